This design comes from an exercise in tuning for small area on the open sky130 flow, not from production work. RTL that was checked went through simulation tests only; none was proved equivalent to the original. The runs stand in the order in which they began. Some may have run side by side, so a run need not build on the results above it, and the first need not be the original design. Some runs may be left out. An edit can pass the tests and still lose a function that they never use. Function not checked in runs 3, 6 and 18: the RTL went through the layout flow alone.

==> design/flow/config.mk <==
export PLATFORM = sky130hd
export DESIGN_NAME = adpll_ctr
export DESIGN_NICKNAME = adpll_ctr
export VERILOG_FILES = /design/flow/design.v
export SDC_FILE = /design/flow/constraint.sdc
export NUM_CORES = 4
export LEC_CHECK = 0
export CAP_MARGIN = 20
export CORE_MARGIN = 2
export CORE_UTILIZATION = 40
export PLACE_DENSITY = 0.6
export SLEW_MARGIN = 20
==> design/flow/constraint.sdc <==
create_clock -name core_clock -period 40.0 [get_ports {clk}]
set_input_delay 8.0000 -clock core_clock [delete_from_list [all_inputs] [get_ports {clk}]]
set_output_delay 8.0000 -clock core_clock [all_outputs]
set_load 0.01 [all_outputs]
==> design/flow/design.v <==
`timescale 1fs / 1fs
module row_col_cod #(
		     parameter WORD_W = 8,
		     parameter ROW_W = 4,  
			 parameter SIZE = (1<<ROW_W)
		     )
   (
    input 		  rst,
    input 		  en,
    input 		  clk,
    input [WORD_W-1:0] 	  word,
    output reg [SIZE-1:0] r_all_nxt, 
    output reg [SIZE-1:0] row_nxt,
    output reg [SIZE-1:0] col_nxt);
   integer 		  i;
   reg [WORD_W-ROW_W-1:0] 	  r_all_bin, col_bin;
   always @* begin
      r_all_nxt[SIZE-1] = 1'b1;
      r_all_bin = word>>ROW_W;  
      for(i = 0; i < SIZE ; i=i+1)begin
	 if( i < r_all_bin)
	   r_all_nxt[i] = 1'b0;
	 else
	   r_all_nxt[i] = 1'b1;
	 if(i == r_all_bin)
	   row_nxt[i] = 1'b1;
	 else
	   row_nxt[i] = 1'b0;
      end
      col_bin = (word<<ROW_W)>>ROW_W;  
      if(r_all_bin[0] == 0)
	for(i=0; i < SIZE; i = i+1)
	  if(i < col_bin)
	    col_nxt[i] = 1'b1;
	  else
	    col_nxt[i] = 1'b0;
      else
	for(i=(SIZE-1); i >= 0 ; i = i-1)
	  if(i >= (SIZE-col_bin))
	    col_nxt[i] = 1'b1;
	  else
	    col_nxt[i] = 1'b0;
   end
endmodule 
`timescale 1fs / 1fs
module row_col_cod_reg #(
		     parameter WORD_W = 8,
		     parameter ROW_W = 4,  
			 parameter SIZE = (1<<ROW_W)
		     )
   (
    input 		  rst,
    input 		  en,
    input 		  clk,
	input [SIZE-1:0] r_all_nxt, 
    input [SIZE-1:0] row_nxt,
    input [SIZE-1:0] col_nxt,
    output reg [SIZE-1:0] r_all, 
    output reg [SIZE-1:0] row,
    output reg [SIZE-1:0] col);
   always @ (posedge clk, posedge rst) begin 
      if(rst)begin
	 r_all <= 16'd0;
	   col <= 16'd0;
	   row <= 16'd0;
      end
      else if(en)begin
	 r_all <= r_all_nxt;
	 row <= row_nxt;
	 col <= col_nxt;
      end
   end 
endmodule
`timescale 1fs / 1fs
module row_col_cod_5x5 #(
		     parameter MAX = 25  
		     )
   (
    input 		  rst,
    input 		  en,
    input 		  clk,
    input [4:0] 	  word,
    output reg [4:0] r_all, 
    output reg [4:0] row,
    output reg [4:0] col);
    parameter SIZE = 3'd5;  
   integer 		  i;
   reg [4:0] 	  r_all_nxt, row_nxt, col_nxt;
   reg [2:0] 	  r_all_bin; 
   reg [2:0] 	  col_bin;
   always @* begin
	  r_all_nxt[4] = 1'b1;
      r_all_nxt[3:0] = r_all[3:0];
      row_nxt = row;
      r_all_bin = 3'd0;
      col_bin = 3'd0;
      col_nxt = col;
      if(word > MAX)
	 r_all_nxt = {SIZE{1'b1}};
      else begin
	 if(word <= 5'd5)begin
	   r_all_bin = 3'd0;
	   col_bin = word;
	 end
	 else
	   if(word <= 5'd10)begin
	      r_all_bin = 3'd1;
	      col_bin = word - 5'd5;
	   end
	   else
	     if(word <= 5'd15)begin
		r_all_bin = 3'd2;
		col_bin = word - 5'd10;
	     end
	     else
	       if(word <= 5'd20)begin
		  r_all_bin = 3'd3;
		  col_bin = word - 5'd15;
	       end
	       else begin
		  r_all_bin = 3'd4;
		  col_bin = word - 5'd20;
	       end
	 for(i = 0; i < SIZE ; i=i+1)begin
	    if( i < r_all_bin)
	      r_all_nxt[i] = 1'b0;
	    else
	      r_all_nxt[i] = 1'b1;
	    if(i == r_all_bin)
	      row_nxt[i] = 1'b1;
	    else
	      row_nxt[i] = 1'b0;
	 end
	 if(r_all_bin[0] == 0)
	   for(i=0; i < SIZE; i = i+1)
	     if(i < col_bin)
	       col_nxt[i] = 1'b1;
	     else
	       col_nxt[i] = 1'b0;
	 else
	   for(i=(SIZE-1); i >= 0 ; i = i-1)
	     if(i >= (SIZE-col_bin))
	       col_nxt[i] = 1'b1;
	     else
	       col_nxt[i] = 1'b0;
      end
   end
   always @ (posedge clk, posedge rst) begin 
      if(rst)begin
	 r_all <= 5'd0;
	 row <= 5'd0;
	 col <= 5'd0;
      end
      else if(en)begin
	 r_all <= r_all_nxt;
	 row <= row_nxt;
	 col <= col_nxt;
      end
   end 
endmodule  
`timescale 1fs / 1fs
module tdc_digital (
		    input 	  rst,
		    input 	  en,
		    input 	  clk,
		    input [6:0]  counter_in,
		    input [15:0] phase_in,
		    output [11:0] tdc_word);
   reg [6:0]				      counter;
   reg [15:0] 				      phase; 				      
   integer 				      i,j;
   always @ (posedge clk, posedge rst) begin 
      if(rst == 1'b1) begin
	 for (i=0; i<7; i=i+1) 
	   counter[i] <= 1'b0;
	 for (i=0; i<16; i=i+1) 
	   phase[i] <= 1'b0;
      end
      else if(en == 1'b1) begin
	 for (i=0; i<7; i=i+1) 
	   counter[i] <= counter_in[i];
	 for (i=0; i<16; i=i+1) 
	   phase[i] <= phase_in[i];
      end
   end 
   wire [6:0]			      counter_aux,counter_mod;
   reg [6:0] 			      counter_last;
   assign counter_aux = (phase[0] == 1) ? counter-1 : counter;
   assign counter_mod = counter_last - counter_aux;
   reg 				      edge_flag;
   reg  [4:0] 			      edge_index,edge_index_last;
   wire [4:0] 			      phase_shift;
   always @* begin
      edge_flag = 1'b0;
      edge_index = 5'd0;
      for (j=1; j<16; j = j+1) begin
	 if(phase[j-1]==1'b1 && phase[j]==1'b0) begin
	    edge_index = j-1'd1;
	    edge_flag = 1'b1;
	 end
	 if(phase[j-1]==1'b0 && phase[j]==1'b1) begin
	    edge_index = j-1'b1 + 5'd16;
	    edge_flag = 1'b1;
	 end
      end
      if(edge_flag == 1'b0)
	if(phase[5] == 1'b1)
	  edge_index = 5'd15;
	else
	  edge_index = 5'd31;
   end 
   assign tdc_word = (counter_mod<<5) + edge_index - edge_index_last;
   always @ (posedge clk, posedge rst)
     if(rst) begin
	counter_last <= 1'b0;
	edge_index_last <= 1'b0;
	end
     else if(en) begin
       counter_last <= counter_aux;
	edge_index_last <= edge_index;
     end	
endmodule
`timescale 1fs / 1fs
module adpll_ctr0(
    input 	      rst,
    input 	      en,
    input 	      clk,
    input [26-1:0] FCW,
    input [1:0]       adpll_mode,
    output reg 	      channel_lock,
    output 	      channel_sat,
    input 	      data_mod,
    output 	      dco_pd,
    output [4:0]      dco_c_l_rall,
    output [4:0]      dco_c_l_row,
    output [4:0]      dco_c_l_col,
    output [15:0]     dco_c_m_rall,
    output [15:0]     dco_c_m_row,
    output [15:0]     dco_c_m_col,
    output [15:0]     dco_c_s_rall,
    output [15:0]     dco_c_s_row,
    output [15:0]     dco_c_s_col,
    output 	      tdc_pd,
    output 	      tdc_pd_inj,
    input [6:0]       tdc_ripple_count,
    input [15:0]      tdc_phase,
    input [3:0]       alpha_l,
    input [3:0]       alpha_m,
    input [3:0]       alpha_s_rx,
    input [3:0]       alpha_s_tx,
    input [3:0]       beta,
    input [2:0]       lambda_rx,
    input [2:0]       lambda_tx,
    input [1:0]       iir_n_rx,
    input [1:0]       iir_n_tx, 
    input [4:0]       FCW_mod,
    input [4:0]       dco_c_l_word_test,
    input [7:0]       dco_c_m_word_test,
    input [7:0]       dco_c_s_word_test,
    input 	      dco_pd_test,
    input 	      tdc_pd_test,
    input 	      tdc_pd_inj_test		 
		 );
   wire signed [4:0]  dco_c_l_word;
   wire signed [7:0]  dco_c_m_word;
   wire signed [7:0]  dco_c_s_word;
   wire [11:0] 	      tdc_word;
   wire [15:0]     dco_c_m_rall_nxt;
   wire [15:0]     dco_c_m_row_nxt;
   wire [15:0]     dco_c_m_col_nxt;
   wire [15:0]     dco_c_s_rall_nxt;
   wire [15:0]     dco_c_s_row_nxt;
   wire [15:0]     dco_c_s_col_nxt;
   parameter IDLE = 5'b00001, PU = 5'b00010, C_L = 5'b00100, C_M = 5'b01000, C_S = 5'b10000;
   parameter  PD = 2'd0, TEST = 2'd1, RX = 2'd2, TX = 2'd3;
   reg [26-1:0] FCW_last;
   reg [1:0] 	   adpll_mode_last;
   reg [3:0] 	   alpha;
   reg [8:0] 	   time_count, time_count_nxt;
   reg 		   dco_pd_state, dco_pd_state_nxt;
   reg 		   tdc_pd_state, tdc_pd_state_nxt;
   reg 		   tdc_pd_inj_state, tdc_pd_inj_state_nxt;
   reg [4:0] 	   state_rx, state_rx_nxt;
   reg 		   rst_accum, rst_accum_nxt;
   reg 		   rst_lock_detect_nxt, rst_lock_detect;
   reg 		   en_lock_detect_nxt, en_lock_detect;
   reg 		   channel_lock_nxt;
   reg 		   en_integral, en_integral_nxt;
   reg 		   en_mod,en_mod_nxt;
   wire 	   rst_accum_all;
   wire        rst_lock_detect_all;
   wire signed [7:0] 		otw_int_round_sat;
   reg signed [4:0] 		otw_l_fixed, otw_l_fixed_nxt;
   reg signed [7:0] 		otw_m_fixed, otw_m_fixed_nxt;
   reg signed [7:0] 		otw_s_fixed, otw_s_fixed_nxt;
   wire signed [27-1:0] 	      ph_diff;
   wire signed [27-1:0] 	      ph_diff_accum;
   reg signed [27-1:0] 	ph_diff_accum_last;
   wire signed [27-1:0] 	ph_diff_mod;
   wire signed [27-1:0] 	freq_dev;
   wire signed [27-1:0] 	integral;
   wire signed [27-1:0] 	integral_beta;
   reg signed [27-1:0] 	integral_last;
   reg [1:0] 			iir_n;
   reg [2:0] 			lambda;
   wire signed [27-1:0] 	iir_out;
   wire signed [27-1:0] 	iir1_in, iir2_in, iir3_in;
   wire signed [27-1:0] 	iir1_out, iir2_out, iir3_out;
   reg signed [27-1:0] 	iir1_out_last, iir2_out_last, iir3_out_last;
   reg signed [27-1-14:0]      aux1, aux1_nxt, aux2, aux2_nxt;
   reg [4:0] 			      aux1_count, aux1_count_nxt, aux2_count, aux2_count_nxt;
   reg 				      lock_detect, lock_detect_nxt;
   reg signed [27-1-14:0]       lock_detect_word, lock_detect_word_nxt;
   row_col_cod_5x5 row_col_cod_l(
			    .rst(rst),
			    .en(en),
			    .clk(clk),
			    .word((dco_c_l_word[4]==0)?dco_c_l_word+5'd13:
				  dco_c_l_word-5'd19),
			    .r_all(dco_c_l_rall),
			    .row(dco_c_l_row),
			    .col(dco_c_l_col)
			    );
   row_col_cod row_col_cod_m(
			    .rst(rst),
			    .en(en),
			    .clk(clk),
			    .word({~dco_c_m_word[7],dco_c_m_word[6:0]}), 
			    .r_all_nxt(dco_c_m_rall_nxt),
			    .row_nxt(dco_c_m_row_nxt),
			    .col_nxt(dco_c_m_col_nxt)
			    );
   row_col_cod_reg row_col_cod_reg_m(
			    .rst(rst),
			    .en(en),
			    .clk(clk),
				.r_all_nxt(dco_c_m_rall_nxt),
			    .row_nxt(dco_c_m_row_nxt),
			    .col_nxt(dco_c_m_col_nxt),
			    .r_all(dco_c_m_rall),
			    .row(dco_c_m_row),
			    .col(dco_c_m_col)
			    );
   row_col_cod row_col_cod_s(
			    .rst(rst),
			    .en(en),
			    .clk(clk),
			    .word({~dco_c_s_word[7],dco_c_s_word[6:0]}),
			    .r_all_nxt(dco_c_s_rall_nxt),
			    .row_nxt(dco_c_s_row_nxt),
			    .col_nxt(dco_c_s_col_nxt)
			    );
   row_col_cod_reg row_col_cod_reg_s(
			    .rst(rst),
			    .en(en),
			    .clk(clk),
				.r_all_nxt(dco_c_s_rall_nxt),
			    .row_nxt(dco_c_s_row_nxt),
			    .col_nxt(dco_c_s_col_nxt),
			    .r_all(dco_c_s_rall),
			    .row(dco_c_s_row),
			    .col(dco_c_s_col)
			    );
   tdc_digital tdc_digital0(
			  .clk(clk),
			  .rst(rst),
			  .en(en),
			  .counter_in(tdc_ripple_count),
			  .phase_in(tdc_phase),
			  .tdc_word(tdc_word));
   assign dco_pd = (adpll_mode == TEST)? dco_pd_test : dco_pd_state;
   assign tdc_pd = (adpll_mode == TEST)? tdc_pd_test : tdc_pd_state;
   assign tdc_pd_inj = (adpll_mode == TEST)? tdc_pd_inj_test : tdc_pd_inj_state;
   assign ph_diff = FCW - {tdc_word,{{(14){1'b0}}}};
   assign freq_dev = (data_mod == 1'b1)? 
		     {{{(12+1){1'b0}}},FCW_mod,{{(14-5){1'b0}}}}:
		     ~{{{(12+1){1'b0}}},FCW_mod,{{(14-5){1'b0}}}}+1;
   assign ph_diff_mod = (en_mod==1'b0)? ph_diff: ph_diff + freq_dev;
   assign ph_diff_accum = ph_diff_accum_last + ph_diff_mod;
   assign rst_accum_all = rst | rst_accum;
   always @ (posedge clk, posedge rst_accum_all)
     if(rst_accum_all)
       ph_diff_accum_last <= 27'd0;
     else if(en)
       ph_diff_accum_last <= ph_diff_accum;
   assign integral = iir_out + integral_last;
   assign integral_beta = integral >>> beta;
   always @ (posedge clk, posedge rst_accum_all)
      if(rst_accum_all)
         integral_last <= 27'd0;
      else if(en&en_integral) 
	          integral_last <= integral;
   assign iir1_in = ph_diff_accum;
   assign iir1_out = (iir1_in>>>lambda)-(iir1_out_last>>>lambda)+iir1_out_last;
   assign iir2_in = iir1_out;
   assign iir2_out = (iir2_in>>>lambda)-(iir2_out_last>>>lambda)+iir2_out_last;
   assign iir3_in = iir2_out;
   assign iir3_out = (iir3_in>>>lambda)-(iir3_out_last>>>lambda)+iir3_out_last;
   assign iir_out = iir_n[1] ? (iir_n[0] ? iir3_out : iir2_out) :
		    (iir_n[0] ? iir1_out : iir1_in);
   always @ (posedge clk, posedge rst_accum_all )
     if(rst_accum_all) begin
	iir1_out_last <= 27'd0;
	iir2_out_last <= 27'd0;
	iir3_out_last <= 27'd0;
     end
     else if(en) begin
	iir1_out_last <= iir1_out;
	iir2_out_last <= iir2_out;
	iir3_out_last <= iir3_out;
     end 
   wire signed [27-1:0] 	ntw;
   wire signed [27-1:0] 	otw;
   wire [14-1:0] 		otw_frac;
   wire signed [27-1-14:0] otw_int;
   wire signed [27-1-14:0] otw_int_round; 
   assign ntw = (en_integral == 1'b1)? integral_beta + (iir_out >>> alpha) :
		iir_out >>> alpha;
   assign otw = (ntw << 7);
   assign otw_int = otw[27-1:14];
   assign otw_int_round = (otw[13]) ? otw_int + 1 : otw_int;
   assign otw_int_round_sat = (state_rx == C_L)? ((otw_int_round > 16'sd12 ) ? 8'sd12 :
   			      ((otw_int_round < -16'sd13 ) ? -8'sd13:otw_int_round )) : 
			      (otw_int_round > 16'sd127 ) ? 8'sd127 :
			      ((otw_int_round < -16'sd128 ) ? -8'sd128: otw_int_round); 
   assign dco_c_l_word = (adpll_mode == TEST)? dco_c_l_word_test :
			 (((state_rx == C_L) && ~rst_accum )? otw_int_round_sat :
			  otw_l_fixed);
   assign dco_c_m_word = (adpll_mode == TEST)? dco_c_m_word_test :
			 (((state_rx == C_M) && ~rst_accum )? otw_int_round_sat :
			 otw_m_fixed);
   assign dco_c_s_word = (adpll_mode == TEST)? dco_c_s_word_test :
			 (((state_rx == C_S) && ~rst_accum )? otw_int_round_sat :
			 otw_s_fixed);
   assign channel_sat = (dco_c_s_word == -8'sd128) || (dco_c_s_word == 8'sd127);
   always @ * begin
      state_rx_nxt = state_rx;
      otw_l_fixed_nxt = otw_l_fixed;
      otw_m_fixed_nxt = otw_m_fixed;
      otw_s_fixed_nxt = otw_s_fixed;
      time_count_nxt = time_count;
      dco_pd_state_nxt = dco_pd_state;
      tdc_pd_state_nxt = tdc_pd_state;
      tdc_pd_inj_state_nxt = tdc_pd_inj_state;  
      rst_accum_nxt = rst_accum;
      rst_lock_detect_nxt = rst_lock_detect;
      en_lock_detect_nxt = en_lock_detect;
      alpha = alpha_s_rx;
      channel_lock_nxt = channel_lock;
      en_integral_nxt = en_integral;
      lambda = lambda_rx;
      iir_n = 2'd0;
      en_mod_nxt = en_mod;
      if( (FCW != FCW_last) || (adpll_mode != adpll_mode_last))
	state_rx_nxt = IDLE;
      else
	case(state_rx)
	  IDLE:
	    begin
	       time_count_nxt = 9'd0;
	       otw_l_fixed_nxt = 5'sd0;
	       otw_m_fixed_nxt = 8'sd0;
	       otw_s_fixed_nxt = 8'sd0;
	       en_lock_detect_nxt = 1'b0;
	       rst_lock_detect_nxt = 1'b1;
	       channel_lock_nxt = 1'b0;
	       en_integral_nxt = 1'b0;
	       en_mod_nxt = 1'b0;
	       if(adpll_mode == PD) begin
		  dco_pd_state_nxt = 1'b1;
		  tdc_pd_state_nxt = 1'b1;
		  tdc_pd_inj_state_nxt = 1'b1;
	       end
	       if(adpll_mode == RX || adpll_mode == TX )
		 state_rx_nxt = PU;
	    end
	  PU: 
	    begin
	       time_count_nxt = time_count + 9'd1;
	       dco_pd_state_nxt = 1'b0;
	       case(time_count)
		 6'd16: tdc_pd_state_nxt = 1'b0;
		 6'd48: tdc_pd_inj_state_nxt = 1'b0;
		 7'd112:
		   begin 
		      state_rx_nxt = C_L;
		      rst_accum_nxt = 1'b1;
		      time_count_nxt = 9'd0; 
		   end
	       endcase
	    end 
	  C_L:  
	    begin
	       rst_accum_nxt = 1'b0;
	       rst_lock_detect_nxt = 1'b0;
	       alpha = alpha_l;
	       en_lock_detect_nxt = 1'b1;
	       if(lock_detect & (~rst_lock_detect))begin
		  otw_l_fixed_nxt = lock_detect_word;	      
		  state_rx_nxt = C_M;
		  rst_accum_nxt = 1'b1;
		  rst_lock_detect_nxt = 1'b1;
	       end
	    end 
	  C_M:  
	    begin
	       rst_accum_nxt = 1'b0;
	       alpha = alpha_m;
	       rst_lock_detect_nxt = 1'b0;
	       if(lock_detect & (~rst_lock_detect))begin		  
		  otw_m_fixed_nxt = lock_detect_word;  
		  state_rx_nxt = C_S;
		  rst_accum_nxt = 1'b1;
		  en_lock_detect_nxt = 1'b0;
	       end
	    end 
	  C_S:  
	    begin 
	       case(adpll_mode)
		 RX: 
		   begin
		      rst_accum_nxt = 1'b0;
		      alpha = alpha_s_rx;
		      iir_n = iir_n_rx;
		      lambda = lambda_rx;
		      time_count_nxt = time_count + 9'd1;
		      if(beta > 4'd0)
			en_integral_nxt = 1'b1;
		      case(time_count)
			9'd480: channel_lock_nxt = 1'b1;   
		      endcase 
		   end 
		 TX:
		   begin
		      rst_accum_nxt = 1'b0;
		      alpha = alpha_s_tx;
		      iir_n = iir_n_tx;
		      lambda = lambda_tx;
		      time_count_nxt = time_count + 9'd1;
		      case(time_count)
			9'd480: channel_lock_nxt = 1'b1;   
		      endcase
		      if(channel_lock == 1'b1) 
			en_mod_nxt = 1'b1;
		   end	 
	       endcase
	    end
	endcase  
   end
   always @ (posedge clk, posedge rst)
     if(rst)begin
	state_rx <= IDLE;
	time_count <= 9'd0;
	dco_pd_state <= 1'b1;
	tdc_pd_state <= 1'b1;
	tdc_pd_inj_state <= 1'b1;
	rst_accum <= 1'b0;
	otw_l_fixed <= 5'sd0;
	otw_m_fixed <= 8'sd0;
	otw_s_fixed <= 8'sd0;
	en_lock_detect <= 1'b0;
	rst_lock_detect <= 1'b0;
	channel_lock <= 1'b0;
	en_integral <= 1'b0;
	en_mod <= 1'b0;
	FCW_last <= 26'd0;
	adpll_mode_last <= 2'd0;
     end
     else if(en)begin
	state_rx <= state_rx_nxt;
	time_count <= time_count_nxt;
	dco_pd_state <= dco_pd_state_nxt;
	tdc_pd_state <= tdc_pd_state_nxt;
	tdc_pd_inj_state <= tdc_pd_inj_state_nxt;
   	rst_accum <= rst_accum_nxt;
	otw_l_fixed <= otw_l_fixed_nxt;
	otw_m_fixed <= otw_m_fixed_nxt;
	otw_s_fixed <= otw_s_fixed_nxt;
	en_lock_detect <= en_lock_detect_nxt;
	rst_lock_detect <= rst_lock_detect_nxt ;
	channel_lock <= channel_lock_nxt;
	en_integral <= en_integral_nxt;
	en_mod <= en_mod_nxt;
	FCW_last <= FCW;
	adpll_mode_last <= adpll_mode;
     end 
   always @ * begin
      aux1_nxt = aux1;
      aux2_nxt = aux2;
      aux1_count_nxt = aux1_count;
      aux2_count_nxt = aux2_count;
      lock_detect_nxt = lock_detect;
      lock_detect_word_nxt = lock_detect_word;
      if(otw_int_round_sat == aux1) begin
	 aux1_count_nxt = aux1_count_nxt + 4'd1;
	 if(aux1_count_nxt == 4'd15 || (state_rx == C_L && aux1_count_nxt == 5'd8 )  )begin
	    lock_detect_nxt = 1'b1;
	    lock_detect_word_nxt = aux1;
	 end
      end
      else 
	if(otw_int_round_sat == aux2) begin
	   aux2_count_nxt = aux2_count_nxt + 4'd1;
	   if(aux2_count_nxt == 4'd15 || (state_rx == C_L && aux1_count_nxt == 5'd8 ) )begin
	      lock_detect_nxt = 1'b1;
	      lock_detect_word_nxt = aux2;   
	   end	   
	end
	else begin
	   aux1_nxt = otw_int_round;
	   aux1_count_nxt = 4'd1;
	   aux2_nxt = aux1;
	   aux2_count_nxt = aux1_count;
	end 
   end 
   assign rst_lock_detect_all  = rst|rst_lock_detect;
   always @ (posedge clk, posedge rst_lock_detect_all)
     if(rst_lock_detect_all)begin
	aux1 <= {(27-14){1'b1}};
     aux2 <= {(27-14){1'b1}};
     aux1_count <=4'h0;
     aux2_count <= 4'h0;
     lock_detect <= 1'b0;
     lock_detect_word <= {(27-14){1'b1}};
  end
     else if(en & en_lock_detect)begin
	aux1 <= aux1_nxt;
	aux2 <= aux2_nxt;
	aux1_count <= aux1_count_nxt;
	aux2_count <= aux2_count_nxt;
	lock_detect <= lock_detect_nxt;
	lock_detect_word <= lock_detect_word_nxt;
     end
endmodule 
`timescale 1fs / 1fs
module adpll_ctr
   (
    input                     rst,
    input                     clk,
    input                     valid,
    input [5-1:0] address,
    input [26-1:0] wdata,
    input                     wstrb,
    output [1:0]              rdata,
    output reg                ready,
    input                     data_mod,  
    output                    dco_pd,
    output reg [1:0]          dco_osc_gain,
    output [4:0]              dco_c_l_rall,
    output [4:0]              dco_c_l_row,
    output [4:0]              dco_c_l_col,
    output [15:0]             dco_c_m_rall,
    output [15:0]             dco_c_m_row,
    output [15:0]             dco_c_m_col,
    output [15:0]             dco_c_s_rall,
    output [15:0]             dco_c_s_row,
    output [15:0]             dco_c_s_col,
    output                    tdc_pd,
    output                    tdc_pd_inj,
    output reg [2:0]          tdc_ctr_freq,
    input [6:0]               tdc_ripple_count,
    input [15:0]              tdc_phase
    );
   always @(posedge clk, posedge rst) begin
     if (rst)
       ready <= 1'b0;
     else
       ready <= valid;
   end
   reg                        rst_soft;
   reg [26-1:0]            FCW;
   reg [1:0]                  adpll_mode;
   reg                        en;
   reg [3:0]                  alpha_l;
   reg [3:0]                  alpha_m;
   reg [3:0]                  alpha_s_rx;
   reg [3:0]                  alpha_s_tx;
   reg [3:0]                  beta;
   reg [2:0]                  lambda_rx;
   reg [2:0]                  lambda_tx;
   reg [1:0]                  iir_n_rx;
   reg [1:0]                  iir_n_tx;
   reg [4:0]                  FCW_mod;
   reg signed [4:0]           dco_c_l_word_test;
   reg signed [7:0]           dco_c_m_word_test;
   reg signed [7:0]           dco_c_s_word_test;
   reg                        dco_pd_test;
   reg                        tdc_pd_test;
   reg                        tdc_pd_inj_test;
   wire                       rst_int;
   assign rst_int = rst | rst_soft;
   wire                       channel_lock;
   wire                       channel_sat;
   assign rdata = (address == (5'd0))? {{1'b0}, channel_lock}:
                  (address == (5'd23))? {{1'b0}, channel_sat}:
                  {2'b11};
   always @ (posedge clk, posedge rst) begin
     if (rst) begin
        rst_soft <= 1'b0;
        FCW <= 26'h2620000;  
        adpll_mode <= 2'b0;
        en <= 1'b0;
        alpha_l <= 4'd14;
        alpha_m <= 4'd8;
        alpha_s_rx <= 4'd7;
        alpha_s_tx <= 4'd4;
        beta <= 4'd0;
        lambda_rx <= 3'd2;
        lambda_tx <= 3'd2;
        iir_n_rx <= 2'd3;
        iir_n_tx <= 2'd2;
        FCW_mod <= 5'b01001;  
        dco_c_l_word_test <= 5'sd0;
        dco_c_m_word_test <= 8'sd0;
        dco_c_s_word_test <= 8'sd0;
        dco_pd_test <= 1'b1;
        tdc_pd_test <= 1'b1;
        tdc_pd_inj_test <= 1'b1;
        tdc_ctr_freq <= 3'b100;
        dco_osc_gain <= 2'b10;
     end else if (valid & wstrb) begin
        case (address)
          (5'd1): rst_soft <= wdata[0];
          (5'd2): FCW <= wdata[26-1:0];
          (5'd3): adpll_mode <= wdata[1:0];
          (5'd4): en <= wdata[0];
          (5'd5): alpha_l <= wdata[3:0];
          (5'd6): alpha_m <= wdata[3:0];
          (5'd7): alpha_s_rx <= wdata[3:0];
          (5'd8): alpha_s_tx <= wdata[3:0];
          (5'd9): beta <= wdata[3:0];
          (5'd10): lambda_rx <= wdata[2:0];
          (5'd11): lambda_tx <= wdata[2:0];
          (5'd12): iir_n_rx <= wdata[1:0];
          (5'd13): iir_n_tx <= wdata[1:0];
          (5'd14): FCW_mod <= wdata[4:0];
          (5'd15): dco_c_l_word_test <= wdata[4:0];
          (5'd16): dco_c_m_word_test <= wdata[7:0];
          (5'd17): dco_c_s_word_test <= wdata[7:0];
          (5'd18): dco_pd_test <= wdata[0];
          (5'd19): tdc_pd_test <= wdata[0];
          (5'd20): tdc_pd_inj_test <= wdata[0];
          (5'd21): tdc_ctr_freq <= wdata[2:0];
          (5'd22): dco_osc_gain <= wdata[1:0];
          default:;
        endcase
     end
   end
   adpll_ctr0 adpll_ctr0
     (
	  .clk               (clk),
	  .rst               (rst_int),
	  .en                (en),
	  .FCW               (FCW[26-1:0]),
	  .adpll_mode        (adpll_mode[1:0]),
	  .data_mod          (data_mod),
	  .tdc_ripple_count  (tdc_ripple_count[6:0]),
	  .tdc_phase         (tdc_phase[15:0]),
	  .alpha_l           (alpha_l[3:0]),
	  .alpha_m           (alpha_m[3:0]),
	  .alpha_s_rx        (alpha_s_rx[3:0]),
	  .alpha_s_tx        (alpha_s_tx[3:0]),
	  .beta              (beta[3:0]),
	  .lambda_rx         (lambda_rx[2:0]),
	  .lambda_tx         (lambda_tx[2:0]),
	  .iir_n_rx          (iir_n_rx[1:0]),
	  .iir_n_tx          (iir_n_tx[1:0]),
	  .FCW_mod           (FCW_mod[4:0]),
	  .dco_c_l_word_test (dco_c_l_word_test[4:0]),
	  .dco_c_m_word_test (dco_c_m_word_test[7:0]),
	  .dco_c_s_word_test (dco_c_s_word_test[7:0]),
	  .dco_pd_test       (dco_pd_test),
	  .tdc_pd_test       (tdc_pd_test),
	  .tdc_pd_inj_test   (tdc_pd_inj_test),
	  .channel_lock      (channel_lock),
	  .channel_sat       (channel_sat),
	  .dco_pd            (dco_pd),
	  .dco_c_l_rall      (dco_c_l_rall[4:0]),
	  .dco_c_l_row       (dco_c_l_row[4:0]),
	  .dco_c_l_col       (dco_c_l_col[4:0]),
	  .dco_c_m_rall      (dco_c_m_rall[15:0]),
	  .dco_c_m_row       (dco_c_m_row[15:0]),
	  .dco_c_m_col       (dco_c_m_col[15:0]),
	  .dco_c_s_rall      (dco_c_s_rall[15:0]),
	  .dco_c_s_row       (dco_c_s_row[15:0]),
	  .dco_c_s_col       (dco_c_s_col[15:0]),
	  .tdc_pd            (tdc_pd),
	  .tdc_pd_inj        (tdc_pd_inj)
      );
endmodule
==> design/flow/run.sh <==
#!/bin/bash
# synth_recipe.tcl (not shown) runs the flow's synth.tcl, then flattens the netlist and writes it again
# the make line also repeats each setting of config.mk as NAME=value (left out here)
make -C /OpenROAD-flow-scripts/flow DESIGN_CONFIG=/design/flow/config.mk WORK_HOME=/design/flow/orfs CLKGATE_MAP_FILE= SYNTH_SCRIPT=/design/flow/synth_recipe.tcl finish
==> results of run 1 <==
[stage by stage]
step	hold slack (ps)	instances	worst slack (ps)
after floorplan	435	5565	4210
after global placement	452	7051	42.2
after detailed placement	465	7051	-73.6
after CTS	478	7171	64.6
after global routing	494	7187	-20.3
final	478	7190	1480
[worst paths after layout]
kind / from / slack [ps] / cells past startpoint / end
setup / recovery: data_mod / 1480 / 97 / rdata[0]
hold / removal: adpll_ctr0.lock_detect / 480 / 1 / adpll_ctr0.lock_detect
max in group asynchronous: rst / 30470 / 4 / adpll_ctr0.row_col_cod_reg_s.r_all[7]
hold reg to reg: adpll_ctr0.lock_detect / 480 / 1 / adpll_ctr0.lock_detect
min in group asynchronous: rst_soft / 590 / 2 / adpll_ctr0.otw_m_fixed[5]
setup reg to reg: adpll_ctr0.tdc_digital0.phase[11] / 12780 / 104 / adpll_ctr0.row_col_cod_l.col[2]
[worst max-delay path: cells and delay by family]
| kind | cells | cell delay (ps) |
|---|---|---|
| adders and majority gates | 11 | 3770 |
| buffers and inverters | 9 | 1980 |
| AOI/OAI and AO/OA | 44 | 9240 |
| and+or+nand+nor | 22 | 4330 |
| muxes | 7 | 2180 |
| xor gates and xnor gates | 4 | 930 |
[metal layers]
metal | up-vias | wire [um] | share of wire (%) | GRT usage (%)
met5 | - | 69 | 0.045 | 0
met4 | 10 | 6080 | 4.0 | 10.2
met3 | 276 | 11200 | 7.3 | 5.38
met2 | 1482 | 70000 | 46 | 41.8
met1 | 20500 | 66400 | 43 | 34.3
li1 | 20100 | - | - | -
[Yosys cell counts (all sizes together) (57+ instances only)]
| library cell | count |
|---|---|
| nand3 | 119 |
| a211oi | 87 |
| a21o | 82 |
| a21oi | 449 |
| xnor2 | 129 |
| xor2 | 108 |
| dfstp | 62 |
| a31oi | 72 |
| dfrtp | 420 |
| and3 | 57 |
| fa | 84 |
| ha | 228 |
| o21ai | 413 |
| nor3 | 92 |
| mux2i | 173 |
| o211ai | 76 |
| nor2 | 479 |
| inv | 386 |
| mux2 | 260 |
| buf | 64 |
| nand2 | 694 |
| clkbuf | 243 |
[timing repair]
| action | CTS | global route |
|---|---|---|
| pin swaps | 0 | 10 |
| endpoints found under the setup margin | 1 | 1 |
| gates resized for setup | 3 | 64 |
| setup buffers | 0 | 15 |
| hold buffers | 0 | 0 |
[flip-flops by register name, summed over array words and instances, names as in the netlist, 14 cells and up]
name,count
adpll_ctr0.iir3_out_last,27
adpll_ctr0.row_col_cod_reg_s.row,16
adpll_ctr0.tdc_digital0.phase,16
adpll_ctr0.integral_last,27
adpll_ctr0.iir1_out_last,27
adpll_ctr0.FCW_last,26
adpll_ctr0.row_col_cod_reg_m.col,16
adpll_ctr0.row_col_cod_reg_m.row,16
adpll_ctr0.row_col_cod_reg_m.r_all,14
adpll_ctr0.row_col_cod_reg_s.col,16
adpll_ctr0.iir2_out_last,27
adpll_ctr0.ph_diff_accum_last,27
adpll_ctr0.row_col_cod_reg_s.r_all,15
FCW,26
[area by class of cell]
cell class / instances / area (um^2) / area share, %
Multi-Input combinational cell: 4388 / 30900 / 59.9
Sequential cell: 482 / 12100 / 23.6
Inverter: 388 / 1460 / 2.83
Antenna cell: 3 / 7.51 / 0.0146
Clock buffer: 92 / 1920 / 3.73
Tap cell: 1500 / 1880 / 3.64
Clock inverter: 28 / 467 / 0.905
Timing Repair Buffer: 309 / 2810 / 5.45
[kinds of logic (layout without fill, tap and decap cells)]
| kind of cell | Yosys count | after routing | synth area share, % |
|---|---|---|---|
| AND/OR/NAND/NOR | 1782 | 1782 | 18.3 |
| other | 0 | 3 | 0 |
| flip-flops | 482 | 482 | 26.8 |
| multiplexers | 456 | 456 | 11.5 |
| XOR/XNOR | 240 | 240 | 4.80 |
| buffers and inverters | 695 | 817 | 5.87 |
| AO/OA/AOI/OAI | 1597 | 1597 | 22.7 |
| adder cells (fa/ha/maj) | 313 | 313 | 10.0 |
==> impl_metrics.env, run 1 <==
export IMPL_grt_max_degree=198
export IMPL_avgRoutedWirePerCell_um=21.4
export IMPL_fp_dieH_um=340
export IMPL_hold_path_class="reg -> reg"
export IMPL_clock_sinks=482
export IMPL_first_pass_iters=6
export IMPL_final_cell_mix="nand2_1 (692), nor2_1 (474), a21oi_1 (439)"
export IMPL_cts_buffers=66
export IMPL_clock_root_buffer="clkbuf_16"
export IMPL_seq_area_frac_synth_pct=26.8
export IMPL_path_clk_slew_ps=60
export IMPL_fmax_mhz=26.0
export IMPL_grt_pass1_wl_mm=241
export IMPL_area_growth_pct=13.9
export IMPL_row_count=123
export IMPL_drive_gt1_share_pct=12.5
export IMPL_drt_vias_per_instance=5.89
export IMPL_setup_tns_ps=0
export IMPL_track_usage_pct=26.0
export IMPL_synth_edf_count=0
export IMPL_core_um2=112000
export IMPL_drt_iter0_drc=3531
export IMPL_critPathCaptureType="primary output"
export IMPL_synth_top_area_share_pct=23.2
export IMPL_n_fill_cell=11200
export IMPL_dpl_hpwl_mm=117
export IMPL_gr_total_overflow=0
export IMPL_slew_viol_final=0
export IMPL_pin_count=181
export IMPL_crit_type="in -> out"
export IMPL_synthTopCellsByArea="dfrtp_1 (23%), ha_1 (6.3%), mux2_2 (5.7%)"
export IMPL_slowest_stage="clkdlybuf4s50_1"
export IMPL_cts_buffer_depth=3
export IMPL_synth_seq_cells=482
export IMPL_final_core_util_pct=45.9
export IMPL_worstSetupStartpointType="input pin"
export IMPL_syn_area_um2=45300
export IMPL_skew_ps=47.1
export IMPL_synth_top_cell_by_area="dfrtp_1"
export IMPL_die_x_um=340
export IMPL_gp_congestion=1.00
export IMPL_async_reset_ff_share_pct=100
export IMPL_finalSetupViolCount=0
export IMPL_outcome="finished clean"
export IMPL_cpMostUsedCell="a21o_1"
export IMPL_synth_nets=5936
export IMPL_port_buffers=180
export IMPL_hold_violations=0
export IMPL_ant_nets=0
export IMPL_place_area_um2=48700
export IMPL_synth_distinct_cells=122
export IMPL_drv_cap=0
export IMPL_postSynthAreaPerCell_um2=8.13
export IMPL_slowest_delay_ps=630
export IMPL_die_area_um2=116000
export IMPL_critPathMaxFanout=9
export IMPL_layout_commonest_cell="nand2_1"
export IMPL_cts_tree="built"
export IMPL_num_vias=42400
export IMPL_max_slew_worst_pin_slew_ps=1150
export IMPL_synth_ff_type="dfrtp_1"
export IMPL_relSlewSlack_pct=23.2
export IMPL_fin_crit_sh_pct=96.3
export IMPL_drc=0
export IMPL_layout_nets=6006
export IMPL_h_tree_depth=3
export IMPL_grt_pass1_vias=40900
export IMPL_yosysWarnings=6
export IMPL_crit_required_ps=32000
export IMPL_postLayoutCellArea_um2=51500
export IMPL_worstSkewPairLatency_ps=650
export IMPL_synthCells=5565
export IMPL_worstPathArrival_ps=30520
export IMPL_antenna_found_initial=8
export IMPL_drt_total_wl_mm=154
export IMPL_start_util_pct=40.3
export IMPL_fin_crit_ps=38520
Power of run 1 is left out: the tool's default activity adds up to more than one toggle a clock period on the data nets, which glitch-free logic cannot reach.
==> run 2: changes to the inputs <==
--- a/design/flow/design.v
+++ b/design/flow/design.v
@@ -3,5 +3,5 @@
 		     parameter WORD_W = 8,
 		     parameter ROW_W = 4,  
-			 parameter SIZE = (1<<ROW_W)
+		     parameter SIZE = (1<<ROW_W)
 		     )
    (
@@ -9,66 +9,29 @@
     input 		  en,
     input 		  clk,
-    input [WORD_W-1:0] 	  word,
-    output reg [SIZE-1:0] r_all_nxt, 
-    output reg [SIZE-1:0] row_nxt,
-    output reg [SIZE-1:0] col_nxt);
+    input 		  off,
+    input [WORD_W-1:0] 	  word_nxt,
+    output reg [SIZE-1:0] r_all,
+    output reg [SIZE-1:0] row,
+    output reg [SIZE-1:0] col);
    integer 		  i;
-   reg [WORD_W-ROW_W-1:0] 	  r_all_bin, col_bin;
+   reg [WORD_W-1:0] 	  word;
+   reg [WORD_W-ROW_W-1:0] r_all_bin, col_bin;
+   always @ (posedge clk, posedge rst)
+     if(rst)
+       word <= {WORD_W{1'b0}};
+     else if(en)
+       word <= word_nxt;
    always @* begin
-      r_all_nxt[SIZE-1] = 1'b1;
-      r_all_bin = word>>ROW_W;  
-      for(i = 0; i < SIZE ; i=i+1)begin
-	 if( i < r_all_bin)
-	   r_all_nxt[i] = 1'b0;
-	 else
-	   r_all_nxt[i] = 1'b1;
-	 if(i == r_all_bin)
-	   row_nxt[i] = 1'b1;
+      r_all_bin = word>>ROW_W;
+      col_bin = word[ROW_W-1:0];
+      for(i = 0; i < SIZE ; i=i+1) begin
+	 r_all[i] = ~off & ~(i < r_all_bin);
+	 row[i] = ~off & (i == r_all_bin);
+	 if(r_all_bin[0] == 0)
+	   col[i] = ~off & (i < col_bin);
 	 else
-	   row_nxt[i] = 1'b0;
+	   col[i] = ~off & (i >= (SIZE-col_bin));
       end
-      col_bin = (word<<ROW_W)>>ROW_W;  
-      if(r_all_bin[0] == 0)
-	for(i=0; i < SIZE; i = i+1)
-	  if(i < col_bin)
-	    col_nxt[i] = 1'b1;
-	  else
-	    col_nxt[i] = 1'b0;
-      else
-	for(i=(SIZE-1); i >= 0 ; i = i-1)
-	  if(i >= (SIZE-col_bin))
-	    col_nxt[i] = 1'b1;
-	  else
-	    col_nxt[i] = 1'b0;
    end
-endmodule 
-`timescale 1fs / 1fs
-module row_col_cod_reg #(
-		     parameter WORD_W = 8,
-		     parameter ROW_W = 4,  
-			 parameter SIZE = (1<<ROW_W)
-		     )
-   (
-    input 		  rst,
-    input 		  en,
-    input 		  clk,
-	input [SIZE-1:0] r_all_nxt, 
-    input [SIZE-1:0] row_nxt,
-    input [SIZE-1:0] col_nxt,
-    output reg [SIZE-1:0] r_all, 
-    output reg [SIZE-1:0] row,
-    output reg [SIZE-1:0] col);
-   always @ (posedge clk, posedge rst) begin 
-      if(rst)begin
-	 r_all <= 16'd0;
-	   col <= 16'd0;
-	   row <= 16'd0;
-      end
-      else if(en)begin
-	 r_all <= r_all_nxt;
-	 row <= row_nxt;
-	 col <= col_nxt;
-      end
-   end 
 endmodule
 `timescale 1fs / 1fs
@@ -77,85 +40,62 @@
 		     )
    (
-    input 		  rst,
-    input 		  en,
-    input 		  clk,
-    input [4:0] 	  word,
-    output reg [4:0] r_all, 
+    input 	     rst,
+    input 	     en,
+    input 	     clk,
+    input 	     off,
+    input [4:0]      word_nxt,
+    output reg [4:0] r_all,
     output reg [4:0] row,
     output reg [4:0] col);
-    parameter SIZE = 3'd5;  
-   integer 		  i;
-   reg [4:0] 	  r_all_nxt, row_nxt, col_nxt;
-   reg [2:0] 	  r_all_bin; 
-   reg [2:0] 	  col_bin;
+   parameter SIZE = 3'd5;  
+   integer 	     i;
+   reg [4:0] 	     word;    
+   reg 		     inv;     
+   reg 		     none;    
+   always @ (posedge clk, posedge rst)
+     if(rst) begin
+	word <= 5'd0;
+	inv <= 1'b0;
+	none <= 1'b1;
+     end
+     else if(en) begin
+	inv <= (word_nxt > MAX);
+	if(word_nxt <= MAX) begin
+	   word <= word_nxt;
+	   none <= 1'b0;
+	end
+     end
+   reg [2:0] 	     r_all_bin;
+   reg [2:0] 	     col_bin;
    always @* begin
-	  r_all_nxt[4] = 1'b1;
-      r_all_nxt[3:0] = r_all[3:0];
-      row_nxt = row;
-      r_all_bin = 3'd0;
-      col_bin = 3'd0;
-      col_nxt = col;
-      if(word > MAX)
-	 r_all_nxt = {SIZE{1'b1}};
+      if(word <= 5'd5)begin
+	 r_all_bin = 3'd0;
+	 col_bin = word;
+      end
+      else if(word <= 5'd10)begin
+	 r_all_bin = 3'd1;
+	 col_bin = word - 5'd5;
+      end
+      else if(word <= 5'd15)begin
+	 r_all_bin = 3'd2;
+	 col_bin = word - 5'd10;
+      end
+      else if(word <= 5'd20)begin
+	 r_all_bin = 3'd3;
+	 col_bin = word - 5'd15;
+      end
       else begin
-	 if(word <= 5'd5)begin
-	   r_all_bin = 3'd0;
-	   col_bin = word;
-	 end
-	 else
-	   if(word <= 5'd10)begin
-	      r_all_bin = 3'd1;
-	      col_bin = word - 5'd5;
-	   end
-	   else
-	     if(word <= 5'd15)begin
-		r_all_bin = 3'd2;
-		col_bin = word - 5'd10;
-	     end
-	     else
-	       if(word <= 5'd20)begin
-		  r_all_bin = 3'd3;
-		  col_bin = word - 5'd15;
-	       end
-	       else begin
-		  r_all_bin = 3'd4;
-		  col_bin = word - 5'd20;
-	       end
-	 for(i = 0; i < SIZE ; i=i+1)begin
-	    if( i < r_all_bin)
-	      r_all_nxt[i] = 1'b0;
-	    else
-	      r_all_nxt[i] = 1'b1;
-	    if(i == r_all_bin)
-	      row_nxt[i] = 1'b1;
-	    else
-	      row_nxt[i] = 1'b0;
-	 end
+	 r_all_bin = 3'd4;
+	 col_bin = word - 5'd20;
+      end
+      for(i = 0; i < SIZE ; i=i+1)begin
+	 r_all[i] = ~off & (inv | ~(i < r_all_bin));
+	 row[i] = ~none & (i == r_all_bin);
 	 if(r_all_bin[0] == 0)
-	   for(i=0; i < SIZE; i = i+1)
-	     if(i < col_bin)
-	       col_nxt[i] = 1'b1;
-	     else
-	       col_nxt[i] = 1'b0;
+	   col[i] = ~none & (i < col_bin);
 	 else
-	   for(i=(SIZE-1); i >= 0 ; i = i-1)
-	     if(i >= (SIZE-col_bin))
-	       col_nxt[i] = 1'b1;
-	     else
-	       col_nxt[i] = 1'b0;
+	   col[i] = ~none & (i >= (SIZE-col_bin));
       end
    end
-   always @ (posedge clk, posedge rst) begin 
-      if(rst)begin
-	 r_all <= 5'd0;
-	 row <= 5'd0;
-	 col <= 5'd0;
-      end
-      else if(en)begin
-	 r_all <= r_all_nxt;
-	 row <= row_nxt;
-	 col <= col_nxt;
-      end
-   end 
 endmodule  
 `timescale 1fs / 1fs
@@ -167,57 +107,44 @@
 		    input [15:0] phase_in,
 		    output [11:0] tdc_word);
-   reg [6:0]				      counter;
-   reg [15:0] 				      phase; 				      
-   integer 				      i,j;
-   always @ (posedge clk, posedge rst) begin 
-      if(rst == 1'b1) begin
-	 for (i=0; i<7; i=i+1) 
-	   counter[i] <= 1'b0;
-	 for (i=0; i<16; i=i+1) 
-	   phase[i] <= 1'b0;
-      end
-      else if(en == 1'b1) begin
-	 for (i=0; i<7; i=i+1) 
-	   counter[i] <= counter_in[i];
-	 for (i=0; i<16; i=i+1) 
-	   phase[i] <= phase_in[i];
-      end
-   end 
-   wire [6:0]			      counter_aux,counter_mod;
-   reg [6:0] 			      counter_last;
-   assign counter_aux = (phase[0] == 1) ? counter-1 : counter;
-   assign counter_mod = counter_last - counter_aux;
+   integer 				      j;
    reg 				      edge_flag;
-   reg  [4:0] 			      edge_index,edge_index_last;
-   wire [4:0] 			      phase_shift;
+   reg  [4:0] 			      edge_index_in;
    always @* begin
       edge_flag = 1'b0;
-      edge_index = 5'd0;
+      edge_index_in = 5'd0;
       for (j=1; j<16; j = j+1) begin
-	 if(phase[j-1]==1'b1 && phase[j]==1'b0) begin
-	    edge_index = j-1'd1;
+	 if(phase_in[j-1]==1'b1 && phase_in[j]==1'b0) begin
+	    edge_index_in = j-1'd1;
 	    edge_flag = 1'b1;
 	 end
-	 if(phase[j-1]==1'b0 && phase[j]==1'b1) begin
-	    edge_index = j-1'b1 + 5'd16;
+	 if(phase_in[j-1]==1'b0 && phase_in[j]==1'b1) begin
+	    edge_index_in = j-1'b1 + 5'd16;
 	    edge_flag = 1'b1;
 	 end
       end
       if(edge_flag == 1'b0)
-	if(phase[5] == 1'b1)
-	  edge_index = 5'd15;
+	if(phase_in[5] == 1'b1)
+	  edge_index_in = 5'd15;
 	else
-	  edge_index = 5'd31;
-   end 
-   assign tdc_word = (counter_mod<<5) + edge_index - edge_index_last;
+	  edge_index_in = 5'd31;
+   end
+   wire [6:0] counter_aux_in = phase_in[0] ? counter_in - 7'd1 : counter_in;
+   reg [6:0]  counter_aux, counter_last;
+   reg [4:0]  edge_index, edge_index_last;
    always @ (posedge clk, posedge rst)
      if(rst) begin
-	counter_last <= 1'b0;
-	edge_index_last <= 1'b0;
-	end
+	counter_aux <= 7'd0;
+	edge_index <= 5'd31;
+	counter_last <= 7'd0;
+	edge_index_last <= 5'd0;
+     end
      else if(en) begin
-       counter_last <= counter_aux;
+	counter_aux <= counter_aux_in;
+	edge_index <= edge_index_in;
+	counter_last <= counter_aux;
 	edge_index_last <= edge_index;
-     end	
+     end
+   wire [6:0] counter_mod = counter_last - counter_aux;
+   assign tdc_word = (counter_mod<<5) + edge_index - edge_index_last;
 endmodule
 `timescale 1fs / 1fs
@@ -266,10 +193,4 @@
    wire signed [7:0]  dco_c_s_word;
    wire [11:0] 	      tdc_word;
-   wire [15:0]     dco_c_m_rall_nxt;
-   wire [15:0]     dco_c_m_row_nxt;
-   wire [15:0]     dco_c_m_col_nxt;
-   wire [15:0]     dco_c_s_rall_nxt;
-   wire [15:0]     dco_c_s_row_nxt;
-   wire [15:0]     dco_c_s_col_nxt;
    parameter IDLE = 5'b00001, PU = 5'b00010, C_L = 5'b00100, C_M = 5'b01000, C_S = 5'b10000;
    parameter  PD = 2'd0, TEST = 2'd1, RX = 2'd2, TX = 2'd3;
@@ -288,4 +209,5 @@
    reg 		   en_integral, en_integral_nxt;
    reg 		   en_mod,en_mod_nxt;
+   reg 		   dec_off;  
    wire 	   rst_accum_all;
    wire        rst_lock_detect_all;
@@ -293,5 +215,4 @@
    reg signed [4:0] 		otw_l_fixed, otw_l_fixed_nxt;
    reg signed [7:0] 		otw_m_fixed, otw_m_fixed_nxt;
-   reg signed [7:0] 		otw_s_fixed, otw_s_fixed_nxt;
    wire signed [27-1:0] 	      ph_diff;
    wire signed [27-1:0] 	      ph_diff_accum;
@@ -308,14 +229,21 @@
    wire signed [27-1:0] 	iir1_out, iir2_out, iir3_out;
    reg signed [27-1:0] 	iir1_out_last, iir2_out_last, iir3_out_last;
-   reg signed [27-1-14:0]      aux1, aux1_nxt, aux2, aux2_nxt;
+   reg [7:0] 			      aux1, aux1_nxt, aux2, aux2_nxt;
+   reg 				      aux1_oor, aux1_oor_nxt, aux2_oor, aux2_oor_nxt;
    reg [4:0] 			      aux1_count, aux1_count_nxt, aux2_count, aux2_count_nxt;
    reg 				      lock_detect, lock_detect_nxt;
-   reg signed [27-1-14:0]       lock_detect_word, lock_detect_word_nxt;
+   reg [7:0] 			      lock_detect_word, lock_detect_word_nxt;
+   always @ (posedge clk, posedge rst)
+     if(rst)
+       dec_off <= 1'b1;
+     else if(en)
+       dec_off <= 1'b0;
    row_col_cod_5x5 row_col_cod_l(
 			    .rst(rst),
 			    .en(en),
 			    .clk(clk),
-			    .word((dco_c_l_word[4]==0)?dco_c_l_word+5'd13:
-				  dco_c_l_word-5'd19),
+			    .off(dec_off),
+			    .word_nxt((dco_c_l_word[4]==0)?dco_c_l_word+5'd13:
+				      dco_c_l_word-5'd19),
 			    .r_all(dco_c_l_rall),
 			    .row(dco_c_l_row),
@@ -326,16 +254,6 @@
 			    .en(en),
 			    .clk(clk),
-			    .word({~dco_c_m_word[7],dco_c_m_word[6:0]}), 
-			    .r_all_nxt(dco_c_m_rall_nxt),
-			    .row_nxt(dco_c_m_row_nxt),
-			    .col_nxt(dco_c_m_col_nxt)
-			    );
-   row_col_cod_reg row_col_cod_reg_m(
-			    .rst(rst),
-			    .en(en),
-			    .clk(clk),
-				.r_all_nxt(dco_c_m_rall_nxt),
-			    .row_nxt(dco_c_m_row_nxt),
-			    .col_nxt(dco_c_m_col_nxt),
+			    .off(dec_off),
+			    .word_nxt({~dco_c_m_word[7],dco_c_m_word[6:0]}),
 			    .r_all(dco_c_m_rall),
 			    .row(dco_c_m_row),
@@ -346,16 +264,6 @@
 			    .en(en),
 			    .clk(clk),
-			    .word({~dco_c_s_word[7],dco_c_s_word[6:0]}),
-			    .r_all_nxt(dco_c_s_rall_nxt),
-			    .row_nxt(dco_c_s_row_nxt),
-			    .col_nxt(dco_c_s_col_nxt)
-			    );
-   row_col_cod_reg row_col_cod_reg_s(
-			    .rst(rst),
-			    .en(en),
-			    .clk(clk),
-				.r_all_nxt(dco_c_s_rall_nxt),
-			    .row_nxt(dco_c_s_row_nxt),
-			    .col_nxt(dco_c_s_col_nxt),
+			    .off(dec_off),
+			    .word_nxt({~dco_c_s_word[7],dco_c_s_word[6:0]}),
 			    .r_all(dco_c_s_rall),
 			    .row(dco_c_s_row),
@@ -373,5 +281,5 @@
    assign tdc_pd_inj = (adpll_mode == TEST)? tdc_pd_inj_test : tdc_pd_inj_state;
    assign ph_diff = FCW - {tdc_word,{{(14){1'b0}}}};
-   assign freq_dev = (data_mod == 1'b1)? 
+   assign freq_dev = (data_mod == 1'b1)?
 		     {{{(12+1){1'b0}}},FCW_mod,{{(14-5){1'b0}}}}:
 		     ~{{{(12+1){1'b0}}},FCW_mod,{{(14-5){1'b0}}}}+1;
@@ -389,12 +297,23 @@
       if(rst_accum_all)
          integral_last <= 27'd0;
-      else if(en&en_integral) 
-	          integral_last <= integral;
+      else if(en&en_integral)
+	 integral_last <= integral;
+   function [27-1:0] iir_stage(input [27-1:0] x, input [27-1:0] y, input [2:0] l);
+      reg signed [27:0] d;
+      reg [27:0] ds;
+      reg [7:0]     bw;
+      begin
+	 d = {x[27-1],x} - {y[27-1],y};
+	 bw = d[7:0] ^ x[7:0] ^ y[7:0];
+	 ds = d >>> l;
+	 iir_stage = y + ds[27-1:0] + bw[l];
+      end
+   endfunction
    assign iir1_in = ph_diff_accum;
-   assign iir1_out = (iir1_in>>>lambda)-(iir1_out_last>>>lambda)+iir1_out_last;
+   assign iir1_out = iir_stage(iir1_in, iir1_out_last, lambda);
    assign iir2_in = iir1_out;
-   assign iir2_out = (iir2_in>>>lambda)-(iir2_out_last>>>lambda)+iir2_out_last;
+   assign iir2_out = iir_stage(iir2_in, iir2_out_last, lambda);
    assign iir3_in = iir2_out;
-   assign iir3_out = (iir3_in>>>lambda)-(iir3_out_last>>>lambda)+iir3_out_last;
+   assign iir3_out = iir_stage(iir3_in, iir3_out_last, lambda);
    assign iir_out = iir_n[1] ? (iir_n[0] ? iir3_out : iir2_out) :
 		    (iir_n[0] ? iir1_out : iir1_in);
@@ -409,19 +328,19 @@
 	iir2_out_last <= iir2_out;
 	iir3_out_last <= iir3_out;
-     end 
+     end
    wire signed [27-1:0] 	ntw;
    wire signed [27-1:0] 	otw;
-   wire [14-1:0] 		otw_frac;
    wire signed [27-1-14:0] otw_int;
-   wire signed [27-1-14:0] otw_int_round; 
-   assign ntw = (en_integral == 1'b1)? integral_beta + (iir_out >>> alpha) :
-		iir_out >>> alpha;
+   wire signed [27-1-14:0] otw_int_round;
+   wire signed [27-1:0] 	iir_alpha = iir_out >>> alpha;
+   wire signed [27-1:0] 	integral_term = integral_beta & {27{en_integral}};
+   assign ntw = integral_term + iir_alpha;
    assign otw = (ntw << 7);
    assign otw_int = otw[27-1:14];
    assign otw_int_round = (otw[13]) ? otw_int + 1 : otw_int;
    assign otw_int_round_sat = (state_rx == C_L)? ((otw_int_round > 16'sd12 ) ? 8'sd12 :
-   			      ((otw_int_round < -16'sd13 ) ? -8'sd13:otw_int_round )) : 
+   			      ((otw_int_round < -16'sd13 ) ? -8'sd13:otw_int_round )) :
 			      (otw_int_round > 16'sd127 ) ? 8'sd127 :
-			      ((otw_int_round < -16'sd128 ) ? -8'sd128: otw_int_round); 
+			      ((otw_int_round < -16'sd128 ) ? -8'sd128: otw_int_round);
    assign dco_c_l_word = (adpll_mode == TEST)? dco_c_l_word_test :
 			 (((state_rx == C_L) && ~rst_accum )? otw_int_round_sat :
@@ -432,5 +351,5 @@
    assign dco_c_s_word = (adpll_mode == TEST)? dco_c_s_word_test :
 			 (((state_rx == C_S) && ~rst_accum )? otw_int_round_sat :
-			 otw_s_fixed);
+			 8'sd0);
    assign channel_sat = (dco_c_s_word == -8'sd128) || (dco_c_s_word == 8'sd127);
    always @ * begin
@@ -438,9 +357,8 @@
       otw_l_fixed_nxt = otw_l_fixed;
       otw_m_fixed_nxt = otw_m_fixed;
-      otw_s_fixed_nxt = otw_s_fixed;
       time_count_nxt = time_count;
       dco_pd_state_nxt = dco_pd_state;
       tdc_pd_state_nxt = tdc_pd_state;
-      tdc_pd_inj_state_nxt = tdc_pd_inj_state;  
+      tdc_pd_inj_state_nxt = tdc_pd_inj_state;
       rst_accum_nxt = rst_accum;
       rst_lock_detect_nxt = rst_lock_detect;
@@ -461,5 +379,4 @@
 	       otw_l_fixed_nxt = 5'sd0;
 	       otw_m_fixed_nxt = 8'sd0;
-	       otw_s_fixed_nxt = 8'sd0;
 	       en_lock_detect_nxt = 1'b0;
 	       rst_lock_detect_nxt = 1'b1;
@@ -483,11 +400,11 @@
 		 6'd48: tdc_pd_inj_state_nxt = 1'b0;
 		 7'd112:
-		   begin 
+		   begin
 		      state_rx_nxt = C_L;
 		      rst_accum_nxt = 1'b1;
-		      time_count_nxt = 9'd0; 
+		      time_count_nxt = 9'd0;
 		   end
 	       endcase
-	    end 
+	    end
 	  C_L:  
 	    begin
@@ -497,10 +414,10 @@
 	       en_lock_detect_nxt = 1'b1;
 	       if(lock_detect & (~rst_lock_detect))begin
-		  otw_l_fixed_nxt = lock_detect_word;	      
+		  otw_l_fixed_nxt = lock_detect_word[4:0];
 		  state_rx_nxt = C_M;
 		  rst_accum_nxt = 1'b1;
 		  rst_lock_detect_nxt = 1'b1;
 	       end
-	    end 
+	    end
 	  C_M:  
 	    begin
@@ -508,15 +425,15 @@
 	       alpha = alpha_m;
 	       rst_lock_detect_nxt = 1'b0;
-	       if(lock_detect & (~rst_lock_detect))begin		  
-		  otw_m_fixed_nxt = lock_detect_word;  
+	       if(lock_detect & (~rst_lock_detect))begin
+		  otw_m_fixed_nxt = lock_detect_word;
 		  state_rx_nxt = C_S;
 		  rst_accum_nxt = 1'b1;
 		  en_lock_detect_nxt = 1'b0;
 	       end
-	    end 
+	    end
 	  C_S:  
-	    begin 
+	    begin
 	       case(adpll_mode)
-		 RX: 
+		 RX:
 		   begin
 		      rst_accum_nxt = 1'b0;
@@ -527,8 +444,7 @@
 		      if(beta > 4'd0)
 			en_integral_nxt = 1'b1;
-		      case(time_count)
-			9'd480: channel_lock_nxt = 1'b1;   
-		      endcase 
-		   end 
+		      if(time_count == 9'd480)
+			channel_lock_nxt = 1'b1;   
+		   end
 		 TX:
 		   begin
@@ -538,10 +454,9 @@
 		      lambda = lambda_tx;
 		      time_count_nxt = time_count + 9'd1;
-		      case(time_count)
-			9'd480: channel_lock_nxt = 1'b1;   
-		      endcase
-		      if(channel_lock == 1'b1) 
+		      if(time_count == 9'd480)
+			channel_lock_nxt = 1'b1;   
+		      if(channel_lock == 1'b1)
 			en_mod_nxt = 1'b1;
-		   end	 
+		   end
 	       endcase
 	    end
@@ -558,5 +473,4 @@
 	otw_l_fixed <= 5'sd0;
 	otw_m_fixed <= 8'sd0;
-	otw_s_fixed <= 8'sd0;
 	en_lock_detect <= 1'b0;
 	rst_lock_detect <= 1'b0;
@@ -573,8 +487,7 @@
 	tdc_pd_state <= tdc_pd_state_nxt;
 	tdc_pd_inj_state <= tdc_pd_inj_state_nxt;
-   	rst_accum <= rst_accum_nxt;
+	rst_accum <= rst_accum_nxt;
 	otw_l_fixed <= otw_l_fixed_nxt;
 	otw_m_fixed <= otw_m_fixed_nxt;
-	otw_s_fixed <= otw_s_fixed_nxt;
 	en_lock_detect <= en_lock_detect_nxt;
 	rst_lock_detect <= rst_lock_detect_nxt ;
@@ -584,47 +497,58 @@
 	FCW_last <= FCW;
 	adpll_mode_last <= adpll_mode;
-     end 
+     end
+   wire otw_int_round_oor = ~((&otw_int_round[12:7]) | ~(|otw_int_round[12:7]));
+   wire match1 = ~aux1_oor & (otw_int_round_sat == aux1);
+   wire match2 = ~aux2_oor & (otw_int_round_sat == aux2);
    always @ * begin
       aux1_nxt = aux1;
       aux2_nxt = aux2;
+      aux1_oor_nxt = aux1_oor;
+      aux2_oor_nxt = aux2_oor;
       aux1_count_nxt = aux1_count;
       aux2_count_nxt = aux2_count;
       lock_detect_nxt = lock_detect;
       lock_detect_word_nxt = lock_detect_word;
-      if(otw_int_round_sat == aux1) begin
-	 aux1_count_nxt = aux1_count_nxt + 4'd1;
-	 if(aux1_count_nxt == 4'd15 || (state_rx == C_L && aux1_count_nxt == 5'd8 )  )begin
+      if(match1) begin
+	 aux1_count_nxt = aux1_count + 5'd1;
+	 if(aux1_count_nxt == 5'd15 || (state_rx == C_L && aux1_count_nxt == 5'd8 )  )begin
 	    lock_detect_nxt = 1'b1;
 	    lock_detect_word_nxt = aux1;
 	 end
       end
-      else 
-	if(otw_int_round_sat == aux2) begin
-	   aux2_count_nxt = aux2_count_nxt + 4'd1;
-	   if(aux2_count_nxt == 4'd15 || (state_rx == C_L && aux1_count_nxt == 5'd8 ) )begin
+      else
+	if(match2) begin
+	   aux2_count_nxt = aux2_count + 5'd1;
+	   if(aux2_count_nxt == 5'd15 || (state_rx == C_L && aux1_count == 5'd8 ) )begin
 	      lock_detect_nxt = 1'b1;
-	      lock_detect_word_nxt = aux2;   
-	   end	   
+	      lock_detect_word_nxt = aux2;
+	   end
 	end
 	else begin
-	   aux1_nxt = otw_int_round;
-	   aux1_count_nxt = 4'd1;
+	   aux1_nxt = otw_int_round[7:0];
+	   aux1_oor_nxt = otw_int_round_oor;
+	   aux1_count_nxt = 5'd1;
 	   aux2_nxt = aux1;
+	   aux2_oor_nxt = aux1_oor;
 	   aux2_count_nxt = aux1_count;
-	end 
-   end 
+	end
+   end
    assign rst_lock_detect_all  = rst|rst_lock_detect;
    always @ (posedge clk, posedge rst_lock_detect_all)
      if(rst_lock_detect_all)begin
-	aux1 <= {(27-14){1'b1}};
-     aux2 <= {(27-14){1'b1}};
-     aux1_count <=4'h0;
-     aux2_count <= 4'h0;
-     lock_detect <= 1'b0;
-     lock_detect_word <= {(27-14){1'b1}};
-  end
+	aux1 <= 8'hff;
+	aux2 <= 8'hff;
+	aux1_oor <= 1'b0;
+	aux2_oor <= 1'b0;
+	aux1_count <= 5'h0;
+	aux2_count <= 5'h0;
+	lock_detect <= 1'b0;
+	lock_detect_word <= 8'hff;
+     end
      else if(en & en_lock_detect)begin
 	aux1 <= aux1_nxt;
 	aux2 <= aux2_nxt;
+	aux1_oor <= aux1_oor_nxt;
+	aux2_oor <= aux2_oor_nxt;
 	aux1_count <= aux1_count_nxt;
 	aux2_count <= aux2_count_nxt;
@@ -632,5 +556,5 @@
 	lock_detect_word <= lock_detect_word_nxt;
      end
-endmodule 
+endmodule
 `timescale 1fs / 1fs
 module adpll_ctr
==> run 2 against run 1 <==
Against the previous run:
- critical endpoint unchanged
- via count fell by 6.0%
- largest cell class unchanged
- worst hold slack improved by 4.8 ps
- worst setup slack got worse by 99 ps
- synthesized cell count fell by 6.6%
==> impl_metrics.env, run 2 <==
export IMPL_reg2reg_to="adpll_ctr0.row_col_cod_l.word[4]"
export IMPL_fin_crit_ps=38620
export IMPL_synth_seq_cells=379
export IMPL_avgRoutedWirePerCell_um=19.9
export IMPL_cts_buffer_depth=3
export IMPL_worstSetupStartpointType="input pin"
export IMPL_final_cell_mix="nand2_1 (658), nor2_1 (432), o21ai_0 (399)"
export IMPL_pin_count=181
export IMPL_finalSetupViolCount=0
export IMPL_hold_path_class="reg -> reg"
export IMPL_ant_nets=0
export IMPL_synthTopCellsByArea="dfrtp_1 (19%), ha_1 (9.3%), mux2_2 (6.3%)"
export IMPL_postSynthAreaPerCell_um2=7.92
export IMPL_async_reset_ff_share_pct=100
export IMPL_hold_buffers=0
export IMPL_layout_nets=5820
export IMPL_cts_buffers=48
export IMPL_drt_total_wl_mm=136
export IMPL_syn_area_um2=41200
export IMPL_fin_crit_sh_pct=96.5
export IMPL_ff2ff_setup_slack_ps=15240
export IMPL_grt_max_degree=201
export IMPL_core_um2=102000
export IMPL_drv_cap=0
export IMPL_max_slew_worst_pin_slew_ps=1150
export IMPL_synth_distinct_cells=121
export IMPL_crit_end="rdata[0]"
export IMPL_crit_start="data_mod"
export IMPL_clock_sinks=379
export IMPL_crit_type="in -> out"
export IMPL_synth_top_cell_by_area="dfrtp_1"
export IMPL_area_growth_pct=15.9
export IMPL_synthCells=5199
export IMPL_grt_pass1_vias=37800
export IMPL_start_util_pct=40.4
export IMPL_fmax_mhz=25.9
export IMPL_dpl_hpwl_mm=105
export IMPL_seq_area_frac_synth_pct=23.2
export IMPL_slowest_delay_ps=610
export IMPL_dp_cells=6749
export IMPL_outcome="finished clean"
export IMPL_drive_gt1_share_pct=14.2
export IMPL_gp_congestion=0.968
export IMPL_cpMostUsedCell="a21o_1"
export IMPL_first_pass_iters=6
export IMPL_drt_vias_per_instance=5.82
export IMPL_die_x_um=325
export IMPL_critPathMaxFanout=8
export IMPL_drt_iter0_drc=3366
export IMPL_final_cell_count_no_fill=6848
export IMPL_slew_viol_final=0
export IMPL_slowest_stage="or4_4"
export IMPL_num_vias=39800
export IMPL_synth_top_area_share_pct=19.5
export IMPL_yosysWarnings=5
export IMPL_critPathCaptureType="primary output"
export IMPL_antenna_found_initial=5
export IMPL_h_tree_depth=2
export IMPL_die_area_um2=105000
export IMPL_skew_ps=41.6
export IMPL_layout_commonest_cell="nand2_1"
export IMPL_gr_total_overflow=0
export IMPL_drc=0
export IMPL_grt_pass1_wl_mm=215
export IMPL_setup_tns_ps=0
export IMPL_port_buffers=180
export IMPL_clock_root_buffer="clkbuf_16"
export IMPL_synth_most_common_cell="nand2_1"
export IMPL_crit_required_ps=32000
export IMPL_relSlewSlack_pct=22.8
export IMPL_row_count=117
export IMPL_synth_nets=5579
export IMPL_worstPathArrival_ps=30620
export IMPL_synth_edf_count=0
export IMPL_worstSkewPairLatency_ps=630
export IMPL_track_usage_pct=25.0
export IMPL_reg2reg_depth=107
export IMPL_synth_common_cells="nand2_1 (658), nor2_1 (433), o21ai_0 (415), a21oi_1 (399), dfrtp_1 (320)"
export IMPL_synth_ff_type="dfrtp_1"
export IMPL_reg2reg_from="adpll_ctr0.tdc_digital0.edge_index[1]"
export IMPL_holdPathStages=1
export IMPL_fp_dieH_um=325
export IMPL_cts_tree="built"
export IMPL_hold_violations=0
export IMPL_path_clk_slew_ps=60
-- run 2: changes by cell type in the layout (fill, tap and decap cells not counted), moves of 69 or more --
cell / change
inv_1: -141
ha_1: +78
fa_1: -69
dfrtp_1: -100
xnor2_1: +88
buf_4: +125
-- run 2: logic make-up (layout without fill, tap and decap cells) --
group	Yosys count	in the layout	synth area share, %
and+or+nand+nor	1728	1728	19.7
AOI/OAI and AO/OA	1527	1527	24.1
buffers and inverters	495	774	4.67
muxes	419	419	11.1
DFF	379	379	23.2
xor gates and xnor gates	330	330	7.15
adders and majority gates	321	321	10.0
other	0	2	0
-- run 2: per-layer routing --
metal	track usage [%]	routed length [um]
met5	0	0
met4	6.58	3650
met3	2.91	8280
met2	39.5	60400
met1	35.9	64100
-- run 2: per-stage QoR --
stage / instance area (um^2) / hold WS (ps) / worst slack [ps] / utilization, %
floorplan: 41200 / 445 / 3690 / -
global route: 47700 / 508 / -32.4 / 46.8
finish: 47700 / 483 / 1380 / 46.8
CTS: 47400 / 479 / 177 / 46.5
global placement: 45700 / 464 / 608 / 44.8
detailed placement: 45700 / 463 / 347 / 44.8
-- run 2: worst min-delay path by stage --
stage	startpoint	to
2_1_floorplan	adpll_ctr0.iir3_out_last[26]	adpll_ctr0.iir3_out_last[26]
3_3_place_gp	adpll_ctr0.iir3_out_last[26]	adpll_ctr0.iir3_out_last[26]
3_5_place_dp	adpll_ctr0.iir3_out_last[26]	adpll_ctr0.iir3_out_last[26]
4_1_cts	adpll_ctr0.iir3_out_last[26]	adpll_ctr0.iir3_out_last[26]
5_1_grt	adpll_ctr0.tdc_digital0.edge_index[0]	adpll_ctr0.tdc_digital0.edge_index[0]
6_report	adpll_ctr0.iir3_out_last[26]	adpll_ctr0.iir3_out_last[26]
-- run 2: layout make-up --
type                            instances  area (um^2)
Antenna cell                            2         5.00
Clock buffer                           67         1370
Clock inverter                         21          299
Fill cell                           10100        54200
Inverter                              250          941
Multi-Input combinational cell       4325        30000
Sequential cell                       379         9560
Tap cell                             1368         1710
Timing Repair Buffer                  436         3780
-- run 2: critical path, delay by kind of cell --
| family | cells | cell delay (ps) |
|---|---|---|
| AO/OA/AOI/OAI | 54 | 9800 |
| AND/OR/NAND/NOR | 26 | 4420 |
| adder cells (fa/ha/maj) | 10 | 3320 |
| multiplexers | 8 | 1740 |
| XOR/XNOR | 8 | 1720 |
| buffers and inverters | 7 | 1630 |
-- run 2: repair_timing --
item | 4_1_cts | 5_1_grt
setup buffers | 0 | 8
gates resized for setup | 0 | 68
endpoints found under the setup margin | 0 | 1
Power of run 2 is left out for the same reason.
==> run 3: changes to the inputs <==
--- a/design/flow/design.v
+++ b/design/flow/design.v
@@ -218,6 +218,4 @@
    wire signed [27-1:0] 	      ph_diff_accum;
    reg signed [27-1:0] 	ph_diff_accum_last;
-   wire signed [27-1:0] 	ph_diff_mod;
-   wire signed [27-1:0] 	freq_dev;
    wire signed [27-1:0] 	integral;
    wire signed [27-1:0] 	integral_beta;
@@ -280,10 +278,24 @@
    assign tdc_pd = (adpll_mode == TEST)? tdc_pd_test : tdc_pd_state;
    assign tdc_pd_inj = (adpll_mode == TEST)? tdc_pd_inj_test : tdc_pd_inj_state;
-   assign ph_diff = FCW - {tdc_word,{{(14){1'b0}}}};
-   assign freq_dev = (data_mod == 1'b1)?
-		     {{{(12+1){1'b0}}},FCW_mod,{{(14-5){1'b0}}}}:
-		     ~{{{(12+1){1'b0}}},FCW_mod,{{(14-5){1'b0}}}}+1;
-   assign ph_diff_mod = (en_mod==1'b0)? ph_diff: ph_diff + freq_dev;
-   assign ph_diff_accum = ph_diff_accum_last + ph_diff_mod;
+   function [27+1:0] rca(input [27:0] a, input [27:0] b, input ci);
+      integer i;
+      reg     c;
+      begin
+	 c = ci;
+	 for (i = 0; i <= 27; i = i + 1) begin
+	    rca[i] = a[i] ^ b[i] ^ c;
+	    c = (a[i] & b[i]) | (a[i] & c) | (b[i] & c);
+	 end
+	 rca[27+1] = c;
+      end
+   endfunction
+   wire [27+1:0] ph_diff_hi = rca({{(27+1-12){1'b0}},FCW[26-1:14]},
+				     ~{{(27+1-12){1'b0}},tdc_word}, 1'b1);
+   assign ph_diff = {ph_diff_hi[27-1-14:0], FCW[14-1:0]};
+   wire [27-10:0] mod_op = {{(27-14){1'b0}},FCW_mod} ^ {(27-9){~data_mod}};
+   wire [27+1:0] accum_p = rca({1'b0,ph_diff_accum_last}, {1'b0,ph_diff}, 1'b0);
+   wire [27+1:0] accum_hi = rca({10'd0,accum_p[27-1:9]},
+				   {10'd0,mod_op & {(27-9){en_mod}}}, en_mod & ~data_mod);
+   assign ph_diff_accum = {accum_hi[27-10:0], accum_p[8:0]};
    assign rst_accum_all = rst | rst_accum;
    always @ (posedge clk, posedge rst_accum_all)
@@ -292,5 +304,6 @@
      else if(en)
        ph_diff_accum_last <= ph_diff_accum;
-   assign integral = iir_out + integral_last;
+   wire [27+1:0] integral_s = rca({1'b0,iir_out}, {1'b0,integral_last}, 1'b0);
+   assign integral = integral_s[27-1:0];
    assign integral_beta = integral >>> beta;
    always @ (posedge clk, posedge rst_accum_all)
@@ -301,11 +314,14 @@
    function [27-1:0] iir_stage(input [27-1:0] x, input [27-1:0] y, input [2:0] l);
       reg signed [27:0] d;
+      reg [27+1:0] t;
       reg [27:0] ds;
       reg [7:0]     bw;
       begin
-	 d = {x[27-1],x} - {y[27-1],y};
+	 t = rca({x[27-1],x}, ~{y[27-1],y}, 1'b1);
+	 d = t[27:0];
 	 bw = d[7:0] ^ x[7:0] ^ y[7:0];
 	 ds = d >>> l;
-	 iir_stage = y + ds[27-1:0] + bw[l];
+	 t = rca({1'b0,y}, {1'b0,ds[27-1:0]}, bw[l]);
+	 iir_stage = t[27-1:0];
       end
    endfunction
@@ -335,8 +351,10 @@
    wire signed [27-1:0] 	iir_alpha = iir_out >>> alpha;
    wire signed [27-1:0] 	integral_term = integral_beta & {27{en_integral}};
-   assign ntw = integral_term + iir_alpha;
+   wire [27+1:0] ntw_s = rca({1'b0,integral_term}, {1'b0,iir_alpha}, 1'b0);
+   assign ntw = ntw_s[27-1:0];
    assign otw = (ntw << 7);
    assign otw_int = otw[27-1:14];
-   assign otw_int_round = (otw[13]) ? otw_int + 1 : otw_int;
+   wire [27+1:0] otw_int_round_s = rca({{(14+1){1'b0}},otw_int}, {(27+1){1'b0}}, otw[13]);
+   assign otw_int_round = otw_int_round_s[27-1-14:0];
    assign otw_int_round_sat = (state_rx == C_L)? ((otw_int_round > 16'sd12 ) ? 8'sd12 :
    			      ((otw_int_round < -16'sd13 ) ? -8'sd13:otw_int_round )) :
==> run 3 against run 2 <==
Against the previous run:
- now fails the layout checks on negative setup slack
- die area down 19%
- worst setup slack got worse by 4800 ps
- final cell count is 22% lower
- routed wire length is 25% lower
- cell area is 12% lower
- critical path depth fell by 9
- fmax down 11%
- global-route usage down 1.1 points
- non-clock buffer count increased by 299
- critical path type unchanged
- critical endpoint unchanged
- largest cell class unchanged
==> impl_metrics.env, run 3 <==
export IMPL_synth_seq_cells=379
export IMPL_async_reset_ff_share_pct=100
export IMPL_pin_count=181
export IMPL_skew_ps=55.3
export IMPL_critPathMaxFanout=4
export IMPL_synth_distinct_cells=88
export IMPL_h_tree_depth=2
export IMPL_port_buffers=180
export IMPL_dpl_hpwl_mm=76.7
export IMPL_failed_checks="negative setup slack"
export IMPL_ant_nets=0
export IMPL_synth_top_cell_by_area="dfrtp_1"
export IMPL_synth_edf_count=0
export IMPL_clock_root_buffer="clkbuf_16"
export IMPL_setup_tns_ps=-3440
export IMPL_final_cell_count_no_fill=5338
export IMPL_drc=0
export IMPL_seq_area_frac_synth_pct=28.8
export IMPL_clock_sinks=379
export IMPL_cts_tree="built"
export IMPL_grt_max_degree=136
export IMPL_fin_crit_sh_pct=109
export IMPL_start_util_pct=40.5
export IMPL_hold_path_class="reg -> async"
export IMPL_cts_buffer_depth=3
export IMPL_syn_area_um2=33200
export IMPL_path_clk_slew_ps=60
export IMPL_worst_path_buf_inv=10
export IMPL_fp_dieH_um=292
export IMPL_gr_total_overflow=0
export IMPL_rsz0062_at_grt="true"
export IMPL_avgRoutedWirePerCell_um=19.1
export IMPL_yosysWarnings=5
export IMPL_postSynthAreaPerCell_um2=9.09
export IMPL_area_growth_pct=26.9
export IMPL_drt_vias_per_instance=5.36
export IMPL_setup_ws_ps=-3440
export IMPL_drt_total_wl_mm=102
export IMPL_drt_iter0_drc=2217
export IMPL_hold_buffers=0
export IMPL_layout_nets=4602
export IMPL_cts_buffers=48
export IMPL_dp_cells=5128
export IMPL_cpMostUsedCell="fa_2"
export IMPL_antenna_found_initial=1
export IMPL_final_cell_mix="buf_4 (553), nand2_1 (412), dfrtp_1 (319)"
export IMPL_die_area_um2=85400
export IMPL_core_um2=82100
export IMPL_first_pass_iters=6
export IMPL_die_x_um=292
export IMPL_worstSkewPairLatency_ps=620
export IMPL_hold_violations=0
export IMPL_slowest_stage="fa_2"
export IMPL_synth_top_area_share_pct=24.1
export IMPL_grt_pass1_vias=28500
export IMPL_max_slew_worst_pin_slew_ps=1160
export IMPL_synth_common_cells="nand2_1 (416), dfrtp_1 (320), nor2_1 (308), inv_1 (292), a21oi_1 (254)"
export IMPL_slew_viol_final=0
export IMPL_row_count=105
export IMPL_critPathCaptureType="primary output"
export IMPL_drive_gt1_share_pct=27.2
export IMPL_synth_most_common_cell="nand2_1"
export IMPL_finalSetupViolCount=1
export IMPL_worstPathArrival_ps=35440
export IMPL_synthTopCellsByArea="dfrtp_1 (24%), fa_1 (14%), mux2_2 (7.8%)"
export IMPL_fin_crit_ps=43440
export IMPL_slowest_delay_ps=560
export IMPL_num_vias=28600
export IMPL_track_usage_pct=23.9
export IMPL_layout_commonest_cell="buf_4"
export IMPL_outcome="complete, but fails checks"
export IMPL_gp_congestion=0.900
export IMPL_synthCells=3656
export IMPL_drv_cap=0
export IMPL_crit_required_ps=32000
export IMPL_synth_ff_type="dfrtp_1"
export IMPL_grt_pass1_wl_mm=162
export IMPL_worstSetupStartpointType="input pin"
export IMPL_relSlewSlack_pct=22.6
export IMPL_crit_type="in -> out"
export IMPL_synth_nets=4029
export IMPL_path_delay_family="adder cells"
export IMPL_fmax_mhz=23.0
==> run 3: changes by cell type in the layout (fill, tap and decap cells not counted), moves of 123 or more <==
cell,delta
o21ai_0,-213
xnor2_1,-129
a21o_1,-123
nand2_1,-246
ha_1,-223
a21oi_1,-157
nor2_1,-126
buf_4,+303
==> run 3: per-layer routing <==
metal	track usage [%]	vias up	part of all wire [%]
met5	0	-	0
met4	7.38	0	3.1
met3	3.30	155	4.8
met2	37.4	680	45
met1	34.3	14100	47
li1	-	13700	-
==> run 3: metrics by stage <==
step / cell area, um^2 / setup slack, ps / hold slack (ps) / util (%)
final: 42200 / -3440 / 468 / 51.4
after global placement: 39300 / -4690 / 453 / 47.8
after floorplan: 33600 / -3130 / 436 / -
after CTS: 42100 / -3400 / 473 / 51.3
after global routing: 42200 / -4590 / 504 / 51.4
after detailed placement: 39300 / -5000 / 455 / 47.8
==> run 3: cells by family (layout without fill, tap and decap cells) <==
logic type	Yosys count	in the layout	share of synthesized area (%)
adders and majority gates	317	317	17.2
and+or+nand+nor	1083	1083	14.9
AOI/OAI and AO/OA	735	735	13.6
other	0	1	0
DFF	379	379	28.8
buffers and inverters	508	1119	5.84
muxes	482	482	15.6
xor gates and xnor gates	152	152	4.09
==> run 3: worst paths after layout <==
path / startpoint / endpoint / slack (ps) / cells past startpoint
hold / removal: rst_soft / adpll_ctr0.otw_m_fixed[7] / 470 / 1
min in group core_clock: adpll_ctr0.lock_detect / adpll_ctr0.lock_detect / 470 / 1
max in group asynchronous: rst / en / 30760 / 3
hold reg to reg: rst_soft / adpll_ctr0.otw_m_fixed[7] / 470 / 1
setup reg to reg: FCW[0] / adpll_ctr0.row_col_cod_l.word[1] / 6660 / 113
setup / recovery: data_mod / rdata[0] / -3440 / 104
==> run 3: what timing repair did <==
action,CTS,global route
resized for setup,78,14
gates cloned,0,0
endpoints found under the setup margin,1,1
pin swaps,43,7
buffers inserted,120,1
==> run 3: final cells by class <==
| type | instances | area (um^2) |
|---|---|---|
| multi-input cells | 2769 | 22500 |
| clock inverters | 23 | 359 |
| diodes | 1 | 2.50 |
| well taps | 1070 | 1340 |
| clock buffers | 65 | 1310 |
| repair buffers | 735 | 5990 |
| flip-flops and latches | 379 | 9560 |
| inverters | 296 | 1120 |
| fillers | 7519 | 39900 |
Power of run 3 is left out for the same reason.
==> run 4: changes to the inputs <==
--- a/design/flow/design.v
+++ b/design/flow/design.v
@@ -279,13 +279,26 @@
    assign tdc_pd_inj = (adpll_mode == TEST)? tdc_pd_inj_test : tdc_pd_inj_state;
    function [27+1:0] rca(input [27:0] a, input [27:0] b, input ci);
-      integer i;
-      reg     c;
+      integer i, d;
+      reg [27:0] p, g, pp, gg;
       begin
-	 c = ci;
-	 for (i = 0; i <= 27; i = i + 1) begin
-	    rca[i] = a[i] ^ b[i] ^ c;
-	    c = (a[i] & b[i]) | (a[i] & c) | (b[i] & c);
-	 end
-	 rca[27+1] = c;
+	 p = a ^ b;
+	 g = a & b;
+	 g[0] = g[0] | (p[0] & ci);
+	 pp = p;
+	 gg = g;
+	 for (d = 1; d <= 27; d = d * 2)
+	   for (i = 2*d-1; i <= 27; i = i + 2*d) begin
+	      gg[i] = gg[i] | (pp[i] & gg[i-d]);
+	      pp[i] = pp[i] & pp[i-d];
+	   end
+	 for (d = 16; d >= 1; d = d / 2)
+	   for (i = 3*d-1; i <= 27; i = i + 2*d) begin
+	      gg[i] = gg[i] | (pp[i] & gg[i-d]);
+	      pp[i] = pp[i] & pp[i-d];
+	   end
+	 rca[0] = p[0] ^ ci;
+	 for (i = 1; i <= 27; i = i + 1)
+	   rca[i] = p[i] ^ gg[i-1];
+	 rca[27+1] = gg[27];
       end
    endfunction
==> run 4 against run 3 <==
Against the previous run:
- now clean on timing, DRC and antenna
- critical path depth rose by 10
- cell area up 1.1%
- count of clock-buffer cells in the layout is 12 higher
- die area is 11% higher
- worst hold slack worse by 55 ps
- register-to-register slack improved by 7400 ps
- synthesized cell count grew 17%
- non-clock buffer count down 414
- routed wire length is 8.7% higher
- worst setup slack better by 4600 ps
- first-iteration DRC count rose by 7.6%
- flip-flop and latch count is the same
==> impl_metrics.env, run 4 <==
export IMPL_outcome="finished clean"
export IMPL_gr_total_overflow=0
export IMPL_pin_count=181
export IMPL_cts_buffer_depth=3
export IMPL_seq_area_frac_synth_pct=25.9
export IMPL_h_tree_depth=2
export IMPL_synth_ff_type="dfrtp_1"
export IMPL_gp_congestion=0.912
export IMPL_path_clk_slew_ps=60
export IMPL_ff2ff_setup_slack_ps=14070
export IMPL_die_x_um=308
export IMPL_dp_cells=5555
export IMPL_synth_distinct_cells=101
export IMPL_crit_type="in -> out"
export IMPL_synth_common_cells="nand2_1 (444), nor2_1 (370), o21ai_0 (329), dfrtp_1 (320), a21oi_1 (299)"
export IMPL_final_cell_count_no_fill=5667
export IMPL_drc=0
export IMPL_drv_cap=0
export IMPL_row_count=111
export IMPL_grt_pass1_wl_mm=173
export IMPL_use_met1_pct=30.7
export IMPL_synth_most_common_cell="nand2_1"
export IMPL_critPathCaptureType="primary output"
export IMPL_worstSkewPairLatency_ps=630
export IMPL_max_slew_worst_pin_slew_ps=1130
export IMPL_cts_buffers=48
export IMPL_drt_iter0_drc=2386
export IMPL_drt_total_wl_mm=111
export IMPL_core_um2=91700
export IMPL_worstSetupStartpointType="input pin"
export IMPL_postSynthAreaPerCell_um2=8.66
export IMPL_clock_root_buffer="clkbuf_16"
export IMPL_ant_nets=0
export IMPL_busiest_layer="met2"
export IMPL_skew_ps=46.3
export IMPL_worstPathArrival_ps=30860
export IMPL_first_pass_iters=5
export IMPL_final_cell_mix="nand2_1 (444), nor2_1 (367), dfrtp_1 (319)"
export IMPL_hold_violations=0
export IMPL_layout_nets=4926
export IMPL_port_buffers=180
export IMPL_antenna_found_initial=4
export IMPL_avgRoutedWirePerCell_um=19.6
export IMPL_synth_top_cell_by_area="dfrtp_1"
export IMPL_drive_gt1_share_pct=14.0
export IMPL_slowest_stage="fa_1"
export IMPL_crit_required_ps=32000
export IMPL_fmax_mhz=25.7
export IMPL_relSlewSlack_pct=22.2
export IMPL_drt_vias_per_instance=5.57
export IMPL_holdWs_ps=413
export IMPL_layout_commonest_cell="nand2_1"
export IMPL_die_area_um2=94800
export IMPL_reg2reg_to="adpll_ctr0.row_col_cod_l.word[1]"
export IMPL_async_reset_ff_share_pct=100
export IMPL_postLayoutCellArea_um2=42600
export IMPL_fin_crit_ps=38860
export IMPL_synth_seq_cells=379
export IMPL_synthTopCellsByArea="dfrtp_1 (22%), ha_1 (9.9%), fa_1 (7.3%)"
export IMPL_area_growth_pct=15.4
export IMPL_reg2reg_depth=120
export IMPL_fin_crit_sh_pct=97.2
export IMPL_grt_pass1_vias=30700
export IMPL_fp_dieH_um=308
export IMPL_final_core_util_pct=46.5
export IMPL_place_area_um2=40400
export IMPL_reg2reg_from="adpll_ctr0.tdc_digital0.edge_index[0]"
export IMPL_synthCells=4267
export IMPL_syn_area_um2=36900
export IMPL_num_vias=31500
export IMPL_cpMostUsedCell="a21o_1"
export IMPL_synth_top_area_share_pct=21.7
export IMPL_synth_nets=4754
export IMPL_finalSetupViolCount=0
export IMPL_cts_tree="built"
export IMPL_slowest_delay_ps=550
export IMPL_dpl_hpwl_mm=85.3
export IMPL_met2_usage_pct=37.6
export IMPL_critPathMaxFanout=4
export IMPL_grt_use_met3_pct=4.33
export IMPL_hold_path_class="reg -> async"
export IMPL_yosysWarnings=5
export IMPL_grt_max_degree=172
export IMPL_synth_edf_count=0
export IMPL_n_fill_cell=8899
export IMPL_clock_sinks=379
export IMPL_track_usage_pct=23.0
export IMPL_start_util_pct=40.3
export IMPL_slew_viol_final=0
## run 4: repair_timing
action                     4_1_cts  5_1_grt
setup buffers                    0       20
resized for setup                5      105
pin swaps                        0       33
hold buffers                     0        0
setup endpoints to repair        1        1
## run 4: area by class of cell
class / count / area (um^2) / share of cell area [%]
Tap cell: 1186 / 1480 / 3.48
Clock buffer: 77 / 1390 / 3.26
Antenna cell: 2 / 5.00 / 0.0117
Clock inverter: 13 / 161 / 0.379
Multi-Input combinational cell: 3389 / 26000 / 61.0
Timing Repair Buffer: 321 / 2890 / 6.78
Sequential cell: 379 / 9560 / 22.4
Inverter: 300 / 1130 / 2.65
## run 4: per-stage QoR
stage               setup TNS, ps  worst slack, ps
floorplan                       0             2380
global placement                0              202
detailed placement           -514             -514
CTS                             0             45.8
global route                 -103             -103
finish                          0             1140
## run 4: cell families after synthesis
logic type | after synthesis | share of synthesized area [%]
and+or+nand+nor | 1226 | 15.4
AOI/OAI and AO/OA | 1052 | 17.6
buffers and inverters | 499 | 5.22
muxes | 433 | 12.7
adders and majority gates | 428 | 17.2
DFF | 379 | 25.9
xor gates and xnor gates | 250 | 5.95
## run 4: layer usage
metal	wire length, um	part of all wire, %
met3	6710	6.1
met4	3300	3.0
met5	41	0.037
met2	51800	47
met1	49000	44
## run 4: how the worst max path moves through the flow
stage                           to  slack [ps]  startpoint
after global placement    rdata[0]         200    data_mod
after floorplan           rdata[0]        2380    data_mod
after global routing      rdata[0]        -100    data_mod
after detailed placement  rdata[0]        -510    data_mod
after CTS                 rdata[0]          50    data_mod
final                     rdata[0]        1140    data_mod
## run 4: critical path, delay by kind of cell
kind,cells,cell delay (ps)
AOI/OAI and AO/OA,42,7700
adders and majority gates,17,6350
and+or+nand+nor,28,3840
muxes,10,1960
xor gates and xnor gates,10,1740
buffers and inverters,7,1240
Power of run 4 is left out for the same reason.
==> run 5: changes to the inputs <==
--- a/design/flow/config.mk
+++ b/design/flow/config.mk
@@ -8,5 +8,5 @@
 export CAP_MARGIN = 20
 export CORE_MARGIN = 2
-export CORE_UTILIZATION = 40
-export PLACE_DENSITY = 0.6
+export CORE_UTILIZATION = 60
+export PLACE_DENSITY = 0.72
 export SLEW_MARGIN = 20
==> run 5 against run 4 <==
Against the previous run:
- worst hold slack better by 69 ps
- count of clock-buffer cells in the layout is 11 lower
- sequential share of layout area grew 0.071 points
- cell area down 0.31%
- clock skew decreased by 22 ps
- critical path depth increased by 5
- flip-flop and latch count unchanged
- area after synthesis stayed put
- register-to-register slack worse by 350 ps
- worst setup slack got worse by 150 ps
- critical path type unchanged
- critical endpoint unchanged
==> impl_metrics.env, run 5 <==
export IMPL_outcome="finished clean"
export IMPL_area_growth_pct=15.0
export IMPL_core_um2=60600
export IMPL_grt_pass1_wl_mm=172
export IMPL_drt_vias_per_instance=6.16
export IMPL_drt_total_wl_mm=109
export IMPL_clock_root_buffer="clkbuf_16"
export IMPL_layout_nets=4969
export IMPL_drv_cap=0
export IMPL_port_buffers=180
export IMPL_die_area_um2=63600
export IMPL_synth_top_area_share_pct=21.7
export IMPL_gp_congestion=0.996
export IMPL_skew_ps=24.6
export IMPL_n_fill_cell=4855
export IMPL_worstSetupStartpointType="input pin"
export IMPL_hold_buffers=0
export IMPL_antenna_found_initial=6
export IMPL_regArea_um2=9560
export IMPL_pin_count=181
export IMPL_crit_required_ps=32000
export IMPL_reg2reg_from="FCW[0]"
export IMPL_path_clk_slew_ps=60
export IMPL_critPathCaptureType="primary output"
export IMPL_synth_edf_count=0
export IMPL_synth_top_cell_by_area="dfrtp_1"
export IMPL_final_core_util_pct=70.2
export IMPL_syn_area_um2=36900
export IMPL_reg2reg_to="adpll_ctr0.row_col_cod_l.word[1]"
export IMPL_clock_sinks=379
export IMPL_start_util_pct=61.0
export IMPL_synth_most_common_cell="nand2_1"
export IMPL_ant_nets=0
export IMPL_grt_max_degree=136
export IMPL_slowest_delay_ps=510
export IMPL_slowest_stage="fa_1"
export IMPL_critPathMaxFanout=6
export IMPL_row_count=90
export IMPL_fmax_mhz=25.6
export IMPL_finalSetupViolCount=0
export IMPL_synthTopCellsByArea="dfrtp_1 (22%), ha_1 (9.9%), fa_1 (7.3%)"
export IMPL_cts_tree="built"
export IMPL_drc=0
export IMPL_worstPathArrival_ps=31010
export IMPL_dpl_hpwl_mm=81.9
export IMPL_crit_end="rdata[0]"
export IMPL_cts_buffers=48
export IMPL_first_pass_iters=6
export IMPL_avgRoutedWirePerCell_um=20.6
export IMPL_worstSkewPairLatency_ps=620
export IMPL_cpMostUsedCell="a21o_1"
export IMPL_synth_nets=4754
export IMPL_reg2reg_depth=127
export IMPL_async_reset_ff_share_pct=100
export IMPL_crit_type="in -> out"
export IMPL_seq_area_frac_synth_pct=25.9
export IMPL_multi_input_area_um2=26000
export IMPL_drt_iter0_drc=2969
export IMPL_drive_gt1_share_pct=15.3
export IMPL_crit_start="data_mod"
export IMPL_grt_pass1_vias=31300
export IMPL_gr_total_overflow=0
export IMPL_max_slew_worst_pin_slew_ps=1140
export IMPL_synth_ff_type="dfrtp_1"
export IMPL_track_usage_pct=33.9
export IMPL_synth_seq_cells=379
export IMPL_fin_crit_ps=39010
export IMPL_relSlewSlack_pct=23.2
export IMPL_cts_buffer_depth=3
export IMPL_postSynthAreaPerCell_um2=8.66
export IMPL_synthCells=4267
export IMPL_synth_distinct_cells=101
export IMPL_hold_violations=0
export IMPL_fin_crit_sh_pct=97.5
export IMPL_hold_path_class="reg -> reg"
export IMPL_synth_common_cells="nand2_1 (444), nor2_1 (370), o21ai_0 (329), dfrtp_1 (320), a21oi_1 (299)"
export IMPL_yosysWarnings=5
export IMPL_ff2ff_setup_slack_ps=13720
export IMPL_die_x_um=252
export IMPL_final_cell_mix="nand2_1 (444), nor2_1 (366), dfrtp_1 (319)"
export IMPL_h_tree_depth=2
export IMPL_layout_commonest_cell="nand2_1"
export IMPL_num_vias=32700
export IMPL_fp_dieH_um=252
export IMPL_slew_viol_final=0
==> run 5: cell count changes in the layout (fill, tap and decap cells not counted), moves of 7 or more <==
cell,before,now
clkbuf_1,22,7
buf_4,137,183
clkinv_2,6,13
a21oi_2,13,21
a21oi_1,286,278
==> run 5: logic make-up after synthesis <==
| family | synth area share [%] |
|---|---|
| DFF | 25.9 |
| xor gates and xnor gates | 5.95 |
| and+or+nand+nor | 15.4 |
| buffers and inverters | 5.22 |
| AOI/OAI and AO/OA | 17.6 |
| adders and majority gates | 17.2 |
| muxes | 12.7 |
==> run 5: critical path: cells and delay by family <==
kind,cells,cell delay [ps]
XOR/XNOR,8,1560
AND/OR/NAND/NOR,32,4280
multiplexers,8,1540
buffers and inverters,8,870
adder cells (fa/ha/maj),19,6940
AO/OA/AOI/OAI,44,7790
==> run 5: per-stage QoR <==
stage          setup slack [ps]  area [um^2]  setup TNS, ps  hold slack [ps]  std cells
2_1_floorplan              2380        36900              0              439       4267
3_3_place_gp                154        40300              0              456       5200
3_5_place_dp               -273        40300           -273              460       5200
4_1_cts                    45.1        42000              0              479       5290
5_1_grt                    -273        42500           -273              506       5305
6_report                    990        42500              0              481       5307
==> run 5: worst min path at each step <==
stage / to / cells after the start / startpoint
after CTS: adpll_ctr0.otw_l_fixed[4] / 2 / adpll_ctr0.otw_l_fixed[4]
final: adpll_ctr0.otw_l_fixed[4] / 2 / adpll_ctr0.otw_l_fixed[4]
after global placement: adpll_ctr0.otw_l_fixed[4] / 2 / adpll_ctr0.otw_l_fixed[4]
after global routing: adpll_ctr0.otw_l_fixed[4] / 2 / adpll_ctr0.otw_l_fixed[4]
after floorplan: adpll_ctr0.otw_l_fixed[4] / 2 / adpll_ctr0.otw_l_fixed[4]
after detailed placement: adpll_ctr0.otw_l_fixed[4] / 2 / adpll_ctr0.otw_l_fixed[4]
==> run 5: layout make-up <==
cell class              instances  area share (%)
multi-input cells            3389            61.1
clock buffers                  66            3.27
inverters                     300            2.65
diodes                          3          0.0177
repair buffers                364            7.50
flip-flops and latches        379            22.5
well taps                     782            2.30
clock inverters                24           0.680
==> run 5: what timing repair did <==
action	4_1_cts	5_1_grt
endpoints found under the setup margin	1	1
gates resized for setup	5	107
setup buffers	0	14
pin swaps	0	21
==> run 5: layer usage <==
layer	wire [um]	track usage [%]	vias up	part of all wire, %
met2	49300	51.9	1199	45
met1	48000	48.5	15900	44
met5	27	0	-	0.025
li1	-	-	15400	-
met3	9100	6.87	170	8.3
met4	3020	10.1	4	2.8
Power of run 5 is left out for the same reason.
==> run 6: changes to the inputs <==
--- a/design/flow/design.v
+++ b/design/flow/design.v
@@ -278,4 +278,16 @@
    assign tdc_pd = (adpll_mode == TEST)? tdc_pd_test : tdc_pd_state;
    assign tdc_pd_inj = (adpll_mode == TEST)? tdc_pd_inj_test : tdc_pd_inj_state;
+   function [27+1:0] rip(input [27:0] a, input [27:0] b, input ci);
+      integer i;
+      reg     c;
+      begin
+	 c = ci;
+	 for (i = 0; i <= 27; i = i + 1) begin
+	    rip[i] = a[i] ^ b[i] ^ c;
+	    c = (a[i] & b[i]) | (a[i] & c) | (b[i] & c);
+	 end
+	 rip[27+1] = c;
+      end
+   endfunction
    function [27+1:0] rca(input [27:0] a, input [27:0] b, input ci);
       integer i, d;
@@ -303,12 +315,13 @@
       end
    endfunction
-   wire [27+1:0] ph_diff_hi = rca({{(27+1-12){1'b0}},FCW[26-1:14]},
+   wire [27+1:0] ph_diff_hi = rip({{(27+1-12){1'b0}},FCW[26-1:14]},
 				     ~{{(27+1-12){1'b0}},tdc_word}, 1'b1);
    assign ph_diff = {ph_diff_hi[27-1-14:0], FCW[14-1:0]};
-   wire [27-10:0] mod_op = {{(27-14){1'b0}},FCW_mod} ^ {(27-9){~data_mod}};
-   wire [27+1:0] accum_p = rca({1'b0,ph_diff_accum_last}, {1'b0,ph_diff}, 1'b0);
-   wire [27+1:0] accum_hi = rca({10'd0,accum_p[27-1:9]},
-				   {10'd0,mod_op & {(27-9){en_mod}}}, en_mod & ~data_mod);
-   assign ph_diff_accum = {accum_hi[27-10:0], accum_p[8:0]};
+   wire [27+1:0] accum_p = rip({1'b0,ph_diff_accum_last}, {1'b0,ph_diff}, 1'b0);
+   wire [27-10:0] mod_add = {{(27-14){1'b0}},FCW_mod} & {(27-9){en_mod}};
+   wire [27+1:0] accum_hi1 = rip({10'd0,accum_p[27-1:9]}, {10'd0,mod_add}, 1'b0);
+   wire [27+1:0] accum_hi0 = rip({10'd0,accum_p[27-1:9]}, {10'd0,~mod_add}, 1'b1);
+   assign ph_diff_accum = {data_mod ? accum_hi1[27-10:0] : accum_hi0[27-10:0],
+			   accum_p[8:0]};
    assign rst_accum_all = rst | rst_accum;
    always @ (posedge clk, posedge rst_accum_all)
@@ -331,5 +344,5 @@
       reg [7:0]     bw;
       begin
-	 t = rca({x[27-1],x}, ~{y[27-1],y}, 1'b1);
+	 t = rip({x[27-1],x}, ~{y[27-1],y}, 1'b1);
 	 d = t[27:0];
 	 bw = d[7:0] ^ x[7:0] ^ y[7:0];
--- a/design/flow/config.mk
+++ b/design/flow/config.mk
@@ -6,7 +6,8 @@
 export NUM_CORES = 4
 export LEC_CHECK = 0
+export ABC_AREA = 1
 export CAP_MARGIN = 20
 export CORE_MARGIN = 2
-export CORE_UTILIZATION = 60
-export PLACE_DENSITY = 0.72
+export CORE_UTILIZATION = 40
+export PLACE_DENSITY = 0.6
 export SLEW_MARGIN = 20
==> run 6 against run 5 <==
Against the previous run:
- highest routed layer is now met4
- critical path depth grew 4
- first-iteration DRC count shrank 12%
- fmax grew 0.30%
- non-clock buffer count grew 249
- still clean on timing, DRC and antenna
- sequential share of layout area grew 0.10 points
- area after synthesis shrank 6.8%
- flip-flop and latch count is the same
- count of clock-buffer cells in the layout grew 2
==> impl_metrics.env, run 6 <==
export IMPL_outcome="finished clean"
export IMPL_die_x_um=297
export IMPL_holdWs_ps=469
export IMPL_met2WireLength_mm=48.9
export IMPL_gp_congestion=0.938
export IMPL_final_cell_mix="nand2_1 (1204), o21ai_0 (588), inv_1 (530)"
export IMPL_fmax_mhz=25.7
export IMPL_drt_total_wl_mm=110
export IMPL_routed_top_layer="met4"
export IMPL_grt_pass1_wl_mm=175
export IMPL_track_usage_pct=24.5
export IMPL_synthCells=4692
export IMPL_drt_vias_per_instance=5.19
export IMPL_area_growth_pct=22.9
export IMPL_critPathCaptureType="primary output"
export IMPL_clock_sinks=379
export IMPL_cts_buffer_depth=3
export IMPL_yosysWarnings=5
export IMPL_relSlewSlack_pct=32.5
export IMPL_synth_seq_cells=379
export IMPL_path_clk_slew_ps=60
export IMPL_cts_buffers=47
export IMPL_synth_nets=5135
export IMPL_hold_path_class="reg -> reg"
export IMPL_crit_type="in -> out"
export IMPL_port_buffers=180
export IMPL_holdPathStages=2
export IMPL_synth_common_cells="nand2_1 (1217), o21ai_0 (633), inv_1 (537), nor2_1 (322), dfrtp_1 (320)"
export IMPL_hold_violations=0
export IMPL_fin_crit_ps=38890
export IMPL_setup_tns_ps=0
export IMPL_die_area_um2=88400
export IMPL_finalSetupViolCount=0
export IMPL_grt_max_degree=93
export IMPL_wl_met1_mm=51.6
export IMPL_slew_viol_final=0
export IMPL_drv_cap=0
export IMPL_drc=0
export IMPL_worstSetupStartpointType="input pin"
export IMPL_row_count=107
export IMPL_num_vias=33000
export IMPL_ant_nets=0
export IMPL_seq_area_frac_synth_pct=27.8
export IMPL_dpl_hpwl_mm=83.7
export IMPL_postSynthAreaPerCell_um2=7.34
export IMPL_synth_ff_type="dfrtp_1"
export IMPL_synth_most_common_cell="nand2_1"
export IMPL_max_slew_worst_pin_slew_ps=1010
export IMPL_worstPathArrival_ps=30890
export IMPL_crit_required_ps=32000
export IMPL_slowest_delay_ps=600
export IMPL_cpMostUsedCell="fa_2"
export IMPL_synthTopCellsByArea="dfrtp_1 (23%), nand2_1 (13%), fa_1 (9.8%)"
export IMPL_first_pass_iters=6
export IMPL_skew_ps=38.8
export IMPL_h_tree_depth=2
export IMPL_cts_tree="built"
export IMPL_drive_gt1_share_pct=16.2
export IMPL_async_reset_ff_share_pct=100
export IMPL_antenna_found_initial=1
export IMPL_fin_crit_sh_pct=97.2
export IMPL_synth_edf_count=0
export IMPL_synth_top_cell_by_area="dfrtp_1"
export IMPL_layout_nets=5616
export IMPL_worstSkewPairLatency_ps=620
export IMPL_final_cell_count_no_fill=6357
export IMPL_gr_total_overflow=0
export IMPL_wl_met3_mm=6.50
export IMPL_core_um2=85300
export IMPL_layout_commonest_cell="nand2_1"
export IMPL_clock_root_buffer="clkbuf_16"
export IMPL_grt_pass1_vias=31800
export IMPL_avgRoutedWirePerCell_um=17.3
export IMPL_synth_distinct_cells=71
export IMPL_drt_iter0_drc=2626
export IMPL_start_util_pct=40.4
export IMPL_syn_area_um2=34400
export IMPL_synth_top_area_share_pct=23.3
export IMPL_rsz0062_at_grt="true"
export IMPL_pin_count=181
export IMPL_fp_dieH_um=297
export IMPL_critPathMaxFanout=5
export IMPL_final_core_util_pct=49.6
export IMPL_dp_cells=6227
export IMPL_reg2reg_depth=137
export IMPL_slowest_stage="fa_2"
==> run 6: cell count changes in the layout (fill, tap and decap cells not counted), sizes merged, moves of 141 or more <==
cell / previous run / this run
buf: 186 / 434
mux2: 217 / 8
nand3: 69 / 212
mux2i: 213 / 72
o21ai: 337 / 653
inv: 302 / 574
nand2: 447 / 1245
==> run 6: through the flow <==
step	setup WS, ps	cell area [um^2]
after floorplan	584	34400
after global placement	-1100	39900
after detailed placement	-1600	39900
after CTS	2.55	41800
after global routing	-194	42300
final	1110	42300
==> run 6: kinds of logic (layout without fill, tap and decap cells) <==
family	count (synthesis)	in the layout	share of synthesized area, %
AND/OR/NAND/NOR	1908	1908	23.2
AO/OA/AOI/OAI	1021	1021	16.4
buffers and inverters	758	1278	8.43
adder cells (fa/ha/maj)	384	384	17.6
flip-flops	379	379	27.8
XOR/XNOR	162	162	4.12
multiplexers	80	80	2.41
other	0	1	0
==> run 6: layout make-up <==
class | count | area [um^2]
inverter | 577 | 2180
timing repair buffer | 613 | 5050
fill | 8503 | 43000
sequential | 379 | 9560
clock buffer | 68 | 1340
tap | 1144 | 1430
antenna | 1 | 2.50
multi-input combinational | 3555 | 22500
clock inverter | 20 | 239
==> run 6: metal layers <==
layer  up-vias  GRT usage (%)
met5         -              0
met4         0           5.90
met3       159           3.01
met2       965           38.7
met1     15600           35.6
li1      16300              -
==> run 6: worst max-delay path: cells and delay by family <==
| kind | cells | cell delay [ps] |
|---|---|---|
| AO/OA/AOI/OAI | 29 | 3590 |
| XOR/XNOR | 3 | 500 |
| adder cells (fa/ha/maj) | 38 | 13530 |
| buffers and inverters | 17 | 1490 |
| multiplexers | 2 | 390 |
| AND/OR/NAND/NOR | 34 | 3330 |
==> run 6: path summary, 6_finish.rpt <==
kind | start | endpoint | slack, ps
max in group asynchronous | rst | adpll_ctr0.ph_diff_accum_last[18] | 29890
min | adpll_ctr0.lock_detect_word[7] | adpll_ctr0.lock_detect_word[7] | 470
min in group asynchronous | rst_soft | adpll_ctr0.integral_last[24] | 500
max reg2reg | FCW[0] | adpll_ctr0.aux2[6] | 9830
min reg2reg | adpll_ctr0.lock_detect_word[7] | adpll_ctr0.lock_detect_word[7] | 470
max | data_mod | rdata[0] | 1110
==> run 6: timing repair <==
action / CTS / global route
resized for setup: 58 / 135
hold endpoints to repair: 0 / 0
pin swaps: 17 / 64
buffers inserted: 21 / 20
hold buffers: 0 / 0
setup endpoints to repair: 1 / 1
Power of run 6 is left out for the same reason.
==> run 7: changes to the inputs <==
--- a/design/flow/design.v
+++ b/design/flow/design.v
@@ -344,5 +344,5 @@
       reg [7:0]     bw;
       begin
-	 t = rip({x[27-1],x}, ~{y[27-1],y}, 1'b1);
+	 t = rca({x[27-1],x}, ~{y[27-1],y}, 1'b1);
 	 d = t[27:0];
 	 bw = d[7:0] ^ x[7:0] ^ y[7:0];
==> run 7 against run 6 <==
Against the previous run:
- still clean
- die area is 2.8% higher
- final cell count is 4.2% lower
- synthesized cell count is 2.4% higher
- critical path depth is 10 lower
- non-clock buffer count is 399 lower
- utilization is 4.4 points lower
- area after synthesis is 2.9% higher
- count of clock-buffer cells in the layout is 6 higher
- fmax is 3.7% higher
- clock skew is 5.0 ps lower
- first-iteration DRC count is 7.0% lower
- routed wire length is 7.6% lower
==> impl_metrics.env, run 7 <==
export IMPL_track_usage_pct=22.3
export IMPL_row_count=109
export IMPL_layout_nets=5364
export IMPL_synth_ff_type="dfrtp_1"
export IMPL_gp_congestion=0.911
export IMPL_grt_pass1_vias=30400
export IMPL_final_cell_mix="nand2_1 (1182), o21ai_0 (647), inv_1 (594)"
export IMPL_worstSetupStartpointType="input pin"
export IMPL_die_x_um=302
export IMPL_synth_top_cell_by_area="dfrtp_1"
export IMPL_synth_top_area_share_pct=22.6
export IMPL_drt_iter0_drc=2442
export IMPL_cpMostUsedCell="nand2_1"
export IMPL_gr_total_overflow=0
export IMPL_fp_dieH_um=302
export IMPL_synthCells=4805
export IMPL_syn_area_um2=35400
export IMPL_drt_vias_per_instance=5.21
export IMPL_port_buffers=180
export IMPL_fin_crit_sh_pct=93.7
export IMPL_area_growth_pct=12.5
export IMPL_slowest_delay_ps=660
export IMPL_die_area_um2=90900
export IMPL_drive_gt1_share_pct=6.60
export IMPL_core_um2=88100
export IMPL_synth_common_cells="nand2_1 (1183), o21ai_0 (648), inv_1 (597), dfrtp_1 (320), ha_1 (272)"
export IMPL_cts_tree="built"
export IMPL_pin_count=181
export IMPL_relSlewSlack_pct=29.8
export IMPL_finalSetupViolCount=0
export IMPL_synth_nets=5286
export IMPL_max_slew_worst_pin_slew_ps=1050
export IMPL_skew_ps=33.8
export IMPL_hold_buffers=0
export IMPL_synth_most_common_cell="nand2_1"
export IMPL_drv_cap=0
export IMPL_slew_viol_final=0
export IMPL_path_clk_slew_ps=60
export IMPL_drc=0
export IMPL_clock_sinks=379
export IMPL_clock_root_buffer="clkbuf_16"
export IMPL_avgRoutedWirePerCell_um=16.6
export IMPL_postSynthAreaPerCell_um2=7.37
export IMPL_path_delay_family="compound AO/OA/AOI/OAI gates"
export IMPL_hold_path_class="reg -> reg"
export IMPL_antenna_found_initial=2
export IMPL_crit_start="data_mod"
export IMPL_synthTopCellsByArea="dfrtp_1 (23%), nand2_1 (13%), ha_1 (9.6%)"
export IMPL_seq_area_frac_synth_pct=27.0
export IMPL_rsz0062_at_grt="false"
export IMPL_worstPathArrival_ps=29490
export IMPL_cts_buffer_depth=3
export IMPL_holdCritStartpoint="adpll_ctr0.lock_detect"
export IMPL_yosysWarnings=5
export IMPL_synth_distinct_cells=74
export IMPL_critPathMaxFanout=34
export IMPL_cts_buffers=48
export IMPL_first_pass_iters=6
export IMPL_synth_seq_cells=379
export IMPL_worstSkewPairLatency_ps=620
export IMPL_grt_pass1_wl_mm=164
export IMPL_crit_type="in -> out"
export IMPL_outcome="finished clean"
export IMPL_critPathCaptureType="primary output"
export IMPL_synth_edf_count=0
export IMPL_drt_total_wl_mm=101
export IMPL_fmax_mhz=26.7
export IMPL_slowest_stage="o21ai_0"
export IMPL_async_reset_ff_share_pct=100
export IMPL_setup_tns_ps=0
export IMPL_hold_violations=0
export IMPL_layout_commonest_cell="nand2_1"
export IMPL_dpl_hpwl_mm=77.5
export IMPL_h_tree_depth=2
export IMPL_post_cts_buffers=0
export IMPL_grt_max_degree=136
export IMPL_start_util_pct=40.2
export IMPL_num_vias=31700
export IMPL_fin_crit_ps=37490
export IMPL_reg2reg_from="FCW[0]"
export IMPL_crit_required_ps=32000
export IMPL_ant_nets=0
export IMPL_worst_path_buf_inv=10
[run 7: cell types whose count changed in the layout (fill, tap and decap cells not counted), moves of 14 or more]
cell / delta
inv_2: -16
ha_1: +59
o21ai_1: -21
nand2_1: -22
fa_1: +29
nor2_1: -54
xnor2_1: +14
mux2i_1: +22
inv_1: +64
a21oi_1: +43
buf_4: -400
o21ai_0: +59
fa_2: -47
[run 7: through the flow]
stage	instances	utilization (%)	hold slack (ps)	setup WS, ps	instance area [um^2]
floorplan	4805	-	422	5920	35400
global placement	5998	43.3	438	2370	38200
detailed placement	5998	43.3	441	1850	38200
CTS	6087	45.2	456	1760	39800
global route	6088	45.2	474	304	39800
finish	6089	45.2	455	2510	39800
[run 7: worst paths after layout]
check | endpoint | cells after the start | slack (ps)
min in group asynchronous | adpll_ctr0.lock_detect | 2 | 590
worst max-delay path | rdata[0] | 113 | 2510
worst min register to register | adpll_ctr0.lock_detect | 2 | 450
worst max register to register | adpll_ctr0.aux1[0] | 133 | 10890
max in group asynchronous | FCW[8] | 3 | 30790
worst min-delay path | adpll_ctr0.lock_detect | 2 | 450
[run 7: per-layer routing]
metal  GRT usage (%)  wire [um]  up-vias  share of wire [%]
met4            5.02       2080        0                2.1
met5               0          0        -                  0
met2            34.8      44300      695                 44
li1                -          -    15900                  -
met1            33.0      50100    15000                 49
met3            2.64       4840      114                4.8
[run 7: worst register-to-register path, delay by kind of cell (launching register included)]
kind / cells / cell delay, ps
compound gates: 35 / 6430
xor+xnor: 4 / 840
fa+ha+maj: 44 / 14620
buf+inv: 9 / 760
flops: 1 / 420
mux: 1 / 180
simple gates: 40 / 5810
[run 7: logic make-up (layout without fill, tap and decap cells)]
kind of cell | count (synthesis) | count (layout) | share of synthesized area [%]
compound gates | 1080 | 1080 | 16.8
xor+xnor | 177 | 177 | 4.40
fa+ha+maj | 422 | 422 | 18.1
buf+inv | 810 | 927 | 8.87
flops | 379 | 379 | 27.0
mux | 95 | 95 | 2.70
other cells | 0 | 2 | 0
simple gates | 1842 | 1842 | 22.1
[run 7: repair_timing]
action                                  in CTS  in global routing
gates resized for setup                      0                  3
endpoints found under the setup margin       0                  1
hold endpoints to repair                     0                  0
[run 7: cell type report]
type	count	area [um^2]
inverters	624	2350
flip-flops and latches	379	9560
multi-input cells	3616	22700
diodes	2	5.00
well taps	1165	1460
clock inverters	15	260
repair buffers	214	2070
fillers	9000	48300
clock buffers	74	1390
Power of run 7 is left out for the same reason.
==> run 8: changes to the inputs <==
==> design/flow/flow/run.sh (new file) <==
#!/bin/bash
# Standard ORFS layout (standard.sh, standard synthesis unchanged) with
# two changes: the port buffers use the smallest buffer cell, and clock tree
# synthesis inserts no dummy loads.
set -euo pipefail
cd "$(dirname "$0")/.."
export BUFFER_PORTS_ARGS="-buffer_cell sky130_fd_sc_hd__buf_1"
export CTS_ARGS="-sink_clustering_enable -repair_clock_nets -dont_use_dummy_load"
bash standard.sh > flow_standard.log 2>&1
==> design/flow/standard.sh (new file) <==
#!/bin/bash
# synth_recipe.tcl (not shown) runs the flow's synth.tcl, then flattens the netlist and writes it again
# the make line also repeats each setting of config.mk as NAME=value (left out here)
make -C /OpenROAD-flow-scripts/flow DESIGN_CONFIG=/design/flow/config.mk WORK_HOME=/design/flow/orfs CLKGATE_MAP_FILE= SYNTH_SCRIPT=/design/flow/synth_recipe.tcl "${@:-finish}"
--- a/design/flow/config.mk
+++ b/design/flow/config.mk
@@ -10,4 +10,5 @@
 export CORE_MARGIN = 2
 export CORE_UTILIZATION = 40
+export CTS_BUF_LIST = sky130_fd_sc_hd__clkbuf_4
 export PLACE_DENSITY = 0.6
 export SLEW_MARGIN = 20
removed: design/flow/run.sh
==> run 8 against run 7 <==
Against the previous run:
- fmax grew 0.16%
- sequential share of layout area is 1.0 points higher
- register-to-register slack worse by 330 ps
- synthesized cell count is the same
- routed wire length fell by 1.5%
- global-route usage is 0.28 points lower
- via count unchanged
- die area is the same
- flip-flop and latch count unchanged
- area after synthesis did not move
- first-iteration DRC count shrank 2.7%
- worst hold slack got worse by 1.0 ps
- critical endpoint unchanged
- largest cell class unchanged
==> impl_metrics.env, run 8 <==
export IMPL_reg2reg_depth=133
export IMPL_hold_violations=0
export IMPL_met2WireLength_mm=43.3
export IMPL_fin_crit_ps=37430
export IMPL_setup_tns_ps=0
export IMPL_gr_total_overflow=0
export IMPL_row_count=109
export IMPL_wl_met1_mm=48.6
export IMPL_track_usage_pct=22.0
export IMPL_num_vias=31700
export IMPL_avgRoutedWirePerCell_um=16.5
export IMPL_hold_path_class="reg -> async"
export IMPL_rsz0062_at_grt="false"
export IMPL_grt_pass1_vias=30400
export IMPL_ant_nets=0
export IMPL_area_growth_pct=8.02
export IMPL_synth_nets=5286
export IMPL_synth_most_common_cell="nand2_1"
export IMPL_routed_top_layer="met4"
export IMPL_synth_top_area_share_pct=22.6
export IMPL_core_um2=88100
export IMPL_first_pass_iters=8
export IMPL_die_area_um2=90900
export IMPL_clock_root_buffer="clkbuf_16"
export IMPL_dpl_hpwl_mm=76.2
export IMPL_ff2ff_setup_slack_ps=10560
export IMPL_outcome="finished clean"
export IMPL_setup_ws_ps=2570
export IMPL_antenna_found_initial=1
export IMPL_gp_congestion=0.895
export IMPL_crit_start="data_mod"
export IMPL_regArea_um2=9560
export IMPL_reg2reg_to="adpll_ctr0.aux1_oor"
export IMPL_post_cts_buffers=0
export IMPL_drt_iter0_drc=2375
export IMPL_cpMostUsedCell="nand2_1"
export IMPL_fp_dieH_um=302
export IMPL_clock_sinks=379
export IMPL_synth_common_cells="nand2_1 (1183), o21ai_0 (648), inv_1 (597), dfrtp_1 (320), ha_1 (272)"
export IMPL_synth_edf_count=0
export IMPL_drv_cap=0
export IMPL_crit_required_ps=32000
export IMPL_reg2reg_from="FCW[0]"
export IMPL_pin_count=181
export IMPL_seq_area_frac_synth_pct=27.0
export IMPL_fin_crit_sh_pct=93.6
export IMPL_n_fill_cell=9201
export IMPL_port_buffers=180
export IMPL_skew_ps=72.1
export IMPL_drt_vias_per_instance=5.24
export IMPL_syn_area_um2=35400
export IMPL_critPathCaptureType="primary output"
export IMPL_final_cell_mix="nand2_1 (1182), o21ai_0 (648), inv_1 (594)"
export IMPL_multi_input_area_um2=22700
export IMPL_dpl_worst_slack_ps=2750
export IMPL_worstSetupStartpointType="input pin"
export IMPL_cts_buffers=48
export IMPL_die_x_um=302
export IMPL_crit_end="rdata[0]"
export IMPL_h_tree_depth=2
export IMPL_cts_buffer_depth=3
export IMPL_postSynthAreaPerCell_um2=7.37
export IMPL_critPathMaxFanout=23
export IMPL_relSlewSlack_pct=28.8
export IMPL_synthTopCellsByArea="dfrtp_1 (23%), nand2_1 (13%), ha_1 (9.6%)"
export IMPL_max_slew_worst_pin_slew_ps=1070
export IMPL_layout_nets=5361
export IMPL_path_clk_slew_ps=60
export IMPL_slowest_stage="fa_1"
export IMPL_postLayoutCellArea_um2=38200
export IMPL_synth_distinct_cells=74
export IMPL_async_reset_ff_share_pct=100
export IMPL_fmax_mhz=26.7
export IMPL_grt_pass1_wl_mm=163
export IMPL_synth_ff_type="dfrtp_1"
export IMPL_hold_buffers=0
export IMPL_yosysWarnings=5
export IMPL_cts_tree="built"
export IMPL_synth_seq_cells=379
export IMPL_slew_viol_final=0
export IMPL_drc=0
export IMPL_drt_total_wl_mm=99.8
export IMPL_grt_max_degree=136
export IMPL_synthCells=4805
export IMPL_worstPathArrival_ps=29430
export IMPL_wl_met3_mm=5.23
export IMPL_crit_type="in -> out"
export IMPL_drive_gt1_share_pct=6.09
export IMPL_worstSkewPairLatency_ps=620
export IMPL_synth_top_cell_by_area="dfrtp_1"
export IMPL_start_util_pct=40.2
export IMPL_slowest_delay_ps=550
export IMPL_finalSetupViolCount=0
export IMPL_place_area_um2=37000
export IMPL_layout_commonest_cell="nand2_1"
export IMPL_post_cts_resized=0
run 8: cell counts after synthesis:
Identical to the previous run, type by type.
run 8: cell type report:
type | instances | share of cell area [%]
Multi-Input combinational cell | 3616 | 59.5
Sequential cell | 379 | 25.0
Inverter | 624 | 6.16
Tap cell | 1165 | 3.81
Clock buffer | 48 | 3.14
Timing Repair Buffer | 211 | 2.41
Antenna cell | 1 | 0.00654
run 8: logic make-up (layout without fill, tap and decap cells):
group,Yosys count,after routing,synth area share (%)
compound gates,1080,1080,16.8
xor+xnor,177,177,4.40
flops,379,379,27.0
mux,95,95,2.70
simple gates,1842,1842,22.1
buf+inv,810,883,8.87
fa+ha+maj,422,422,18.1
other cells,0,1,0
run 8: metal layers:
| metal | track usage (%) | vias up |
|---|---|---|
| met5 | 0 | - |
| met4 | 5.93 | 0 |
| met3 | 2.99 | 128 |
| met2 | 34.1 | 743 |
| met1 | 32.2 | 15000 |
| li1 | - | 15900 |
run 8: critical path: cells and delay by family:
| kind | cells | cell delay (ps) |
|---|---|---|
| buf+inv | 11 | 1430 |
| fa+ha+maj | 17 | 6390 |
| simple gates | 45 | 4940 |
| xor+xnor | 4 | 860 |
| compound gates | 41 | 7620 |
| mux | 1 | 190 |
run 8: how the worst min path moves through the flow:
| stage | startpoint | to | slack (ps) | cells after the start |
|---|---|---|---|---|
| 2_1_floorplan | adpll_ctr0.lock_detect | adpll_ctr0.lock_detect | 420 | 2 |
| 3_3_place_gp | adpll_ctr0.lock_detect | adpll_ctr0.lock_detect | 440 | 2 |
| 3_5_place_dp | adpll_ctr0.lock_detect | adpll_ctr0.lock_detect | 440 | 2 |
| 4_1_cts | adpll_ctr0.lock_detect | adpll_ctr0.lock_detect | 450 | 2 |
| 5_1_grt | adpll_ctr0.aux1[5] | adpll_ctr0.aux2[5] | 480 | 2 |
| 6_report | rst_soft | adpll_ctr0.rst_lock_detect | 450 | 1 |
run 8: stage by stage:
| stage | util [%] | hold slack [ps] | std cells |
|---|---|---|---|
| final | 43.4 | 454 | 6044 |
| after global routing | 43.4 | 478 | 6044 |
| after CTS | 43.4 | 453 | 6043 |
| after detailed placement | 42.0 | 438 | 5995 |
| after global placement | 42.0 | 440 | 5995 |
| after floorplan | - | 422 | 4805 |
Power of run 8 is left out for the same reason.
==> run 9: changes to the inputs <==
==> design/flow/flow/run.sh (replaced) <==
#!/bin/bash
# Standard ORFS layout (standard.sh, standard synthesis unchanged) with
# two changes: the port buffers use the smallest buffer cell, and clock tree
# synthesis inserts no dummy loads and builds the tree from clkbuf_4 cells.
set -euo pipefail
cd "$(dirname "$0")/.."
export BUFFER_PORTS_ARGS="-buffer_cell sky130_fd_sc_hd__buf_1"
export CTS_ARGS="-sink_clustering_enable -repair_clock_nets -dont_use_dummy_load -buf_list sky130_fd_sc_hd__clkbuf_4"
bash standard.sh > flow_standard.log 2>&1
--- a/design/flow/config.mk
+++ b/design/flow/config.mk
@@ -10,5 +10,4 @@
 export CORE_MARGIN = 2
 export CORE_UTILIZATION = 40
-export CTS_BUF_LIST = sky130_fd_sc_hd__clkbuf_4
 export PLACE_DENSITY = 0.6
 export SLEW_MARGIN = 20
==> run 9 against run 8 <==
Against the previous run:
- non-clock buffer count unchanged
- via count increased by 0.84%
- count of clock-buffer cells in the layout increased by 62
- first-iteration DRC count decreased by 0.42%
- routed wire length increased by 0.31%
- critical path type unchanged
- highest routed layer unchanged
- largest cell class unchanged
==> impl_metrics.env, run 9 <==
export IMPL_cts_buffers=110
export IMPL_outcome="finished clean"
export IMPL_post_cts_buffers=0
export IMPL_hold_path_class="reg -> reg"
export IMPL_drive_gt1_share_pct=7.27
export IMPL_slowest_delay_ps=550
export IMPL_slew_viol_final=0
export IMPL_drt_iter0_drc=2365
export IMPL_synth_top_cell_by_area="dfrtp_1"
export IMPL_worstSetupStartpointType="input pin"
export IMPL_hold_buffers=0
export IMPL_cts_tree="built"
export IMPL_fin_crit_sh_pct=93.6
export IMPL_critPathMaxFanout=23
export IMPL_cts_buffer_depth=3
export IMPL_hold_violations=0
export IMPL_seq_area_frac_synth_pct=27.0
export IMPL_drv_cap=0
export IMPL_synth_edf_count=0
export IMPL_die_x_um=302
export IMPL_drt_vias_per_instance=5.23
export IMPL_ant_nets=0
export IMPL_synthCells=4805
export IMPL_max_slew_worst_pin_slew_ps=1080
export IMPL_core_um2=88100
export IMPL_fin_crit_ps=37440
export IMPL_path_clk_slew_ps=60
export IMPL_fmax_mhz=26.7
export IMPL_crit_type="in -> out"
export IMPL_slowest_stage="fa_1"
export IMPL_synth_nets=5286
export IMPL_synth_distinct_cells=74
export IMPL_h_tree_depth=3
export IMPL_drc=0
export IMPL_track_usage_pct=22.2
export IMPL_layout_nets=5423
export IMPL_critPathCaptureType="primary output"
export IMPL_num_vias=32000
export IMPL_drt_total_wl_mm=100
export IMPL_clock_sinks=379
export IMPL_worstPathArrival_ps=29440
export IMPL_rsz0062_at_grt="false"
export IMPL_avgRoutedWirePerCell_um=16.4
export IMPL_skew_ps=129
export IMPL_area_growth_pct=6.97
export IMPL_crit_required_ps=32000
export IMPL_clock_root_buffer="clkbuf_4"
export IMPL_die_area_um2=90900
export IMPL_worstSkewPairLatency_ps=930
export IMPL_start_util_pct=40.2
export IMPL_antenna_found_initial=2
export IMPL_yosysWarnings=5
export IMPL_gp_congestion=0.895
export IMPL_syn_area_um2=35400
export IMPL_cpMostUsedCell="nand2_1"
export IMPL_synth_top_area_share_pct=22.6
export IMPL_grt_max_degree=136
export IMPL_dpl_hpwl_mm=76.2
export IMPL_async_reset_ff_share_pct=100
export IMPL_fp_dieH_um=302
export IMPL_grt_pass1_vias=30900
export IMPL_n_fill_cell=9287
export IMPL_port_buffers=180
export IMPL_post_cts_resized=0
export IMPL_final_cell_mix="nand2_1 (1182), o21ai_0 (648), inv_1 (594)"
export IMPL_row_count=109
export IMPL_finalSetupViolCount=0
export IMPL_synth_common_cells="nand2_1 (1183), o21ai_0 (648), inv_1 (597), dfrtp_1 (320), ha_1 (272)"
export IMPL_layout_commonest_cell="nand2_1"
export IMPL_setup_tns_ps=0
export IMPL_relSlewSlack_pct=28.1
export IMPL_postSynthAreaPerCell_um2=7.37
export IMPL_synth_most_common_cell="nand2_1"
export IMPL_grt_pass1_wl_mm=163
export IMPL_synth_seq_cells=379
export IMPL_first_pass_iters=8
export IMPL_gr_total_overflow=0
export IMPL_synth_ff_type="dfrtp_1"
export IMPL_pin_count=181
export IMPL_synthTopCellsByArea="dfrtp_1 (23%), nand2_1 (13%), ha_1 (9.6%)"
-- run 9: changes by cell type in the layout (fill, tap and decap cells not counted), sizes merged --
cell    change
diode       +1
clkbuf     +62
-- run 9: final timing paths --
check	startpoint	endpoint	slack (ps)	depth (start not counted)
min	adpll_ctr0.aux1[5]	adpll_ctr0.aux2[5]	430	2
min in group asynchronous	rst_soft	adpll_ctr0.state_rx[3]	460	1
min reg2reg	adpll_ctr0.aux1[5]	adpll_ctr0.aux2[5]	430	2
max reg2reg	FCW[0]	adpll_ctr0.aux1_oor	10510	133
max	data_mod	rdata[0]	2560	119
max in group asynchronous	rst	FCW[15]	31390	3
-- run 9: final cells by class --
class                           instances  area, um^2  share of cell area, %
Clock buffer                          110         826                   2.18
Sequential cell                       379        9560                   25.2
Multi-Input combinational cell       3616       22700                   60.1
Inverter                              624        2350                   6.22
Timing Repair Buffer                  211         921                   2.43
Tap cell                             1165        1460                   3.85
Antenna cell                            2        5.00                 0.0132
-- run 9: worst max-delay path, delay by kind of cell --
kind | cells | cell delay, ps
buffers and inverters | 11 | 1420
XOR/XNOR | 4 | 870
AO/OA/AOI/OAI | 41 | 7570
multiplexers | 1 | 190
adder cells (fa/ha/maj) | 17 | 6400
AND/OR/NAND/NOR | 45 | 4930
-- run 9: per-stage QoR --
| stage | utilization [%] | instances | area, um^2 | setup WS (ps) | hold slack [ps] |
|---|---|---|---|---|---|
| after floorplan | - | 4805 | 35400 | 5920 | 422 |
| after global placement | 42.0 | 5995 | 37000 | 3180 | 440 |
| after detailed placement | 42.0 | 5995 | 37000 | 2750 | 438 |
| after CTS | 43.0 | 6105 | 37900 | 2680 | 444 |
| after global routing | 43.0 | 6107 | 37900 | 317 | 455 |
| final | 43.0 | 6107 | 37900 | 2560 | 428 |
-- run 9: per-layer routing --
| layer | GRT usage (%) | vias to the layer above | wire [um] |
|---|---|---|---|
| met5 | 0 | - | 0 |
| met4 | 7.36 | 0 | 2830 |
| met3 | 3.17 | 145 | 5470 |
| met2 | 33.9 | 852 | 43300 |
| met1 | 32.2 | 15000 | 48500 |
| li1 | - | 16000 | - |
-- run 9: cell families (layout without fill, tap and decap cells) --
kind of cell               count (synthesis)  count (layout)  synth area share [%]
AOI/OAI and AO/OA                       1080            1080                  16.8
and+or+nand+nor                         1842            1842                  22.1
adders and majority gates                422             422                  18.1
DFF                                      379             379                  27.0
buffers and inverters                    810             945                  8.87
xor gates and xnor gates                 177             177                  4.40
muxes                                     95              95                  2.70
other                                      0               2                     0
Power of run 9 is left out for the same reason.
==> run 10: changes to the inputs <==
--- a/design/flow/design.v
+++ b/design/flow/design.v
@@ -9,5 +9,4 @@
     input 		  en,
     input 		  clk,
-    input 		  off,
     input [WORD_W-1:0] 	  word_nxt,
     output reg [SIZE-1:0] r_all,
@@ -15,21 +14,22 @@
     output reg [SIZE-1:0] col);
    integer 		  i;
-   reg [WORD_W-1:0] 	  word;
-   reg [WORD_W-ROW_W-1:0] r_all_bin, col_bin;
+   reg [WORD_W:0] 	  word;
+   reg [WORD_W-ROW_W:0]   r_all_bin;
+   reg [ROW_W-1:0] 	  col_bin;
    always @ (posedge clk, posedge rst)
      if(rst)
-       word <= {WORD_W{1'b0}};
+       word <= {1'b1, {WORD_W{1'b0}}};
      else if(en)
-       word <= word_nxt;
+       word <= {1'b0, word_nxt};
    always @* begin
       r_all_bin = word>>ROW_W;
       col_bin = word[ROW_W-1:0];
       for(i = 0; i < SIZE ; i=i+1) begin
-	 r_all[i] = ~off & ~(i < r_all_bin);
-	 row[i] = ~off & (i == r_all_bin);
+	 r_all[i] = ~(i < r_all_bin);
+	 row[i] = (i == r_all_bin);
 	 if(r_all_bin[0] == 0)
-	   col[i] = ~off & (i < col_bin);
+	   col[i] = (i < col_bin);
 	 else
-	   col[i] = ~off & (i >= (SIZE-col_bin));
+	   col[i] = (i >= (SIZE-col_bin));
       end
    end
@@ -43,5 +43,4 @@
     input 	     en,
     input 	     clk,
-    input 	     off,
     input [4:0]      word_nxt,
     output reg [4:0] r_all,
@@ -90,5 +89,5 @@
       end
       for(i = 0; i < SIZE ; i=i+1)begin
-	 r_all[i] = ~off & (inv | ~(i < r_all_bin));
+	 r_all[i] = inv | (~none & ~(i < r_all_bin));
 	 row[i] = ~none & (i == r_all_bin);
 	 if(r_all_bin[0] == 0)
@@ -107,26 +106,14 @@
 		    input [15:0] phase_in,
 		    output [11:0] tdc_word);
-   integer 				      j;
-   reg 				      edge_flag;
-   reg  [4:0] 			      edge_index_in;
+   wire [14:0] phase_edge = phase_in[15:1] ^ phase_in[14:0];
+   reg  [3:0]  edge_pos;
+   integer     j;
    always @* begin
-      edge_flag = 1'b0;
-      edge_index_in = 5'd0;
-      for (j=1; j<16; j = j+1) begin
-	 if(phase_in[j-1]==1'b1 && phase_in[j]==1'b0) begin
-	    edge_index_in = j-1'd1;
-	    edge_flag = 1'b1;
-	 end
-	 if(phase_in[j-1]==1'b0 && phase_in[j]==1'b1) begin
-	    edge_index_in = j-1'b1 + 5'd16;
-	    edge_flag = 1'b1;
-	 end
-      end
-      if(edge_flag == 1'b0)
-	if(phase_in[5] == 1'b1)
-	  edge_index_in = 5'd15;
-	else
-	  edge_index_in = 5'd31;
+      edge_pos = 4'd15;
+      for (j = 0; j < 15; j = j + 1)
+	if (phase_edge[j])
+	  edge_pos = j;
    end
+   wire [4:0] edge_index_in = {phase_in[15] ^ ~(|phase_edge), edge_pos};
    wire [6:0] counter_aux_in = phase_in[0] ? counter_in - 7'd1 : counter_in;
    reg [6:0]  counter_aux, counter_last;
@@ -209,5 +196,4 @@
    reg 		   en_integral, en_integral_nxt;
    reg 		   en_mod,en_mod_nxt;
-   reg 		   dec_off;  
    wire 	   rst_accum_all;
    wire        rst_lock_detect_all;
@@ -232,14 +218,8 @@
    reg 				      lock_detect, lock_detect_nxt;
    reg [7:0] 			      lock_detect_word, lock_detect_word_nxt;
-   always @ (posedge clk, posedge rst)
-     if(rst)
-       dec_off <= 1'b1;
-     else if(en)
-       dec_off <= 1'b0;
    row_col_cod_5x5 row_col_cod_l(
 			    .rst(rst),
 			    .en(en),
 			    .clk(clk),
-			    .off(dec_off),
 			    .word_nxt((dco_c_l_word[4]==0)?dco_c_l_word+5'd13:
 				      dco_c_l_word-5'd19),
@@ -252,5 +232,4 @@
 			    .en(en),
 			    .clk(clk),
-			    .off(dec_off),
 			    .word_nxt({~dco_c_m_word[7],dco_c_m_word[6:0]}),
 			    .r_all(dco_c_m_rall),
@@ -262,5 +241,4 @@
 			    .en(en),
 			    .clk(clk),
-			    .off(dec_off),
 			    .word_nxt({~dco_c_s_word[7],dco_c_s_word[6:0]}),
 			    .r_all(dco_c_s_rall),
@@ -396,5 +374,9 @@
 			 (((state_rx == C_S) && ~rst_accum )? otw_int_round_sat :
 			 8'sd0);
-   assign channel_sat = (dco_c_s_word == -8'sd128) || (dco_c_s_word == 8'sd127);
+   wire otw_s_sat = otw[13] ? ((otw_int >= 13'sd126) || (otw_int <= -13'sd129)) :
+		    ((otw_int >= 13'sd127) || (otw_int <= -13'sd128));
+   assign channel_sat = (adpll_mode == TEST)?
+			((dco_c_s_word_test == 8'sh80) || (dco_c_s_word_test == 8'sh7f)) :
+			((state_rx == C_S) && ~rst_accum && otw_s_sat);
    always @ * begin
       state_rx_nxt = state_rx;
==> run 10 against run 9 <==
Against the previous run:
- critical path type unchanged
- highest routed layer is now met5
- largest cell class unchanged
- synthesized cell count increased by 0.23%
- clock skew increased by 21 ps
- flip-flop and latch count unchanged
- critical endpoint unchanged
==> impl_metrics.env, run 10 <==
export IMPL_finalSetupViolCount=0
export IMPL_gp_congestion=0.923
export IMPL_synth_nets=5291
export IMPL_area_growth_pct=7.08
export IMPL_reg2reg_from="FCW[0]"
export IMPL_yosysWarnings=5
export IMPL_cts_buffers=111
export IMPL_wl_met3_mm=5.64
export IMPL_gr_total_overflow=0
export IMPL_hold_path_class="reg -> reg"
export IMPL_hold_violations=0
export IMPL_num_vias=31800
export IMPL_fin_crit_ps=36220
export IMPL_crit_required_ps=32000
export IMPL_n_fill_cell=9142
export IMPL_worstSkewPairLatency_ps=950
export IMPL_die_area_um2=90500
export IMPL_syn_area_um2=35300
export IMPL_post_cts_resized=0
export IMPL_post_cts_buffers=0
export IMPL_holdCritStartpoint="adpll_ctr0.aux1[1]"
export IMPL_clock_sinks=379
export IMPL_drc=0
export IMPL_synth_seq_cells=379
export IMPL_cts_tree="built"
export IMPL_synth_top_cell_by_area="dfrtp_1"
export IMPL_synth_common_cells="nand2_1 (1221), o21ai_0 (646), inv_1 (620), dfrtp_1 (320), nor2_1 (304)"
export IMPL_ant_nets=0
export IMPL_wl_met1_mm=48.2
export IMPL_layout_commonest_cell="nand2_1"
export IMPL_synth_edf_count=0
export IMPL_critPathCaptureType="primary output"
export IMPL_fin_crit_sh_pct=90.6
export IMPL_slowest_delay_ps=530
export IMPL_slowest_stage="o22ai_1"
export IMPL_skew_ps=150
export IMPL_met2WireLength_mm=42.8
export IMPL_postSynthAreaPerCell_um2=7.32
export IMPL_drv_cap=0
export IMPL_grt_pass1_wl_mm=161
export IMPL_grt_max_degree=136
export IMPL_port_buffers=180
export IMPL_final_cell_mix="nand2_1 (1220), o21ai_0 (646), inv_1 (618)"
export IMPL_relSlewSlack_pct=27.0
export IMPL_start_util_pct=40.5
export IMPL_fmax_mhz=27.6
export IMPL_h_tree_depth=3
export IMPL_crit_start="data_mod"
export IMPL_grt_pass1_vias=30600
export IMPL_seq_area_frac_synth_pct=27.1
export IMPL_cpMostUsedCell="nand2_1"
export IMPL_drt_total_wl_mm=98.6
export IMPL_hold_buffers=0
export IMPL_die_x_um=301
export IMPL_rsz0062_at_grt="false"
export IMPL_dpl_hpwl_mm=74.8
export IMPL_row_count=108
export IMPL_drive_gt1_share_pct=6.72
export IMPL_max_slew_worst_pin_slew_ps=1100
export IMPL_path_clk_slew_ps=60
export IMPL_synth_ff_type="dfrtp_1"
export IMPL_final_core_util_pct=43.4
export IMPL_drt_vias_per_instance=5.20
export IMPL_synth_distinct_cells=68
export IMPL_core_um2=87000
export IMPL_antenna_found_initial=5
export IMPL_clock_root_buffer="clkbuf_4"
export IMPL_setup_tns_ps=0
export IMPL_critPathMaxFanout=31
export IMPL_layout_nets=5436
export IMPL_drt_iter0_drc=2165
export IMPL_worstPathArrival_ps=28220
export IMPL_fp_dieH_um=301
export IMPL_synthTopCellsByArea="dfrtp_1 (23%), nand2_1 (13%), ha_1 (9.4%)"
export IMPL_avgRoutedWirePerCell_um=16.1
export IMPL_crit_type="in -> out"
export IMPL_synth_most_common_cell="nand2_1"
export IMPL_worstSetupStartpointType="input pin"
export IMPL_routed_top_layer="met5"
export IMPL_slew_viol_final=0
export IMPL_outcome="finished clean"
export IMPL_first_pass_iters=6
export IMPL_track_usage_pct=21.9
export IMPL_pin_count=181
export IMPL_synthCells=4816
export IMPL_synth_top_area_share_pct=22.7
export IMPL_cts_buffer_depth=3
export IMPL_async_reset_ff_share_pct=100
run 10: logic make-up (layout without fill, tap and decap cells):
kind of cell	count (synthesis)	in the layout	share of synthesized area, %
AO/OA/AOI/OAI	1048	1048	16.4
XOR/XNOR	186	186	4.64
adder cells (fa/ha/maj)	416	416	18.0
buffers and inverters	821	964	8.96
flip-flops	379	379	27.1
multiplexers	98	98	2.83
other	0	4	0
AND/OR/NAND/NOR	1868	1868	22.1
run 10: per-stage QoR:
step,cells,hold WS [ps],area (um^2),setup WS [ps]
floorplan,4816,422,35300,6770
global placement,6003,442,36900,4360
detailed placement,6003,447,36900,3990
CTS,6114,440,37700,3940
global route,6118,457,37800,1910
finish,6118,433,37800,3780
run 10: cell type report:
type / instances / area [um^2] / share of cell area (%)
inverter: 648 / 2440 / 6.47
antenna: 4 / 10.0 / 0.0265
timing repair buffer: 205 / 876 / 2.32
sequential: 379 / 9560 / 25.3
tap: 1155 / 1450 / 3.83
multi-input combinational: 3616 / 22600 / 59.8
clock buffer: 111 / 833 / 2.21
run 10: final timing paths:
kind                                            end  slack, ps  cells past startpoint
setup / recovery                           rdata[0]       3780                    115
hold / removal                   adpll_ctr0.aux2[1]        430                      2
min in group asynchronous  adpll_ctr0.aux1_count[2]        570                      2
setup reg to reg                 adpll_ctr0.aux1[6]      11350                    140
max in group asynchronous                   FCW[13]      31450                      3
hold reg to reg                  adpll_ctr0.aux2[1]        430                      2
run 10: metal layers:
metal | vias up | GRT usage [%]
met5 | - | 0
met4 | 2 | 5.72
met3 | 127 | 3.17
met2 | 814 | 34.0
met1 | 14900 | 31.8
li1 | 16000 | -
run 10: worst max-delay path: cells and delay by family:
| family | cells | cell delay (ps) |
|---|---|---|
| xor gates and xnor gates | 3 | 660 |
| and+or+nand+nor | 36 | 3480 |
| buffers and inverters | 14 | 1210 |
| adders and majority gates | 16 | 6090 |
| muxes | 3 | 490 |
| AOI/OAI and AO/OA | 43 | 8210 |
Power of run 10 is left out for the same reason.
==> run 11: changes to the inputs <==
--- a/design/flow/flow/run.sh
+++ b/design/flow/flow/run.sh
@@ -6,4 +6,4 @@
 cd "$(dirname "$0")/.."
 export BUFFER_PORTS_ARGS="-buffer_cell sky130_fd_sc_hd__buf_1"
-export CTS_ARGS="-sink_clustering_enable -repair_clock_nets -dont_use_dummy_load -buf_list sky130_fd_sc_hd__clkbuf_4"
+export CTS_ARGS="-sink_clustering_enable -repair_clock_nets -dont_use_dummy_load -buf_list sky130_fd_sc_hd__clkbuf_4 -sink_clustering_size 8 -sink_clustering_max_diameter 50"
 bash standard.sh > flow_standard.log 2>&1
==> run 11 against run 10 <==
Against the previous run:
- still clean
- register-to-register slack worse by 30 ps
- critical path type unchanged
- flip-flop and latch count unchanged
- global-route usage down 0.10 points
- sequential share of layout area up 0.20 points
- first-iteration DRC count down 3.3%
- routed wire length down 0.51%
- clock skew down 47 ps
- count of clock-buffer cells in the layout down 40
- critical endpoint unchanged
- utilization down 0.34 points
==> impl_metrics.env, run 11 <==
export IMPL_critPathMaxFanout=31
export IMPL_path_clk_slew_ps=70
export IMPL_max_slew_worst_pin_slew_ps=1080
export IMPL_yosysWarnings=5
export IMPL_synth_top_area_share_pct=22.7
export IMPL_avgRoutedWirePerCell_um=16.1
export IMPL_start_util_pct=40.5
export IMPL_first_pass_iters=6
export IMPL_critPathCaptureType="primary output"
export IMPL_die_area_um2=90500
export IMPL_synth_ff_type="dfrtp_1"
export IMPL_hold_buffers=0
export IMPL_h_tree_depth=3
export IMPL_n_fill_cell=9139
export IMPL_num_vias=31500
export IMPL_reg2reg_from="FCW[0]"
export IMPL_synthTopCellsByArea="dfrtp_1 (23%), nand2_1 (13%), ha_1 (9.4%)"
export IMPL_gr_total_overflow=0
export IMPL_worst_path_buf_inv=14
export IMPL_holdCritStartpoint="adpll_ctr0.lock_detect_word[3]"
export IMPL_multi_input_area_um2=22600
export IMPL_holdPathStages=2
export IMPL_hold_violations=0
export IMPL_slowest_delay_ps=510
export IMPL_synthCells=4816
export IMPL_final_cell_count_no_fill=6080
export IMPL_finalSetupViolCount=0
export IMPL_relSlewSlack_pct=27.8
export IMPL_dp_cells=6003
export IMPL_drv_cap=0
export IMPL_slew_viol_final=0
export IMPL_fin_crit_ps=36210
export IMPL_skew_ps=103
export IMPL_postSynthAreaPerCell_um2=7.32
export IMPL_die_x_um=301
export IMPL_area_growth_pct=6.25
export IMPL_setup_ws_ps=3790
export IMPL_pin_count=181
export IMPL_layout_nets=5396
export IMPL_grt_pass1_vias=30300
export IMPL_drt_total_wl_mm=98.1
export IMPL_crit_type="in -> out"
export IMPL_drc=0
export IMPL_clock_root_buffer="clkbuf_4"
export IMPL_fin_crit_sh_pct=90.5
export IMPL_syn_area_um2=35300
export IMPL_grt_pass1_wl_mm=160
export IMPL_layout_commonest_cell="nand2_1"
export IMPL_regArea_um2=9560
export IMPL_path_delay_family="compound AO/OA/AOI/OAI gates"
export IMPL_reg2reg_to="adpll_ctr0.aux1[6]"
export IMPL_ant_nets=0
export IMPL_gp_congestion=0.923
export IMPL_setup_tns_ps=0
export IMPL_async_reset_ff_share_pct=100
export IMPL_post_cts_buffers=0
export IMPL_slowest_stage="fa_1"
export IMPL_cts_buffers=71
export IMPL_seq_area_frac_synth_pct=27.1
export IMPL_core_um2=87000
export IMPL_rsz0062_at_grt="false"
export IMPL_post_cts_resized=0
export IMPL_synth_seq_cells=379
export IMPL_synth_common_cells="nand2_1 (1221), o21ai_0 (646), inv_1 (620), dfrtp_1 (320), nor2_1 (304)"
export IMPL_cpMostUsedCell="nand2_1"
export IMPL_crit_start="data_mod"
export IMPL_final_cell_mix="nand2_1 (1220), o21ai_0 (646), inv_1 (618)"
export IMPL_port_buffers=180
export IMPL_reg2reg_depth=140
export IMPL_hold_path_class="reg -> reg"
export IMPL_clock_sinks=379
export IMPL_drive_gt1_share_pct=5.96
export IMPL_worstSkewPairLatency_ps=860
export IMPL_synth_top_cell_by_area="dfrtp_1"
export IMPL_fp_dieH_um=301
export IMPL_synth_distinct_cells=68
export IMPL_dpl_worst_slack_ps=3990
export IMPL_fmax_mhz=27.6
export IMPL_row_count=108
export IMPL_crit_required_ps=32000
export IMPL_hold_end="adpll_ctr0.lock_detect_word[3]"
export IMPL_cts_buffer_depth=3
export IMPL_grt_max_degree=136
export IMPL_ff2ff_setup_slack_ps=11320
export IMPL_outcome="finished clean"
export IMPL_synth_edf_count=0
export IMPL_dpl_hpwl_mm=74.8
export IMPL_worstPathArrival_ps=28210
export IMPL_drt_vias_per_instance=5.19
export IMPL_synth_most_common_cell="nand2_1"
export IMPL_drt_iter0_drc=2094
export IMPL_synth_nets=5291
export IMPL_track_usage_pct=21.8
export IMPL_antenna_found_initial=3
export IMPL_cts_tree="built"
export IMPL_worstSetupStartpointType="input pin"
-- run 11: worst max path at each step --
| stage | endpoint | slack, ps | cells past startpoint |
|---|---|---|---|
| after floorplan | rdata[0] | 6770 | 115 |
| after global placement | rdata[0] | 4360 | 115 |
| after detailed placement | rdata[0] | 3990 | 115 |
| after CTS | rdata[0] | 3940 | 115 |
| after global routing | rdata[0] | 1950 | 115 |
| final | rdata[0] | 3790 | 115 |
-- run 11: per-layer routing --
layer / vias up / share of wire, % / GRT usage (%)
met4: 0 / 2.2 / 5.46
met2: 754 / 44 / 34.1
met1: 14800 / 49 / 31.8
met5: - / 0 / 0
li1: 15900 / - / -
met3: 120 / 5.0 / 2.84
-- run 11: area by class of cell --
class | instances | area share (%)
diodes | 6 | 0.0401
clock buffers | 71 | 1.42
inverters | 648 | 6.52
multi-input cells | 3616 | 60.3
flip-flops and latches | 379 | 25.5
well taps | 1155 | 3.86
repair buffers | 205 | 2.34
-- run 11: logic make-up after synthesis --
kind of cell	Yosys count	synth area share [%]
simple gates	1868	22.1
compound gates	1048	16.4
flops	379	27.1
fa+ha+maj	416	18.0
buf+inv	821	8.96
xor+xnor	186	4.64
mux	98	2.83
-- run 11: worst register-to-register path, delay by kind of cell (launching register included) --
kind / cells / cell delay [ps]
AO/OA/AOI/OAI: 26 / 5610
XOR/XNOR: 4 / 890
adder cells (fa/ha/maj): 44 / 14480
buffers and inverters: 19 / 1300
flip-flops: 1 / 430
multiplexers: 3 / 510
AND/OR/NAND/NOR: 44 / 5320
-- run 11: through the flow --
| step | hold WS [ps] | instance area (um^2) | util (%) |
|---|---|---|---|
| floorplan | 422 | 35300 | - |
| global placement | 442 | 36900 | 42.4 |
| detailed placement | 447 | 36900 | 42.4 |
| CTS | 467 | 37400 | 43.0 |
| global route | 480 | 37500 | 43.0 |
| finish | 466 | 37500 | 43.0 |
Power of run 11 is left out for the same reason.
==> run 12: changes to the inputs <==
--- a/design/flow/design.v
+++ b/design/flow/design.v
@@ -180,5 +180,5 @@
    wire signed [7:0]  dco_c_s_word;
    wire [11:0] 	      tdc_word;
-   parameter IDLE = 5'b00001, PU = 5'b00010, C_L = 5'b00100, C_M = 5'b01000, C_S = 5'b10000;
+   parameter IDLE = 3'b000, PU = 3'b001, C_L = 3'b010, C_M = 3'b011, C_S = 3'b100;
    parameter  PD = 2'd0, TEST = 2'd1, RX = 2'd2, TX = 2'd3;
    reg [26-1:0] FCW_last;
@@ -189,5 +189,10 @@
    reg 		   tdc_pd_state, tdc_pd_state_nxt;
    reg 		   tdc_pd_inj_state, tdc_pd_inj_state_nxt;
-   reg [4:0] 	   state_rx, state_rx_nxt;
+   reg [2:0] 	   state_rx, state_rx_nxt;
+   wire 	   st_idle = ~|state_rx;
+   wire 	   st_pu = state_rx[0] & ~state_rx[1];
+   wire 	   st_cl = state_rx[1] & ~state_rx[0];
+   wire 	   st_cm = state_rx[1] & state_rx[0];
+   wire 	   st_cs = state_rx[2];
    reg 		   rst_accum, rst_accum_nxt;
    reg 		   rst_lock_detect_nxt, rst_lock_detect;
@@ -277,13 +282,16 @@
 	 pp = p;
 	 gg = g;
-	 for (d = 1; d <= 27; d = d * 2)
-	   for (i = 2*d-1; i <= 27; i = i + 2*d) begin
-	      gg[i] = gg[i] | (pp[i] & gg[i-d]);
-	      pp[i] = pp[i] & pp[i-d];
+	 for (i = 0; i <= 27; i = i + 1)
+	   if (i % 4 != 0) begin
+	      gg[i] = gg[i] | (pp[i] & gg[i-1]);
+	      pp[i] = pp[i] & pp[i-1];
 	   end
-	 for (d = 16; d >= 1; d = d / 2)
-	   for (i = 3*d-1; i <= 27; i = i + 2*d) begin
-	      gg[i] = gg[i] | (pp[i] & gg[i-d]);
-	      pp[i] = pp[i] & pp[i-d];
+	 for (i = 7; i <= 27; i = i + 4) begin
+	    gg[i] = gg[i] | (pp[i] & gg[i-4]);
+	    pp[i] = pp[i] & pp[i-4];
+	 end
+	 for (i = 4; i <= 27; i = i + 1)
+	   if (i % 4 != 3) begin
+	      gg[i] = g[i] | (p[i] & gg[i-1]);
 	   end
 	 rca[0] = p[0] ^ ci;
@@ -361,16 +369,16 @@
    wire [27+1:0] otw_int_round_s = rca({{(14+1){1'b0}},otw_int}, {(27+1){1'b0}}, otw[13]);
    assign otw_int_round = otw_int_round_s[27-1-14:0];
-   assign otw_int_round_sat = (state_rx == C_L)? ((otw_int_round > 16'sd12 ) ? 8'sd12 :
+   assign otw_int_round_sat = st_cl? ((otw_int_round > 16'sd12 ) ? 8'sd12 :
    			      ((otw_int_round < -16'sd13 ) ? -8'sd13:otw_int_round )) :
 			      (otw_int_round > 16'sd127 ) ? 8'sd127 :
 			      ((otw_int_round < -16'sd128 ) ? -8'sd128: otw_int_round);
    assign dco_c_l_word = (adpll_mode == TEST)? dco_c_l_word_test :
-			 (((state_rx == C_L) && ~rst_accum )? otw_int_round_sat :
+			 ((st_cl && ~rst_accum )? otw_int_round_sat :
 			  otw_l_fixed);
    assign dco_c_m_word = (adpll_mode == TEST)? dco_c_m_word_test :
-			 (((state_rx == C_M) && ~rst_accum )? otw_int_round_sat :
+			 ((st_cm && ~rst_accum )? otw_int_round_sat :
 			 otw_m_fixed);
    assign dco_c_s_word = (adpll_mode == TEST)? dco_c_s_word_test :
-			 (((state_rx == C_S) && ~rst_accum )? otw_int_round_sat :
+			 ((st_cs && ~rst_accum )? otw_int_round_sat :
 			 8'sd0);
    wire otw_s_sat = otw[13] ? ((otw_int >= 13'sd126) || (otw_int <= -13'sd129)) :
@@ -378,5 +386,5 @@
    assign channel_sat = (adpll_mode == TEST)?
 			((dco_c_s_word_test == 8'sh80) || (dco_c_s_word_test == 8'sh7f)) :
-			((state_rx == C_S) && ~rst_accum && otw_s_sat);
+			(st_cs && ~rst_accum && otw_s_sat);
    always @ * begin
       state_rx_nxt = state_rx;
@@ -399,6 +407,6 @@
 	state_rx_nxt = IDLE;
       else
-	case(state_rx)
-	  IDLE:
+	begin
+	  if (st_idle)
 	    begin
 	       time_count_nxt = 9'd0;
@@ -418,5 +426,5 @@
 		 state_rx_nxt = PU;
 	    end
-	  PU: 
+	  if (st_pu)  
 	    begin
 	       time_count_nxt = time_count + 9'd1;
@@ -433,5 +441,5 @@
 	       endcase
 	    end
-	  C_L:  
+	  if (st_cl)  
 	    begin
 	       rst_accum_nxt = 1'b0;
@@ -446,5 +454,5 @@
 	       end
 	    end
-	  C_M:  
+	  if (st_cm)  
 	    begin
 	       rst_accum_nxt = 1'b0;
@@ -458,5 +466,5 @@
 	       end
 	    end
-	  C_S:  
+	  if (st_cs)  
 	    begin
 	       case(adpll_mode)
@@ -487,5 +495,5 @@
 	       endcase
 	    end
-	endcase  
+	end
    end
    always @ (posedge clk, posedge rst)
@@ -538,5 +546,5 @@
       if(match1) begin
 	 aux1_count_nxt = aux1_count + 5'd1;
-	 if(aux1_count_nxt == 5'd15 || (state_rx == C_L && aux1_count_nxt == 5'd8 )  )begin
+	 if(aux1_count_nxt == 5'd15 || (st_cl && aux1_count_nxt == 5'd8 )  )begin
 	    lock_detect_nxt = 1'b1;
 	    lock_detect_word_nxt = aux1;
@@ -546,5 +554,5 @@
 	if(match2) begin
 	   aux2_count_nxt = aux2_count + 5'd1;
-	   if(aux2_count_nxt == 5'd15 || (state_rx == C_L && aux1_count == 5'd8 ) )begin
+	   if(aux2_count_nxt == 5'd15 || (st_cl && aux1_count == 5'd8 ) )begin
 	      lock_detect_nxt = 1'b1;
 	      lock_detect_word_nxt = aux2;
==> run 12 against run 11 <==
Against the previous run:
- still clean on timing, DRC and antenna
- die area fell by 0.80%
- count of clock-buffer cells in the layout increased by 1
- flip-flop and latch count shrank 2
- fmax down 5.6%
- non-clock buffer count rose by 12
- area after synthesis is 0.81% lower
- first-iteration DRC count increased by 4.7%
- worst setup slack worse by 2200 ps
- critical endpoint unchanged
- largest cell class unchanged
==> impl_metrics.env, run 12 <==
export IMPL_outcome="finished clean"
export IMPL_fin_crit_ps=38360
export IMPL_cts_tree="built"
export IMPL_max_slew_worst_pin_slew_ps=1090
export IMPL_relSlewSlack_pct=27.2
export IMPL_critPathMaxFanout=35
export IMPL_dpl_hpwl_mm=76.9
export IMPL_ant_nets=0
export IMPL_num_vias=31100
export IMPL_layout_commonest_cell="nand2_1"
export IMPL_slowest_stage="a2111oi_1"
export IMPL_grt_pass1_vias=30400
export IMPL_synth_most_common_cell="nand2_1"
export IMPL_track_usage_pct=22.5
export IMPL_clock_sinks=377
export IMPL_drt_total_wl_mm=99.9
export IMPL_synth_nets=5215
export IMPL_final_core_util_pct=43.0
export IMPL_first_pass_iters=6
export IMPL_die_x_um=300
export IMPL_gr_total_overflow=0
export IMPL_synth_ff_type="dfrtp_1"
export IMPL_layout_nets=5327
export IMPL_row_count=108
export IMPL_finalSetupViolCount=0
export IMPL_regArea_um2=9510
export IMPL_slew_viol_final=0
export IMPL_async_reset_ff_share_pct=100
export IMPL_seq_area_frac_synth_pct=27.2
export IMPL_synth_seq_cells=377
export IMPL_yosysWarnings=5
export IMPL_worstPathArrival_ps=30360
export IMPL_gp_congestion=0.907
export IMPL_die_area_um2=89800
export IMPL_synth_top_area_share_pct=22.8
export IMPL_cts_buffer_depth=3
export IMPL_hold_buffers=0
export IMPL_final_cell_mix="nand2_1 (1154), inv_1 (670), o21ai_0 (651)"
export IMPL_drt_iter0_drc=2193
export IMPL_drive_gt1_share_pct=6.01
export IMPL_port_buffers=180
export IMPL_core_um2=86800
export IMPL_synth_common_cells="nand2_1 (1156), inv_1 (672), o21ai_0 (651), dfrtp_1 (319), nor2_1 (269)"
export IMPL_fin_crit_sh_pct=95.9
export IMPL_hold_path_class="reg -> async"
export IMPL_synth_edf_count=0
export IMPL_crit_required_ps=32000
export IMPL_drc=0
export IMPL_crit_type="in -> out"
export IMPL_area_growth_pct=6.61
export IMPL_n_fill_cell=9085
export IMPL_cts_buffers=72
export IMPL_fp_dieH_um=300
export IMPL_grt_max_degree=136
export IMPL_worstSetupStartpointType="input pin"
export IMPL_drv_cap=0
export IMPL_path_clk_slew_ps=90
export IMPL_slowest_delay_ps=670
export IMPL_rsz0062_at_grt="false"
export IMPL_synthTopCellsByArea="dfrtp_1 (23%), nand2_1 (12%), fa_1 (12%)"
export IMPL_pin_count=181
export IMPL_worstSkewPairLatency_ps=910
export IMPL_syn_area_um2=35000
export IMPL_grt_pass1_wl_mm=163
export IMPL_drt_vias_per_instance=5.19
export IMPL_start_util_pct=40.3
export IMPL_post_cts_buffers=0
export IMPL_cpMostUsedCell="fa_1"
export IMPL_skew_ps=133
export IMPL_fmax_mhz=26.1
export IMPL_holdWs_ps=407
export IMPL_synth_top_cell_by_area="dfrtp_1"
export IMPL_critPathCaptureType="primary output"
export IMPL_h_tree_depth=3
export IMPL_synthCells=4712
export IMPL_antenna_found_initial=4
export IMPL_multi_input_area_um2=22100
export IMPL_setup_tns_ps=0
export IMPL_avgRoutedWirePerCell_um=16.7
export IMPL_synth_distinct_cells=68
export IMPL_hold_violations=0
export IMPL_postSynthAreaPerCell_um2=7.42
export IMPL_clock_root_buffer="clkbuf_4"
==> run 12: changes by cell type after synthesis, sizes merged, moves of 29 or more <==
cell / change
nor2: -38
nand3: -34
xor2: -29
nand2: -74
inv: +61
fa: +52
==> run 12: cell type report <==
type                    count  area share, %
repair buffers            217           2.62
multi-input cells        3450           59.4
inverters                 706           7.13
well taps                1155           3.88
diodes                      5         0.0336
flip-flops and latches    377           25.5
clock buffers              72           1.45
==> run 12: per-layer routing <==
layer / track usage [%] / part of all wire, % / up-vias / routed length, um
li1: - / - / 15500 / -
met1: 31.0 / 46 / 14600 / 46300
met2: 36.9 / 45 / 850 / 45400
met3: 3.27 / 5.6 / 186 / 5610
met4: 5.99 / 2.5 / 2 / 2540
met5: 0 / 0.013 / - / 13
==> run 12: metrics by stage <==
step	area, um^2	setup slack (ps)	cells
after detailed placement	36700	1560	5905
after CTS	37300	1500	5977
after floorplan	35000	4060	4712
after global placement	36700	1690	5905
final	37300	1640	5982
after global routing	37300	82.7	5979
==> run 12: path summary, 6_finish.rpt <==
path	startpoint	to	slack, ps	depth (start not counted)
setup / recovery	data_mod	rdata[0]	1640	103
max in group asynchronous	rst	adpll_ctr0.FCW_last[22]	31030	4
hold reg to reg	rst_soft	adpll_ctr0.en_integral	410	1
hold / removal	rst_soft	adpll_ctr0.en_integral	410	1
setup reg to reg	FCW[0]	adpll_ctr0.aux1[0]	8440	140
min in group core_clock	adpll_ctr0.lock_detect	adpll_ctr0.lock_detect	460	2
==> run 12: critical path: cells and delay by family <==
| family | cells | cell delay, ps |
|---|---|---|
| buffers and inverters | 14 | 1390 |
| muxes | 1 | 340 |
| and+or+nand+nor | 26 | 3130 |
| xor gates and xnor gates | 4 | 1000 |
| AOI/OAI and AO/OA | 27 | 5200 |
| adders and majority gates | 31 | 11300 |
==> run 12: what timing repair did <==
action                                  CTS  global route
resized for setup                         0             2
endpoints found under the setup margin    0             1
endpoints found under the hold margin     0             0
==> run 12: cell families (layout without fill, tap and decap cells) <==
logic type,count (synthesis),count (layout),share of synthesized area [%]
and+or+nand+nor,1716,1716,20.2
AOI/OAI and AO/OA,1065,1065,16.8
buffers and inverters,885,995,9.62
adders and majority gates,444,444,20.2
DFF,377,377,27.2
xor gates and xnor gates,135,135,3.38
muxes,90,90,2.60
other,0,5,0
Power of run 12 is left out for the same reason.
==> run 13: changes to the inputs <==
--- a/design/flow/config.mk
+++ b/design/flow/config.mk
@@ -9,5 +9,5 @@
 export CAP_MARGIN = 20
 export CORE_MARGIN = 2
-export CORE_UTILIZATION = 40
+export CORE_UTILIZATION = 50
 export PLACE_DENSITY = 0.6
 export SLEW_MARGIN = 20
==> run 13 against run 12 <==
Against the previous run:
- utilization is 11 points higher
- sequential share of layout area is 0.22 points higher
- critical path depth is the same
- flip-flop and latch count did not move
- worst hold slack improved by 41 ps
- register-to-register slack gained 130 ps
- critical path type unchanged
==> impl_metrics.env, run 13 <==
export IMPL_outcome="finished clean"
export IMPL_worst_path_buf_inv=15
export IMPL_drt_iter0_drc=2617
export IMPL_synth_edf_count=0
export IMPL_gr_total_overflow=0
export IMPL_use_met1_pct=44.5
export IMPL_cts_buffer_depth=3
export IMPL_slowest_stage="fa_1"
export IMPL_critical_path_depth=103
export IMPL_critPathCaptureType="primary output"
export IMPL_core_um2=68900
export IMPL_path_clk_slew_ps=90
export IMPL_dpl_hpwl_mm=77.6
export IMPL_synth_most_common_cell="nand2_1"
export IMPL_synth_ff_type="dfrtp_1"
export IMPL_clock_sinks=377
export IMPL_h_tree_depth=3
export IMPL_row_count=96
export IMPL_synth_nets=5215
export IMPL_reg2reg_depth=140
export IMPL_layout_commonest_cell="nand2_1"
export IMPL_drive_gt1_share_pct=5.98
export IMPL_reg2reg_from="FCW[0]"
export IMPL_grt_pass1_wl_mm=163
export IMPL_skew_ps=155
export IMPL_worstSkewPairLatency_ps=890
export IMPL_crit_required_ps=32000
export IMPL_grt_use_met3_pct=4.00
export IMPL_multi_input_area_um2=22200
export IMPL_grt_pass1_vias=29500
export IMPL_rsz0062_at_grt="false"
export IMPL_drc=0
export IMPL_clock_root_buffer="clkbuf_4"
export IMPL_synthCells=4712
export IMPL_synth_top_cell_by_area="dfrtp_1"
export IMPL_ff2ff_setup_slack_ps=8570
export IMPL_drt_total_wl_mm=101
export IMPL_synthTopCellsByArea="dfrtp_1 (23%), nand2_1 (12%), fa_1 (12%)"
export IMPL_grt_max_degree=136
export IMPL_start_util_pct=50.7
export IMPL_final_cell_mix="nand2_1 (1154), inv_1 (670), o21ai_0 (641)"
export IMPL_postSynthAreaPerCell_um2=7.42
export IMPL_crit_start="data_mod"
export IMPL_crit_end="rdata[0]"
export IMPL_slew_viol_final=0
export IMPL_synth_common_cells="nand2_1 (1156), inv_1 (672), o21ai_0 (651), dfrtp_1 (319), nor2_1 (269)"
export IMPL_slowest_delay_ps=510
export IMPL_syn_area_um2=35000
export IMPL_busiest_layer="met1"
export IMPL_crit_type="in -> out"
export IMPL_relSlewSlack_pct=33.0
export IMPL_fin_crit_sh_pct=95.8
export IMPL_hold_path_class="reg -> reg"
export IMPL_finalSetupViolCount=0
export IMPL_fmax_mhz=26.1
export IMPL_track_usage_pct=28.7
export IMPL_max_slew_worst_pin_slew_ps=1010
export IMPL_worstPathArrival_ps=30300
export IMPL_cts_tree="built"
export IMPL_gp_congestion=0.919
export IMPL_ant_nets=0
export IMPL_hold_violations=0
export IMPL_n_fill_cell=6964
export IMPL_die_x_um=268
export IMPL_layout_nets=5319
export IMPL_fin_crit_ps=38300
export IMPL_area_growth_pct=5.68
export IMPL_hold_buffers=0
export IMPL_async_reset_ff_share_pct=100
export IMPL_avgRoutedWirePerCell_um=17.6
export IMPL_critPathMaxFanout=24
export IMPL_drt_vias_per_instance=5.39
export IMPL_cts_buffers=67
export IMPL_num_vias=31000
export IMPL_seq_area_frac_synth_pct=27.2
export IMPL_synth_top_area_share_pct=22.8
export IMPL_synth_distinct_cells=68
export IMPL_met2_usage_pct=42.1
export IMPL_antenna_found_initial=2
export IMPL_cpMostUsedCell="fa_1"
export IMPL_reg2reg_to="adpll_ctr0.aux2[5]"
export IMPL_drv_cap=0
export IMPL_worstSetupStartpointType="input pin"
export IMPL_regArea_um2=9510
export IMPL_die_area_um2=72100
export IMPL_yosysWarnings=5
export IMPL_fp_dieH_um=268
export IMPL_port_buffers=180
export IMPL_synth_seq_cells=377
export IMPL_pin_count=181
export IMPL_path_delay_family="adder cells"
export IMPL_setup_tns_ps=0
export IMPL_first_pass_iters=6
run 13: changes by cell type in the layout (fill, tap and decap cells not counted):
cell / change
buf_12: -1
clkbuf_4: -5
diode_2: -2
o21ai_2: +3
xnor2_1: -1
nor3_2: +2
buf_6: +1
xnor2_2: +1
nor3_1: -2
buf_4: -3
o21ai_1: +7
o21ai_0: -10
run 13: kinds of logic (layout without fill, tap and decap cells):
| family | after synthesis | count (layout) | synth area share, % |
|---|---|---|---|
| xor gates and xnor gates | 135 | 135 | 3.38 |
| buffers and inverters | 885 | 987 | 9.62 |
| and+or+nand+nor | 1716 | 1716 | 20.2 |
| AOI/OAI and AO/OA | 1065 | 1065 | 16.8 |
| DFF | 377 | 377 | 27.2 |
| other | 0 | 3 | 0 |
| muxes | 90 | 90 | 2.60 |
| adders and majority gates | 444 | 444 | 20.2 |
run 13: worst reg2reg max path, delay by kind of cell (launching register included):
family | cells | cell delay, ps
buffers and inverters | 20 | 1560
flip-flops | 1 | 490
adder cells (fa/ha/maj) | 59 | 19590
AND/OR/NAND/NOR | 35 | 4780
XOR/XNOR | 5 | 1130
AO/OA/AOI/OAI | 21 | 3700
run 13: worst min path at each step:
stage | from | to | slack, ps | depth (start not counted)
finish | FCW[18] | adpll_ctr0.FCW_last[18] | 450 | 2
global route | adpll_ctr0.lock_detect_word[2] | adpll_ctr0.lock_detect_word[2] | 480 | 2
CTS | FCW[18] | adpll_ctr0.FCW_last[18] | 430 | 2
detailed placement | adpll_ctr0.lock_detect | adpll_ctr0.lock_detect | 450 | 2
global placement | adpll_ctr0.lock_detect | adpll_ctr0.lock_detect | 440 | 2
floorplan | adpll_ctr0.lock_detect | adpll_ctr0.lock_detect | 420 | 2
run 13: layout make-up:
class | instances | share of cell area (%)
Multi-Input combinational cell | 3450 | 60.0
Clock buffer | 67 | 1.36
Timing Repair Buffer | 214 | 2.56
Sequential cell | 377 | 25.7
Tap cell | 931 | 3.15
Antenna cell | 3 | 0.0203
Inverter | 706 | 7.19
run 13: routing by layer:
metal  vias up  wire (um)
li1      15500          -
met1     14500      50600
met2       856      42000
met3       126       6120
met4         0       2320
met5         -          0
run 13: stage by stage:
step	instances	utilization, %	area, um^2	setup WS, ps	hold WS [ps]
3_5_place_dp	5675	52.8	36400	773	447
2_1_floorplan	4712	-	35000	4060	422
3_3_place_gp	5675	52.8	36400	963	438
5_1_grt	5748	53.6	37000	116	479
4_1_cts	5742	53.5	36900	756	434
6_report	5748	53.6	37000	1700	448
run 13: what timing repair did:
item | 4_1_cts | 5_1_grt
gates resized for setup | 0 | 18
setup endpoints to repair | 0 | 1
buffers inserted | 0 | 2
Power of run 13 is left out for the same reason.
==> run 14: changes to the inputs <==
--- a/design/flow/config.mk
+++ b/design/flow/config.mk
@@ -9,5 +9,5 @@
 export CAP_MARGIN = 20
 export CORE_MARGIN = 2
-export CORE_UTILIZATION = 50
+export CORE_UTILIZATION = 30
 export PLACE_DENSITY = 0.6
 export SLEW_MARGIN = 20
==> run 14 against run 13 <==
Against the previous run:
- still clean on timing, DRC and antenna
- die area up 66%
- critical path depth shrank 10
- non-clock buffer count grew 6
- critical path type unchanged
- register-to-register slack better by 60 ps
- synthesized cell count unchanged
- worst setup slack worse by 180 ps
- cell area up 2.1%
- area after synthesis stayed put
- flip-flop and latch count unchanged
- count of clock-buffer cells in the layout decreased by 1
- first-iteration DRC count is 17% lower
==> impl_metrics.env, run 14 <==
export IMPL_outcome="finished clean"
export IMPL_avgRoutedWirePerCell_um=15.9
export IMPL_fin_crit_ps=38490
export IMPL_yosysWarnings=5
export IMPL_slowest_stage="fa_1"
export IMPL_cts_tree="built"
export IMPL_synthTopCellsByArea="dfrtp_1 (23%), nand2_1 (12%), fa_1 (12%)"
export IMPL_grt_pass1_wl_mm=165
export IMPL_gr_total_overflow=0
export IMPL_async_reset_ff_share_pct=100
export IMPL_use_met1_pct=22.6
export IMPL_die_x_um=345
export IMPL_synth_nets=5215
export IMPL_synth_most_common_cell="nand2_1"
export IMPL_met2_usage_pct=27.9
export IMPL_post_cts_buffers=0
export IMPL_rsz0062_at_grt="false"
export IMPL_worstPathArrival_ps=30490
export IMPL_grt_max_degree=220
export IMPL_pin_count=181
export IMPL_synth_edf_count=0
export IMPL_start_util_pct=30.2
export IMPL_dp_cells=6276
export IMPL_gp_congestion=0.913
export IMPL_ant_nets=0
export IMPL_drt_total_wl_mm=101
export IMPL_reg2reg_from="FCW[0]"
export IMPL_num_vias=31100
export IMPL_cpMostUsedCell="fa_1"
export IMPL_postSynthAreaPerCell_um2=7.42
export IMPL_grt_use_met3_pct=2.60
export IMPL_fmax_mhz=26.0
export IMPL_critPathCaptureType="primary output"
export IMPL_hold_path_class="reg -> reg"
export IMPL_critPathMaxFanout=35
export IMPL_crit_start="data_mod"
export IMPL_drv_cap=0
export IMPL_skew_ps=103
export IMPL_drive_gt1_share_pct=5.93
export IMPL_layout_nets=5324
export IMPL_slew_viol_final=0
export IMPL_slowest_delay_ps=510
export IMPL_syn_area_um2=35000
export IMPL_hold_violations=0
export IMPL_holdCritStartpoint="adpll_ctr0.lock_detect"
export IMPL_synth_seq_cells=377
export IMPL_cts_buffer_depth=3
export IMPL_core_um2=116000
export IMPL_busiest_layer="met2"
export IMPL_worstSkewPairLatency_ps=870
export IMPL_dpl_hpwl_mm=78.1
export IMPL_fp_dieH_um=345
export IMPL_antenna_found_initial=6
export IMPL_h_tree_depth=3
export IMPL_port_buffers=180
export IMPL_worstSetupStartpointType="input pin"
export IMPL_path_clk_slew_ps=90
export IMPL_crit_type="in -> out"
export IMPL_cts_buffers=66
export IMPL_crit_required_ps=32000
export IMPL_drt_vias_per_instance=4.91
export IMPL_setup_tns_ps=0
export IMPL_area_growth_pct=7.85
export IMPL_synthCells=4712
export IMPL_row_count=125
export IMPL_synth_top_area_share_pct=22.8
export IMPL_layout_commonest_cell="nand2_1"
export IMPL_grt_pass1_vias=30500
export IMPL_path_delay_family="adder cells"
export IMPL_worst_path_buf_inv=12
export IMPL_seq_area_frac_synth_pct=27.2
export IMPL_synth_distinct_cells=68
export IMPL_clock_root_buffer="clkbuf_4"
export IMPL_fin_crit_sh_pct=96.2
export IMPL_track_usage_pct=16.9
export IMPL_relSlewSlack_pct=34.0
export IMPL_final_cell_count_no_fill=6345
export IMPL_die_area_um2=119000
export IMPL_synth_top_cell_by_area="dfrtp_1"
export IMPL_final_cell_mix="nand2_1 (1154), inv_1 (670), o21ai_0 (651)"
export IMPL_drc=0
export IMPL_drt_iter0_drc=2172
export IMPL_synth_common_cells="nand2_1 (1156), inv_1 (672), o21ai_0 (651), dfrtp_1 (319), nor2_1 (269)"
export IMPL_clock_sinks=377
export IMPL_finalSetupViolCount=0
export IMPL_synth_ff_type="dfrtp_1"
export IMPL_first_pass_iters=6
export IMPL_hold_buffers=0
export IMPL_max_slew_worst_pin_slew_ps=989
==> run 14: cell counts after synthesis <==
Identical to the previous run, type by type.
==> run 14: worst reg2reg max path: cells and delay by family, from the launching register on <==
family                   cells  cell delay, ps
AND/OR/NAND/NOR             40            5580
XOR/XNOR                     3             690
AO/OA/AOI/OAI               21            3280
adder cells (fa/ha/maj)     59           19920
flip-flops                   1             450
buffers and inverters       18            1260
==> run 14: layer usage <==
layer	vias to the layer above	wire, um	share of wire (%)
li1	15500	-	-
met1	14700	46300	46
met2	787	46200	46
met3	162	5400	5.3
met4	8	2980	3.0
met5	-	57	0.056
==> run 14: per-stage QoR <==
stage | worst slack, ps | cell area, um^2 | hold WS [ps] | utilization (%)
finish | 1510 | 37700 | 467 | 32.5
global placement | 1950 | 37200 | 440 | 32.1
CTS | 1790 | 37700 | 461 | 32.5
detailed placement | 1830 | 37200 | 440 | 32.1
global route | 55.3 | 37700 | 484 | 32.5
floorplan | 4060 | 35000 | 422 | -
==> run 14: worst paths after layout <==
kind	endpoint	slack [ps]	cells past startpoint
worst max register to register	adpll_ctr0.aux1_oor	8630	141
worst min-delay path	adpll_ctr0.lock_detect	470	2
min in group asynchronous	adpll_ctr0.integral_last[20]	560	1
max in group asynchronous	adpll_ctr0.iir1_out_last[13]	30590	4
worst min register to register	adpll_ctr0.lock_detect	470	2
worst max-delay path	rdata[0]	1510	93
==> run 14: logic make-up after synthesis <==
family | share of synthesized area, %
simple gates | 20.2
compound gates | 16.8
xor+xnor | 3.38
fa+ha+maj | 20.2
flops | 27.2
mux | 2.60
buf+inv | 9.62
==> run 14: final cells by class <==
class / instances / area (um^2)
multi-input combinational: 3450 / 22100
timing repair buffer: 220 / 1010
inverter: 706 / 2660
tap: 1524 / 1910
sequential: 377 / 9510
antenna: 2 / 5.00
clock buffer: 66 / 495
fill: 12300 / 78200
==> run 14: repair_timing <==
item                       in CTS  in global routing
resized for setup               0                  1
hold endpoints to repair        0                  0
setup endpoints to repair       0                  1
Power of run 14 is left out for the same reason.
==> run 15: changes to the inputs <==
--- a/design/flow/config.mk
+++ b/design/flow/config.mk
@@ -7,7 +7,7 @@
 export LEC_CHECK = 0
 export ABC_AREA = 1
-export CAP_MARGIN = 20
+export CAP_MARGIN = 5
 export CORE_MARGIN = 2
-export CORE_UTILIZATION = 30
+export CORE_UTILIZATION = 40
 export PLACE_DENSITY = 0.6
-export SLEW_MARGIN = 20
+export SLEW_MARGIN = 5
==> run 15 against run 14 <==
Against the previous run:
- still clean on timing, DRC and antenna
- via count decreased by 0.20%
- first-iteration DRC count is 0.97% higher
- sequential share of layout area up 0.29 points
- clock skew grew 30 ps
- area after synthesis is the same
- largest cell class unchanged
- highest routed layer unchanged
==> impl_metrics.env, run 15 <==
export IMPL_synth_nets=5215
export IMPL_drive_gt1_share_pct=6.01
export IMPL_track_usage_pct=22.5
export IMPL_outcome="finished clean"
export IMPL_clock_sinks=377
export IMPL_synth_ff_type="dfrtp_1"
export IMPL_max_slew_worst_pin_slew_ps=1090
export IMPL_clock_root_buffer="clkbuf_4"
export IMPL_synth_top_cell_by_area="dfrtp_1"
export IMPL_core_um2=86800
export IMPL_path_clk_slew_ps=90
export IMPL_setup_tns_ps=0
export IMPL_fin_crit_ps=38360
export IMPL_row_count=108
export IMPL_antenna_found_initial=4
export IMPL_cts_buffer_depth=3
export IMPL_dpl_hpwl_mm=76.9
export IMPL_gr_total_overflow=0
export IMPL_holdWs_ps=407
export IMPL_gp_congestion=0.907
export IMPL_skew_ps=133
export IMPL_crit_required_ps=32000
export IMPL_postSynthAreaPerCell_um2=7.42
export IMPL_port_buffers=180
export IMPL_yosysWarnings=5
export IMPL_slowest_stage="a2111oi_1"
export IMPL_hold_path_class="reg -> async"
export IMPL_finalSetupViolCount=0
export IMPL_synth_common_cells="nand2_1 (1156), inv_1 (672), o21ai_0 (651), dfrtp_1 (319), nor2_1 (269)"
export IMPL_worstSkewPairLatency_ps=910
export IMPL_ant_nets=0
export IMPL_reg2reg_from="FCW[0]"
export IMPL_synth_edf_count=0
export IMPL_postLayoutCellArea_um2=37300
export IMPL_slew_viol_final=0
export IMPL_synthCells=4712
export IMPL_die_x_um=300
export IMPL_final_core_util_pct=43.0
export IMPL_h_tree_depth=3
export IMPL_slowest_delay_ps=670
export IMPL_syn_area_um2=35000
export IMPL_synthTopCellsByArea="dfrtp_1 (23%), nand2_1 (12%), fa_1 (12%)"
export IMPL_fin_crit_sh_pct=95.9
export IMPL_pin_count=181
export IMPL_num_vias=31100
export IMPL_grt_max_degree=136
export IMPL_rsz0062_at_grt="false"
export IMPL_seq_area_frac_synth_pct=27.2
export IMPL_async_reset_ff_share_pct=100
export IMPL_worstPathArrival_ps=30360
export IMPL_cpMostUsedCell="fa_1"
export IMPL_area_growth_pct=6.61
export IMPL_grt_pass1_wl_mm=163
export IMPL_cts_buffers=72
export IMPL_synth_top_area_share_pct=22.8
export IMPL_grt_pass1_vias=30400
export IMPL_start_util_pct=40.3
export IMPL_crit_type="in -> out"
export IMPL_final_cell_mix="nand2_1 (1154), inv_1 (670), o21ai_0 (651)"
export IMPL_critPathMaxFanout=35
export IMPL_synth_seq_cells=377
export IMPL_first_pass_iters=6
export IMPL_drt_vias_per_instance=5.19
export IMPL_place_area_um2=36700
export IMPL_drt_total_wl_mm=99.9
export IMPL_drc=0
export IMPL_cts_tree="built"
export IMPL_fmax_mhz=26.1
export IMPL_hold_buffers=0
export IMPL_fp_dieH_um=300
export IMPL_synth_distinct_cells=68
export IMPL_layout_commonest_cell="nand2_1"
export IMPL_relSlewSlack_pct=27.2
export IMPL_drt_iter0_drc=2193
export IMPL_hold_violations=0
export IMPL_layout_nets=5327
export IMPL_die_area_um2=89800
export IMPL_worstSetupStartpointType="input pin"
export IMPL_critPathCaptureType="primary output"
export IMPL_drv_cap=0
export IMPL_crit_start="data_mod"
export IMPL_synth_most_common_cell="nand2_1"
export IMPL_avgRoutedWirePerCell_um=16.7
## run 15: cell types whose count changed in the layout (fill, tap and decap cells not counted)
cell      delta
a311oi_1     -1
a311oi_2     +1
buf_12       +1
buf_16       -1
buf_4        -3
clkbuf_4     +6
diode_2      +3
## run 15: final timing paths
kind / to / slack [ps] / cells after the start
min in group core_clock: adpll_ctr0.lock_detect / 460 / 2
max in group asynchronous: adpll_ctr0.FCW_last[22] / 31030 / 4
setup reg to reg: adpll_ctr0.aux1[0] / 8440 / 140
setup / recovery: rdata[0] / 1640 / 103
hold / removal: adpll_ctr0.en_integral / 410 / 1
hold reg to reg: adpll_ctr0.en_integral / 410 / 1
## run 15: metrics by stage
step,std cells,worst slack [ps]
floorplan,4712,4060
global placement,5905,1690
detailed placement,5905,1560
CTS,5977,1500
global route,5979,82.7
finish,5982,1640
## run 15: per-layer routing
layer  wire length, um  GRT usage, %  vias up
li1                  -             -    15500
met1             46300          31.0    14600
met2             45400          36.9      850
met3              5610          3.27      186
met4              2540          5.99        2
met5                13             0        -
## run 15: critical path, delay by kind of cell
kind,cells,cell delay [ps]
buf+inv,14,1390
xor+xnor,4,1000
mux,1,340
compound gates,27,5200
fa+ha+maj,31,11300
simple gates,26,3130
## run 15: cells by family (layout without fill, tap and decap cells)
kind of cell / Yosys count / after routing / synth area share [%]
flops: 377 / 377 / 27.2
xor+xnor: 135 / 135 / 3.38
other cells: 0 / 5 / 0
mux: 90 / 90 / 2.60
fa+ha+maj: 444 / 444 / 20.2
buf+inv: 885 / 995 / 9.62
simple gates: 1716 / 1716 / 20.2
compound gates: 1065 / 1065 / 16.8
## run 15: cell type report
cell class / instances / area [um^2]
diodes: 5 / 12.5
clock buffers: 72 / 541
repair buffers: 217 / 978
flip-flops and latches: 377 / 9510
inverters: 706 / 2660
fillers: 9085 / 49500
well taps: 1155 / 1450
multi-input cells: 3450 / 22100
## run 15: what timing repair did
action                                  CTS  global route
buffers inserted                          0             0
endpoints found under the setup margin    0             1
gates resized for setup                   0             2
Power of run 15 is left out for the same reason.
==> run 16: changes to the inputs <==
--- a/design/flow/flow/run.sh
+++ b/design/flow/flow/run.sh
@@ -6,4 +6,5 @@
 cd "$(dirname "$0")/.."
 export BUFFER_PORTS_ARGS="-buffer_cell sky130_fd_sc_hd__buf_1"
+export RECOVER_POWER=100
 export CTS_ARGS="-sink_clustering_enable -repair_clock_nets -dont_use_dummy_load -buf_list sky130_fd_sc_hd__clkbuf_4 -sink_clustering_size 8 -sink_clustering_max_diameter 50"
 bash standard.sh > flow_standard.log 2>&1
--- a/design/flow/config.mk
+++ b/design/flow/config.mk
@@ -7,7 +7,7 @@
 export LEC_CHECK = 0
 export ABC_AREA = 1
-export CAP_MARGIN = 5
+export CAP_MARGIN = 20
 export CORE_MARGIN = 2
 export CORE_UTILIZATION = 40
 export PLACE_DENSITY = 0.6
-export SLEW_MARGIN = 5
+export SLEW_MARGIN = 20
==> run 16 against run 15 <==
Against the previous run:
- clock skew fell by 2.1 ps
- the layout now fails its checks (max-capacitance violations, max-slew violations)
- first-iteration DRC count fell by 1.1%
- die area unchanged
- synthesized cell count stayed put
- flip-flop and latch count stayed put
- worst hold slack gained 56 ps
- sequential share of layout area rose by 0.096 points
- worst setup slack lost 6.4 ps
- non-clock buffer count is the same
- routed wire length about the same
- final cell count barely moved
==> impl_metrics.env, run 16 <==
export IMPL_setup_tns_ps=0
export IMPL_synth_ff_type="dfrtp_1"
export IMPL_dpl_hpwl_mm=76.9
export IMPL_synth_top_cell_by_area="dfrtp_1"
export IMPL_fp_dieH_um=300
export IMPL_relSlewSlack_pct=-469
export IMPL_drt_vias_per_instance=5.18
export IMPL_crit_required_ps=32000
export IMPL_synth_most_common_cell="nand2_1"
export IMPL_drive_gt1_share_pct=5.27
export IMPL_synth_top_area_share_pct=22.8
export IMPL_fmax_mhz=26.1
export IMPL_crit_type="in -> out"
export IMPL_drt_total_wl_mm=99.8
export IMPL_clock_root_buffer="clkbuf_4"
export IMPL_post_cts_buffers=0
export IMPL_syn_area_um2=35000
export IMPL_drt_iter0_drc=2168
export IMPL_drc=0
export IMPL_max_slew_worst_pin_slew_ps=8530
export IMPL_track_usage_pct=22.5
export IMPL_cts_buffers=72
export IMPL_synth_nets=5215
export IMPL_synth_edf_count=0
export IMPL_worstSkewPairLatency_ps=910
export IMPL_synth_seq_cells=377
export IMPL_skew_ps=131
export IMPL_grt_pass1_wl_mm=163
export IMPL_hold_violations=0
export IMPL_avgRoutedWirePerCell_um=16.7
export IMPL_seq_area_frac_synth_pct=27.2
export IMPL_n_fill_cell=9116
export IMPL_path_clk_slew_ps=90
export IMPL_synthCells=4712
export IMPL_yosysWarnings=5
export IMPL_clock_sinks=377
export IMPL_slowest_stage="a2111oi_1"
export IMPL_critPathCaptureType="primary output"
export IMPL_num_vias=31000
export IMPL_holdCritStartpoint="adpll_ctr0.lock_detect"
export IMPL_gr_total_overflow=0
export IMPL_final_cell_mix="nand2_1 (1161), inv_1 (672), o21ai_0 (666)"
export IMPL_fin_crit_ps=38370
export IMPL_first_pass_iters=6
export IMPL_hold_path_class="reg -> reg"
export IMPL_worstSetupStartpointType="input pin"
export IMPL_synth_distinct_cells=68
export IMPL_die_x_um=300
export IMPL_synthTopCellsByArea="dfrtp_1 (23%), nand2_1 (12%), fa_1 (12%)"
export IMPL_final_cell_count_no_fill=5984
export IMPL_cts_tree="built"
export IMPL_hold_buffers=0
export IMPL_place_area_um2=36700
export IMPL_drv_cap=13
export IMPL_slowest_delay_ps=670
export IMPL_synth_common_cells="nand2_1 (1156), inv_1 (672), o21ai_0 (651), dfrtp_1 (319), nor2_1 (269)"
export IMPL_slew_viol_final=813
export IMPL_rsz0062_at_grt="false"
export IMPL_pin_count=181
export IMPL_area_growth_pct=6.17
export IMPL_outcome="complete, but fails checks"
export IMPL_async_reset_ff_share_pct=100
export IMPL_dp_cells=5905
export IMPL_core_um2=86800
export IMPL_postLayoutCellArea_um2=37100
export IMPL_layout_nets=5327
export IMPL_start_util_pct=40.3
export IMPL_cpMostUsedCell="fa_1"
export IMPL_layout_commonest_cell="nand2_1"
export IMPL_finalSetupViolCount=0
export IMPL_gp_congestion=0.907
export IMPL_cts_buffer_depth=3
export IMPL_post_cts_resized=0
export IMPL_fin_crit_sh_pct=95.9
export IMPL_antenna_found_initial=4
export IMPL_reg2reg_from="FCW[0]"
export IMPL_critPathMaxFanout=35
export IMPL_port_buffers=180
export IMPL_postSynthAreaPerCell_um2=7.42
export IMPL_grt_pass1_vias=30400
export IMPL_h_tree_depth=3
export IMPL_row_count=108
export IMPL_grt_max_degree=136
export IMPL_die_area_um2=89800
export IMPL_worstPathArrival_ps=30370
export IMPL_failed_checks="max-capacitance violations, max-slew violations"
export IMPL_crit_start="data_mod"
export IMPL_ant_nets=0
## run 16: worst max-delay path, delay by kind of cell
family,cells,cell delay [ps]
AO/OA/AOI/OAI,27,5170
XOR/XNOR,4,1000
adder cells (fa/ha/maj),31,11300
buffers and inverters,14,1410
multiplexers,1,340
AND/OR/NAND/NOR,26,3150
## run 16: path summary, 6_finish.rpt
check                                              endpoint  slack, ps  cells past startpoint
worst max-delay path                               rdata[0]       1630                    103
worst min-delay path                 adpll_ctr0.lock_detect        460                      2
worst max register to register           adpll_ctr0.aux1[0]       6510                    141
worst min register to register       adpll_ctr0.lock_detect        460                      2
max in group asynchronous       adpll_ctr0.iir1_out_last[3]      24410                      3
min in group asynchronous            adpll_ctr0.en_integral        600                      1
## run 16: layout make-up
cell class	instances	area [um^2]	share of cell area (%)
Timing Repair Buffer	217	921	2.48
Antenna cell	7	17.5	0.0472
Clock buffer	72	541	1.46
Multi-Input combinational cell	3450	22000	59.4
Sequential cell	377	9510	25.6
Inverter	706	2660	7.15
Tap cell	1155	1450	3.89
## run 16: cell families after synthesis
group           Yosys count  share of synthesized area (%)
buf+inv                 885                           9.62
fa+ha+maj               444                           20.2
xor+xnor                135                           3.38
mux                      90                           2.60
simple gates           1716                           20.2
flops                   377                           27.2
compound gates         1065                           16.8
## run 16: per-stage QoR
| step | hold slack (ps) | util, % | setup slack [ps] |
|---|---|---|---|
| final | 463 | 42.8 | 1630 |
| after global placement | 416 | 42.3 | 1690 |
| after CTS | 408 | 43.0 | 1500 |
| after detailed placement | 421 | 42.3 | 1560 |
| after global routing | 493 | 42.8 | 79.9 |
| after floorplan | 422 | - | 4060 |
## run 16: metal layers
layer  up-vias  GRT usage (%)  part of all wire, %
met3       158           3.27                  5.6
li1      15500              -                    -
met5         -              0                0.013
met2       838           36.9                   46
met4         2           5.99                  2.4
met1     14600           31.0                   46
Power of run 16 is left out for the same reason.
==> run 17: changes to the inputs <==
--- a/design/flow/design.v
+++ b/design/flow/design.v
@@ -330,5 +330,5 @@
       reg [7:0]     bw;
       begin
-	 t = rca({x[27-1],x}, ~{y[27-1],y}, 1'b1);
+	 t = rip({x[27-1],x}, ~{y[27-1],y}, 1'b1);
 	 d = t[27:0];
 	 bw = d[7:0] ^ x[7:0] ^ y[7:0];
--- a/design/flow/flow/run.sh
+++ b/design/flow/flow/run.sh
@@ -6,5 +6,4 @@
 cd "$(dirname "$0")/.."
 export BUFFER_PORTS_ARGS="-buffer_cell sky130_fd_sc_hd__buf_1"
-export RECOVER_POWER=100
 export CTS_ARGS="-sink_clustering_enable -repair_clock_nets -dont_use_dummy_load -buf_list sky130_fd_sc_hd__clkbuf_4 -sink_clustering_size 8 -sink_clustering_max_diameter 50"
 bash standard.sh > flow_standard.log 2>&1
==> run 17 against run 16 <==
Against the previous run:
- now clean on timing, DRC and antenna
- critical path depth increased by 12
- final cell count is 1.6% lower
- count of clock-buffer cells in the layout is 3 lower
- utilization increased by 0.37 points
- global-route usage fell by 0.36 points
- fmax down 0.66%
- clock skew shrank 16 ps
- routed wire length down 2.7%
- cell area fell by 0.84%
- die area is 1.4% lower
- worst hold slack got worse by 4.4 ps
- via count down 1.8%
- critical endpoint unchanged
==> impl_metrics.env, run 17 <==
export IMPL_finalSetupViolCount=0
export IMPL_skew_ps=115
export IMPL_fp_dieH_um=298
export IMPL_worstPathArrival_ps=30620
export IMPL_drt_iter0_drc=2143
export IMPL_fin_crit_ps=38620
export IMPL_clock_sinks=377
export IMPL_layout_commonest_cell="nand2_1"
export IMPL_synth_seq_cells=377
export IMPL_dpl_worst_slack_ps=596
export IMPL_die_area_um2=88600
export IMPL_clock_root_buffer="clkbuf_4"
export IMPL_drt_total_wl_mm=97.1
export IMPL_hold_path_class="reg -> reg"
export IMPL_reg2reg_depth=141
export IMPL_drive_gt1_share_pct=7.29
export IMPL_pin_count=181
export IMPL_grt_pass1_vias=29600
export IMPL_core_um2=85300
export IMPL_grt_pass1_wl_mm=159
export IMPL_track_usage_pct=22.1
export IMPL_max_slew_worst_pin_slew_ps=1030
export IMPL_antenna_found_initial=2
export IMPL_cts_buffer_depth=3
export IMPL_slowest_delay_ps=480
export IMPL_area_growth_pct=6.78
export IMPL_grt_max_degree=136
export IMPL_first_pass_iters=5
export IMPL_final_cell_mix="nand2_1 (1115), o21ai_0 (652), inv_1 (642)"
export IMPL_critPathCaptureType="primary output"
export IMPL_ant_nets=0
export IMPL_cts_tree="built"
export IMPL_hold_violations=0
export IMPL_avgRoutedWirePerCell_um=16.5
export IMPL_crit_required_ps=32000
export IMPL_cpMostUsedCell="fa_1"
export IMPL_syn_area_um2=34500
export IMPL_synthCells=4640
export IMPL_synth_nets=5104
export IMPL_critPathMaxFanout=13
export IMPL_drt_vias_per_instance=5.17
export IMPL_holdPathStages=2
export IMPL_worstSetupStartpointType="input pin"
export IMPL_drc=0
export IMPL_async_reset_ff_share_pct=100
export IMPL_worstSkewPairLatency_ps=870
export IMPL_synth_top_area_share_pct=23.2
export IMPL_fmax_mhz=25.9
export IMPL_outcome="finished clean"
export IMPL_synth_most_common_cell="nand2_1"
export IMPL_seq_area_frac_synth_pct=27.6
export IMPL_num_vias=30500
export IMPL_fin_crit_sh_pct=96.6
export IMPL_row_count=107
export IMPL_gr_total_overflow=0
export IMPL_layout_nets=5210
export IMPL_die_x_um=298
export IMPL_dpl_hpwl_mm=73.6
export IMPL_synth_edf_count=0
export IMPL_cts_buffers=69
export IMPL_synth_common_cells="nand2_1 (1119), o21ai_0 (665), inv_1 (643), dfrtp_1 (319), nor2_1 (247)"
export IMPL_slew_viol_final=0
export IMPL_drv_cap=0
export IMPL_synthTopCellsByArea="dfrtp_1 (23%), nand2_1 (12%), fa_1 (11%)"
export IMPL_h_tree_depth=3
export IMPL_port_buffers=180
export IMPL_crit_type="in -> out"
export IMPL_synth_ff_type="dfrtp_1"
export IMPL_relSlewSlack_pct=31.2
export IMPL_setup_ws_ps=1380
export IMPL_start_util_pct=40.4
export IMPL_gp_congestion=0.911
export IMPL_synth_distinct_cells=67
export IMPL_path_clk_slew_ps=100
export IMPL_yosysWarnings=5
export IMPL_slowest_stage="fa_1"
export IMPL_postSynthAreaPerCell_um2=7.43
export IMPL_synth_top_cell_by_area="dfrtp_1"
## run 17: cell families after synthesis
family | Yosys count | synth area share (%)
adders and majority gates | 405 | 18.7
buffers and inverters | 848 | 9.60
muxes | 66 | 1.94
and+or+nand+nor | 1713 | 21.0
DFF | 377 | 27.6
AOI/OAI and AO/OA | 1048 | 16.5
xor gates and xnor gates | 183 | 4.65
## run 17: cell type report
type                            instances  area, um^2
Timing Repair Buffer                  219        1010
Multi-Input combinational cell       3415       21800
Antenna cell                            2        5.00
Inverter                              664        2510
Tap cell                             1144        1430
Clock buffer                           69         518
Fill cell                            8900       48500
Sequential cell                       377        9510
## run 17: path summary, 6_finish.rpt
check                                        from                                to  slack, ps
max                                      data_mod                          rdata[0]       1380
min                        adpll_ctr0.lock_detect            adpll_ctr0.lock_detect        460
max reg2reg                                FCW[0]                adpll_ctr0.aux1[6]       9130
min reg2reg                adpll_ctr0.lock_detect            adpll_ctr0.lock_detect        460
max in group asynchronous                     rst            adpll_ctr0.FCW_last[4]      30910
min in group asynchronous                rst_soft  adpll_ctr0.row_col_cod_l.word[1]        480
## run 17: what timing repair did
item | CTS | global route
buffers inserted | 0 | 6
endpoints found under the setup margin | 0 | 1
endpoints found under the hold margin | 0 | 0
resized for setup | 0 | 48
hold buffers | 0 | 0
## run 17: metal layers
layer	GRT usage [%]	routed length (um)	vias up
li1	-	-	15200
met1	31.5	45900	14300
met2	34.7	42700	778
met3	3.11	5770	126
met4	6.94	2730	0
met5	0	0	-
## run 17: metrics by stage
stage	std cells	hold slack, ps	instance area [um^2]	util (%)	setup TNS [ps]
after global routing	5889	488	36800	43.2	-51.6
after detailed placement	5812	440	36100	42.3	0
after global placement	5812	438	36100	42.3	0
final	5890	458	36800	43.2	0
after CTS	5881	464	36600	42.9	0
after floorplan	4640	422	34500	-	0
## run 17: worst max-delay path, delay by kind of cell
family | cells | cell delay [ps]
and+or+nand+nor | 33 | 3170
xor gates and xnor gates | 2 | 370
AOI/OAI and AO/OA | 19 | 2720
muxes | 1 | 200
buffers and inverters | 20 | 1720
adders and majority gates | 40 | 14430
Power of run 17 is left out for the same reason.
==> run 18: changes to the inputs <==
--- a/design/flow/design.v
+++ b/design/flow/design.v
@@ -316,5 +316,5 @@
      else if(en)
        ph_diff_accum_last <= ph_diff_accum;
-   wire [27+1:0] integral_s = rca({1'b0,iir_out}, {1'b0,integral_last}, 1'b0);
+   wire [27+1:0] integral_s = rip({1'b0,iir_out}, {1'b0,integral_last}, 1'b0);
    assign integral = integral_s[27-1:0];
    assign integral_beta = integral >>> beta;
==> run 18 against run 17 <==
Against the previous run:
- still clean on timing, DRC and antenna
- count of clock-buffer cells in the layout rose by 1
- cell area rose by 3.9%
- die area shrank 1.3%
- clock skew up 35 ps
- first-iteration DRC count decreased by 5.7%
- synthesized cell count decreased by 2.2%
- routed wire length grew 0.54%
- critical path type unchanged
- highest routed layer is now met5
==> impl_metrics.env, run 18 <==
export IMPL_async_reset_ff_share_pct=100
export IMPL_layout_nets=5312
export IMPL_synthTopCellsByArea="dfrtp_1 (23%), nand2_1 (13%), fa_1 (11%)"
export IMPL_synth_common_cells="nand2_1 (1146), o21ai_0 (653), inv_1 (619), dfrtp_1 (319), nor2_1 (249)"
export IMPL_relSlewSlack_pct=32.6
export IMPL_fin_crit_sh_pct=97.7
export IMPL_core_um2=84000
export IMPL_antenna_found_initial=2
export IMPL_reg2reg_to="adpll_ctr0.aux1[2]"
export IMPL_synth_ff_type="dfrtp_1"
export IMPL_cpMostUsedCell="fa_2"
export IMPL_grt_max_degree=136
export IMPL_die_x_um=296
export IMPL_drive_gt1_share_pct=13.2
export IMPL_final_cell_count_no_fill=5994
export IMPL_synth_top_area_share_pct=23.5
export IMPL_hold_violations=0
export IMPL_area_growth_pct=12.5
export IMPL_path_clk_slew_ps=110
export IMPL_yosysWarnings=5
export IMPL_synth_seq_cells=377
export IMPL_fmax_mhz=25.6
export IMPL_clock_root_buffer="clkbuf_4"
export IMPL_cts_buffers=70
export IMPL_first_pass_iters=6
export IMPL_outcome="finished clean"
export IMPL_synth_distinct_cells=76
export IMPL_crit_required_ps=32000
export IMPL_drt_total_wl_mm=97.6
export IMPL_start_util_pct=40.5
export IMPL_pin_count=181
export IMPL_seq_area_frac_synth_pct=27.9
export IMPL_reg2reg_from="FCW[0]"
export IMPL_dp_cells=5892
export IMPL_drc=0
export IMPL_layout_commonest_cell="nand2_1"
export IMPL_hold_path_class="reg -> async"
export IMPL_crit_start="data_mod"
export IMPL_skew_ps=150
export IMPL_critPathCaptureType="primary output"
export IMPL_finalSetupViolCount=0
export IMPL_drt_iter0_drc=2020
export IMPL_ff2ff_setup_slack_ps=8580
export IMPL_dpl_hpwl_mm=74.5
export IMPL_drt_vias_per_instance=5.12
export IMPL_track_usage_pct=22.5
export IMPL_avgRoutedWirePerCell_um=16.3
export IMPL_grt_pass1_vias=29800
export IMPL_clock_sinks=377
export IMPL_gp_congestion=0.873
export IMPL_postSynthAreaPerCell_um2=7.49
export IMPL_num_vias=30700
export IMPL_synth_most_common_cell="nand2_1"
export IMPL_fp_dieH_um=296
export IMPL_critPathMaxFanout=5
export IMPL_h_tree_depth=3
export IMPL_syn_area_um2=34000
export IMPL_row_count=106
export IMPL_hold_buffers=0
export IMPL_final_cell_mix="nand2_1 (1144), inv_1 (611), o21ai_0 (594)"
export IMPL_drv_cap=0
export IMPL_cts_tree="built"
export IMPL_port_buffers=180
export IMPL_slew_viol_final=0
export IMPL_max_slew_worst_pin_slew_ps=1010
export IMPL_slowest_stage="fa_1"
export IMPL_fin_crit_ps=39070
export IMPL_worstPathArrival_ps=31070
export IMPL_cts_buffer_depth=3
export IMPL_die_area_um2=87400
export IMPL_crit_type="in -> out"
export IMPL_worstSkewPairLatency_ps=900
export IMPL_synth_top_cell_by_area="dfrtp_1"
export IMPL_dpl_worst_slack_ps=-1080
export IMPL_slowest_delay_ps=550
export IMPL_synth_nets=4990
export IMPL_crit_end="rdata[0]"
export IMPL_worstSetupStartpointType="input pin"
export IMPL_reg2reg_depth=122
export IMPL_synth_edf_count=0
export IMPL_n_fill_cell=8509
export IMPL_synthCells=4539
export IMPL_setup_ws_ps=934
export IMPL_grt_pass1_wl_mm=158
export IMPL_gr_total_overflow=0
export IMPL_ant_nets=0
==> run 18: cell types whose count changed in the layout (fill, tap and decap cells not counted), sizes merged, moves of 8 or more <==
cell    previous run  this run
nand3            169       131
mux2i             58        66
inv              659       632
buf              216       434
mux2               8        22
a21oi            177       130
o211ai            46        55
nand2           1175      1186
ha               223       203
==> run 18: critical path, delay by kind of cell <==
kind	cells	cell delay, ps
AOI/OAI and AO/OA	22	2780
adders and majority gates	43	16250
muxes	3	740
buffers and inverters	14	1330
xor gates and xnor gates	1	180
and+or+nand+nor	17	1800
==> run 18: per-stage QoR <==
step                setup TNS [ps]  area (um^2)  util (%)  hold slack, ps
detailed placement           -1080        37100      44.2             446
finish                           0        38300      45.6             427
global placement              -699        37100      44.2             444
floorplan                        0        34000         -             422
global route                  -150        38300      45.6             477
CTS                              0        37800      45.0             453
==> run 18: kinds of logic (layout without fill, tap and decap cells) <==
logic type	count (synthesis)	after routing	synth area share, %
AOI/OAI and AO/OA	1007	1007	16.2
xor gates and xnor gates	175	175	4.53
buffers and inverters	823	1143	9.38
and+or+nand+nor	1677	1677	20.7
muxes	88	88	2.67
other	0	1	0
adders and majority gates	392	392	18.6
DFF	377	377	27.9
==> run 18: layout make-up <==
cell class | instances | area, um^2 | area share, %
clock buffer | 70 | 526 | 1.37
tap | 1134 | 1420 | 3.71
multi-input combinational | 3339 | 21800 | 56.9
inverter | 638 | 2410 | 6.30
sequential | 377 | 9510 | 24.9
timing repair buffer | 435 | 2620 | 6.86
antenna | 1 | 2.50 | 0.00654
==> run 18: how the worst min path moves through the flow <==
stage / to / slack (ps) / cells past startpoint
after floorplan: adpll_ctr0.lock_detect / 420 / 2
after global placement: adpll_ctr0.lock_detect / 440 / 2
after detailed placement: adpll_ctr0.lock_detect / 450 / 2
after CTS: adpll_ctr0.en_lock_detect / 450 / 1
after global routing: adpll_ctr0.lock_detect / 480 / 2
final: adpll_ctr0.en_lock_detect / 430 / 1
==> run 18: layer usage <==
metal  global-route usage, %  wire, um  up-vias
met1                    32.4     46800    14500
met2                    35.1     43400      700
met4                    7.33      2770        2
li1                        -         -    15300
met3                    2.88      4720      131
met5                       0        13        -
==> run 18: repair_timing <==
action | CTS | global route
pin swaps | 7 | 61
resized for setup | 44 | 141
hold endpoints to repair | 0 | 0
buffers inserted | 11 | 21
endpoints found under the setup margin | 1 | 1
Power of run 18 is left out for the same reason.
==> run 19: changes to the inputs <==
--- a/design/flow/design.v
+++ b/design/flow/design.v
@@ -282,16 +282,13 @@
 	 pp = p;
 	 gg = g;
-	 for (i = 0; i <= 27; i = i + 1)
-	   if (i % 4 != 0) begin
-	      gg[i] = gg[i] | (pp[i] & gg[i-1]);
-	      pp[i] = pp[i] & pp[i-1];
+	 for (d = 1; d <= 27; d = d * 2)
+	   for (i = 2*d-1; i <= 27; i = i + 2*d) begin
+	      gg[i] = gg[i] | (pp[i] & gg[i-d]);
+	      pp[i] = pp[i] & pp[i-d];
 	   end
-	 for (i = 7; i <= 27; i = i + 4) begin
-	    gg[i] = gg[i] | (pp[i] & gg[i-4]);
-	    pp[i] = pp[i] & pp[i-4];
-	 end
-	 for (i = 4; i <= 27; i = i + 1)
-	   if (i % 4 != 3) begin
-	      gg[i] = g[i] | (p[i] & gg[i-1]);
+	 for (d = 16; d >= 1; d = d / 2)
+	   for (i = 3*d-1; i <= 27; i = i + 2*d) begin
+	      gg[i] = gg[i] | (pp[i] & gg[i-d]);
+	      pp[i] = pp[i] & pp[i-d];
 	   end
 	 rca[0] = p[0] ^ ci;
@@ -316,5 +313,5 @@
      else if(en)
        ph_diff_accum_last <= ph_diff_accum;
-   wire [27+1:0] integral_s = rip({1'b0,iir_out}, {1'b0,integral_last}, 1'b0);
+   wire [27+1:0] integral_s = rca({1'b0,iir_out}, {1'b0,integral_last}, 1'b0);
    assign integral = integral_s[27-1:0];
    assign integral_beta = integral >>> beta;
==> run 19 against run 18 <==
Against the previous run:
- synthesized cell count is 3.0% higher
- clock skew is 49 ps higher
- via count is 0.72% higher
- routed wire length hardly changed
- final cell count fell by 0.87%
- global-route usage barely moved
- worst hold slack gained 18 ps
- flip-flop and latch count is the same
- critical path depth grew 8
==> impl_metrics.env, run 19 <==
export IMPL_outcome="finished clean"
export IMPL_skew_ps=200
export IMPL_slowest_stage="fa_1"
export IMPL_drt_total_wl_mm=97.6
export IMPL_worst_path_buf_inv=9
export IMPL_area_growth_pct=7.21
export IMPL_synth_most_common_cell="nand2_1"
export IMPL_track_usage_pct=22.6
export IMPL_path_delay_family="adder cells"
export IMPL_gr_total_overflow=0
export IMPL_crit_required_ps=32000
export IMPL_syn_area_um2=34100
export IMPL_die_area_um2=87500
export IMPL_synthCells=4675
export IMPL_cts_tree="built"
export IMPL_pin_count=181
export IMPL_ant_nets=0
export IMPL_hold_path_class="reg -> async"
export IMPL_synth_ff_type="dfrtp_1"
export IMPL_finalSetupViolCount=0
export IMPL_synth_top_area_share_pct=23.4
export IMPL_drv_cap=0
export IMPL_reg2reg_depth=129
export IMPL_path_clk_slew_ps=80
export IMPL_gp_congestion=0.902
export IMPL_layout_nets=5238
export IMPL_dpl_hpwl_mm=74.4
export IMPL_num_vias=30900
export IMPL_drt_iter0_drc=2326
export IMPL_fin_crit_ps=38720
export IMPL_drive_gt1_share_pct=6.67
export IMPL_final_cell_mix="nand2_1 (1261), o21ai_0 (678), inv_1 (512)"
export IMPL_clock_sinks=377
export IMPL_fp_dieH_um=296
export IMPL_grt_pass1_vias=29800
export IMPL_port_buffers=180
export IMPL_synth_distinct_cells=69
export IMPL_fmax_mhz=25.8
export IMPL_row_count=107
export IMPL_synth_seq_cells=377
export IMPL_critical_path_depth=108
export IMPL_yosysWarnings=5
export IMPL_first_pass_iters=6
export IMPL_worstSkewPairLatency_ps=900
export IMPL_grt_max_degree=82
export IMPL_crit_type="in -> out"
export IMPL_postSynthAreaPerCell_um2=7.29
export IMPL_cpMostUsedCell="fa_1"
export IMPL_seq_area_frac_synth_pct=27.9
export IMPL_fin_crit_sh_pct=96.8
export IMPL_slew_viol_final=0
export IMPL_drt_vias_per_instance=5.20
export IMPL_max_slew_worst_pin_slew_ps=986
export IMPL_hold_buffers=0
export IMPL_layout_commonest_cell="nand2_1"
export IMPL_clock_root_buffer="clkbuf_4"
export IMPL_slowest_delay_ps=610
export IMPL_critPathCaptureType="primary output"
export IMPL_holdWs_ps=445
export IMPL_drc=0
export IMPL_worstPathArrival_ps=30720
export IMPL_core_um2=84700
export IMPL_ff2ff_setup_slack_ps=9600
export IMPL_start_util_pct=40.2
export IMPL_worstSetupStartpointType="input pin"
export IMPL_cts_buffer_depth=3
export IMPL_synth_top_cell_by_area="dfrtp_1"
export IMPL_n_fill_cell=8856
export IMPL_avgRoutedWirePerCell_um=16.4
export IMPL_synthTopCellsByArea="dfrtp_1 (23%), nand2_1 (14%), o21ai_0 (10%)"
export IMPL_relSlewSlack_pct=34.0
export IMPL_synth_edf_count=0
export IMPL_hold_violations=0
export IMPL_synth_nets=5116
export IMPL_cts_buffers=72
export IMPL_h_tree_depth=3
export IMPL_die_x_um=296
export IMPL_async_reset_ff_share_pct=100
export IMPL_grt_pass1_wl_mm=159
export IMPL_synth_common_cells="nand2_1 (1263), o21ai_0 (686), inv_1 (515), dfrtp_1 (319), nor2_1 (286)"
export IMPL_antenna_found_initial=2
export IMPL_critPathMaxFanout=12
-- run 19: cell types whose count changed in the layout (fill, tap and decap cells not counted), sizes merged, moves of 17 or more --
cell   delta
xor2     -17
o21ai    +17
inv      -95
xnor2    +26
ha       +22
fa       -32
a21oi    +66
nand2   +102
buf     -210
nor2     +37
nand3    +60
-- run 19: cell families after synthesis --
kind of cell | count (synthesis) | synth area share [%]
DFF | 377 | 27.9
AOI/OAI and AO/OA | 1069 | 17.0
and+or+nand+nor | 1876 | 22.8
xor gates and xnor gates | 184 | 4.73
muxes | 66 | 1.99
adders and majority gates | 382 | 17.5
buffers and inverters | 721 | 8.10
-- run 19: cell type report --
cell class                      instances  area [um^2]  share of cell area [%]
Sequential cell                       377         9510                    26.0
Multi-Input combinational cell       3577        21900                    60.0
Tap cell                             1144         1430                    3.92
Antenna cell                            3         7.51                  0.0205
Clock buffer                           72          541                    1.48
Inverter                              543         2050                    5.62
Timing Repair Buffer                  226         1070                    2.93
-- run 19: metrics by stage --
stage	cell area (um^2)	setup slack [ps]	instances	setup TNS (ps)	util, %
after floorplan	34100	3500	4675	0	-
after global placement	35800	1370	5857	0	42.2
after detailed placement	35800	1040	5858	0	42.3
after CTS	36300	978	5930	0	42.9
after global routing	36500	-64.8	5941	-64.8	43.1
final	36500	1280	5942	0	43.1
-- run 19: timing repair --
action                                  in CTS  in global routing
resized for setup                            0                 26
setup buffers                                0                  7
endpoints found under the setup margin       0                  1
-- run 19: layer usage --
| metal | vias up | track usage, % | share of wire [%] | wire length, um |
|---|---|---|---|---|
| met2 | 813 | 36.1 | 45 | 43800 |
| met4 | 0 | 7.03 | 2.9 | 2820 |
| met5 | - | 0 | 0 | 0 |
| met3 | 136 | 3.06 | 5.0 | 4930 |
| li1 | 15500 | - | - | - |
| met1 | 14400 | 31.6 | 47 | 46100 |
-- run 19: path summary, 6_finish.rpt --
path                                            from                           end
worst max-delay path                        data_mod                      rdata[0]
worst min-delay path            adpll_ctr0.rst_accum  adpll_ctr0.integral_last[26]
worst max register to register                FCW[1]            adpll_ctr0.aux1[2]
worst min register to register  adpll_ctr0.rst_accum  adpll_ctr0.integral_last[26]
max in group asynchronous                        rst  adpll_ctr0.iir3_out_last[13]
min in group core_clock           adpll_ctr0.aux1[2]            adpll_ctr0.aux2[2]
Power of run 19 is left out for the same reason.

## static timing again, ports no longer ideal
The flow's constraints put no driver on any port. The routed layouts listed below were extracted and timed again, unchanged, in two steps.
Step 1 sets driving cells, clkbuf_16 on the clock port and buf_2 on the other inputs (assumed; they add their load-dependent delay and slew).
Step 2, shift: input delay + t, output delay - t, t = (earliest + latest rising clock arrival at the registers) / 2. This alone moves slack from input paths to output paths.
a / b / c = no drivers / after step 1 / after step 2; a / b = the first two.
run | t (ns) | setup slack, ns | worst register clock-pin slew, ns | worst data-port slew with drivers (ns)
run 1 | 0.701 | 1.481 / 1.407 / 1.407 | 0.07 / 0.07 | 0.09
run 2 | 0.674 | 1.382 / 1.310 / 1.310 | 0.07 / 0.07 | 0.07
run 3 | 0.665 | -3.440 / -3.466 / -3.466 | 0.06 / 0.06 | 0.07
run 4 | 0.672 | 1.138 / 1.069 / 1.069 | 0.07 / 0.07 | 0.11
run 5 | 0.674 | 0.990 / 0.927 / 0.927 | 0.06 / 0.06 | 0.11
run 6 | 0.667 | 1.106 / 1.085 / 1.085 | 0.06 / 0.06 | 0.06
run 7 | 0.676 | 2.509 / 2.489 / 2.489 | 0.07 / 0.07 | 0.08
run 8 | 0.642 | 2.568 / 2.544 / 2.544 | 0.06 / 0.06 | 0.10
run 9 | 0.925 | 2.562 / 2.537 / 2.537 | 0.07 / 0.07 | 0.11
run 10 | 0.926 | 3.780 / 3.755 / 3.755 | 0.07 / 0.07 | 0.05
run 11 | 0.871 | 3.793 / 3.769 / 3.769 | 0.10 / 0.10 | 0.05
run 12 | 0.908 | 1.637 / 1.615 / 1.615 | 0.11 / 0.11 | 0.09
run 13 | 0.877 | 1.698 / 1.677 / 1.677 | 0.11 / 0.11 | 0.05
run 14 | 0.883 | 1.514 / 1.492 / 1.492 | 0.10 / 0.10 | 0.11
run 15 | 0.908 | 1.637 / 1.615 / 1.615 | 0.11 / 0.11 | 0.09
run 16 | 0.908 | 1.631 / 1.609 / 1.609 | 0.11 / 0.11 | 0.09
run 17 | 0.865 | 1.376 / 1.339 / 1.339 | 0.10 / 0.10 | 0.08
run 18 | 0.878 | 0.934 / 0.908 / 0.908 | 0.11 / 0.11 | 0.06
run 19 | 0.865 | 1.275 / 1.251 / 1.251 | 0.10 / 0.10 | 0.12
The setup slack of run 1, which loses most, moves by -0.074 ns with the drivers and by -0.074 ns with both steps.
